Context: an optimization exercise on an open-source flow, tuned for small area. The choices shown serve that exercise and are no tape-out recipe. The RTL was checked by simulation tests, not by an equivalence proof against the original design. Runs are listed by start time; runs that overlapped did not see each other's results, and the first one shown may already differ from the original design. Not every run is shown, and edits may drop behaviour that the tests do not exercise. The clock cells of runs 10 to 14 come from the design's own scripts or RTL, not from TritonCTS. No driver is modelled on the clock port, so clock power and skew are understated where the tree is cut down; a real chip needs a root buffer or a tree. No activity file was given, so power comes from the tool's default toggle rates.

File: flow/run.sh
#!/bin/bash
# synth_recipe.tcl (not shown) runs the flow's synth.tcl, then flattens the netlist and writes it again
# the make line also repeats each setting of config.mk as NAME=value (left out here)
make -C /OpenROAD-flow-scripts/flow DESIGN_CONFIG=/design/flow/config.mk WORK_HOME=/design/flow/orfs CLKGATE_MAP_FILE= SYNTH_SCRIPT=/design/flow/synth_recipe.tcl finish
File: flow/config.mk
export PLATFORM = sky130hd
export DESIGN_NAME = vga_writer
export DESIGN_NICKNAME = vga_writer
export VERILOG_FILES = /design/flow/design.v
export SDC_FILE = /design/flow/constraint.sdc
export NUM_CORES = 4
export LEC_CHECK = 0
export CAP_MARGIN = 20
export CORE_MARGIN = 2
export CORE_UTILIZATION = 40
export SLEW_MARGIN = 20
File: flow/constraint.sdc
create_clock -name core_clock -period 12.0 [get_ports {vclock}]
set_input_delay 2.4000 -clock core_clock [delete_from_list [all_inputs] [get_ports {vclock}]]
set_output_delay 2.4000 -clock core_clock [all_outputs]
set_load 0.01 [all_outputs]
File: flow/design.v
`timescale 1ns / 1ps
module delayN
	#(parameter NDELAY = 4)
	(clk,in,out);
   input clk;
   input in;
   output out;
   reg [NDELAY-1:0] shiftreg;
   wire 	    out = shiftreg[NDELAY-1];
   always @(posedge clk)
     shiftreg <= {shiftreg[NDELAY-2:0],in};
endmodule  
`timescale 1ns / 1ps
module polar_to_cartesian
    (input [11:0] r_theta,  
     output reg signed [8:0] x_value,  
     output reg signed [8:0] y_value);
	parameter POS = 9'sb0_0000_0001;
	parameter NEG = 9'sb1_1111_1111;
   parameter ZERO = 9'sb0_0000_0000;
   wire [31:0] rsin_15deg;  
   wire [31:0] rsin_30deg;  
   wire [31:0] rsin_45deg;  
   wire [31:0] rsin_60deg;  
   wire [31:0] rsin_75deg;  
   assign rsin_15deg = (r_theta[7:0]*66) >> 8;  
   assign rsin_30deg = r_theta[7:0] >> 2;  
   assign rsin_45deg = (r_theta[7:0]*181) >> 8;             
   assign rsin_60deg = (r_theta[7:0]*222) >> 8;  
   assign rsin_75deg = (r_theta[7:0]*247) >> 8;
   always @(*) begin
      case (r_theta[11:8])
         4'h1: begin  
            x_value = POS*rsin_75deg[7:0]; 
            y_value = POS*rsin_15deg[7:0];
         end
         4'h2: begin  
            x_value = POS*rsin_60deg[7:0]; 
            y_value = POS*rsin_30deg[7:0];
         end
         4'h3: begin  
            x_value = POS*rsin_45deg[7:0]; 
            y_value = POS*rsin_45deg[7:0];
         end
         4'h4: begin  
            x_value = POS*rsin_30deg[7:0]; 
            y_value = POS*rsin_60deg[7:0];
         end
         4'h5: begin  
            x_value = POS*rsin_15deg[7:0]; 
            y_value = POS*rsin_75deg[7:0];
         end
         4'h6: begin  
            x_value = POS*ZERO; 
            y_value = POS*r_theta[7:0];
         end
         4'h7: begin  
            x_value = NEG*rsin_15deg[7:0]; 
            y_value = POS*rsin_75deg[7:0];
         end
         4'h8: begin  
            x_value = NEG*rsin_30deg[7:0]; 
            y_value = POS*rsin_60deg[7:0];
         end
         4'h9: begin  
            x_value = NEG*rsin_45deg[7:0]; 
            y_value = POS*rsin_45deg[7:0];
         end
         4'hA: begin  
            x_value = NEG*rsin_60deg[7:0]; 
            y_value = POS*rsin_30deg[7:0];
         end
         4'hB: begin  
            x_value = NEG*rsin_75deg[7:0]; 
            y_value = POS*rsin_15deg[7:0];
         end
         4'hC: begin  
            x_value = NEG*r_theta[7:0]; 
            y_value = ZERO;
         end
         default: begin  
            x_value = POS*r_theta[7:0]; 
            y_value = ZERO;
         end
      endcase
   end
endmodule
`timescale 1ns / 1ps
module alpha_blend 
   #(parameter ALPHA_M = 2,ALPHA_N = 4,ALPHA_N_LOG_2 = 2)
   (input [23:0] pixel_1,
    input [23:0] pixel_2,
    output [23:0] overlap_pixel);
   wire [7:0] alpha_blend_R;
   wire [7:0] alpha_blend_G;
   wire [7:0] alpha_blend_B;
   wire [23:0] alpha_blend_pixel;
	assign alpha_blend_R = ((pixel_1[23:16]*ALPHA_M)>>ALPHA_N_LOG_2) + 
	                           ((pixel_2[23:16]*(ALPHA_N-ALPHA_M))>>ALPHA_N_LOG_2);
	assign alpha_blend_G = ((pixel_1[15:8]*ALPHA_M)>>ALPHA_N_LOG_2) + 
	                           ((pixel_2[15:8]*(ALPHA_N-ALPHA_M))>>ALPHA_N_LOG_2);
	assign alpha_blend_B = ((pixel_1[7:0]*ALPHA_M)>>ALPHA_N_LOG_2) +
	                           ((pixel_2[7:0]*(ALPHA_N-ALPHA_M))>>ALPHA_N_LOG_2);
   assign alpha_blend_pixel = {alpha_blend_R, alpha_blend_G, alpha_blend_B};
	assign overlap_pixel = ((pixel_1 & pixel_2) > 0) ? alpha_blend_pixel : (pixel_1 | pixel_2);
endmodule
`timescale 1ns / 1ps
module blob
	#(parameter WIDTH = 64,HEIGHT = 64,COLOR = 24'hFF_FF_FF,BLANK_COLOR=24'h00_00_00)
    (input signed [11:0] center_x,
     input signed [11:0] x_value,
     input signed [11:0] center_y,
     input signed [11:0] y_value,
     output reg [23:0] pixel);
	 parameter WIDTH_D2 = WIDTH/2;
	 parameter HEIGHT_D2 = HEIGHT/2;
	 wire in_square;
	 assign in_square = 	(x_value >= (center_x-WIDTH_D2) && x_value < (center_x+WIDTH_D2)) && 
								(y_value >= (center_y-HEIGHT_D2) && y_value < (center_y+HEIGHT_D2)); 
	 always @(*) begin
		if (in_square) begin
			pixel = COLOR;
		end
		else begin
			pixel = BLANK_COLOR;
		end
	 end
endmodule
`timescale 1ns / 1ps
module oriented_blob
	#(parameter WIDTH = 64,HEIGHT = 64,COLOR = 24'hFF_FF_FF,
	  BLANK_COLOR=24'h00_00_00,INDICATOR_COLOR = 24'h00_FF_00)
    (input signed [11:0] center_x,
     input signed [11:0] x_value,
     input signed [11:0] center_y,
     input signed [11:0] y_value,
	  input [4:0] orientation,
     input clock,
     output reg [23:0] pixel);
	 parameter WIDTH_D2 = WIDTH/2;
	 parameter HEIGHT_D2 = HEIGHT/2;
	 parameter D180 = 12;
    parameter D360 = 24;
    reg in_square;
    reg signed [11:0] delta_x;
	 reg signed [11:0] delta_y;
	 reg signed [11:0] abs_delta_x;
	 reg signed [11:0] abs_delta_y;
    reg [31:0] orientation_quadrant;  
    reg [4:0] orientation2;
    reg test_on_00;
    reg test_on_45;
    reg test_on_90;
    reg signed [31:0] test_on_15;  
	 reg signed [31:0] test_on_30;  
	 reg signed [31:0] test_on_60;  
	 reg signed [31:0] test_on_75;  
    reg [1:0] orientation_quadrant2;
    reg signed [11:0] delta_x2;
    reg signed [11:0] delta_y2;
    reg in_square2;
    reg [4:0] orientation3;
	 parameter ROUNDING_FACTOR = 2;
	 parameter ROUNDING_FACTOR_2 = 2 * ROUNDING_FACTOR;
    reg on_00;
	 reg on_15;
	 reg on_30;
	 reg on_45;
	 reg on_60;
	 reg on_75;
	 reg on_90;
    reg right_quadrant;
    reg [2:0] orientation_angle;
	 reg in_square3;
    always @(posedge clock) begin
      in_square <= (x_value >= (center_x-WIDTH_D2) && x_value < (center_x+WIDTH_D2)) && 
                   (y_value >= (center_y-HEIGHT_D2) && y_value < (center_y+HEIGHT_D2)); 
      delta_x <= x_value - center_x;
      delta_y <= y_value - center_y;
      abs_delta_x <= (center_x > x_value) ? (center_x - x_value) : (x_value - center_x);
      abs_delta_y <= (center_y > y_value) ? (center_y - y_value) : (y_value - center_y);
      orientation_quadrant <= (orientation * 170) >> 10; 
      orientation2 <= orientation;
      test_on_00 <= (!(abs_delta_x == 0)) && (abs_delta_y == 0);  
      test_on_90 <= (abs_delta_x == 0) && (!(abs_delta_y == 0));  
      test_on_45 <= abs_delta_x == abs_delta_y;  
      test_on_15 <= ((abs_delta_x*17) >>> 6) - abs_delta_y;   
      test_on_30 <= ((abs_delta_x*37) >>> 6) - abs_delta_y;  
      test_on_60 <= ((abs_delta_x*111) >>> 6) - abs_delta_y;  
      test_on_75 <= ((abs_delta_x*240) >>> 6) - abs_delta_y;  
      orientation_quadrant2 <= orientation_quadrant[1:0];
      in_square2 <= in_square;
      orientation3 <= orientation2;
      delta_x2 <= delta_x;
      delta_y2 <= delta_y;
      on_00 <= test_on_00;
      on_90 <= test_on_90;
      on_45 <= test_on_45;
      on_15 <= (test_on_15 - ROUNDING_FACTOR <= 0) && 
					(test_on_15 + ROUNDING_FACTOR >= 0);
      on_30 <= (test_on_30 - ROUNDING_FACTOR <= 0) && 
					(test_on_30 + ROUNDING_FACTOR >= 0);
      on_60 <= (test_on_60 - ROUNDING_FACTOR <= 0) && 
					(test_on_60 + ROUNDING_FACTOR >= 0);
      on_75 <= (test_on_75 - ROUNDING_FACTOR_2 <= 0) && 
					(test_on_75 + ROUNDING_FACTOR_2 >= 0);
      case (orientation_quadrant2)         
         1: begin
            right_quadrant <= (delta_x2 <= 0) && (delta_y2 >=0) && in_square2;
            orientation_angle <= D180 - orientation3;  
         end
         2: begin
            right_quadrant <= (delta_x2 <= 0) && (delta_y2 <=0) && in_square2;
            orientation_angle <= orientation3 - D180;  
         end
         3: begin
            right_quadrant <= (delta_x2 >= 0) && (delta_y2 <=0) && in_square2;
            orientation_angle <= D360 - orientation3;  
         end
         default: begin
            right_quadrant <= (delta_x2 >= 0) && (delta_y2 >=0) && in_square2;
            orientation_angle <= orientation3;
         end
      endcase
		in_square3 <= in_square2;
      if (right_quadrant) begin
         case (orientation_angle)
            1: begin
               pixel <= on_15 ? INDICATOR_COLOR : COLOR;
            end
            2: begin
               pixel <= on_30 ? INDICATOR_COLOR : COLOR;
            end
            3: begin
               pixel <= on_45 ? INDICATOR_COLOR : COLOR;
            end
            4: begin
               pixel <= on_60 ? INDICATOR_COLOR : COLOR;
            end
            5: begin
               pixel <= on_75 ? INDICATOR_COLOR : COLOR;
            end
            6: begin
               pixel <= on_90 ? INDICATOR_COLOR : COLOR;
            end
            default: begin
               pixel <= on_00 ? INDICATOR_COLOR : COLOR;
            end
         endcase
      end
      else begin
			if (in_square3) begin
				pixel <= COLOR;
			end
			else begin
				pixel <= BLANK_COLOR;
			end
      end
    end
endmodule
`timescale 1ns / 1ps
module grid
	#(parameter BLANK_COLOR = 24'h00_00_00, GRID_COLOR = 24'hFF_00_00, 
					 LEFT_BORDER = -128, RIGHT_BORDER = 128,
					 TOP_BORDER = 640, BOTTOM_BORDER = 128, LINE_WIDTH = 1)
    (input signed [11:0] x_value,
     input signed [11:0] y_value,
     input clock,
     output reg [23:0] pixel);
   reg on_border;
	reg out_of_border;
	parameter BORDER_WIDTH = 3;  
	reg signed [11:0] y_value_e;
   reg signed [11:0] x_value_e;
	reg signed [31:0] test_15deg;  
	reg signed [31:0] test_45deg;  
	reg signed [31:0] test_75deg;  
	reg [31:0] r_e;  
	reg signed [11:0] y_value_e2;
	reg on_border2;
	reg out_of_border2;
	reg on_arc;
	parameter R_7 = 224*224;
	parameter R_6 = 192*192;
	parameter R_5 = 160*160;
	parameter R_4 = 128*128;
	parameter R_3 = 96*96;
	parameter R_2 = 64*64;
	parameter R_1 = 32*32;
	reg on_15_pos;
	reg on_15_neg;
	reg on_45_pos;
	reg on_45_neg;
	reg on_75_pos;
	reg on_75_neg;
	parameter ROUNDING_FACTOR = 64;
	parameter ROUNDING_FACTOR_2 = 2*ROUNDING_FACTOR;
	parameter ROUNDING_FACTOR_4 = 4*ROUNDING_FACTOR;
	parameter RADIAL_ROUNDING_FACTOR = 3;
	reg on_border3;
	reg out_of_border3;
   always @(posedge clock) begin
      y_value_e <= y_value - BOTTOM_BORDER;
      x_value_e <= x_value;
      on_border <=(x_value - RIGHT_BORDER >= 0) | (x_value - LEFT_BORDER <= 0) |
                  (y_value - TOP_BORDER >= 0) | (y_value - BOTTOM_BORDER <= 0);
      out_of_border <=  (x_value > RIGHT_BORDER + BORDER_WIDTH) 	| (x_value < LEFT_BORDER - BORDER_WIDTH) |
                        (y_value > TOP_BORDER + BORDER_WIDTH) 	| (y_value < BOTTOM_BORDER - BORDER_WIDTH);
      test_15deg <= (x_value_e*17) >>> 6;   
      test_45deg <= x_value_e;              
      test_75deg <= (x_value_e*240) >>> 6;  
      r_e <= x_value_e*x_value_e + y_value_e*y_value_e;
      y_value_e2 <= y_value_e;
      on_border2 <= on_border;
      out_of_border2 <= out_of_border;
      on_15_pos <= 	((test_15deg - y_value_e2) - LINE_WIDTH <= 0) && 
                     ((test_15deg - y_value_e2) + LINE_WIDTH >= 0);
      on_15_neg <= 	((test_15deg + y_value_e2) - LINE_WIDTH <= 0) && 
                     ((test_15deg + y_value_e2) + LINE_WIDTH >= 0);
      on_45_pos <= 	((test_45deg - y_value_e2) - LINE_WIDTH <= 0) && 
                     ((test_45deg - y_value_e2) + LINE_WIDTH >= 0);
      on_45_neg <= 	((test_45deg + y_value_e2) - LINE_WIDTH <= 0) && 
                     ((test_45deg + y_value_e2) + LINE_WIDTH >= 0);
      on_75_pos <= 	((test_75deg - y_value_e2) - (LINE_WIDTH*RADIAL_ROUNDING_FACTOR) <= 0) && 
                     ((test_75deg - y_value_e2) + (LINE_WIDTH*RADIAL_ROUNDING_FACTOR) >= 0);
      on_75_neg <= 	((test_75deg + y_value_e2) - (LINE_WIDTH*RADIAL_ROUNDING_FACTOR) <= 0) && 
                     ((test_75deg + y_value_e2) + (LINE_WIDTH*RADIAL_ROUNDING_FACTOR) >= 0);
      on_arc <= ((r_e - R_1 - (LINE_WIDTH*ROUNDING_FACTOR) <= 0) && (r_e - R_1 + (LINE_WIDTH*ROUNDING_FACTOR) >= 0)) |
                ((r_e - R_2 - (LINE_WIDTH*ROUNDING_FACTOR_2) <= 0) && (r_e - R_2 + (LINE_WIDTH*ROUNDING_FACTOR_2) >= 0)) |
                ((r_e - R_3 - (LINE_WIDTH*ROUNDING_FACTOR_2) <= 0) && (r_e - R_3 + (LINE_WIDTH*ROUNDING_FACTOR_2) >= 0)) |
                ((r_e - R_4 - (LINE_WIDTH*ROUNDING_FACTOR_2) <= 0) && (r_e - R_4 + (LINE_WIDTH*ROUNDING_FACTOR_2) >= 0)) |
                ((r_e - R_5 - (LINE_WIDTH*ROUNDING_FACTOR_4) <= 0) && (r_e - R_5 + (LINE_WIDTH*ROUNDING_FACTOR_4) >= 0)) |
                ((r_e - R_6 - (LINE_WIDTH*ROUNDING_FACTOR_4) <= 0) && (r_e - R_6 + (LINE_WIDTH*ROUNDING_FACTOR_4) >= 0)) |
                ((r_e - R_7 - (LINE_WIDTH*ROUNDING_FACTOR_4) <= 0) && (r_e - R_7 + (LINE_WIDTH*ROUNDING_FACTOR_4) >= 0));
      on_border3 <= on_border2;
      out_of_border3 <= out_of_border2;               
      if ((!out_of_border3) && (on_border3 | on_arc | on_15_pos | on_15_neg | 
                                 on_45_pos | on_45_neg | on_75_pos | on_75_neg)) begin
         pixel <= GRID_COLOR;
      end
      else begin
         pixel <= BLANK_COLOR;
      end
   end
endmodule
`timescale 1ns / 1ps
module vga_writer (
   input vclock,						 
   input reset,						 
   input [11:0] location,		 
   input [4:0] orientation,		 
   input [11:0] target_location, 
   input new_data,					 
   input orientation_ready,   	 
   input [10:0] hcount,			 
   input [9:0]  vcount, 			 
   input hsync,						 
   input vsync,						 
   input blank,						 
   output phsync,					 
   output pvsync,					 
   output pblank,					 
   output reg [23:0] pixel		 
   );
	parameter PIPELINE_LENGTH = 5;
	delayN #(.NDELAY(PIPELINE_LENGTH)) hdelay (.clk(vclock),.in(hsync),.out(phsync));
	delayN #(.NDELAY(PIPELINE_LENGTH)) vdelay (.clk(vclock),.in(vsync),.out(pvsync));
	delayN #(.NDELAY(PIPELINE_LENGTH)) bdelay (.clk(vclock),.in(blank),.out(pblank));
   parameter TOTAL_WIDTH = 1024;
	parameter TOTAL_HEIGHT = 768;
   wire signed [11:0] x_value;
   wire signed [11:0] y_value;
   assign x_value = hcount - TOTAL_WIDTH/2;
   assign y_value = TOTAL_HEIGHT - vcount;
   parameter BLANK_COLOR = 24'h00_00_00;
   parameter GRID_COLOR = 24'hFF_FF_FF;
   parameter TARGET_WIDTH = 16;
	parameter TARGET_HEIGHT = 16;
	parameter TARGET_COLOR = 24'h00_FF_00;
	parameter ROVER_HEIGHT = 16;
	parameter ROVER_WIDTH = 16;
	parameter ROVER_COLOR = 24'hFF_00_00;
	parameter ROVER_ORIENTED_COLOR = 24'h00_00_FF;
	parameter GRID_LINE_WIDTH = 1;
	parameter GRID_HEIGHT = 256;
	parameter GRID_WIDTH = 512;
	parameter GRID_RIGHT_BORDER = (TOTAL_WIDTH-GRID_WIDTH)/2;
	parameter GRID_LEFT_BORDER = -1*GRID_RIGHT_BORDER;
	parameter GRID_BOTTOM_BORDER = (TOTAL_HEIGHT-GRID_HEIGHT)/2;
	parameter GRID_TOP_BORDER = TOTAL_HEIGHT - GRID_BOTTOM_BORDER;
   reg signed [11:0] target_x;
   reg signed [11:0] target_y;
   wire signed [8:0] temp_target_x;
   wire signed [8:0] temp_target_y;
   wire signed [11:0] sized_temp_target_x;
	wire signed [11:0] sized_temp_target_y;
   reg signed [11:0] rover_x;
   reg signed [11:0] rover_y;
   wire signed [8:0] temp_rover_x;
   wire signed [8:0] temp_rover_y;
	wire signed [11:0] sized_temp_rover_x;
	wire signed [11:0] sized_temp_rover_y;
   polar_to_cartesian ptcr (.r_theta(location),.x_value(temp_rover_x),.y_value(temp_rover_y));
   assign sized_temp_rover_x = {temp_rover_x[8],temp_rover_x[8],temp_rover_x[8],temp_rover_x};
	assign sized_temp_rover_y = {temp_rover_y[8],temp_rover_y[8],temp_rover_y[8],temp_rover_y};
   polar_to_cartesian ptct (.r_theta(target_location),.x_value(temp_target_x),.y_value(temp_target_y));
   assign sized_temp_target_x = {temp_target_x[8],temp_target_x[8],temp_target_x[8],temp_target_x};
	assign sized_temp_target_y = {temp_target_y[8],temp_target_y[8],temp_target_y[8],temp_target_y};
	reg signed [11:0] max_x;
	reg signed [11:0] max_y;
	wire [2:0] scale_factor;
	assign scale_factor = 10;
   wire [23:0] grid_pixel;
   grid 	#(.GRID_COLOR(GRID_COLOR),.BLANK_COLOR(BLANK_COLOR), 
			  .BOTTOM_BORDER(GRID_BOTTOM_BORDER),.TOP_BORDER(GRID_TOP_BORDER),
			  .LEFT_BORDER(GRID_LEFT_BORDER),.RIGHT_BORDER(GRID_RIGHT_BORDER),
			  .LINE_WIDTH(GRID_LINE_WIDTH))
		grid(.x_value(x_value),.y_value(y_value),.pixel(grid_pixel),.clock(vclock));
   wire [23:0] target_pixel;
	blob #(.WIDTH(TARGET_WIDTH),.HEIGHT(TARGET_HEIGHT),.COLOR(TARGET_COLOR),.BLANK_COLOR(BLANK_COLOR))
		  target(.center_x(target_x),.center_y(target_y),.x_value(x_value),.y_value(y_value),.pixel(target_pixel));
   wire [23:0] rover_pixel_noO;
   blob #(.WIDTH(ROVER_WIDTH),.HEIGHT(ROVER_HEIGHT),.COLOR(ROVER_COLOR),.BLANK_COLOR(BLANK_COLOR))
		  rover_noO(.center_x(rover_x),.center_y(rover_y),.x_value(x_value),.y_value(y_value),.pixel(rover_pixel_noO));
   wire [23:0] rover_pixel_yesO;
   oriented_blob #(.WIDTH(ROVER_WIDTH),.HEIGHT(ROVER_HEIGHT),.COLOR(ROVER_ORIENTED_COLOR),
						 .BLANK_COLOR(BLANK_COLOR),.INDICATOR_COLOR(ROVER_COLOR))
		  rover_yesO(.center_x(rover_x),.center_y(rover_y),.x_value(x_value),.y_value(y_value),.pixel(rover_pixel_yesO),
						 .orientation(orientation),.clock(vclock));
   reg [23:0] target_pixel2;
   reg [23:0] target_pixel3;
   reg [23:0] target_pixel4;
   reg [23:0] target_pixel5;
   reg [23:0] rover_pixel_noO2;
   reg [23:0] rover_pixel_noO3;
   reg [23:0] rover_pixel_noO4;
   reg [23:0] rover_pixel;
   reg [23:0] grid_pixel2;
   parameter ALPHA_M = 2;
   parameter ALPHA_N = 4;
   parameter ALPHA_N_LOG_2 = 2;
   wire [23:0] overlap_pixel;
   alpha_blend #(.ALPHA_M(ALPHA_M),.ALPHA_N(ALPHA_N),.ALPHA_N_LOG_2(ALPHA_N_LOG_2))
              ab(.pixel_1(rover_pixel),.pixel_2(target_pixel5),.overlap_pixel(overlap_pixel));
   always @(posedge vclock) begin
		if (reset) begin
            rover_x <= 0; 
            rover_y <= GRID_BOTTOM_BORDER/2;
      end
		else begin
			if (!vsync) begin
				if (new_data | orientation_ready) begin
					rover_x <= sized_temp_rover_x * scale_factor;
					rover_y <= (sized_temp_rover_y * scale_factor) + GRID_BOTTOM_BORDER;		
				end
            target_x <= sized_temp_target_x * scale_factor;
				target_y <= (sized_temp_target_y * scale_factor) + GRID_BOTTOM_BORDER;
			end
			else begin
				rover_pixel_noO2 <= rover_pixel_noO;
				target_pixel2 <= target_pixel;
				rover_pixel_noO3 <= rover_pixel_noO2;
				target_pixel3 <= target_pixel2;
            rover_pixel_noO4 <= rover_pixel_noO3;
            target_pixel4 <= target_pixel3;
				rover_pixel <= orientation_ready ? rover_pixel_yesO : rover_pixel_noO4;
				target_pixel5 <= target_pixel4;
            grid_pixel2 <= grid_pixel;
				pixel <= |overlap_pixel ? overlap_pixel : grid_pixel2;
			end
		end
   end
endmodule
==> impl_metrics.ini, run 1 <==
[critical_path]
cpMaxStageDelayCell = fa_1
critical-path-max-stage-delay_ps = 770
end_kind = register
crit_fanout = 8
startpoint_type = input port
arrival_ps = 11060
cp_common_cell = fa_1
crit_required_ps = 12350
path_class = input port to register

[synth]
syn_avg_cell_area_um2 = 8.72
ys_ff_latch = 338
synth_nets = 8352
ys_types = 94
synth_edf_count = 31
seq_area_frac_synth_pct = 12.2
synthCells = 6663
async_flop_share_pct = 0
yosys_warnings = 7
synth_area_mm2 = 0.0581
ys.flop_type = dfxtp_1

[floorplanning]
die_h_um = 385
start_util_pct = 40.4
core_mm2 = 0.144
rows = 139
die_w_um = 385
die-area_mm2 = 0.148
io_pins = 84

[run]
maxCapViolations = 0

[timing]
fin_skew_ps = 28.8
setup_tns_ps = 0
finalSetupViolCount = 0
hold_violations = 0
slew_violations = 0
rsz0062_at_grt = false
tightestPinTransition_ps = 1240
relSlewSlack_pct = 15.2
max_freq_mhz = 93.4
fin_crit_sh_pct = 89.2
layout_min_cycle_time_ps = 10700

[drt]
drt-pass1-iter-count = 8
drc = 0
drtIter0Drc = 3168
vias = 46000
wl_mm = 162
routed_via_density = 5.31
ant_nets = 0
wl_per_cell_um = 18.7

[global_route]
grt_pass1_vias = 46900
antenna_found_initial = 14
gr-total-overflow = 0
grt.total_usage_pct = 22.0
grt_max_degree = 36
grt_pass1_wl_mm = 259

[clock_network]
cts-root-buf = clkbuf_16
clock_path_buffers = 3
clock-sinks = 338
cts_resized = 0
hold_buffers = 0
cts_setup_buffers = 0
tritoncts.num_buffers = 43
clk_pin_slew_ps = 60
htreeDepth = 2
clk_latency_ps = 620
cts_tree = done

[placement]
place_hpwl_mm = 134
dpl-instance-area_mm2 = 0.0612
port_buffers = 83
place.gp.congestion = 0.953
placedCellCount = 8577

[layout]
stdcell_count = 8661
final_cell_mix = inv_1, ha_1, fa_1
final_area_mm2 = 0.0627
nets = 8408
final_common_cell = inv_1
area_growth_pct = 8.01
drive_gt1_share_pct = 3.39

[min_path]
holdCritPathClass = register to register

[run_status]
status = no timing/DRC/antenna violations
critical path: cells and delay by family:
kind / cells / cell delay (ps)
compound gates: 9 / 1930
xor+xnor: 2 / 530
buf+inv: 7 / 1170
fa+ha+maj: 10 / 4750
simple gates: 2 / 270
metrics by stage:
step | util, % | hold slack (ps) | setup slack, ps
after floorplan | - | 310 | 2050
after global placement | 42.5 | 310 | 810
after detailed placement | 42.5 | 312 | 679
after CTS | 43.6 | 325 | 1350
after global routing | 43.6 | 329 | 846
final | 43.6 | 323 | 1300
kinds of logic (layout without fill, tap and decap cells):
kind of cell / Yosys count / in the layout / synth area share (%)
other: 0 / 4 / 0
AOI/OAI and AO/OA: 1118 / 1118 / 12.6
adders and majority gates: 1632 / 1632 / 43.0
buffers and inverters: 1414 / 1505 / 9.32
and+or+nand+nor: 1547 / 1547 / 13.6
DFF: 338 / 338 / 12.2
xor gates and xnor gates: 592 / 592 / 8.95
muxes: 22 / 22 / 0.399
flip-flops by register name, summed over array words and instances, names as in the netlist, 13 cells and up:
name	count
grid.r_e	32
rover_yesO.test_on_75	16
grid.test_75deg	15
rover_yesO.test_on_60	15
rover_yesO.test_on_30	14
rover_yesO.test_on_15	13
final cells by class:
cell class / instances / area [um2]
Clock buffer: 63 / 1330
Antenna cell: 4 / 10.0
Multi-Input combinational cell: 4911 / 45600
Inverter: 1269 / 4760
Tap cell: 1903 / 2380
Fill cell: 14100 / 81100
Sequential cell: 338 / 7080
Timing Repair Buffer: 156 / 1380
Clock inverter: 17 / 193
synthesized netlist by cell type, drive strengths merged, types with 13 or more instances:
cell type  number  area share (%)
nor4b          13            0.22
o31ai          18            0.24
a211oi         18            0.23
clkbuf        101            0.65
o21ai         212             1.8
o211ai         18            0.23
o22ai          17            0.18
nor4           71            0.82
dfxtp         307              11
xor2          163             2.5
o41ai          13            0.20
edfxtp         31             1.6
nand2         303             2.0
a31oi          35            0.38
a21boi         26            0.34
o2111ai        18            0.27
or4            29            0.39
nand3         124             1.1
nor3          141             1.2
mux2i          13            0.22
nor2b          96             1.0
fa            606              21
o221ai         20            0.30
a21oi         335             2.9
or2            40            0.43
and3           35            0.38
nor2          390             2.5
o21a           52            0.67
o21bai         53            0.69
nand2b         76            0.82
inv          1265             8.2
a221oi         27            0.41
nand4          69            0.74
and2           79            0.85
a21o          101             1.3
ha           1026              22
xnor2         428             6.5
or3            28            0.30
a22oi          27            0.35
buf            44            0.47
worst paths after layout:
path	from	to	slack, ps	cells after the start
setup reg to reg	rover_yesO.delta_x[0]$_DFF_P_	grid.r_e[23]$_DFF_P_	4070	30
hold reg to reg	rover_yesO.delta_y[6]$_DFF_P_	rover_yesO.delta_y2[6]$_DFF_P_	320	0
hold / removal	rover_yesO.delta_y[6]$_DFF_P_	rover_yesO.delta_y2[6]$_DFF_P_	320	0
setup / recovery	target_location[4]	target_x[8]$_DFFE_PP_	1300	30
per-layer routing:
| layer | up-vias | track usage, % | share of wire (%) |
|---|---|---|---|
| li1 | 22300 | - | - |
| met1 | 22200 | 30.0 | 46 |
| met5 | - | 0 | 0.071 |
| met3 | 269 | 3.25 | 5.6 |
| met4 | 18 | 6.21 | 2.9 |
| met2 | 1211 | 36.2 | 46 |
Power of run 1 is left out: the tool's default activity adds up to more than one toggle a clock period on the data nets, which glitch-free logic cannot reach.
==> run 2, diff against run 1 <==
==> flow/design.v (replaced) <==
`timescale 1ns / 1ps
module delayN
	#(parameter NDELAY = 4)
	(clk,in,out);
   input clk;
   input in;
   output out;
   reg [NDELAY-1:0] shiftreg;
   wire 	    out = shiftreg[NDELAY-1];
   always @(posedge clk)
     shiftreg <= {shiftreg[NDELAY-2:0],in};
endmodule  
`timescale 1ns / 1ps
module vga_writer (
   input vclock,
   input reset,
   input [11:0] location,
   input [4:0] orientation,
   input [11:0] target_location,
   input new_data,
   input orientation_ready,
   input [10:0] hcount,
   input [9:0]  vcount,
   input hsync,
   input vsync,
   input blank,
   output phsync,
   output pvsync,
   output pblank,
   output [23:0] pixel
   );
   delayN #(.NDELAY(5)) hdelay (.clk(vclock),.in(hsync),.out(phsync));
   delayN #(.NDELAY(5)) vdelay (.clk(vclock),.in(vsync),.out(pvsync));
   delayN #(.NDELAY(5)) bdelay (.clk(vclock),.in(blank),.out(pblank));
   function [15:0] add16;
      input [15:0] a;
      input [15:0] b;
      input cin;
      integer i;
      reg c;
      begin
         c = cin;
         for (i = 0; i < 16; i = i + 1) begin
            add16[i] = a[i] ^ b[i] ^ c;
            c = (a[i] & b[i]) | (a[i] & c) | (b[i] & c);
         end
      end
   endfunction
   function ltu16;
      input [15:0] a;
      input [15:0] b;
      integer i;
      reg c;
      begin
         c = 1'b0;
         for (i = 0; i < 16; i = i + 1)
            c = (~a[i] & b[i]) | (~(a[i] ^ b[i]) & c);
         ltu16 = c;
      end
   endfunction
   reg [11:0] tloc;
   reg [11:0] rloc;
   reg        rrst;    
   always @(posedge vclock) begin
      if (reset) rrst <= 1'b1;
      else if (!vsync && (new_data | orientation_ready)) begin
         rrst <= 1'b0;
         rloc <= location;
      end
      if (!reset && !vsync) tloc <= target_location;
   end
   function [16:0] p2c;      
      input [11:0] loc;
      reg [7:0] r;
      reg [15:0] p66, p181, p222, p247;
      reg [7:0] s15, s30, s45, s60, s75, xm, y;
      reg xn;
      begin
         r = loc[7:0];
         p66  = add16({2'b0, r, 6'b0}, {7'b0, r, 1'b0}, 1'b0);
         p181 = add16(add16({1'b0, r, 7'b0}, {3'b0, r, 5'b0}, 1'b0),
                      add16(add16({4'b0, r, 4'b0}, {6'b0, r, 2'b0}, 1'b0), {8'b0, r}, 1'b0), 1'b0);
         p222 = add16(add16({r, 8'b0}, ~{3'b0, r, 5'b0}, 1'b1), ~{7'b0, r, 1'b0}, 1'b1);
         p247 = add16(add16({r, 8'b0}, ~{5'b0, r, 3'b0}, 1'b1), ~{8'b0, r}, 1'b1);
         s15 = p66[15:8]; s30 = {2'b0, r[7:2]}; s45 = p181[15:8]; s60 = p222[15:8]; s75 = p247[15:8];
         xn = 1'b0;
         case (loc[11:8])
            4'd1:  begin xm = s75; y = s15; end
            4'd2:  begin xm = s60; y = s30; end
            4'd3:  begin xm = s45; y = s45; end
            4'd4:  begin xm = s30; y = s60; end
            4'd5:  begin xm = s15; y = s75; end
            4'd6:  begin xm = 8'd0; y = r; end
            4'd7:  begin xm = s15; y = s75; xn = 1'b1; end
            4'd8:  begin xm = s30; y = s60; xn = 1'b1; end
            4'd9:  begin xm = s45; y = s45; xn = 1'b1; end
            4'd10: begin xm = s60; y = s30; xn = 1'b1; end
            4'd11: begin xm = s75; y = s15; xn = 1'b1; end
            4'd12: begin xm = r; y = 8'd0; xn = 1'b1; end
            default: begin xm = r; y = 8'd0; end
         endcase
         p2c = {xn, xm, y};
      end
   endfunction
   wire [16:0] tc = p2c(tloc);
   wire [16:0] rc = p2c(rloc);
   wire [15:0] tdxh = add16(add16({6'b0, hcount[10:1]}, {8'b0, tc[15:8]} ^ {16{~tc[16]}}, ~tc[16]), 16'hFF04, 1'b0);
   wire [15:0] tdyh = add16(add16({7'b0, vcount[9:1]}, {8'b0, tc[7:0]}, vcount[0]), 16'hFF03, 1'b0);
   wire tsq = (tdxh[15:3] == 13'd0) && (tdyh[15:3] == 13'd0);
   wire [15:0] rxs  = rrst ? 16'hFFFF : ({8'b0, rc[15:8]} ^ {16{~rc[16]}});    
   wire        rxc  = rrst ? 1'b1 : ~rc[16];
   wire [15:0] rdxh = add16(add16({6'b0, hcount[10:1]}, rxs, rxc), 16'hFF04, 1'b0);
   wire [15:0] rys  = rrst ? 16'hFFC0 : {8'b0, rc[7:0]};
   wire [15:0] rdyh = add16(add16({7'b0, vcount[9:1]}, rys, vcount[0]), 16'hFF03, 1'b0);
   wire rsq = (rdxh[15:3] == 13'd0) && (rdyh[15:3] == 13'd0);
   wire [3:0] dx = {~rdxh[2], rdxh[1:0], hcount[0]};
   wire [3:0] dy = {rdyh[2], ~rdyh[1:0], vcount[0]};
   function [3:0] ab;
      input [3:0] v;
      case (v)
         4'd0: ab = 4'd0;
         4'd1: ab = 4'd1;
         4'd2: ab = 4'd2;
         4'd3: ab = 4'd3;
         4'd4: ab = 4'd4;
         4'd5: ab = 4'd5;
         4'd6: ab = 4'd6;
         4'd7: ab = 4'd7;
         4'd8: ab = 4'd8;
         4'd9: ab = 4'd7;
         4'd10: ab = 4'd6;
         4'd11: ab = 4'd5;
         4'd12: ab = 4'd4;
         4'd13: ab = 4'd3;
         4'd14: ab = 4'd2;
         4'd15: ab = 4'd1;
      endcase
   endfunction
   wire [3:0] adx = ab(dx);
   wire [3:0] ady = ab(dy);
   reg  [4:0] qa;
   always @(*) begin
      case (orientation)
         5'd0: qa = 5'd0;
         5'd1: qa = 5'd1;
         5'd2: qa = 5'd2;
         5'd3: qa = 5'd3;
         5'd4: qa = 5'd4;
         5'd5: qa = 5'd5;
         5'd6: qa = 5'd6;
         5'd7: qa = 5'd13;
         5'd8: qa = 5'd12;
         5'd9: qa = 5'd11;
         5'd10: qa = 5'd10;
         5'd11: qa = 5'd9;
         5'd12: qa = 5'd8;
         5'd13: qa = 5'd17;
         5'd14: qa = 5'd18;
         5'd15: qa = 5'd19;
         5'd16: qa = 5'd20;
         5'd17: qa = 5'd21;
         5'd18: qa = 5'd22;
         5'd19: qa = 5'd29;
         5'd20: qa = 5'd28;
         5'd21: qa = 5'd27;
         5'd22: qa = 5'd26;
         5'd23: qa = 5'd25;
         5'd24: qa = 5'd24;
         5'd25: qa = 5'd1;
         5'd26: qa = 5'd2;
         5'd27: qa = 5'd3;
         5'd28: qa = 5'd4;
         5'd29: qa = 5'd5;
         5'd30: qa = 5'd6;
         5'd31: qa = 5'd13;
      endcase
   end
   wire [1:0] quad = qa[4:3];
   wire [2:0] ang  = qa[2:0];
   reg on_line;
   always @(*) begin
      on_line = 1'b0;
      case ({ang, adx, ady})
         {3'd0, 4'd1, 4'd0}: on_line = 1'b1;
         {3'd0, 4'd2, 4'd0}: on_line = 1'b1;
         {3'd0, 4'd3, 4'd0}: on_line = 1'b1;
         {3'd0, 4'd4, 4'd0}: on_line = 1'b1;
         {3'd0, 4'd5, 4'd0}: on_line = 1'b1;
         {3'd0, 4'd6, 4'd0}: on_line = 1'b1;
         {3'd0, 4'd7, 4'd0}: on_line = 1'b1;
         {3'd0, 4'd8, 4'd0}: on_line = 1'b1;
         {3'd1, 4'd0, 4'd0}: on_line = 1'b1;
         {3'd1, 4'd0, 4'd1}: on_line = 1'b1;
         {3'd1, 4'd0, 4'd2}: on_line = 1'b1;
         {3'd1, 4'd1, 4'd0}: on_line = 1'b1;
         {3'd1, 4'd1, 4'd1}: on_line = 1'b1;
         {3'd1, 4'd1, 4'd2}: on_line = 1'b1;
         {3'd1, 4'd2, 4'd0}: on_line = 1'b1;
         {3'd1, 4'd2, 4'd1}: on_line = 1'b1;
         {3'd1, 4'd2, 4'd2}: on_line = 1'b1;
         {3'd1, 4'd3, 4'd0}: on_line = 1'b1;
         {3'd1, 4'd3, 4'd1}: on_line = 1'b1;
         {3'd1, 4'd3, 4'd2}: on_line = 1'b1;
         {3'd1, 4'd4, 4'd0}: on_line = 1'b1;
         {3'd1, 4'd4, 4'd1}: on_line = 1'b1;
         {3'd1, 4'd4, 4'd2}: on_line = 1'b1;
         {3'd1, 4'd4, 4'd3}: on_line = 1'b1;
         {3'd1, 4'd5, 4'd0}: on_line = 1'b1;
         {3'd1, 4'd5, 4'd1}: on_line = 1'b1;
         {3'd1, 4'd5, 4'd2}: on_line = 1'b1;
         {3'd1, 4'd5, 4'd3}: on_line = 1'b1;
         {3'd1, 4'd6, 4'd0}: on_line = 1'b1;
         {3'd1, 4'd6, 4'd1}: on_line = 1'b1;
         {3'd1, 4'd6, 4'd2}: on_line = 1'b1;
         {3'd1, 4'd6, 4'd3}: on_line = 1'b1;
         {3'd1, 4'd7, 4'd0}: on_line = 1'b1;
         {3'd1, 4'd7, 4'd1}: on_line = 1'b1;
         {3'd1, 4'd7, 4'd2}: on_line = 1'b1;
         {3'd1, 4'd7, 4'd3}: on_line = 1'b1;
         {3'd1, 4'd8, 4'd0}: on_line = 1'b1;
         {3'd1, 4'd8, 4'd1}: on_line = 1'b1;
         {3'd1, 4'd8, 4'd2}: on_line = 1'b1;
         {3'd1, 4'd8, 4'd3}: on_line = 1'b1;
         {3'd1, 4'd8, 4'd4}: on_line = 1'b1;
         {3'd2, 4'd0, 4'd0}: on_line = 1'b1;
         {3'd2, 4'd0, 4'd1}: on_line = 1'b1;
         {3'd2, 4'd0, 4'd2}: on_line = 1'b1;
         {3'd2, 4'd1, 4'd0}: on_line = 1'b1;
         {3'd2, 4'd1, 4'd1}: on_line = 1'b1;
         {3'd2, 4'd1, 4'd2}: on_line = 1'b1;
         {3'd2, 4'd2, 4'd0}: on_line = 1'b1;
         {3'd2, 4'd2, 4'd1}: on_line = 1'b1;
         {3'd2, 4'd2, 4'd2}: on_line = 1'b1;
         {3'd2, 4'd2, 4'd3}: on_line = 1'b1;
         {3'd2, 4'd3, 4'd0}: on_line = 1'b1;
         {3'd2, 4'd3, 4'd1}: on_line = 1'b1;
         {3'd2, 4'd3, 4'd2}: on_line = 1'b1;
         {3'd2, 4'd3, 4'd3}: on_line = 1'b1;
         {3'd2, 4'd4, 4'd0}: on_line = 1'b1;
         {3'd2, 4'd4, 4'd1}: on_line = 1'b1;
         {3'd2, 4'd4, 4'd2}: on_line = 1'b1;
         {3'd2, 4'd4, 4'd3}: on_line = 1'b1;
         {3'd2, 4'd4, 4'd4}: on_line = 1'b1;
         {3'd2, 4'd5, 4'd0}: on_line = 1'b1;
         {3'd2, 4'd5, 4'd1}: on_line = 1'b1;
         {3'd2, 4'd5, 4'd2}: on_line = 1'b1;
         {3'd2, 4'd5, 4'd3}: on_line = 1'b1;
         {3'd2, 4'd5, 4'd4}: on_line = 1'b1;
         {3'd2, 4'd6, 4'd1}: on_line = 1'b1;
         {3'd2, 4'd6, 4'd2}: on_line = 1'b1;
         {3'd2, 4'd6, 4'd3}: on_line = 1'b1;
         {3'd2, 4'd6, 4'd4}: on_line = 1'b1;
         {3'd2, 4'd6, 4'd5}: on_line = 1'b1;
         {3'd2, 4'd7, 4'd2}: on_line = 1'b1;
         {3'd2, 4'd7, 4'd3}: on_line = 1'b1;
         {3'd2, 4'd7, 4'd4}: on_line = 1'b1;
         {3'd2, 4'd7, 4'd5}: on_line = 1'b1;
         {3'd2, 4'd7, 4'd6}: on_line = 1'b1;
         {3'd2, 4'd8, 4'd2}: on_line = 1'b1;
         {3'd2, 4'd8, 4'd3}: on_line = 1'b1;
         {3'd2, 4'd8, 4'd4}: on_line = 1'b1;
         {3'd2, 4'd8, 4'd5}: on_line = 1'b1;
         {3'd2, 4'd8, 4'd6}: on_line = 1'b1;
         {3'd3, 4'd0, 4'd0}: on_line = 1'b1;
         {3'd3, 4'd1, 4'd1}: on_line = 1'b1;
         {3'd3, 4'd2, 4'd2}: on_line = 1'b1;
         {3'd3, 4'd3, 4'd3}: on_line = 1'b1;
         {3'd3, 4'd4, 4'd4}: on_line = 1'b1;
         {3'd3, 4'd5, 4'd5}: on_line = 1'b1;
         {3'd3, 4'd6, 4'd6}: on_line = 1'b1;
         {3'd3, 4'd7, 4'd7}: on_line = 1'b1;
         {3'd3, 4'd8, 4'd8}: on_line = 1'b1;
         {3'd4, 4'd0, 4'd0}: on_line = 1'b1;
         {3'd4, 4'd0, 4'd1}: on_line = 1'b1;
         {3'd4, 4'd0, 4'd2}: on_line = 1'b1;
         {3'd4, 4'd1, 4'd0}: on_line = 1'b1;
         {3'd4, 4'd1, 4'd1}: on_line = 1'b1;
         {3'd4, 4'd1, 4'd2}: on_line = 1'b1;
         {3'd4, 4'd1, 4'd3}: on_line = 1'b1;
         {3'd4, 4'd2, 4'd1}: on_line = 1'b1;
         {3'd4, 4'd2, 4'd2}: on_line = 1'b1;
         {3'd4, 4'd2, 4'd3}: on_line = 1'b1;
         {3'd4, 4'd2, 4'd4}: on_line = 1'b1;
         {3'd4, 4'd2, 4'd5}: on_line = 1'b1;
         {3'd4, 4'd3, 4'd3}: on_line = 1'b1;
         {3'd4, 4'd3, 4'd4}: on_line = 1'b1;
         {3'd4, 4'd3, 4'd5}: on_line = 1'b1;
         {3'd4, 4'd3, 4'd6}: on_line = 1'b1;
         {3'd4, 4'd3, 4'd7}: on_line = 1'b1;
         {3'd4, 4'd4, 4'd4}: on_line = 1'b1;
         {3'd4, 4'd4, 4'd5}: on_line = 1'b1;
         {3'd4, 4'd4, 4'd6}: on_line = 1'b1;
         {3'd4, 4'd4, 4'd7}: on_line = 1'b1;
         {3'd4, 4'd4, 4'd8}: on_line = 1'b1;
         {3'd4, 4'd5, 4'd6}: on_line = 1'b1;
         {3'd4, 4'd5, 4'd7}: on_line = 1'b1;
         {3'd4, 4'd5, 4'd8}: on_line = 1'b1;
         {3'd4, 4'd6, 4'd8}: on_line = 1'b1;
         {3'd5, 4'd0, 4'd0}: on_line = 1'b1;
         {3'd5, 4'd0, 4'd1}: on_line = 1'b1;
         {3'd5, 4'd0, 4'd2}: on_line = 1'b1;
         {3'd5, 4'd0, 4'd3}: on_line = 1'b1;
         {3'd5, 4'd0, 4'd4}: on_line = 1'b1;
         {3'd5, 4'd1, 4'd0}: on_line = 1'b1;
         {3'd5, 4'd1, 4'd1}: on_line = 1'b1;
         {3'd5, 4'd1, 4'd2}: on_line = 1'b1;
         {3'd5, 4'd1, 4'd3}: on_line = 1'b1;
         {3'd5, 4'd1, 4'd4}: on_line = 1'b1;
         {3'd5, 4'd1, 4'd5}: on_line = 1'b1;
         {3'd5, 4'd1, 4'd6}: on_line = 1'b1;
         {3'd5, 4'd1, 4'd7}: on_line = 1'b1;
         {3'd5, 4'd2, 4'd3}: on_line = 1'b1;
         {3'd5, 4'd2, 4'd4}: on_line = 1'b1;
         {3'd5, 4'd2, 4'd5}: on_line = 1'b1;
         {3'd5, 4'd2, 4'd6}: on_line = 1'b1;
         {3'd5, 4'd2, 4'd7}: on_line = 1'b1;
         {3'd5, 4'd2, 4'd8}: on_line = 1'b1;
         {3'd5, 4'd3, 4'd7}: on_line = 1'b1;
         {3'd5, 4'd3, 4'd8}: on_line = 1'b1;
         {3'd6, 4'd0, 4'd1}: on_line = 1'b1;
         {3'd6, 4'd0, 4'd2}: on_line = 1'b1;
         {3'd6, 4'd0, 4'd3}: on_line = 1'b1;
         {3'd6, 4'd0, 4'd4}: on_line = 1'b1;
         {3'd6, 4'd0, 4'd5}: on_line = 1'b1;
         {3'd6, 4'd0, 4'd6}: on_line = 1'b1;
         {3'd6, 4'd0, 4'd7}: on_line = 1'b1;
         {3'd6, 4'd0, 4'd8}: on_line = 1'b1;
         {3'd7, 4'd1, 4'd0}: on_line = 1'b1;
         {3'd7, 4'd2, 4'd0}: on_line = 1'b1;
         {3'd7, 4'd3, 4'd0}: on_line = 1'b1;
         {3'd7, 4'd4, 4'd0}: on_line = 1'b1;
         {3'd7, 4'd5, 4'd0}: on_line = 1'b1;
         {3'd7, 4'd6, 4'd0}: on_line = 1'b1;
         {3'd7, 4'd7, 4'd0}: on_line = 1'b1;
         {3'd7, 4'd8, 4'd0}: on_line = 1'b1;
         default: on_line = 1'b0;
      endcase
   end
   wire dx0 = (dx == 4'd0);
   wire dy0 = (dy == 4'd0);
   wire xle = dx[3] | dx0;
   wire xge = ~dx[3];
   wire yle = dy[3] | dy0;
   wire yge = ~dy[3];
   reg right_q;
   always @(*) begin
      case (quad)
         2'd1: right_q = xle & yge;
         2'd2: right_q = xle & yle;
         2'd3: right_q = xge & yle;
         default: right_q = xge & yge;
      endcase
   end
   wire [1:0] ob = !rsq ? 2'b00 : ((right_q & on_line) ? 2'b10 : 2'b01);
   wire oob = ltu16(16'd771, {5'b0, hcount}) | ltu16({5'b0, hcount}, 16'd253) |
              ltu16({6'b0, vcount}, 16'd253) | ltu16(16'd515, {6'b0, vcount});
   wire brd = ~ltu16({5'b0, hcount}, 16'd768) | ltu16({5'b0, hcount}, 16'd257) |
              ltu16({6'b0, vcount}, 16'd257) | ~ltu16({6'b0, vcount}, 16'd512);
   wire       neg = ~hcount[9];
   wire [7:0] u   = hcount[7:0] ^ {8{neg}};       
   wire [7:0] yc  = ~vcount[7:0];                 
   wire [15:0] e15 = add16(add16({4'b0, u, 4'b0}, {8'b0, u}, 1'b0),
                           {2'b11, ~yc, 6'b111111}, 1'b1);
   wire [15:0] e15b = add16(e15, neg ? 16'd80 : 16'd0, 1'b0);
   wire l15 = (e15b[15:8] == 8'd0) && ~(e15b[7] & e15b[6]);
   wire [15:0] e45 = add16({8'b0, u}, {8'hFF, ~yc}, 1'b1);
   wire l45 = (e45 == 16'd0) | (e45 == 16'd1) | (neg ? (e45 == 16'hFFFF) : (e45 == 16'd2));
   wire [15:0] e75 = add16(add16({4'b0, u, 4'b0}, ~{8'b0, u}, 1'b1),
                           {6'b111111, ~yc, 2'b11}, 1'b1);
   wire [15:0] e75b = add16(e75, neg ? 16'd26 : 16'd8, 1'b0);    
   wire l75 = (e75b[15:5] == 11'd0) && ~(e75b[4] & e75b[3] & e75b[2]);
   function arcp;
      input [7:0] uu;
      input n;
      input [7:0] yy;
      input [7:0] m;
      input [7:0] ye;
      arcp = (uu == (n ? m - 8'd1 : m)) && (yy == ye - 8'd1);
   endfunction
   wire arc = arcp(u, neg, yc, 8'd224, 8'd16) | arcp(u, neg, yc, 8'd192, 8'd16) |
              arcp(u, neg, yc, 8'd160, 8'd16) | arcp(u, neg, yc, 8'd144, 8'd128) |
              arcp(u, neg, yc, 8'd128, 8'd144) | arcp(u, neg, yc, 8'd88, 8'd40) |
              arcp(u, neg, yc, 8'd40, 8'd88) | arcp(u, neg, yc, 8'd16, 8'd160) |
              arcp(u, neg, yc, 8'd16, 8'd192) | arcp(u, neg, yc, 8'd16, 8'd224);
   wire gb = ~oob & (brd | l15 | l45 | l75 | arc);
   reg [3:0] gp;
   reg [1:0] op1, op2, op3, op4;
   always @(posedge vclock) begin
      gp  <= {gp[2:0], gb};
      op1 <= ob;
      op2 <= op1;
      op3 <= op2;
      op4 <= op3;
   end
   reg [2:0] tp;       
   reg [2:0] rp;       
   reg [2:0] col;      
   reg [2:0] pix;
   wire rR = orientation_ready ? op4[1] : rp[2];
   wire rB = orientation_ready & op4[0];
   wire g4 = gp[3];
   wire t4 = tp[2];
   always @(posedge vclock) begin
      if (!reset && vsync) begin
         tp  <= {tp[1:0], tsq};
         rp  <= {rp[1:0], rsq};
         col <= {rR | (~rB & ~t4 & g4), t4 | (~rR & ~rB & g4), rB | (~rR & ~t4 & g4)};
         pix <= col;
      end
   end
   assign pixel = {{8{pix[2]}}, {8{pix[1]}}, {8{pix[0]}}};
endmodule
==> impl_metrics.ini, run 2 <==
[placement]
place.gp.congestion = 0.927
placedCellCount = 1505
place_hpwl_mm = 21.5
port_buffers = 83

[critical_path]
end_kind = register
path_class = register to register
startpoint_type = register
crit_required_ps = 12270
cpMaxStageDelayCell = edfxtp_1
arrival_ps = 10370
cp_common_cell = fa_1
critical-path-max-stage-delay_ps = 580
crit_fanout = 8

[global_route]
gr-total-overflow = 0
grt.total_usage_pct = 19.9
grt_max_degree = 21
antenna_found_initial = 0
grt_pass1_wl_mm = 44.5
grt_pass1_vias = 8305

[floorplanning]
rows = 59
io_pins = 84
die_w_um = 166
die_h_um = 166
die-area_mm2 = 0.0277
core_mm2 = 0.0260
start_util_pct = 40.6

[timing]
fin_skew_ps = 7.49
finalSetupViolCount = 0
hold_violations = 0
fin_crit_sh_pct = 84.2
tightestPinTransition_ps = 861
setup_tns_ps = 0
rsz0062_at_grt = false
layout_min_cycle_time_ps = 10100
slew_violations = 0
relSlewSlack_pct = 42.2
max_freq_mhz = 99.0

[synth]
synth_xor_area_share_pct = 3.16
async_flop_share_pct = 0
synth_top_family_by_area = adder cells
synth_area_mm2 = 0.0105
synth_compound_area_share_pct = 15.8
yosysMostFrequentCell = inv_1
syn_avg_cell_area_um2 = 9.27
synthSimpleGateAreaFrac_pct = 12.9
ys_ff_latch = 64
synth_fa_ha_area_share_pct = 41.7
synth_area_leaders = fa_1, ha_1, edfxtp_1
synthMuxAreaShare_pct = 1.02
synth_top_area_share_pct = 23.0
netlist_top_cells_count = inv_1, ha_1, fa_1, nor2_1, nand2_1
ys_types = 91
ys.flop_type = edfxtp_1
synth_nets = 1466
synthCells = 1138
seq_area_frac_synth_pct = 15.6
synth_edf_count = 36
yosys_warnings = 2
yosys.area.top_type = fa_1

[power_and_ir_drop]
leakage_uw = 0.00513
pwr_density_cell_mw_per_mm2 = 127
power_uw = 1500
irDropWorstVdd_mv = 0.0927

[layout]
area_growth_pct = 12.1
nets = 1509
final_common_cell = inv_1
antennaDiodeCount = 0
largest_registers = rloc x12, tloc x12
final_cell_mix = inv_1, ha_1, fa_1
stdcell_count = 1521
drive_gt1_share_pct = 4.38

[drt]
wl_per_cell_um = 17.8
drt-pass1-iter-count = 6
wl_mm = 27.0
ant_nets = 0
routed_via_density = 5.56
drtIter0Drc = 639
drc = 0
vias = 8450

[clock_network]
cts_tree = done
clk_latency_ps = 330
hold_buffers = 0
clk_pin_slew_ps = 60
tritoncts.num_buffers = 9
cts_resized = 0
htreeDepth = 3
clock-sinks = 64
cts_setup_buffers = 0
clock_path_buffers = 2
cts-root-buf = clkbuf_16

[run]
maxCapViolations = 0

[run_status]
status = no timing/DRC/antenna violations

[min_path]
holdCritPathClass = register to register
## run 2: worst paths after layout
check / start / end / slack, ps / cells after the start
setup / recovery: rloc[2]$_DFFE_PP_ / op1[1]$_SDFF_PN0_ / 1900 / 38
hold reg to reg: hdelay.shiftreg[0]$_DFF_P_ / hdelay.shiftreg[1]$_DFF_P_ / 320 / 0
setup reg to reg: rloc[2]$_DFFE_PP_ / op1[1]$_SDFF_PN0_ / 1900 / 38
hold / removal: hdelay.shiftreg[0]$_DFF_P_ / hdelay.shiftreg[1]$_DFF_P_ / 320 / 0
## run 2: layout make-up
type | instances | area, um2
Clock inverter | 7 | 103
Tap cell | 335 | 419
Fill cell | 2504 | 14200
Inverter | 180 | 676
Sequential cell | 64 | 1640
Timing Repair Buffer | 91 | 891
Multi-Input combinational cell | 835 | 7860
Clock buffer | 9 | 225
## run 2: routing by layer
layer	share of wire (%)	track usage, %	up-vias
li1	-	-	4055
met1	46	28.3	4038
met2	46	32.0	329
met3	7.6	3.77	28
met4	1.2	3.75	0
met5	0	0	-
## run 2: stage by stage
step,util [%],area [um2],hold slack (ps),setup slack (ps)
after floorplan,-,10500,310,2540
after global placement,44.2,11500,310,2070
after detailed placement,44.2,11500,312,1910
after CTS,45.5,11800,325,1900
after global routing,45.5,11800,329,1190
final,45.5,11800,324,1900
## run 2: cells by family (layout without fill, tap and decap cells)
family | after synthesis | after routing
AND/OR/NAND/NOR | 270 | 270
buffers and inverters | 239 | 287
multiplexers | 9 | 9
AO/OA/AOI/OAI | 237 | 237
flip-flops | 64 | 64
XOR/XNOR | 38 | 38
adder cells (fa/ha/maj) | 281 | 281
## run 2: power breakdown
part	switching (uW)	internal, uW	leakage (uW)
clock network	108	184	0.000162
registers	19.9	243	0.000573
logic	542	401	0.00440
total	669	829	0.00513
## run 2: worst max-delay path: cells and delay by family, from the launching register on
kind,cells,cell delay [ps]
buffers and inverters,8,490
AND/OR/NAND/NOR,7,1570
flip-flops,1,580
AO/OA/AOI/OAI,3,540
XOR/XNOR,1,150
adder cells (fa/ha/maj),19,6710
==> run 3, diff against run 2 <==
==> flow/design.v (replaced) <==
`timescale 1ns / 1ps
module delayN
	#(parameter NDELAY = 4)
	(clk,in,out);
   input clk;
   input in;
   output out;
   reg [NDELAY-1:0] shiftreg;
   wire 	    out = shiftreg[NDELAY-1];
   always @(posedge clk)
     shiftreg <= {shiftreg[NDELAY-2:0],in};
endmodule  
`timescale 1ns / 1ps
module vga_writer (
   input vclock,
   input reset,
   input [11:0] location,
   input [4:0] orientation,
   input [11:0] target_location,
   input new_data,
   input orientation_ready,
   input [10:0] hcount,
   input [9:0]  vcount,
   input hsync,
   input vsync,
   input blank,
   output phsync,
   output pvsync,
   output pblank,
   output [23:0] pixel
   );
   delayN #(.NDELAY(5)) hdelay (.clk(vclock),.in(hsync),.out(phsync));
   delayN #(.NDELAY(5)) vdelay (.clk(vclock),.in(vsync),.out(pvsync));
   delayN #(.NDELAY(5)) bdelay (.clk(vclock),.in(blank),.out(pblank));
   function [15:0] add16;
      input [15:0] a;
      input [15:0] b;
      input cin;
      integer i;
      reg c;
      begin
         c = cin;
         for (i = 0; i < 16; i = i + 1) begin
            add16[i] = a[i] ^ b[i] ^ c;
            c = (a[i] & b[i]) | (a[i] & c) | (b[i] & c);
         end
      end
   endfunction
   function ltu16;
      input [15:0] a;
      input [15:0] b;
      integer i;
      reg c;
      begin
         c = 1'b0;
         for (i = 0; i < 16; i = i + 1)
            c = (~a[i] & b[i]) | (~(a[i] ^ b[i]) & c);
         ltu16 = c;
      end
   endfunction
   reg [11:0] tloc;
   reg [11:0] rloc;
   reg        rrst;    
   always @(posedge vclock) begin
      if (reset) rrst <= 1'b1;
      else if (!vsync && (new_data | orientation_ready)) begin
         rrst <= 1'b0;
         rloc <= location;
      end
      if (!reset && !vsync) tloc <= target_location;
   end
   function [17:0] p2c;      
      input [11:0] loc;
      reg [7:0] r;
      reg [1:0] c;
      reg sw, xn, c1, c2, c3, nz;
      reg [15:0] p9, p66, o1, o2, t, hi;
      reg [7:0] lo;
      begin
         r = loc[7:0];
         xn   = ((loc[11:8] == 4'd7) | (loc[11:8] == 4'd8) | (loc[11:8] == 4'd9) | (loc[11:8] == 4'd10) | (loc[11:8] == 4'd11) | (loc[11:8] == 4'd12));
         sw   = ((loc[11:8] == 4'd4) | (loc[11:8] == 4'd5) | (loc[11:8] == 4'd6) | (loc[11:8] == 4'd7) | (loc[11:8] == 4'd8));
         c[0] = ((loc[11:8] == 4'd1) | (loc[11:8] == 4'd3) | (loc[11:8] == 4'd5) | (loc[11:8] == 4'd7) | (loc[11:8] == 4'd9) | (loc[11:8] == 4'd11));
         c[1] = (loc[11:8] == 4'd2) | (loc[11:8] == 4'd3) | (loc[11:8] == 4'd4) |
                (loc[11:8] == 4'd8) | (loc[11:8] == 4'd9) | (loc[11:8] == 4'd10);
         c1 = ~c[1] & c[0];
         c2 = c[1] & ~c[0];
         c3 = c[1] & c[0];
         p9  = add16({5'b0, r, 3'b0}, {8'b0, r}, 1'b0);
         p66 = add16({2'b0, r, 6'b0}, {7'b0, r, 1'b0}, 1'b0);
         o1  = c[0] ? p9 : (c2 ? {7'b0, r, 1'b0} : 16'd0);
         o2  = c3 ? p66 : (c2 ? {3'b0, r, 5'b0} : 16'd0);
         t   = add16(o1, o2, 1'b0);
         nz  = |t[7:0];
         hi  = add16({8'b0, r}, ~{8'b0, t[15:8]}, ~nz);
         lo  = c3 ? hi[7:0] : (c2 ? {2'b0, r[7:2]} : (c1 ? p66[15:8] : 8'd0));
         p2c = {1'b0, xn, sw ? lo : hi[7:0], sw ? hi[7:0] : lo};
      end
   endfunction
   wire [17:0] tc = p2c(tloc);
   wire [17:0] rc = p2c(rloc);
   wire [15:0] tz = add16({6'b0, hcount[10:1]}, {8'b0, tc[15:8]} ^ {16{~tc[16]}}, ~tc[16]);
   wire [15:0] tw = add16({7'b0, vcount[9:1]}, {8'b0, tc[7:0]}, vcount[0]);
   wire tsq = ((tz[11:2] == 10'd63) | (tz[11:2] == 10'd64)) &
              ((tw[11:0] == 12'd253) | (tw[11:0] == 12'd254) | (tw[11:0] == 12'd255) |
               ((tw[11:3] == 9'd32) & ~(tw[2] & (tw[1] | tw[0]))));
   wire [7:0]  rxm = rc[15:8] & {8{~rrst}};
   wire [7:0]  ry  = rrst ? 8'd192 : rc[7:0];
   wire [15:0] rz = add16({6'b0, hcount[10:1]}, {8'b0, rxm} ^ {16{~rc[16] | rrst}}, ~rc[16] | rrst);
   wire [15:0] rw = add16({7'b0, vcount[9:1]}, {8'b0, ry}, vcount[0]);
   wire [11:0] rwo = rrst ? 12'd256 : 12'd0;
   wire rsq = ((rz[11:2] == 10'd63) | (rz[11:2] == 10'd64)) &
              (rrst ? ((rw[11:0] == 12'd509) | (rw[11:0] == 12'd510) | (rw[11:0] == 12'd511) |
                       ((rw[11:3] == 9'd64) & ~(rw[2] & (rw[1] | rw[0]))))
                    : ((rw[11:0] == 12'd253) | (rw[11:0] == 12'd254) | (rw[11:0] == 12'd255) |
                       ((rw[11:3] == 9'd32) & ~(rw[2] & (rw[1] | rw[0])))));
   wire [2:0] wl;    
   assign wl[0] = ((rw[2:0] == 3'd6) | (rw[2:0] == 3'd0) | (rw[2:0] == 3'd2) | (rw[2:0] == 3'd4));
   assign wl[1] = ((rw[2:0] == 3'd7) | (rw[2:0] == 3'd0) | (rw[2:0] == 3'd3) | (rw[2:0] == 3'd4));
   assign wl[2] = ((rw[2:0] == 3'd1) | (rw[2:0] == 3'd2) | (rw[2:0] == 3'd3) | (rw[2:0] == 3'd4));
   wire [3:0] dx = {rz[2], rz[1:0], hcount[0]};
   wire [3:0] dy = {wl[2], ~wl[1:0], vcount[0]};
   function [3:0] ab;    
      input [3:0] v;
      begin
         ab[0] = ((v == 4'd1) | (v == 4'd3) | (v == 4'd5) | (v == 4'd7) | (v == 4'd9) | (v == 4'd11) | (v == 4'd13) | (v == 4'd15));
         ab[1] = ((v == 4'd2) | (v == 4'd3) | (v == 4'd6) | (v == 4'd7) | (v == 4'd9) | (v == 4'd10) | (v == 4'd13) | (v == 4'd14));
         ab[2] = ((v == 4'd4) | (v == 4'd5) | (v == 4'd6) | (v == 4'd7) | (v == 4'd9) | (v == 4'd10) | (v == 4'd11) | (v == 4'd12));
         ab[3] = ((v == 4'd8));
      end
   endfunction
   wire [3:0] adx = ab(dx);
   wire [3:0] ady = ab(dy);
   wire [4:0] qa;    
   assign qa[0] = ((orientation == 5'd1) | (orientation == 5'd3) | (orientation == 5'd5) | (orientation == 5'd7) | (orientation == 5'd9) | (orientation == 5'd11) | (orientation == 5'd13) | (orientation == 5'd15) | (orientation == 5'd17) | (orientation == 5'd19) | (orientation == 5'd21) | (orientation == 5'd23) | (orientation == 5'd25) | (orientation == 5'd27) | (orientation == 5'd29) | (orientation == 5'd31));
   assign qa[1] = ((orientation == 5'd2) | (orientation == 5'd3) | (orientation == 5'd6) | (orientation == 5'd9) | (orientation == 5'd10) | (orientation == 5'd14) | (orientation == 5'd15) | (orientation == 5'd18) | (orientation == 5'd21) | (orientation == 5'd22) | (orientation == 5'd26) | (orientation == 5'd27) | (orientation == 5'd30));
   assign qa[2] = ((orientation == 5'd4) | (orientation == 5'd5) | (orientation == 5'd6) | (orientation == 5'd7) | (orientation == 5'd8) | (orientation == 5'd16) | (orientation == 5'd17) | (orientation == 5'd18) | (orientation == 5'd19) | (orientation == 5'd20) | (orientation == 5'd28) | (orientation == 5'd29) | (orientation == 5'd30) | (orientation == 5'd31));
   assign qa[3] = ((orientation == 5'd7) | (orientation == 5'd8) | (orientation == 5'd9) | (orientation == 5'd10) | (orientation == 5'd11) | (orientation == 5'd12) | (orientation == 5'd19) | (orientation == 5'd20) | (orientation == 5'd21) | (orientation == 5'd22) | (orientation == 5'd23) | (orientation == 5'd24) | (orientation == 5'd31));
   assign qa[4] = ((orientation == 5'd13) | (orientation == 5'd14) | (orientation == 5'd15) | (orientation == 5'd16) | (orientation == 5'd17) | (orientation == 5'd18) | (orientation == 5'd19) | (orientation == 5'd20) | (orientation == 5'd21) | (orientation == 5'd22) | (orientation == 5'd23) | (orientation == 5'd24));
   wire [1:0] quad = qa[4:3];
   wire [2:0] ang  = qa[2:0];
   wire on_line = ({ang, adx, ady} == 11'd16) |
                  ({ang, adx, ady} == 11'd32) |
                  ({ang, adx, ady} == 11'd48) |
                  ({ang, adx, ady} == 11'd64) |
                  ({ang, adx, ady} == 11'd80) |
                  ({ang, adx, ady} == 11'd96) |
                  ({ang, adx, ady} == 11'd112) |
                  ({ang, adx, ady} == 11'd128) |
                  ({ang, adx, ady} == 11'd256) |
                  ({ang, adx, ady} == 11'd257) |
                  ({ang, adx, ady} == 11'd258) |
                  ({ang, adx, ady} == 11'd272) |
                  ({ang, adx, ady} == 11'd273) |
                  ({ang, adx, ady} == 11'd274) |
                  ({ang, adx, ady} == 11'd288) |
                  ({ang, adx, ady} == 11'd289) |
                  ({ang, adx, ady} == 11'd290) |
                  ({ang, adx, ady} == 11'd304) |
                  ({ang, adx, ady} == 11'd305) |
                  ({ang, adx, ady} == 11'd306) |
                  ({ang, adx, ady} == 11'd320) |
                  ({ang, adx, ady} == 11'd321) |
                  ({ang, adx, ady} == 11'd322) |
                  ({ang, adx, ady} == 11'd323) |
                  ({ang, adx, ady} == 11'd336) |
                  ({ang, adx, ady} == 11'd337) |
                  ({ang, adx, ady} == 11'd338) |
                  ({ang, adx, ady} == 11'd339) |
                  ({ang, adx, ady} == 11'd352) |
                  ({ang, adx, ady} == 11'd353) |
                  ({ang, adx, ady} == 11'd354) |
                  ({ang, adx, ady} == 11'd355) |
                  ({ang, adx, ady} == 11'd368) |
                  ({ang, adx, ady} == 11'd369) |
                  ({ang, adx, ady} == 11'd370) |
                  ({ang, adx, ady} == 11'd371) |
                  ({ang, adx, ady} == 11'd384) |
                  ({ang, adx, ady} == 11'd385) |
                  ({ang, adx, ady} == 11'd386) |
                  ({ang, adx, ady} == 11'd387) |
                  ({ang, adx, ady} == 11'd388) |
                  ({ang, adx, ady} == 11'd512) |
                  ({ang, adx, ady} == 11'd513) |
                  ({ang, adx, ady} == 11'd514) |
                  ({ang, adx, ady} == 11'd528) |
                  ({ang, adx, ady} == 11'd529) |
                  ({ang, adx, ady} == 11'd530) |
                  ({ang, adx, ady} == 11'd544) |
                  ({ang, adx, ady} == 11'd545) |
                  ({ang, adx, ady} == 11'd546) |
                  ({ang, adx, ady} == 11'd547) |
                  ({ang, adx, ady} == 11'd560) |
                  ({ang, adx, ady} == 11'd561) |
                  ({ang, adx, ady} == 11'd562) |
                  ({ang, adx, ady} == 11'd563) |
                  ({ang, adx, ady} == 11'd576) |
                  ({ang, adx, ady} == 11'd577) |
                  ({ang, adx, ady} == 11'd578) |
                  ({ang, adx, ady} == 11'd579) |
                  ({ang, adx, ady} == 11'd580) |
                  ({ang, adx, ady} == 11'd592) |
                  ({ang, adx, ady} == 11'd593) |
                  ({ang, adx, ady} == 11'd594) |
                  ({ang, adx, ady} == 11'd595) |
                  ({ang, adx, ady} == 11'd596) |
                  ({ang, adx, ady} == 11'd609) |
                  ({ang, adx, ady} == 11'd610) |
                  ({ang, adx, ady} == 11'd611) |
                  ({ang, adx, ady} == 11'd612) |
                  ({ang, adx, ady} == 11'd613) |
                  ({ang, adx, ady} == 11'd626) |
                  ({ang, adx, ady} == 11'd627) |
                  ({ang, adx, ady} == 11'd628) |
                  ({ang, adx, ady} == 11'd629) |
                  ({ang, adx, ady} == 11'd630) |
                  ({ang, adx, ady} == 11'd642) |
                  ({ang, adx, ady} == 11'd643) |
                  ({ang, adx, ady} == 11'd644) |
                  ({ang, adx, ady} == 11'd645) |
                  ({ang, adx, ady} == 11'd646) |
                  ({ang, adx, ady} == 11'd768) |
                  ({ang, adx, ady} == 11'd785) |
                  ({ang, adx, ady} == 11'd802) |
                  ({ang, adx, ady} == 11'd819) |
                  ({ang, adx, ady} == 11'd836) |
                  ({ang, adx, ady} == 11'd853) |
                  ({ang, adx, ady} == 11'd870) |
                  ({ang, adx, ady} == 11'd887) |
                  ({ang, adx, ady} == 11'd904) |
                  ({ang, adx, ady} == 11'd1024) |
                  ({ang, adx, ady} == 11'd1025) |
                  ({ang, adx, ady} == 11'd1026) |
                  ({ang, adx, ady} == 11'd1040) |
                  ({ang, adx, ady} == 11'd1041) |
                  ({ang, adx, ady} == 11'd1042) |
                  ({ang, adx, ady} == 11'd1043) |
                  ({ang, adx, ady} == 11'd1057) |
                  ({ang, adx, ady} == 11'd1058) |
                  ({ang, adx, ady} == 11'd1059) |
                  ({ang, adx, ady} == 11'd1060) |
                  ({ang, adx, ady} == 11'd1061) |
                  ({ang, adx, ady} == 11'd1075) |
                  ({ang, adx, ady} == 11'd1076) |
                  ({ang, adx, ady} == 11'd1077) |
                  ({ang, adx, ady} == 11'd1078) |
                  ({ang, adx, ady} == 11'd1079) |
                  ({ang, adx, ady} == 11'd1092) |
                  ({ang, adx, ady} == 11'd1093) |
                  ({ang, adx, ady} == 11'd1094) |
                  ({ang, adx, ady} == 11'd1095) |
                  ({ang, adx, ady} == 11'd1096) |
                  ({ang, adx, ady} == 11'd1110) |
                  ({ang, adx, ady} == 11'd1111) |
                  ({ang, adx, ady} == 11'd1112) |
                  ({ang, adx, ady} == 11'd1128) |
                  ({ang, adx, ady} == 11'd1280) |
                  ({ang, adx, ady} == 11'd1281) |
                  ({ang, adx, ady} == 11'd1282) |
                  ({ang, adx, ady} == 11'd1283) |
                  ({ang, adx, ady} == 11'd1284) |
                  ({ang, adx, ady} == 11'd1296) |
                  ({ang, adx, ady} == 11'd1297) |
                  ({ang, adx, ady} == 11'd1298) |
                  ({ang, adx, ady} == 11'd1299) |
                  ({ang, adx, ady} == 11'd1300) |
                  ({ang, adx, ady} == 11'd1301) |
                  ({ang, adx, ady} == 11'd1302) |
                  ({ang, adx, ady} == 11'd1303) |
                  ({ang, adx, ady} == 11'd1315) |
                  ({ang, adx, ady} == 11'd1316) |
                  ({ang, adx, ady} == 11'd1317) |
                  ({ang, adx, ady} == 11'd1318) |
                  ({ang, adx, ady} == 11'd1319) |
                  ({ang, adx, ady} == 11'd1320) |
                  ({ang, adx, ady} == 11'd1335) |
                  ({ang, adx, ady} == 11'd1336) |
                  ({ang, adx, ady} == 11'd1537) |
                  ({ang, adx, ady} == 11'd1538) |
                  ({ang, adx, ady} == 11'd1539) |
                  ({ang, adx, ady} == 11'd1540) |
                  ({ang, adx, ady} == 11'd1541) |
                  ({ang, adx, ady} == 11'd1542) |
                  ({ang, adx, ady} == 11'd1543) |
                  ({ang, adx, ady} == 11'd1544) |
                  ({ang, adx, ady} == 11'd1808) |
                  ({ang, adx, ady} == 11'd1824) |
                  ({ang, adx, ady} == 11'd1840) |
                  ({ang, adx, ady} == 11'd1856) |
                  ({ang, adx, ady} == 11'd1872) |
                  ({ang, adx, ady} == 11'd1888) |
                  ({ang, adx, ady} == 11'd1904) |
                  ({ang, adx, ady} == 11'd1920);
   wire dx0 = (dx == 4'd0);
   wire dy0 = (dy == 4'd0);
   wire xle = dx[3] | dx0;
   wire xge = ~dx[3];
   wire yle = dy[3] | dy0;
   wire yge = ~dy[3];
   reg right_q;
   always @(*) begin
      case (quad)
         2'd1: right_q = xle & yge;
         2'd2: right_q = xle & yle;
         2'd3: right_q = xge & yle;
         default: right_q = xge & yge;
      endcase
   end
   wire [1:0] ob = !rsq ? 2'b00 : ((right_q & on_line) ? 2'b10 : 2'b01);
   wire oob = ltu16(16'd771, {5'b0, hcount}) | ltu16({5'b0, hcount}, 16'd253) |
              ltu16({6'b0, vcount}, 16'd253) | ltu16(16'd515, {6'b0, vcount});
   wire brd = ~ltu16({5'b0, hcount}, 16'd768) | ltu16({5'b0, hcount}, 16'd257) |
              ltu16({6'b0, vcount}, 16'd257) | ~ltu16({6'b0, vcount}, 16'd512);
   wire       neg = ~hcount[9];
   wire [7:0] u   = hcount[7:0] ^ {8{neg}};       
   wire [7:0] v   = vcount[7:0];                  
   wire [7:0] yc  = ~v;                           
   wire [15:0] e45 = add16({8'b0, u}, {8'b0, v}, neg);
   wire l45 = (e45 == 16'd255) | (e45 == 16'd256) | (e45 == 16'd257);
   wire [15:0] s17 = add16({4'b0, u, 4'b0}, {8'b0, u}, 1'b0);
   wire [15:0] s17n = add16(s17, {9'b0, neg, 1'b0, neg, 4'b0}, 1'b0);
   wire [15:0] e15 = add16({9'b0, s17n[12:6]}, {8'b0, v}, 1'b0);
   wire l15 = (e15 == 16'd255) | (e15 == 16'd256) | (e15 == 16'd257);
   wire ulo = ~u[7] & ~(u[6] & (u[5] | u[4] | u[3]));
   wire [15:0] t75 = add16({9'h1FF, ~u[6:0]}, {11'b0, neg, 2'b0, neg, 1'b1}, 1'b0);
   wire [15:0] s75 = add16({5'b0, u[6:0], 4'b0}, t75, 1'b0);
   wire [15:0] e75 = add16({6'b0, s75[11:2]}, {8'b0, v}, 1'b0);
   wire l75 = ulo & ~ltu16(e75, 16'd253) & ltu16(e75, 16'd260);
   function arcp;
      input [7:0] uu;
      input n;
      input [7:0] yy;
      input [7:0] m;
      input [7:0] ye;
      arcp = (uu == (n ? m - 8'd1 : m)) && (yy == ye - 8'd1);
   endfunction
   wire arc = arcp(u, neg, yc, 8'd224, 8'd16) | arcp(u, neg, yc, 8'd192, 8'd16) |
              arcp(u, neg, yc, 8'd160, 8'd16) | arcp(u, neg, yc, 8'd144, 8'd128) |
              arcp(u, neg, yc, 8'd128, 8'd144) | arcp(u, neg, yc, 8'd88, 8'd40) |
              arcp(u, neg, yc, 8'd40, 8'd88) | arcp(u, neg, yc, 8'd16, 8'd160) |
              arcp(u, neg, yc, 8'd16, 8'd192) | arcp(u, neg, yc, 8'd16, 8'd224);
   wire gb = ~oob & (brd | l15 | l45 | l75 | arc);
   reg [3:0] gp;
   reg [1:0] op1, op2, op3, op4;
   always @(posedge vclock) begin
      gp  <= {gp[2:0], gb};
      op1 <= ob;
      op2 <= op1;
      op3 <= op2;
      op4 <= op3;
   end
   reg [2:0] tp;       
   reg [2:0] rp;       
   reg [2:0] col;      
   reg [2:0] pix;
   wire rR = orientation_ready ? op4[1] : rp[2];
   wire rB = orientation_ready & op4[0];
   wire g4 = gp[3];
   wire t4 = tp[2];
   always @(posedge vclock) begin
      if (!reset && vsync) begin
         tp  <= {tp[1:0], tsq};
         rp  <= {rp[1:0], rsq};
         col <= {rR | (~rB & ~t4 & g4), t4 | (~rR & ~rB & g4), rB | (~rR & ~t4 & g4)};
         pix <= col;
      end
   end
   assign pixel = {{8{pix[2]}}, {8{pix[1]}}, {8{pix[0]}}};
endmodule
==> impl_metrics.ini, run 3 <==
[synth]
yosys.area.top_type = fa_1
yosys_warnings = 2
synth_area_leaders = fa_1, edfxtp_1, ha_1
ys.flop_type = edfxtp_1
synth_area_mm2 = 0.00905
synth_compound_area_share_pct = 17.2
synthMuxAreaShare_pct = 0.898
synth_top_family_by_area = adder cells
ys_types = 77
yosysMostFrequentCell = fa_1
synth_nets = 1260
synth_xor_area_share_pct = 4.26
synth_fa_ha_area_share_pct = 32.6
synth_top_area_share_pct = 23.7
synthSimpleGateAreaFrac_pct = 19.0
async_flop_share_pct = 0
seq_area_frac_synth_pct = 18.1
ys_ff_latch = 64
synth_edf_count = 36
netlist_top_cells_count = fa_1, inv_1, nand2_1, nor2_1, ha_1
syn_avg_cell_area_um2 = 8.77
synthCells = 1032

[global_route]
grt.total_usage_pct = 19.9
grt_max_degree = 29
grt_pass1_vias = 7407
grt_pass1_wl_mm = 38.3
gr-total-overflow = 0
antenna_found_initial = 0

[floorplanning]
start_util_pct = 40.4
rows = 55
io_pins = 84
die-area_mm2 = 0.0239
core_mm2 = 0.0224
die_h_um = 154
die_w_um = 154

[min_path]
holdCritPathClass = register to register

[clock_network]
cts_tree = done
htreeDepth = 3
cts-root-buf = clkbuf_16
clock_path_buffers = 2
clock-sinks = 64
clk_latency_ps = 340
tritoncts.num_buffers = 9
clk_pin_slew_ps = 60

[placement]
placedCellCount = 1341
port_buffers = 83
place.gp.congestion = 0.881
place_ws_ps = 867
place_hpwl_mm = 18.3

[drt]
wl_per_cell_um = 17.2
drt-pass1-iter-count = 5
wl_mm = 23.4
drc = 0
drtIter0Drc = 692
routed_via_density = 5.68
ant_nets = 0
vias = 7731

[timing]
max_freq_mhz = 90.3
finalSetupViolCount = 0
worst_slack_ps = 928
fin_crit_sh_pct = 92.3
rsz0062_at_grt = false
layout_min_cycle_time_ps = 11070
holdWs_ps = 315
hold_violations = 0
relSlewSlack_pct = 37.8
slew_violations = 0
setup_tns_ps = 0
fin_skew_ps = 8.51
tightestPinTransition_ps = 933

[run]
maxCapViolations = 0

[layout]
final_common_cell = fa_1
stdcell_count = 1361
nets = 1299
area_growth_pct = 13.6
drive_gt1_share_pct = 5.02
antennaDiodeCount = 0
final_cell_mix = fa_1, inv_1, nand2_1
largest_registers = rloc x12, tloc x12

[critical_path]
end_kind = register
crit_required_ps = 12250
cpMaxStageDelayCell = or4b_2
cp_common_cell = fa_1
startpoint_type = register
path_class = register to register
crit_fanout = 15
critical-path-max-stage-delay_ps = 640
arrival_ps = 11330

[power_and_ir_drop]
combPwrFrac_pct = 61.7
power_frac_seq_pct = 19.2
p_int_uw = 738
pwr_density_cell_mw_per_mm2 = 130
irDropWorstVdd_mv = 0.0622
p_sw_uw = 605
leakage_uw = 0.00415
swShare_pct = 45.0
p_clk_share_pct = 19.1

[run_status]
status = no timing/DRC/antenna violations
==> run 3: power by group through the flow <==
stage	registers [uW]	clock network (uW)	logic, uW
5_1_grt	260	272	938
3_3_place_gp	262	0	806
6_report	258	256	828
3_5_place_dp	262	0	816
2_1_floorplan	255	0	617
4_1_cts	258	262	822
==> run 3: logic make-up (layout without fill, tap and decap cells) <==
| kind of cell | count (synthesis) | count (layout) |
|---|---|---|
| muxes | 8 | 8 |
| and+or+nand+nor | 341 | 341 |
| AOI/OAI and AO/OA | 239 | 239 |
| buffers and inverters | 167 | 211 |
| adders and majority gates | 172 | 172 |
| xor gates and xnor gates | 41 | 41 |
| DFF | 64 | 64 |
==> run 3: through the flow <==
stage / area [um2] / utilization (%) / power (uW)
after floorplan: 9050 / - / 872
final: 10300 / 45.9 / 1340
after global placement: 9960 / 44.4 / 1070
after global routing: 10300 / 45.9 / 1470
after CTS: 10300 / 45.7 / 1340
after detailed placement: 9960 / 44.4 / 1080
==> run 3: final cells by class <==
type	instances	area (um2)
Clock buffer	12	268
Fill cell	2179	12100
Tap cell	285	357
Clock inverter	4	26.3
Sequential cell	64	1640
Multi-Input combinational cell	801	6700
Inverter	100	375
Timing Repair Buffer	95	921
==> run 3: timing repair <==
item / CTS / global route
resized for setup: 0 / 1
setup buffers: 0 / 4
endpoints found under the setup margin: 0 / 3
hold buffers: 0 / 0
==> run 3: worst paths after layout <==
path                 startpoint                end  slack, ps  cells after the start
max          rloc[11]$_DFFE_PP_  op1[0]$_SDFF_PN0_        930                     42
min           op1[0]$_SDFF_PN0_     op2[0]$_DFF_P_        320                      0
min reg2reg   op1[0]$_SDFF_PN0_     op2[0]$_DFF_P_        320                      0
max reg2reg  rloc[11]$_DFFE_PP_  op1[0]$_SDFF_PN0_        930                     42
==> run 3: routing by layer <==
| layer | routed length (um) | global-route usage [%] | share of wire [%] |
|---|---|---|---|
| met1 | 10500 | 27.2 | 45 |
| met5 | 0 | 0 | 0 |
| met4 | 408 | 4.54 | 1.7 |
| met3 | 1130 | 2.55 | 4.8 |
| met2 | 11400 | 33.9 | 49 |
==> run 3: critical path: cells and delay by family (launching register included) <==
kind            cells  cell delay [ps]
compound gates     10             2260
fa+ha+maj          15             5210
buf+inv             6              510
flops               1              600
simple gates       11             2410
==> run 4, diff against run 3 <==
--- a/flow/config.mk
+++ b/flow/config.mk
@@ -5,7 +5,9 @@
 export SDC_FILE = /design/flow/constraint.sdc
 export NUM_CORES = 4
 export LEC_CHECK = 0
+export ABC_AREA = 1
 export CAP_MARGIN = 20
 export CORE_MARGIN = 2
-export CORE_UTILIZATION = 40
+export CORE_UTILIZATION = 60
+export CTS_BUF_LIST = sky130_fd_sc_hd__clkbuf_2 sky130_fd_sc_hd__clkbuf_4
 export SLEW_MARGIN = 20
==> impl_metrics.ini, run 4 <==
[floorplanning]
die_w_um = 123
core_mm2 = 0.0139
start_util_pct = 61.3
rows = 43
io_pins = 84
die_h_um = 123
die-area_mm2 = 0.0152

[synth]
synth_top_area_share_pct = 25.2
ys_types = 56
async_flop_share_pct = 0
synth_compound_area_share_pct = 9.32
ys.flop_type = edfxtp_1
synthMuxAreaShare_pct = 0
yosys_warnings = 2
synth_area_leaders = fa_1, edfxtp_1, ha_1
yosysMostFrequentCell = inv_1
yosys.area.top_type = fa_1
synth_top_family_by_area = adder cells
synthCells = 1056
synthSimpleGateAreaFrac_pct = 21.9
seq_area_frac_synth_pct = 19.3
ys_ff_latch = 64
synth_area_mm2 = 0.00851
netlist_top_cells_count = inv_1, nand2_1, nor2_1, fa_1, o21ai_0
synth_edf_count = 36
syn_avg_cell_area_um2 = 8.06
synth_fa_ha_area_share_pct = 34.7
synth_xor_area_share_pct = 2.98
synth_nets = 1284

[drt]
routed_via_density = 5.50
vias = 7196
drt-pass1-iter-count = 6
drc = 0
ant_nets = 0
wl_mm = 19.5
drtIter0Drc = 678
wl_per_cell_um = 14.9

[layout]
final_area_mm2 = 0.00955
post-route-util_pct = 68.8
largest_registers = rloc x12, tloc x12
final_cell_mix = inv_1, nand2_1, nor2_1
final_common_cell = inv_1
fillers = 1217
area_growth_pct = 12.1
nets = 1348
drive_gt1_share_pct = 4.18

[clock_network]
clock-sinks = 64
clock_path_buffers = 2
tritoncts.num_buffers = 9
cts_tree = done
htreeDepth = 3
cts_setup_buffers = 0
cts-root-buf = clkbuf_4
hold_buffers = 0
cts_resized = 0
clk_pin_slew_ps = 100
clk_latency_ps = 450

[critical_path]
endpoint = op1[0]$_SDFF_PN0_
startpoint_type = register
path_class = register to register
r2r_start = rloc[10]$_DFFE_PP_
cp_common_cell = fa_1
critPathLaunch = rloc[10]$_DFFE_PP_
end_kind = register
crit_fanout = 13
crit_required_ps = 12330
cpMaxStageDelayCell = nor2_1
arrival_ps = 10550
rrSetupSlack_ps = 1780
reg2regPathDepth = 36
critical-path-max-stage-delay_ps = 710
rr_endpoint = op1[0]$_SDFF_PN0_

[timing]
worst_slack_ps = 1780
max_freq_mhz = 97.8
hold_violations = 0
slew_violations = 0
fin_crit_sh_pct = 85.2
fin_skew_ps = 17.8
layout_min_cycle_time_ps = 10220
relSlewSlack_pct = 44.7
finalSetupViolCount = 0
rsz0062_at_grt = false
setup_tns_ps = 0
tightestPinTransition_ps = 830

[global_route]
grt_max_degree = 24
gr-total-overflow = 0
grt_pass1_vias = 6860
grt.total_usage_pct = 27.7
grt_pass1_wl_mm = 32.5
antenna_found_initial = 1

[power_and_ir_drop]
pwr_density_cell_mw_per_mm2 = 118
leakage_uw = 0.00451
irDropWorstVdd_mv = 0.0784

[placement]
place_ws_ps = 1840
place_hpwl_mm = 16.3
port_buffers = 83
dpl-instance-area_mm2 = 0.00938
place.gp.congestion = 0.951

[run]
maxCapViolations = 0

[min_path]
holdCritPathClass = register to register

[run_status]
status = no timing/DRC/antenna violations
run 4: changes by cell type after synthesis, moves of 22 or more:
cell / change
o22ai_1: -23
a21oi_1: -35
nor2_1: +25
inv_1: +110
nand2_1: +71
clkbuf_1: -31
xnor2_1: -22
run 4: routing by layer:
metal	GRT usage, %	share of wire, %	vias to the layer above
met4	9.59	2.3	0
met3	4.34	7.0	42
met1	38.2	45	3340
li1	-	-	3513
met5	0	0	-
met2	44.9	46	301
run 4: layout make-up:
| type | count | area [um2] | share of cell area [%] |
|---|---|---|---|
| Multi-Input combinational cell | 746 | 5870 | 61.5 |
| Clock inverter | 6 | 82.6 | 0.865 |
| Antenna cell | 3 | 7.51 | 0.0786 |
| Sequential cell | 64 | 1640 | 17.2 |
| Clock buffer | 10 | 75.1 | 0.786 |
| Tap cell | 180 | 225 | 2.36 |
| Timing Repair Buffer | 84 | 838 | 8.78 |
| Inverter | 215 | 807 | 8.45 |
run 4: how the worst min path moves through the flow:
stage                               start                         end  slack, ps  depth (start not counted)
2_1_floorplan  bdelay.shiftreg[0]$_DFF_P_  bdelay.shiftreg[1]$_DFF_P_        310                          0
3_3_place_gp   hdelay.shiftreg[0]$_DFF_P_  hdelay.shiftreg[1]$_DFF_P_        310                          0
3_5_place_dp   bdelay.shiftreg[2]$_DFF_P_  bdelay.shiftreg[3]$_DFF_P_        310                          0
4_1_cts        hdelay.shiftreg[2]$_DFF_P_  hdelay.shiftreg[3]$_DFF_P_        330                          0
5_1_grt        bdelay.shiftreg[1]$_DFF_P_  bdelay.shiftreg[2]$_DFF_P_        340                          0
6_report       vdelay.shiftreg[3]$_DFF_P_  vdelay.shiftreg[4]$_DFF_P_        330                          0
run 4: per-stage QoR:
step | std cells | power, uW | hold WS [ps]
finish | 1308 | 1130 | 331
global route | 1307 | 1250 | 335
CTS | 1305 | 1130 | 325
detailed placement | 1289 | 956 | 312
global placement | 1289 | 945 | 309
floorplan | 1056 | 784 | 310
run 4: logic make-up (layout without fill, tap and decap cells):
kind of cell	after synthesis	after routing
DFF	64	64
adders and majority gates	172	172
xor gates and xnor gates	29	29
other	0	3
AOI/OAI and AO/OA	132	132
buffers and inverters	246	315
and+or+nand+nor	413	413
run 4: critical path: cells and delay by family, from the launching register on:
family	cells	cell delay, ps
adders and majority gates	17	6140
and+or+nand+nor	7	1910
buffers and inverters	7	760
AOI/OAI and AO/OA	4	670
DFF	1	460
xor gates and xnor gates	1	180
run 4: power breakdown:
part,switching (uW),internal [uW],leakage [uW]
registers,10.6,243,0.000572
clock network,81.6,86.2,0.0000910
logic,433,272,0.00384
==> run 5, diff against run 4 <==
==> flow/flow/run.sh (new file) <==
#!/bin/bash
# Layout flow: the standard flow (standard.sh) with two changes.
# 1. Synthesis is ORFS's own synthesis script with the full-adder extraction
#    step off (ADDER_MAP_FILE empty, no Kogge-Stone adder map) and abc run with
#    an area script (flow/abc_deep.script: &deepsyn, then area mapping), so the
#    arithmetic is optimised together with the logic around it. Registers are
#    inferred, mapped and named exactly as in the standard synthesis.
# 2. Port buffers are the smallest buffer cell (buf_1) instead of the default.
# Each step's full output goes to its own log here (synth.log, layout.log);
# ORFS's per-step logs are under orfs/logs.
set -euo pipefail
W=$(pwd)
mkdir -p "$W/syn_scripts"
for f in "$FLOW_HOME"/scripts/*; do ln -sf "$f" "$W/syn_scripts/"; done
rm -f "$W/syn_scripts/abc_area.script"
cp "$W/flow/abc_deep.script" "$W/syn_scripts/abc_area.script"
SCRIPTS_DIR="$W/syn_scripts" ADDER_MAP_FILE= SYNTH_OPERATIONS_ARGS=-noshare ABC_AREA=1 \
  bash standard.sh synth > "$W/synth.log" 2>&1
BUFFER_PORTS_ARGS="-buffer_cell sky130_fd_sc_hd__buf_1" \
  bash standard.sh > "$W/layout.log" 2>&1
==> flow/flow/abc_deep.script (new file) <==
strash
&get -n
&deepsyn -T 120 -S 1
&put
dch -f
map -a
topo
==> flow/standard.sh (new file) <==
#!/bin/bash
# synth_recipe.tcl (not shown) runs the flow's synth.tcl, then flattens the netlist and writes it again
# the make line also repeats each setting of config.mk as NAME=value (left out here)
make -C /OpenROAD-flow-scripts/flow DESIGN_CONFIG=/design/flow/config.mk WORK_HOME=/design/flow/orfs CLKGATE_MAP_FILE= SYNTH_SCRIPT=/design/flow/synth_recipe.tcl "${@:-finish}"
==> flow/config.mk (replaced) <==
export PLATFORM = sky130hd
export DESIGN_NAME = vga_writer
export DESIGN_NICKNAME = vga_writer
export VERILOG_FILES = /design/flow/design.v
export SDC_FILE = /design/flow/constraint.sdc
export NUM_CORES = 4
export LEC_CHECK = 0
export CAP_MARGIN = 20
export CORE_MARGIN = 2
export CORE_UTILIZATION = 60
export CTS_BUF_LIST = sky130_fd_sc_hd__clkbuf_4 sky130_fd_sc_hd__clkbuf_8
export SLEW_MARGIN = 20
removed: flow/run.sh
==> impl_metrics.ini, run 5 <==
[run_status]
status = no timing/DRC/antenna violations

[global_route]
antenna_found_initial = 0
grt_pass1_wl_mm = 34.6
gr-total-overflow = 0
grt_max_degree = 18
grt.total_usage_pct = 31.3
grt_pass1_vias = 7433

[floorplanning]
die-area_mm2 = 0.0137
die_w_um = 117
core_mm2 = 0.0126
rows = 41
die_h_um = 117
io_pins = 84
start_util_pct = 61.0

[critical_path]
startpoint_type = register
arrival_ps = 7650
cp_common_cell = o21ai_0
critical-path-max-stage-delay_ps = 740
end_kind = register
crit_fanout = 8
path_class = register to register
cpMaxStageDelayCell = a2111oi_0
crit_required_ps = 11980

[power_and_ir_drop]
pwr_density_cell_mw_per_mm2 = 125
irDropWorstVdd_mv = 0.137
leakage_uw = 0.00319

[timing]
fin_crit_sh_pct = 63.9
slew_violations = 0
setup_tns_ps = 0
finalSetupViolCount = 0
tightestPinTransition_ps = 981
fin_skew_ps = 14.0
hold_violations = 0
rsz0062_at_grt = false
layout_min_cycle_time_ps = 7670
relSlewSlack_pct = 34.4
max_freq_mhz = 130

[synth]
seq_area_frac_synth_pct = 21.4
syn_avg_cell_area_um2 = 6.10
yosys.area.top_type = edfxtp_1
ys_ff_latch = 64
synth_area_mm2 = 0.00767
async_flop_share_pct = 0
synth_top_area_share_pct = 14.1
synth_area_leaders = edfxtp_1, nor2_1, nand2_1
yosysMostFrequentCell = nor2_1
ys.flop_type = edfxtp_1
yosys_warnings = 2
synth_nets = 1314
synthCells = 1257
ys_types = 44
synth_edf_count = 36
netlist_top_cells_count = nor2_1, nand2_1, clkinv_1, o21ai_0, xor2_1

[clock_network]
clk_latency_ps = 320
hold_buffers = 0
cts_tree = done
clock_path_buffers = 2
cts-root-buf = clkbuf_8
cts_setup_buffers = 0
cts_resized = 0
clock-sinks = 64
htreeDepth = 3
clk_pin_slew_ps = 70
tritoncts.num_buffers = 9

[drt]
wl_per_cell_um = 14.1
wl_mm = 21.3
ant_nets = 0
routed_via_density = 5.77
drtIter0Drc = 876
drc = 0
vias = 8702
drt-pass1-iter-count = 6

[placement]
port_buffers = 83
place.gp.congestion = 1.01
dpl-instance-area_mm2 = 0.00804
place_hpwl_mm = 17.3

[run]
maxCapViolations = 0

[layout]
nets = 1388
final_cell_mix = nor2_1, nand2_1, clkinv_1
largest_registers = rloc x12, tloc x12
final_common_cell = nor2_1
antennaDiodeCount = 0
final_area_mm2 = 0.00824
area_growth_pct = 7.47
drive_gt1_share_pct = 4.57

[min_path]
holdCritPathClass = register to register
-- run 5: changes by cell type in the layout (fill, tap and decap cells not counted), sizes merged, moves of 83 or more --
cell | previous run | this run
inv | 214 | 0
clkinv | 5 | 175
nor2 | 117 | 254
fa | 107 | 0
buf | 1 | 84
clkdlybuf4s50 | 83 | 0
-- run 5: routing by layer --
metal / wire, um / global-route usage, %
met5: 0 / 0
met4: 411 / 8.71
met1: 9260 / 43.1
met2: 9870 / 51.9
met3: 1790 / 4.17
-- run 5: critical path, delay by kind of cell, from the launching register on --
kind	cells	cell delay [ps]
XOR/XNOR	3	520
buffers and inverters	3	440
AO/OA/AOI/OAI	13	3080
adder cells (fa/ha/maj)	2	780
AND/OR/NAND/NOR	17	2080
flip-flops	1	430
-- run 5: power by group --
part / switching, uW / internal [uW]
clock: 84.3 / 95.8
sequential: 11.4 / 243
combinational: 389 / 205
total: 485 / 544
-- run 5: kinds of logic after synthesis --
logic type,count (synthesis),synth area share [%]
AOI/OAI and AO/OA,263,21.0
adders and majority gates,9,1.17
DFF,64,21.4
buffers and inverters,192,10.4
muxes,1,0.131
xor gates and xnor gates,110,12.6
and+or+nand+nor,618,33.3
-- run 5: worst paths after layout --
kind	endpoint	start	cells past startpoint	slack, ps
max reg2reg	rp[0]$_DFFE_PP_	rloc[4]$_DFFE_PP_	38	4330
min reg2reg	op3[0]$_DFF_P_	op2[0]$_DFF_P_	0	330
min	op3[0]$_DFF_P_	op2[0]$_DFF_P_	0	330
max	rp[0]$_DFFE_PP_	rloc[4]$_DFFE_PP_	38	4330
-- run 5: layout make-up --
cell class	count	area [um2]
Timing Repair Buffer	84	319
Clock buffer	9	124
Fill cell	1252	4330
Multi-Input combinational cell	1001	5230
Sequential cell	64	1640
Tap cell	172	215
Clock inverter	7	72.6
Inverter	171	642
-- run 5: per-stage QoR --
stage	total power (uW)	utilization [%]	hold WS, ps	instances	setup WS (ps)
floorplan	723	-	310	1257	5590
global placement	834	64.0	310	1492	4450
detailed placement	839	64.0	314	1492	4260
CTS	1020	65.6	325	1508	4390
global route	1120	65.6	332	1508	3430
finish	1030	65.6	326	1508	4330
==> run 6, diff against run 5 <==
--- a/flow/flow/run.sh
+++ b/flow/flow/run.sh
@@ -2,7 +2,7 @@
 # Layout flow: the standard flow (standard.sh) with two changes.
 # 1. Synthesis is ORFS's own synthesis script with the full-adder extraction
 #    step off (ADDER_MAP_FILE empty, no Kogge-Stone adder map) and abc run with
-#    an area script (flow/abc_deep.script: &deepsyn, then area mapping), so the
+#    an area script (flow/abc_deep.script: &deepsyn, then amap area mapping), so the
 #    arithmetic is optimised together with the logic around it. Registers are
 #    inferred, mapped and named exactly as in the standard synthesis.
 # 2. Port buffers are the smallest buffer cell (buf_1) instead of the default.
==> flow/flow/abc_deep.script (replaced) <==
strash
&get -n
&deepsyn -T 120 -S 1
&put
dch -f
amap
topo
==> impl_metrics.ini, run 6 <==
[floorplanning]
die-area_mm2 = 0.0126
die_w_um = 112
rows = 39
core_mm2 = 0.0114
start_util_pct = 61.5
io_pins = 84
die_h_um = 112

[layout]
antennaDiodeCount = 0
multi_input_area_mm2 = 0.00481
nets = 1276
drive_gt1_share_pct = 1.55
regArea_mm2 = 0.00164
post-route-util_pct = 66.2
largest_registers = rloc x12, tloc x12
final_common_cell = nor2_1
stdcell_count = 1367
area_growth_pct = 7.50
fillers = 1078
final_cell_mix = nor2_1, o21ai_0, nand2_1

[timing]
fin_crit_sh_pct = 66.3
relSlewSlack_pct = 35.7
layout_min_cycle_time_ps = 7960
rsz0062_at_grt = false
fin_skew_ps = 8.85
max_freq_mhz = 126
finalSetupViolCount = 0
slew_violations = 0
holdWs_ps = 328
tightestPinTransition_ps = 955
setup_tns_ps = 0
hold_violations = 0

[critical_path]
crit_fanout = 7
arrival_ps = 8250
critPathLaunch = rloc[1]$_DFFE_PP_
startpoint_type = register
critical-path-max-stage-delay_ps = 500
crit_required_ps = 12290
cpMaxStageDelayCell = a21oi_1
cp_common_cell = nor2_1
path_class = register to register
r2r_start = rloc[1]$_DFFE_PP_
end_kind = register

[synth]
synth_area_mm2 = 0.00703
seq_area_frac_synth_pct = 23.4
yosys.area.top_type = edfxtp_1
netlist_top_cells_count = nor2_1, o21ai_0, nand2_1, a21oi_1, clkinv_1
synthCells = 1144
yosysMostFrequentCell = nor2_1
syn_avg_cell_area_um2 = 6.14
synth_edf_count = 36
synth_area_leaders = edfxtp_1, nor2_1, o21ai_0
ys_ff_latch = 64
yosys_warnings = 2
ys.flop_type = edfxtp_1
synth_top_area_share_pct = 15.4
synth_nets = 1201
async_flop_share_pct = 0
ys_types = 52

[drt]
vias = 8440
routed_via_density = 6.17
ant_nets = 0
drtIter0Drc = 1148
drt-pass1-iter-count = 7
wl_per_cell_um = 14.9
wl_mm = 20.4
drc = 0

[global_route]
gr-total-overflow = 0
grt.total_usage_pct = 32.4
grt_pass1_vias = 7174
antenna_found_initial = 0
grt_pass1_wl_mm = 33.9
grt_max_degree = 22

[power_and_ir_drop]
pwr_density_cell_mw_per_mm2 = 117
leakage_uw = 0.00253
irDropWorstVdd_mv = 0.0907
power_uw = 887

[clock_network]
cts_resized = 0
clk_pin_slew_ps = 70
cts-root-buf = clkbuf_8
clock_path_buffers = 2
cts_setup_buffers = 0
clk_latency_ps = 350
cts_tree = done
tritoncts.num_buffers = 9
hold_buffers = 0
clock-sinks = 64
htreeDepth = 3

[placement]
place_hpwl_mm = 16.1
port_buffers = 83
placedCellCount = 1350
place.gp.congestion = 1.02

[min_path]
holdCritPathClass = register to register
hp-start = hdelay.shiftreg[2]$_DFF_P_

[run_status]
status = no timing/DRC/antenna violations

[run]
maxCapViolations = 0
[run 6: cell count changes after synthesis, moves of 11 or more]
cell,delta
xor2_1,-86
or2_0,+12
clkinv_1,-58
nor2_1,-23
nand3_1,-27
xnor2_1,-23
a21oi_1,+54
o21a_1,+15
nand4_1,-13
o22ai_1,+49
or2_2,-21
o21ai_0,+68
nor2b_1,+11
nand2_1,-97
[run 6: power by group]
group	total, uW	internal (uW)	switching [uW]	leakage, uW
clock	162	77.8	84.4	0.0000902
combinational	470	155	315	0.00186
sequential	255	243	11.6	0.000572
[run 6: routing by layer]
layer	share of wire [%]	vias up	GRT usage [%]
li1	-	4336	-
met1	44	3627	45.4
met2	45	430	52.2
met3	9.2	47	5.83
met4	1.9	0	8.13
met5	0	-	0
[run 6: critical path: cells and delay by family, from the launching register on]
kind                   cells  cell delay (ps)
AO/OA/AOI/OAI             22             4630
buffers and inverters      4              800
flip-flops                 1              440
AND/OR/NAND/NOR           14             2020
[run 6: cell families (layout without fill, tap and decap cells)]
| family | after synthesis | count (layout) | share of synthesized area, % |
|---|---|---|---|
| AOI/OAI and AO/OA | 465 | 465 | 39.5 |
| xor gates and xnor gates | 1 | 1 | 0.125 |
| buffers and inverters | 134 | 214 | 8.28 |
| DFF | 64 | 64 | 23.4 |
| and+or+nand+nor | 480 | 480 | 28.7 |
[run 6: final cells by class]
cell class	instances	area share (%)
Tap cell	143	2.37
Timing Repair Buffer	85	4.32
Multi-Input combinational cell	946	63.6
Sequential cell	64	21.7
Clock inverter	6	0.596
Inverter	113	5.61
Clock buffer	10	1.74
[run 6: per-stage QoR]
step	setup WS [ps]	cell area (um2)
floorplan	5600	7030
global placement	4010	7370
detailed placement	3990	7370
CTS	4220	7540
global route	3040	7550
finish	4040	7550
[run 6: final timing paths]
path	to	slack, ps	depth (start not counted)
hold / removal	hdelay.shiftreg[3]$_DFF_P_	330	0
setup reg to reg	op1[0]$_SDFF_PN0_	4040	40
setup / recovery	op1[0]$_SDFF_PN0_	4040	40
hold reg to reg	hdelay.shiftreg[3]$_DFF_P_	330	0
==> run 7, diff against run 6 <==
--- a/flow/config.mk
+++ b/flow/config.mk
@@ -8,5 +8,7 @@
 export CAP_MARGIN = 20
 export CORE_MARGIN = 2
 export CORE_UTILIZATION = 60
-export CTS_BUF_LIST = sky130_fd_sc_hd__clkbuf_4 sky130_fd_sc_hd__clkbuf_8
+export CTS_BUF_LIST = sky130_fd_sc_hd__clkbuf_8 sky130_fd_sc_hd__clkbuf_16
+export CTS_CLUSTER_DIAMETER = 100
+export CTS_CLUSTER_SIZE = 32
 export SLEW_MARGIN = 20
==> impl_metrics.ini, run 7 <==
[critical_path]
critical-path-max-stage-delay_ps = 490
cp_common_cell = nor2_1
path_class = register to register
startpoint_type = register
rrSetupSlack_ps = 4120
cpMaxStageDelayCell = a21oi_1
crit_required_ps = 12270
crit_fanout = 7
r2r_start = rloc[1]$_DFFE_PP_
reg2regPathDepth = 40
end_kind = register
arrival_ps = 8160
rr_endpoint = op1[0]$_SDFF_PN0_

[timing]
setup_tns_ps = 0
relSlewSlack_pct = 36.4
slew_violations = 0
tightestPinTransition_ps = 954
layout_min_cycle_time_ps = 7880
fin_skew_ps = 5.69
max_freq_mhz = 127
finalSetupViolCount = 0
rsz0062_at_grt = false
fin_crit_sh_pct = 65.7
hold_violations = 0

[min_path]
holdCritPathClass = register to register
hp-start = hdelay.shiftreg[3]$_DFF_P_
hold_path_end = hdelay.shiftreg[4]$_DFF_P_
hold_depth = 0

[layout]
largest_registers = rloc x12, tloc x12
drive_gt1_share_pct = 1.47
final_common_cell = nor2_1
post-route-util_pct = 67.0
area_growth_pct = 8.88
nets = 1276
final_cell_mix = nor2_1, o21ai_0, nand2_1
antennaDiodeCount = 0

[synth]
synth_area_leaders = edfxtp_1, nor2_1, o21ai_0
netlist_top_cells_count = nor2_1, o21ai_0, nand2_1, a21oi_1, clkinv_1
ys_ff_latch = 64
ys.flop_type = edfxtp_1
synth_area_mm2 = 0.00703
synthCells = 1144
synth_edf_count = 36
yosysMostFrequentCell = nor2_1
syn_avg_cell_area_um2 = 6.14
seq_area_frac_synth_pct = 23.4
yosys.area.top_type = edfxtp_1
synth_nets = 1201
yosys_warnings = 2
synth_top_area_share_pct = 15.4
async_flop_share_pct = 0
ys_types = 52

[power_and_ir_drop]
irDropWorstVdd_mv = 0.125
leakage_uw = 0.00257
power_frac_seq_pct = 26.5
swShare_pct = 44.0
combPwrFrac_pct = 49.0
p_int_uw = 538
p_sw_uw = 423
p_clk_share_pct = 24.5
pwr_density_cell_mw_per_mm2 = 126

[placement]
place.gp.congestion = 1.02
place_hpwl_mm = 16.1
port_buffers = 83

[clock_network]
cts_resized = 0
tritoncts.num_buffers = 9
hold_buffers = 0
cts_tree = done
clock-sinks = 64
clock_path_buffers = 2
cts_setup_buffers = 0
clk_pin_slew_ps = 50
clk_latency_ps = 340
htreeDepth = 3
cts-root-buf = clkbuf_16

[floorplanning]
rows = 39
io_pins = 84
die_w_um = 112
start_util_pct = 61.5
core_mm2 = 0.0114
die_h_um = 112
die-area_mm2 = 0.0126

[global_route]
grt_pass1_wl_mm = 34.0
grt_pass1_vias = 7191
gr-total-overflow = 0
antenna_found_initial = 0
grt_max_degree = 22
grt.total_usage_pct = 32.5

[drt]
wl_per_cell_um = 15.0
routed_via_density = 6.16
drc = 0
ant_nets = 0
vias = 8414
drt-pass1-iter-count = 5
drtIter0Drc = 1144
wl_mm = 20.5

[run_status]
status = no timing/DRC/antenna violations

[run]
maxCapViolations = 0
==> run 7: cell counts after synthesis <==
No cell type changed its count.
==> run 7: worst max-delay path: cells and delay by family, from the launching register on <==
| family | cells | cell delay, ps |
|---|---|---|
| simple gates | 14 | 2000 |
| compound gates | 22 | 4580 |
| buf+inv | 4 | 790 |
| flops | 1 | 430 |
==> run 7: how the worst max path moves through the flow <==
stage,start,end,slack (ps),cells past startpoint
4_1_cts,rloc[4]$_DFFE_PP_,op1[0]$_SDFF_PN0_,4250,40
2_1_floorplan,hcount[9],gp[0]$_DFF_P_,5600,28
3_3_place_gp,hcount[9],gp[0]$_DFF_P_,4010,29
3_5_place_dp,hcount[9],gp[0]$_DFF_P_,3990,29
6_report,rloc[1]$_DFFE_PP_,op1[0]$_SDFF_PN0_,4120,40
5_1_grt,rloc[4]$_DFFE_PP_,op1[0]$_SDFF_PN0_,3100,40
==> run 7: kinds of logic after synthesis <==
kind of cell              after synthesis  synth area share (%)
buffers and inverters                 134                  8.28
AOI/OAI and AO/OA                     465                  39.5
xor gates and xnor gates                1                 0.125
and+or+nand+nor                       480                  28.7
DFF                                    64                  23.4
==> run 7: per-stage QoR <==
step	instance area [um2]	instances	power, uW	setup WS, ps	hold slack [ps]
after floorplan	7030	1144	616	5600	310
after global placement	7370	1350	710	4010	310
final	7650	1367	961	4120	325
after detailed placement	7370	1350	715	3990	312
after CTS	7640	1366	951	4250	325
after global routing	7650	1367	1040	3100	327
==> run 7: power by group through the flow <==
stage          combinational [uW]  sequential, uW  clock [uW]
2_1_floorplan                 360             256           0
3_3_place_gp                  451             259           0
3_5_place_dp                  456             259           0
4_1_cts                       459             255         238
5_1_grt                       536             256         247
6_report                      471             255         235
==> run 7: area by class of cell <==
class	count	area [um2]
sequential	64	1640
timing repair buffer	85	327
clock inverter	7	48.8
clock buffer	9	225
inverter	113	424
fill	1063	3770
multi-input combinational	946	4810
tap	143	179
==> run 7: metal layers <==
layer  share of wire [%]  wire length (um)  vias to the layer above  track usage (%)
met2                  45              9240                      438             52.4
met5                   0                 0                        -                0
met1                  44              8960                     3608             45.4
met4                 1.7               353                        0             8.70
li1                    -                 -                     4329                -
met3                 9.6              1970                       39             5.51
==> run 8, diff against run 7 <==
--- a/flow/design.v
+++ b/flow/design.v
@@ -99,26 +99,18 @@
    endfunction
    wire [17:0] tc = p2c(tloc);
    wire [17:0] rc = p2c(rloc);
-   wire [15:0] tz = add16({6'b0, hcount[10:1]}, {8'b0, tc[15:8]} ^ {16{~tc[16]}}, ~tc[16]);
-   wire [15:0] tw = add16({7'b0, vcount[9:1]}, {8'b0, tc[7:0]}, vcount[0]);
-   wire tsq = ((tz[11:2] == 10'd63) | (tz[11:2] == 10'd64)) &
-              ((tw[11:0] == 12'd253) | (tw[11:0] == 12'd254) | (tw[11:0] == 12'd255) |
-               ((tw[11:3] == 9'd32) & ~(tw[2] & (tw[1] | tw[0]))));
+   wire [15:0] hh = add16({6'b0, hcount[10:1]}, 16'hFF04, 1'b0);
+   wire [15:0] vv = add16({7'b0, vcount[9:1]}, 16'hFF03, vcount[0]);
+   wire [15:0] tz = add16(hh, {8'b0, tc[15:8]} ^ {16{~tc[16]}}, ~tc[16]);
+   wire [15:0] tw = add16(vv, {8'b0, tc[7:0]}, 1'b0);
+   wire tsq = (tz[15:3] == 13'd0) & (tw[15:3] == 13'd0);
    wire [7:0]  rxm = rc[15:8] & {8{~rrst}};
    wire [7:0]  ry  = rrst ? 8'd192 : rc[7:0];
-   wire [15:0] rz = add16({6'b0, hcount[10:1]}, {8'b0, rxm} ^ {16{~rc[16] | rrst}}, ~rc[16] | rrst);
-   wire [15:0] rw = add16({7'b0, vcount[9:1]}, {8'b0, ry}, vcount[0]);
-   wire [11:0] rwo = rrst ? 12'd256 : 12'd0;
-   wire rsq = ((rz[11:2] == 10'd63) | (rz[11:2] == 10'd64)) &
-              (rrst ? ((rw[11:0] == 12'd509) | (rw[11:0] == 12'd510) | (rw[11:0] == 12'd511) |
-                       ((rw[11:3] == 9'd64) & ~(rw[2] & (rw[1] | rw[0]))))
-                    : ((rw[11:0] == 12'd253) | (rw[11:0] == 12'd254) | (rw[11:0] == 12'd255) |
-                       ((rw[11:3] == 9'd32) & ~(rw[2] & (rw[1] | rw[0])))));
-   wire [2:0] wl;    
-   assign wl[0] = ((rw[2:0] == 3'd6) | (rw[2:0] == 3'd0) | (rw[2:0] == 3'd2) | (rw[2:0] == 3'd4));
-   assign wl[1] = ((rw[2:0] == 3'd7) | (rw[2:0] == 3'd0) | (rw[2:0] == 3'd3) | (rw[2:0] == 3'd4));
-   assign wl[2] = ((rw[2:0] == 3'd1) | (rw[2:0] == 3'd2) | (rw[2:0] == 3'd3) | (rw[2:0] == 3'd4));
-   wire [3:0] dx = {rz[2], rz[1:0], hcount[0]};
+   wire [15:0] rz = add16(hh, {8'b0, rxm} ^ {16{~rc[16] | rrst}}, ~rc[16] | rrst);
+   wire [15:0] rw = add16(vv, {8'b0, ry}, 1'b0);
+   wire rsq = (rz[15:3] == 13'd0) & (rw[15:3] == (rrst ? 13'd32 : 13'd0));
+   wire [2:0] wl = rw[2:0];
+   wire [3:0] dx = {~rz[2], rz[1:0], hcount[0]};
    wire [3:0] dy = {wl[2], ~wl[1:0], vcount[0]};
    function [3:0] ab;    
       input [3:0] v;
--- a/flow/flow/run.sh
+++ b/flow/flow/run.sh
@@ -2,7 +2,8 @@
 # Layout flow: the standard flow (standard.sh) with two changes.
 # 1. Synthesis is ORFS's own synthesis script with the full-adder extraction
 #    step off (ADDER_MAP_FILE empty, no Kogge-Stone adder map) and abc run with
-#    an area script (flow/abc_deep.script: &deepsyn, then amap area mapping), so the
+#    an area script (flow/abc_deep.script: four rounds of &deepsyn, then amap
+#    area mapping), so the
 #    arithmetic is optimised together with the logic around it. Registers are
 #    inferred, mapped and named exactly as in the standard synthesis.
 # 2. Port buffers are the smallest buffer cell (buf_1) instead of the default.
==> flow/flow/abc_deep.script (replaced) <==
strash
&get -n
&deepsyn -T 60 -S 1
&deepsyn -T 60 -S 2
&deepsyn -T 60 -S 3
&deepsyn -T 60 -S 4
&put
dch
amap
topo
==> flow/config.mk (replaced) <==
export PLATFORM = sky130hd
export DESIGN_NAME = vga_writer
export DESIGN_NICKNAME = vga_writer
export VERILOG_FILES = /design/flow/design.v
export SDC_FILE = /design/flow/constraint.sdc
export NUM_CORES = 4
export LEC_CHECK = 0
export CAP_MARGIN = 20
export CORE_MARGIN = 2
export CORE_UTILIZATION = 65
export CTS_BUF_LIST = sky130_fd_sc_hd__clkbuf_4 sky130_fd_sc_hd__clkbuf_8
export SLEW_MARGIN = 20
==> impl_metrics.ini, run 8 <==
[clock_network]
clk_latency_ps = 370
cts_resized = 0
clk_pin_slew_ps = 80
clock-sinks = 64
cts_setup_buffers = 0
cts_tree = done
hold_buffers = 0
clock_path_buffers = 2
cts-root-buf = clkbuf_8
htreeDepth = 3
tritoncts.num_buffers = 9

[critical_path]
cpMaxStageDelayCell = o21ai_0
critical-path-max-stage-delay_ps = 670
end_kind = register
cp_common_cell = nor2_1
cp_num_buf_inv = 3
arrival_ps = 8530
startpoint_type = register
path_class = register to register
rrSetupSlack_ps = 3760
crit_family = compound AO/OA/AOI/OAI gates
crit_required_ps = 12300
crit_fanout = 8

[layout]
largest_registers = rloc x12, tloc x12
final_cell_mix = nor2_1, o21ai_0, clkinv_1
area_growth_pct = 9.02
antennaDiodeCount = 0
multi_input_area_mm2 = 0.00460
drive_gt1_share_pct = 1.83
fillers = 886
nets = 1257
regArea_mm2 = 0.00164
final_common_cell = nor2_1

[floorplanning]
io_pins = 84
die_w_um = 107
die-area_mm2 = 0.0114
die_h_um = 107
start_util_pct = 66.7
core_mm2 = 0.0103
rows = 37

[timing]
relSlewSlack_pct = 26.6
max_freq_mhz = 121
fin_crit_sh_pct = 68.6
finalSetupViolCount = 0
hold_violations = 0
layout_min_cycle_time_ps = 8240
worst_slack_ps = 3760
setup_tns_ps = 0
rsz0062_at_grt = false
fin_skew_ps = 7.20
slew_violations = 0
tightestPinTransition_ps = 1100

[synth]
yosysMostFrequentCell = nor2_1
synth_compound_area_share_pct = 37.8
synth_fa_ha_area_share_pct = 0
synth_area_leaders = edfxtp_1, nor2_1, o21ai_0
yosys_warnings = 2
ys.flop_type = edfxtp_1
synth_edf_count = 36
synth_nets = 1178
synthCells = 1121
ys_ff_latch = 64
synth_top_family_by_area = compound AO/OA/AOI/OAI gates
synthSimpleGateAreaFrac_pct = 29.0
synth_area_mm2 = 0.00688
seq_area_frac_synth_pct = 23.9
async_flop_share_pct = 0
syn_avg_cell_area_um2 = 6.14
yosys.area.top_type = edfxtp_1
netlist_top_cells_count = nor2_1, o21ai_0, clkinv_1, nand2_1, a21oi_1
synth_xor_area_share_pct = 0
synthMuxAreaShare_pct = 0
synth_top_area_share_pct = 15.7
ys_types = 48

[global_route]
grt_pass1_vias = 7113
grt_pass1_wl_mm = 32.7
grt_max_degree = 20
grt.total_usage_pct = 35.1
antenna_found_initial = 0
gr-total-overflow = 0

[placement]
place_hpwl_mm = 15.5
port_buffers = 83
place.gp.congestion = 1.08
place_ws_ps = 4030

[min_path]
holdCritPathClass = register to register

[drt]
drtIter0Drc = 1066
vias = 8374
drc = 0
ant_nets = 0
wl_mm = 20.2
drt-pass1-iter-count = 6
wl_per_cell_um = 15.0
routed_via_density = 6.24

[power_and_ir_drop]
irDropWorstVdd_mv = 0.107
pwr_density_cell_mw_per_mm2 = 123
leakage_uw = 0.00259

[run_status]
status = no timing/DRC/antenna violations

[run]
maxCapViolations = 0
[run 8: cell types whose count changed after synthesis, moves of 5 or more]
| cell | delta |
|---|---|
| a21oi_1 | -12 |
| a31oi_1 | +5 |
| clkinv_1 | +16 |
| nand2_1 | -16 |
| nor2_1 | +19 |
| nor3_1 | -9 |
| o21a_1 | +9 |
| o21ai_0 | -17 |
| o32ai_1 | -5 |
[run 8: path summary, 6_finish.rpt]
kind | start | endpoint | cells past startpoint
max reg2reg | rloc[9]$_DFFE_PP_ | op1[1]$_SDFF_PN0_ | 36
min | op2[1]$_DFF_P_ | op3[1]$_DFF_P_ | 0
min reg2reg | op2[1]$_DFF_P_ | op3[1]$_DFF_P_ | 0
max | rloc[9]$_DFFE_PP_ | op1[1]$_SDFF_PN0_ | 36
[run 8: layout make-up]
cell class | count | share of cell area, %
inverter | 129 | 6.45
clock inverter | 7 | 1.70
tap | 136 | 2.27
multi-input combinational | 907 | 61.3
sequential | 64 | 21.9
clock buffer | 9 | 1.65
timing repair buffer | 89 | 4.75
[run 8: cells by family after synthesis]
| group | after synthesis |
|---|---|
| compound gates | 433 |
| buf+inv | 150 |
| flops | 64 |
| simple gates | 474 |
[run 8: where the power goes]
part	switching, uW	leakage [uW]	total [uW]	internal (uW)
combinational	286	0.00190	432	146
clock	98.7	0.000126	240	141
sequential	11.7	0.000572	255	243
[run 8: worst reg2reg max path, delay by kind of cell, from the launching register on]
kind            cells  cell delay [ps]
flops               1              440
compound gates     16             3930
buf+inv             3              850
simple gates       17             2940
[run 8: layer usage]
metal,vias up,routed length [um],track usage (%)
li1,4195,-,-
met1,3629,8420,47.9
met2,501,8990,57.4
met3,49,2340,6.57
met4,0,414,8.44
met5,-,0,0
[run 8: stage by stage]
stage	std cells	utilization (%)	hold WS (ps)	power, uW	area (um2)
after floorplan	1121	-	310	584	6880
after CTS	1341	72.7	324	914	7500
after detailed placement	1325	70.2	312	676	7250
after global placement	1325	70.2	311	669	7250
final	1341	72.7	325	926	7500
after global routing	1341	72.7	334	990	7500
==> run 9, diff against run 8 <==
--- a/flow/design.v
+++ b/flow/design.v
@@ -58,17 +58,6 @@
          ltu16 = c;
       end
    endfunction
-   reg [11:0] tloc;
-   reg [11:0] rloc;
-   reg        rrst;    
-   always @(posedge vclock) begin
-      if (reset) rrst <= 1'b1;
-      else if (!vsync && (new_data | orientation_ready)) begin
-         rrst <= 1'b0;
-         rloc <= location;
-      end
-      if (!reset && !vsync) tloc <= target_location;
-   end
    function [17:0] p2c;      
       input [11:0] loc;
       reg [7:0] r;
@@ -97,18 +86,36 @@
          p2c = {1'b0, xn, sw ? lo : hi[7:0], sw ? hi[7:0] : lo};
       end
    endfunction
-   wire [17:0] tc = p2c(tloc);
-   wire [17:0] rc = p2c(rloc);
+   reg [11:0] tloc;
+   reg        rxs;
+   reg [7:0]  rxv;
+   reg [7:0]  ry;
+   reg        rrst;    
+   wire [17:0] pc  = p2c(vsync ? tloc : location);
+   wire        pxs = ~pc[16];                     
+   wire [7:0]  pxv = pc[15:8] ^ {8{pxs}};
+   always @(posedge vclock) begin
+      if (reset) begin
+         rrst <= 1'b1;
+         rxs  <= 1'b0;
+         rxv  <= 8'd0;
+         ry   <= 8'd0;
+      end else if (!vsync && (new_data | orientation_ready)) begin
+         rrst <= 1'b0;
+         rxs  <= pxs;
+         rxv  <= pxv;
+         ry   <= pc[7:0];
+      end
+      if (!reset && !vsync) tloc <= target_location;
+   end
    wire [15:0] hh = add16({6'b0, hcount[10:1]}, 16'hFF04, 1'b0);
    wire [15:0] vv = add16({7'b0, vcount[9:1]}, 16'hFF03, vcount[0]);
-   wire [15:0] tz = add16(hh, {8'b0, tc[15:8]} ^ {16{~tc[16]}}, ~tc[16]);
-   wire [15:0] tw = add16(vv, {8'b0, tc[7:0]}, 1'b0);
+   wire [15:0] tz = add16(hh, {{8{pxs}}, pxv}, pxs);
+   wire [15:0] tw = add16(vv, {8'b0, pc[7:0]}, 1'b0);
    wire tsq = (tz[15:3] == 13'd0) & (tw[15:3] == 13'd0);
-   wire [7:0]  rxm = rc[15:8] & {8{~rrst}};
-   wire [7:0]  ry  = rrst ? 8'd192 : rc[7:0];
-   wire [15:0] rz = add16(hh, {8'b0, rxm} ^ {16{~rc[16] | rrst}}, ~rc[16] | rrst);
+   wire [15:0] rz = add16(hh, {{8{rxs}}, rxv}, rxs);
    wire [15:0] rw = add16(vv, {8'b0, ry}, 1'b0);
-   wire rsq = (rz[15:3] == 13'd0) & (rw[15:3] == (rrst ? 13'd32 : 13'd0));
+   wire rsq = (rz[15:3] == 13'd0) & (rw[15:3] == (rrst ? 13'd8 : 13'd0));
    wire [2:0] wl = rw[2:0];
    wire [3:0] dx = {~rz[2], rz[1:0], hcount[0]};
    wire [3:0] dy = {wl[2], ~wl[1:0], vcount[0]};
==> impl_metrics.ini, run 9 <==
[synth]
synth_fa_ha_area_share_pct = 0
synth_nets = 987
synth_edf_count = 24
yosys_warnings = 2
synth_top_family_by_area = compound AO/OA/AOI/OAI gates
synthSimpleGateAreaFrac_pct = 25.1
syn_avg_cell_area_um2 = 6.39
seq_area_frac_synth_pct = 27.3
synth_compound_area_share_pct = 37.3
ys_ff_latch = 69
ys.flop_type = dfxtp_1
async_flop_share_pct = 0
ys_types = 46
synth_area_mm2 = 0.00594
synth_top_area_share_pct = 15.2
yosysMostFrequentCell = nor2_1
synthMuxAreaShare_pct = 0
yosys.area.top_type = dfxtp_1
synth_xor_area_share_pct = 0.295
synth_area_leaders = dfxtp_1, nor2_1, edfxtp_1
synthCells = 930
netlist_top_cells_count = nor2_1, clkinv_1, o21ai_0, a21oi_1, nand2_1

[floorplanning]
die_h_um = 99.6
core_mm2 = 0.00881
start_util_pct = 67.4
die_w_um = 99.6
io_pins = 84
die-area_mm2 = 0.00992
rows = 34

[clock_network]
clock-sinks = 69
cts-root-buf = clkbuf_8
cts_resized = 0
tritoncts.num_buffers = 9
htreeDepth = 3
clk_latency_ps = 360
clock_path_buffers = 2
clk_pin_slew_ps = 80
hold_buffers = 0
cts_tree = done
cts_setup_buffers = 0

[critical_path]
path_class = input port to register
end_kind = register
cp_common_cell = nor2_1
r2r_start = tloc[11]$_DFFE_PP_
rrSetupSlack_ps = 4470
endpoint = tp[0]$_DFFE_PP_
arrival_ps = 10500
rr_endpoint = tp[0]$_DFFE_PP_
critPathLaunch = vsync
cpMaxStageDelayCell = o22ai_1
reg2regPathDepth = 33
critical-path-max-stage-delay_ps = 730
startpoint_type = input port
crit_required_ps = 12220
crit_fanout = 16

[power_and_ir_drop]
irDropWorstVdd_mv = 0.0792
pwr_density_cell_mw_per_mm2 = 142
leakage_uw = 0.00225

[placement]
port_buffers = 83
dpl-instance-area_mm2 = 0.00627
place_hpwl_mm = 14.3
place_ws_ps = 1860
place.gp.congestion = 1.00

[timing]
layout_min_cycle_time_ps = 10270
max_freq_mhz = 97.3
worst_slack_ps = 1730
tightestPinTransition_ps = 1230
setup_tns_ps = 0
slew_violations = 0
fin_crit_sh_pct = 85.6
rsz0062_at_grt = false
finalSetupViolCount = 0
fin_skew_ps = 16.6
relSlewSlack_pct = 17.3
hold_violations = 0
holdWs_ps = 322

[global_route]
grt_pass1_vias = 6829
grt_max_degree = 19
antenna_found_initial = 0
grt_pass1_wl_mm = 31.2
gr-total-overflow = 0
grt.total_usage_pct = 38.3

[layout]
final_area_mm2 = 0.00649
nets = 1065
final_cell_mix = nor2_1, clkinv_1, o21ai_0
area_growth_pct = 9.33
antennaDiodeCount = 0
largest_reg_flops = 12
regArea_mm2 = 0.00162
drive_gt1_share_pct = 2.07
largest_registers = tloc x12, rxv x8, ry x8
multi_input_area_mm2 = 0.00372
fillers = 719
largest-register = tloc
final_common_cell = nor2_1

[drt]
drt-pass1-iter-count = 14
ant_nets = 0
wl_mm = 18.8
routed_via_density = 6.60
vias = 7400
drc = 0
wl_per_cell_um = 16.7
drtIter0Drc = 773

[min_path]
holdCritPathClass = register to register
hp-start = bdelay.shiftreg[2]$_DFF_P_

[run]
maxCapViolations = 0

[run_status]
status = no timing/DRC/antenna violations
-- run 9: how the worst min path moves through the flow --
stage	end	slack, ps	cells past startpoint
finish	bdelay.shiftreg[3]$_DFF_P_	320	0
detailed placement	op3[0]$_DFF_P_	310	0
floorplan	bdelay.shiftreg[1]$_DFF_P_	310	0
CTS	bdelay.shiftreg[3]$_DFF_P_	320	0
global route	hdelay.shiftreg[2]$_DFF_P_	340	0
global placement	hdelay.shiftreg[1]$_DFF_P_	310	0
-- run 9: area by class of cell --
class,count,share of cell area (%)
Multi-Input combinational cell,723,57.3
Sequential cell,69,25.0
Inverter,117,6.76
Timing Repair Buffer,88,5.38
Tap cell,108,2.08
Clock buffer,9,1.91
Clock inverter,7,1.60
-- run 9: report_power, final --
group | leakage (uW) | internal (uW) | switching [uW]
combinational | 0.00154 | 141 | 293
clock | 0.000115 | 120 | 102
sequential | 0.000599 | 258 | 9.76
-- run 9: per-layer routing --
metal  up-vias  track usage, %  wire length (um)
met3       135            7.45              2260
met1      3157            47.3              7050
met5         -               0                 0
met4         0            19.4              1080
li1       3509               -                 -
met2       599            63.5              8380
-- run 9: critical path: cells and delay by family --
kind | cells | cell delay, ps
AO/OA/AOI/OAI | 21 | 4470
buffers and inverters | 4 | 1500
AND/OR/NAND/NOR | 14 | 2100
-- run 9: metrics by stage --
step	instances	utilization, %	power [uW]
2_1_floorplan	930	-	588
3_3_place_gp	1105	71.2	673
3_5_place_dp	1105	71.2	684
4_1_cts	1121	73.7	908
5_1_grt	1121	73.7	985
6_report	1121	73.7	923
-- run 9: kinds of logic (layout without fill, tap and decap cells) --
logic type      after synthesis  count (layout)
compound gates              368             368
simple gates                353             353
buf+inv                     138             221
flops                        69              69
xor+xnor                      2               2
==> run 10, diff against run 9 <==
==> flow/flow/run.sh (replaced) <==
#!/bin/bash
# Layout flow: the standard flow (standard.sh) with three changes.
# 1. Synthesis is ORFS's own synthesis script with the full-adder extraction
#    step off (ADDER_MAP_FILE empty, no Kogge-Stone adder map) and abc run with
#    an area script (flow/abc_deep.script: four rounds of &deepsyn, then amap
#    area mapping), so the arithmetic is optimised together with the logic
#    around it. Registers are inferred, mapped and named exactly as in the
#    standard synthesis.
# 2. Port buffers are the smallest buffer cell (buf_1) instead of the default.
# 3. Clock tree: flow/cts.tcl is ORFS's cts.tcl with clock_tree_synthesis
#    replaced by four clkbuf_8, one per quadrant of the registers, each at
#    the centre of its registers and fed from the clock port; the rest of the
#    step (placement legalisation, timing repair) is unchanged.
# Each step's full output goes to its own log here (synth.log, layout.log);
# ORFS's per-step logs are under orfs/logs.
set -euo pipefail
W=$(pwd)
mkdir -p "$W/syn_scripts" "$W/lay_scripts"
for f in "$FLOW_HOME"/scripts/*; do
  ln -sf "$f" "$W/syn_scripts/"
  ln -sf "$f" "$W/lay_scripts/"
done
rm -f "$W/syn_scripts/abc_area.script" "$W/lay_scripts/cts.tcl"
cp "$W/flow/abc_deep.script" "$W/syn_scripts/abc_area.script"
cp "$W/flow/cts.tcl" "$W/lay_scripts/cts.tcl"
SCRIPTS_DIR="$W/syn_scripts" ADDER_MAP_FILE= SYNTH_OPERATIONS_ARGS=-noshare ABC_AREA=1 \
  bash standard.sh synth > "$W/synth.log" 2>&1
SCRIPTS_DIR="$W/lay_scripts" FLOW_CLK_GROUPS=4 FLOW_CLK_BUF=sky130_fd_sc_hd__clkbuf_8 \
BUFFER_PORTS_ARGS="-buffer_cell sky130_fd_sc_hd__buf_1" \
  bash standard.sh > "$W/layout.log" 2>&1
==> flow/flow/cts.tcl (new file) <==
utl::set_metrics_stage "cts__{}"
source $::env(SCRIPTS_DIR)/load.tcl
source $::env(SCRIPTS_DIR)/lec_check.tcl
erase_non_stage_variables cts
load_design 3_place.odb 3_place.sdc
source_step_tcl PRE CTS

# Clone clock tree inverters next to register loads
# so cts does not try to buffer the inverted clocks.
repair_clock_inverters

proc save_progress { stage } {
  puts "Run 'make gui_$stage.odb' to load progress snapshot"
  orfs_write_db $::env(RESULTS_DIR)/$stage.odb
  orfs_write_sdc $::env(RESULTS_DIR)/$stage.sdc
}

# Run CTS
set cts_args [list \
  -sink_clustering_enable \
  -repair_clock_nets]

append_env_var cts_args CTS_BUF_DISTANCE -distance_between_buffers 1
append_env_var cts_args CTS_CLUSTER_SIZE -sink_clustering_size 1
append_env_var cts_args CTS_CLUSTER_DIAMETER -sink_clustering_max_diameter 1
append_env_var cts_args CTS_BUF_LIST -buf_list 1
append_env_var cts_args CTS_LIB_NAME -library 1


if { [env_var_exists_and_non_empty CTS_ARGS] } {
  set cts_args $::env(CTS_ARGS)
}

set_dont_use $::env(DONT_USE_CELLS)

# The clock tree: the registers are split into FLOW_CLK_GROUPS groups (2 or 4:
# halves by x, then by y) and each group gets one buffer at its centre, fed
# from the clock port (instead of clock_tree_synthesis).
proc my_clock_buffers {} {
  set groups $::env(FLOW_CLK_GROUPS)
  set mname $::env(FLOW_CLK_BUF)
  set block [ord::get_db_block]
  set clk_port_net [[$block findBTerm vclock] getNet]
  $clk_port_net setSigType CLOCK
  set master [[ord::get_db] findMaster $mname]
  set sinks {}
  foreach iterm [$clk_port_net getITerms] {
    set loc [[$iterm getInst] getLocation]
    lappend sinks [list $iterm [lindex $loc 0] [lindex $loc 1]]
  }
  # split by x into two halves, then (for 4 groups) each half by y
  set sinks [lsort -integer -index 1 $sinks]
  set h [expr {[llength $sinks] / 2}]
  set parts [list [lrange $sinks 0 [expr {$h - 1}]] [lrange $sinks $h end]]
  if {$groups == 4} {
    set p4 {}
    foreach p $parts {
      set p [lsort -integer -index 2 $p]
      set q [expr {[llength $p] / 2}]
      lappend p4 [lrange $p 0 [expr {$q - 1}]] [lrange $p $q end]
    }
    set parts $p4
  }
  set k 0
  foreach p $parts {
    set buf [odb::dbInst_create $block $master clkbuf_leaf_$k]
    set net [odb::dbNet_create $block clknet_leaf_$k]
    $net setSigType CLOCK
    set sx 0
    set sy 0
    foreach s $p {
      set iterm [lindex $s 0]
      set sx [expr {$sx + [lindex $s 1]}]
      set sy [expr {$sy + [lindex $s 2]}]
      $iterm disconnect
      $iterm connect $net
    }
    [$buf findITerm A] connect $clk_port_net
    [$buf findITerm X] connect $net
    $buf setLocation [expr {$sx / [llength $p]}] [expr {$sy / [llength $p]}]
    $buf setPlacementStatus PLACED
    puts "my_clock_buffers: $mname clkbuf_leaf_$k drives [llength $p] clock pins"
    incr k
  }
}
my_clock_buffers

utl::push_metrics_stage "cts__{}__pre_repair_timing"
log_cmd estimate_parasitics -placement
if { $::env(DETAILED_METRICS) } {
  report_metrics 4 "cts pre-repair-timing"
}
utl::pop_metrics_stage

set_placement_padding -global \
  -left $::env(CELL_PAD_IN_SITES_DETAIL_PLACEMENT) \
  -right $::env(CELL_PAD_IN_SITES_DETAIL_PLACEMENT)

set result [catch { detailed_placement } msg]
if { $result != 0 } {
  save_progress 4_1_error
  error "Detailed placement failed in CTS: $msg"
}

log_cmd estimate_parasitics -placement

if { $::env(CTS_SNAPSHOTS) } {
  save_progress 4_1_pre_repair_hold_setup
}

if { !$::env(SKIP_CTS_REPAIR_TIMING) } {
  if { $::env(EQUIVALENCE_CHECK) } {
    write_eqy_verilog 4_before_rsz.v
  }
  if { $::env(LEC_CHECK) } {
    write_lec_verilog 4_before_rsz_lec.v
  }

  repair_timing_helper

  if { $::env(EQUIVALENCE_CHECK) } {
    run_equivalence_test
  }
  if { $::env(LEC_CHECK) } {
    write_lec_verilog 4_after_rsz_lec.v
    run_lec_test 4_rsz 4_before_rsz_lec.v 4_after_rsz_lec.v
  }

  set result [catch { detailed_placement } msg]
  if { $result != 0 } {
    save_progress 4_1_error
    error "Detailed placement failed in CTS: $msg"
  }

  check_placement -verbose
}

report_metrics 4 "cts final"

source_step_tcl POST CTS

orfs_write_db $::env(RESULTS_DIR)/4_1_cts.odb
orfs_write_sdc $::env(RESULTS_DIR)/4_cts.sdc
--- a/flow/config.mk
+++ b/flow/config.mk
@@ -8,5 +8,4 @@
 export CAP_MARGIN = 20
 export CORE_MARGIN = 2
 export CORE_UTILIZATION = 65
-export CTS_BUF_LIST = sky130_fd_sc_hd__clkbuf_4 sky130_fd_sc_hd__clkbuf_8
 export SLEW_MARGIN = 20
==> impl_metrics.ini, run 10 <==
[drt]
wirelength_met1_mm = 7.08
wl_per_cell_um = 16.0
wl_mm = 17.8
ant_nets = 0
routed_via_density = 6.48
drtIter0Drc = 619
vias = 7181
dr_wl_met3_mm = 1.88
routed.top_layer = met4
drc = 0
drt-pass1-iter-count = 6
met2_length_mm = 8.09

[power_and_ir_drop]
leakage_uw = 0.00217
pwr_density_cell_mw_per_mm2 = 124
irDropWorstVdd_mv = 0.0603

[global_route]
gr-total-overflow = 0
grt_max_degree = 19
grt_pass1_vias = 6620
antenna_found_initial = 0
grt_pass1_wl_mm = 29.6
grt.total_usage_pct = 35.3

[critical_path]
end_kind = register
cpMaxStageDelayCell = o22ai_1
crit_required_ps = 12050
arrival_ps = 10370
crit_fanout = 16
startpoint_type = input port
critical-path-max-stage-delay_ps = 740
path_class = input port to register

[floorplanning]
io_pins = 84
rows = 34
die_h_um = 99.6
start_util_pct = 67.4
die_w_um = 99.6
core_mm2 = 0.00881
die-area_mm2 = 0.00992

[clock_network]
cts_setup_buffers = 0
hold_buffers = 0
cts_resized = 0
clk_latency_ps = 170
clk_pin_slew_ps = 120

[timing]
fin_skew_ps = 15.3
finalSetupViolCount = 0
setup_tns_ps = 0
fin_crit_sh_pct = 86.0
rsz0062_at_grt = false
tightestPinTransition_ps = 1110
holdWs_ps = 336
relSlewSlack_pct = 25.4
hold_violations = 0
slew_violations = 0
layout_min_cycle_time_ps = 10330
worst_slack_ps = 1670
max_freq_mhz = 96.8

[layout]
drive_gt1_share_pct = 0.899
area_growth_pct = 6.43
final_area_mm2 = 0.00632
largest_reg_flops = 12
largest-register = tloc
nets = 1060
fillers = 752
antennaDiodeCount = 0
final_common_cell = nor2_1
final_cell_mix = nor2_1, clkinv_1, o21ai_0
post-route-util_pct = 71.8
largest_registers = tloc x12, rxv x8, ry x8

[synth]
seq_area_frac_synth_pct = 27.3
synth_edf_count = 24
synth_area_leaders = dfxtp_1, nor2_1, edfxtp_1
syn_avg_cell_area_um2 = 6.39
synth_nets = 987
async_flop_share_pct = 0
ys_ff_latch = 69
synth_top_area_share_pct = 15.2
yosysMostFrequentCell = nor2_1
synthCells = 930
ys.flop_type = dfxtp_1
netlist_top_cells_count = nor2_1, clkinv_1, o21ai_0, a21oi_1, nand2_1
synth_area_mm2 = 0.00594
yosys.area.top_type = dfxtp_1
ys_types = 46
yosys_warnings = 2

[placement]
port_buffers = 83
dpl-instance-area_mm2 = 0.00627
place.gp.congestion = 1.00
place_hpwl_mm = 14.3
place_ws_ps = 1860

[min_path]
holdCritPathClass = register to register

[run_status]
status = no timing/DRC/antenna violations

[run]
maxCapViolations = 0
-- run 10: path summary, 6_finish.rpt --
path,slack [ps],endpoint,startpoint,depth (start not counted)
max reg2reg,4710,tp[0]$_DFFE_PP_,tloc[1]$_DFFE_PP_,38
max,1670,tp[0]$_DFFE_PP_,vsync,40
min reg2reg,340,op3[1]$_DFF_P_,op2[1]$_DFF_P_,0
min,340,op3[1]$_DFF_P_,op2[1]$_DFF_P_,0
-- run 10: area by class of cell --
type                            instances  area [um2]  share of cell area (%)
Multi-Input combinational cell        723        3720                    58.9
Sequential cell                        69        1620                    25.7
Inverter                              117         439                    6.95
Timing Repair Buffer                   88         349                    5.52
Tap cell                              108         135                    2.14
Buffer                                  4        55.1                   0.871
-- run 10: cell families after synthesis --
kind of cell	Yosys count	share of synthesized area, %
XOR/XNOR	2	0.295
AND/OR/NAND/NOR	353	25.1
buffers and inverters	138	10.0
AO/OA/AOI/OAI	368	37.3
flip-flops	69	27.3
-- run 10: through the flow --
step           power (uW)  cells
2_1_floorplan         588    930
5_1_grt               843   1109
3_3_place_gp          673   1105
6_report              784   1109
3_5_place_dp          684   1105
4_1_cts               751   1109
-- run 10: worst max-delay path: cells and delay by family --
kind | cells | cell delay, ps
AOI/OAI and AO/OA | 21 | 4360
buffers and inverters | 4 | 1500
and+or+nand+nor | 15 | 2130
-- run 10: power by group --
part	total [uW]	leakage, uW	internal, uW	switching, uW
logic	429	0.00154	141	288
registers	267	0.000599	258	9.55
clock network	88.1	0.0000288	31.0	57.1
-- run 10: metal layers --
| metal | vias up | track usage, % |
|---|---|---|
| li1 | 3493 | - |
| met1 | 3082 | 45.6 |
| met2 | 528 | 60.6 |
| met3 | 78 | 3.30 |
| met4 | 0 | 14.3 |
| met5 | - | 0 |
==> run 11, diff against run 10 <==
--- a/flow/flow/run.sh
+++ b/flow/flow/run.sh
@@ -2,7 +2,7 @@
 # Layout flow: the standard flow (standard.sh) with three changes.
 # 1. Synthesis is ORFS's own synthesis script with the full-adder extraction
 #    step off (ADDER_MAP_FILE empty, no Kogge-Stone adder map) and abc run with
-#    an area script (flow/abc_deep.script: four rounds of &deepsyn, then amap
+#    an area script (flow/abc_deep.script: eight rounds of &deepsyn, then amap
 #    area mapping), so the arithmetic is optimised together with the logic
 #    around it. Registers are inferred, mapped and named exactly as in the
 #    standard synthesis.
==> flow/flow/abc_deep.script (replaced) <==
strash
&get -n
&deepsyn -T 45 -S 1
&deepsyn -T 45 -S 2
&deepsyn -T 45 -S 3
&deepsyn -T 45 -S 4
&deepsyn -T 45 -S 5
&deepsyn -T 45 -S 6
&deepsyn -T 45 -S 7
&deepsyn -T 45 -S 8
&put
dch
amap
topo
--- a/flow/config.mk
+++ b/flow/config.mk
@@ -8,4 +8,5 @@
 export CAP_MARGIN = 20
 export CORE_MARGIN = 2
 export CORE_UTILIZATION = 65
+export GPL_TIMING_DRIVEN = 0
 export SLEW_MARGIN = 20
==> impl_metrics.ini, run 11 <==
[global_route]
grt.total_usage_pct = 31.1
grt_pass1_vias = 6046
grt_max_degree = 19
antenna_found_initial = 0
gr-total-overflow = 0
grt_pass1_wl_mm = 26.3

[clock_network]
clk_latency_ps = 160
cts_resized = 0
cts_setup_buffers = 0
hold_buffers = 0
clk_pin_slew_ps = 110

[layout]
area_growth_pct = 8.60
final_common_cell = nor2_1
drive_gt1_share_pct = 2.67
largest_registers = tloc x12, rxv x8, ry x8
fillers = 776
largest_reg_flops = 12
stdcell_count = 1118
final_cell_mix = nor2_1, clkinv_1, o21ai_0
antennaDiodeCount = 0
largest-register = tloc
nets = 1069

[placement]
place.gp.congestion = 1.01
port_buffers = 83
place_hpwl_mm = 12.6
placedCellCount = 1114

[critical_path]
critical-path-max-stage-delay_ps = 690
r2r_start = tloc[1]$_DFFE_PP_
startpoint_type = input port
crit_family = compound AO/OA/AOI/OAI gates
crit_required_ps = 11940
cp_common_cell = nand2_1
rr_endpoint = tp[0]$_DFFE_PP_
rrSetupSlack_ps = 4940
worst-path-stages = 46
cp_num_buf_inv = 5
arrival_ps = 9990
cpMaxStageDelayCell = o22ai_1
path_class = input port to register
crit_fanout = 16
reg2regPathDepth = 44
end_kind = register

[synth]
syn_avg_cell_area_um2 = 6.42
synthCells = 923
synth_nets = 980
ys.flop_type = dfxtp_1
ys_types = 46
synth_area_mm2 = 0.00592
yosysMostFrequentCell = nor2_1
synth_area_leaders = dfxtp_1, edfxtp_1, nor2_1
synth_edf_count = 24
netlist_top_cells_count = nor2_1, clkinv_1, o21ai_0, nand2_1, a21oi_1
yosys_warnings = 2
yosys.area.top_type = dfxtp_1
seq_area_frac_synth_pct = 27.4
synth_top_area_share_pct = 15.2
ys_ff_latch = 69
async_flop_share_pct = 0

[power_and_ir_drop]
swShare_pct = 44.0
pwr_density_cell_mw_per_mm2 = 119
leakage_uw = 0.00222
irDropWorstVdd_mv = 0.0708
p_sw_uw = 337
combPwrFrac_pct = 54.1
power_frac_seq_pct = 34.7
p_clk_share_pct = 11.1
p_int_uw = 430

[drt]
wl_mm = 15.5
drc = 0
drt-pass1-iter-count = 5
vias = 6860
ant_nets = 0
routed_via_density = 6.14
wl_per_cell_um = 13.8
drtIter0Drc = 449

[timing]
layout_min_cycle_time_ps = 10050
hold_violations = 0
setup_tns_ps = 0
rsz0062_at_grt = false
max_freq_mhz = 99.5
fin_skew_ps = 12.1
finalSetupViolCount = 0
fin_crit_sh_pct = 83.8
tightestPinTransition_ps = 1050
relSlewSlack_pct = 29.4
slew_violations = 0

[floorplanning]
die-area_mm2 = 0.00989
die_w_um = 99.5
io_pins = 84
core_mm2 = 0.00876
die_h_um = 99.5
start_util_pct = 67.6
rows = 34

[min_path]
holdCritPathClass = register to register
hold_path_end = op4[1]$_DFF_P_
hp-start = op3[1]$_DFF_P_
hold_depth = 0

[run]
maxCapViolations = 0

[run_status]
status = no timing/DRC/antenna violations
[run 11: cells by family after synthesis]
logic type,count (synthesis),synth area share (%)
compound gates,368,37.6
buf+inv,139,10.1
simple gates,347,24.9
flops,69,27.4
[run 11: area by class of cell]
class	instances	area [um2]	share of cell area [%]
Multi-Input combinational cell	715	3710	57.7
Timing Repair Buffer	83	312	4.84
Buffer	25	213	3.31
Sequential cell	69	1620	25.2
Inverter	118	443	6.89
Tap cell	108	135	2.10
[run 11: power groups by stage]
stage | Sequential, uW | Combinational [uW] | Clock [uW]
global route | 268 | 474 | 95.5
global placement | 271 | 399 | 0
finish | 266 | 415 | 85.3
CTS | 272 | 407 | 65.1
detailed placement | 272 | 404 | 0
floorplan | 270 | 317 | 0
[run 11: worst max path at each step]
stage | to | start | slack [ps]
after floorplan | tp[0]$_DFFE_PP_ | vsync | 3860
after global routing | tp[0]$_DFFE_PP_ | vsync | 780
after global placement | tp[0]$_DFFE_PP_ | vsync | 2070
after CTS | tp[0]$_DFFE_PP_ | vsync | 1850
after detailed placement | tp[0]$_DFFE_PP_ | vsync | 1850
final | tp[0]$_DFFE_PP_ | vsync | 1950
[run 11: through the flow]
step                util, %  total power, uW  worst slack, ps  hold slack [ps]  cell area (um2)
finish                 73.4              767             1950              335             6430
global route           73.4              838              778              344             6430
CTS                    73.4              744             1850              312             6430
detailed placement     72.8              676             1850              312             6380
global placement       72.7              670             2070              310             6370
floorplan                 -              587             3860              310             5920
[run 11: layer usage]
| metal | part of all wire (%) | GRT usage (%) | vias to the layer above |
|---|---|---|---|
| li1 | - | - | 3518 |
| met1 | 44 | 42.4 | 2963 |
| met2 | 44 | 52.2 | 331 |
| met3 | 8.9 | 3.30 | 48 |
| met4 | 3.2 | 9.48 | 0 |
| met5 | 0 | 0 | - |
==> run 12, diff against run 11 <==
--- a/flow/design.v
+++ b/flow/design.v
@@ -87,9 +87,9 @@
       end
    endfunction
    reg [11:0] tloc;
-   reg        rxs;
-   reg [7:0]  rxv;
-   reg [7:0]  ry;
+   reg        nrxs;
+   reg [7:0]  nrxv;
+   reg [7:0]  nry;
    reg        rrst;    
    wire [17:0] pc  = p2c(vsync ? tloc : location);
    wire        pxs = ~pc[16];                     
@@ -97,17 +97,20 @@
    always @(posedge vclock) begin
       if (reset) begin
          rrst <= 1'b1;
-         rxs  <= 1'b0;
-         rxv  <= 8'd0;
-         ry   <= 8'd0;
+         nrxs <= 1'b1;
+         nrxv <= 8'hFF;
+         nry  <= 8'hFF;
       end else if (!vsync && (new_data | orientation_ready)) begin
          rrst <= 1'b0;
-         rxs  <= pxs;
-         rxv  <= pxv;
-         ry   <= pc[7:0];
+         nrxs <= ~pxs;
+         nrxv <= ~pxv;
+         nry  <= ~pc[7:0];
       end
       if (!reset && !vsync) tloc <= target_location;
    end
+   wire       rxs = ~nrxs;
+   wire [7:0] rxv = ~nrxv;
+   wire [7:0] ry  = ~nry;
    wire [15:0] hh = add16({6'b0, hcount[10:1]}, 16'hFF04, 1'b0);
    wire [15:0] vv = add16({7'b0, vcount[9:1]}, 16'hFF03, vcount[0]);
    wire [15:0] tz = add16(hh, {{8{pxs}}, pxv}, pxs);
==> impl_metrics.ini, run 12 <==
[run_status]
status = no timing/DRC/antenna violations

[floorplanning]
core_mm2 = 0.00881
start_util_pct = 67.4
rows = 34
die_h_um = 99.6
die_w_um = 99.6
die-area_mm2 = 0.00991
io_pins = 84

[synth]
yosys.area.top_type = dfxtp_1
synthCells = 925
ys.flop_type = dfxtp_1
ys_types = 49
synth_nets = 982
seq_area_frac_synth_pct = 27.3
synth_area_leaders = dfxtp_1, edfxtp_1, nor2_1
netlist_top_cells_count = nor2_1, o21ai_0, nand2_1, clkinv_1, a21oi_1
syn_avg_cell_area_um2 = 6.42
synth_edf_count = 24
yosysMostFrequentCell = nor2_1
ys_ff_latch = 69
async_flop_share_pct = 0
synth_area_mm2 = 0.00593
yosys_warnings = 2
synth_top_area_share_pct = 15.2

[power_and_ir_drop]
irDropWorstVdd_mv = 0.0686
leakage_uw = 0.00226
pwr_density_cell_mw_per_mm2 = 118

[timing]
fin_crit_sh_pct = 87.1
finalSetupViolCount = 0
tightestPinTransition_ps = 1080
max_freq_mhz = 95.7
layout_min_cycle_time_ps = 10450
fin_skew_ps = 16.7
slew_violations = 0
hold_violations = 0
setup_tns_ps = 0
rsz0062_at_grt = false
worst_slack_ps = 1550
relSlewSlack_pct = 27.1

[critical_path]
crit_fanout = 15
crit_required_ps = 11940
path_class = input port to register
cpMaxStageDelayCell = or4_1
r2r_start = tloc[10]$_DFFE_PP_
rrSetupSlack_ps = 4420
critical-path-max-stage-delay_ps = 530
arrival_ps = 10400
crit_family = compound AO/OA/AOI/OAI gates
end_kind = register
rr_endpoint = tp[0]$_DFFE_PP_
worst-path-stages = 37
reg2regPathDepth = 35
startpoint_type = input port
cp_num_buf_inv = 5

[global_route]
grt_pass1_vias = 5834
gr-total-overflow = 0
antenna_found_initial = 0
grt.total_usage_pct = 31.6
grt_pass1_wl_mm = 26.6
grt_max_degree = 19

[layout]
largest_reg_flops = 12
fillers = 783
post-route-util_pct = 73.3
nets = 1072
drive_gt1_share_pct = 2.67
final_cell_mix = nor2_1, o21ai_0, nand2_1
final_common_cell = nor2_1
multi_input_area_mm2 = 0.00381
largest_registers = tloc x12, nrxv x8, nry x8
area_growth_pct = 8.71
largest-register = tloc
antennaDiodeCount = 0
regArea_mm2 = 0.00162

[clock_network]
cts_setup_buffers = 0
cts_resized = 0
clk_latency_ps = 160
clk_pin_slew_ps = 110
hold_buffers = 0

[placement]
port_buffers = 83
place.gp.congestion = 1.02
place_ws_ps = 1550
place_hpwl_mm = 13.1

[min_path]
hold_path_end = gp[2]$_DFF_P_
holdCritPathClass = register to register
hold_depth = 0
hp-start = gp[1]$_DFF_P_

[drt]
vias = 6890
wl_mm = 16.2
ant_nets = 0
drtIter0Drc = 511
routed_via_density = 6.15
drt-pass1-iter-count = 5
wl_per_cell_um = 14.5
drc = 0

[run]
maxCapViolations = 0
## run 12: changes by cell type after synthesis, sizes merged, moves of 7 or more
cell,delta
o22a,+10
nor4,-8
nand2,+11
o22ai,-23
o21ai,+16
clkinv,-24
o21a,-8
nor3,+15
nand3,+7
## run 12: worst max-delay path by stage
stage          startpoint              end  slack, ps
6_report            vsync  tp[0]$_DFFE_PP_       1550
5_1_grt             vsync  tp[0]$_DFFE_PP_        550
4_1_cts             vsync  tp[0]$_DFFE_PP_       1500
3_5_place_dp        vsync  tp[0]$_DFFE_PP_       1550
3_3_place_gp        vsync  tp[0]$_DFFE_PP_       1690
2_1_floorplan       vsync  tp[0]$_DFFE_PP_       3590
## run 12: where the power goes
part | internal [uW] | switching, uW
Clock | 31.0 | 54.9
Sequential | 258 | 9.95
Combinational | 136 | 271
Total | 425 | 335
## run 12: layer usage
layer / vias up / part of all wire (%) / track usage [%]
met1: 2966 / 45 / 44.5
met3: 30 / 8.3 / 1.62
met5: - / 0 / 0
met2: 349 / 45 / 54.0
li1: 3545 / - / -
met4: 0 / 2.0 / 7.06
## run 12: cells by family (layout without fill, tap and decap cells)
kind of cell	count (synthesis)	in the layout	synth area share, %
AO/OA/AOI/OAI	369	369	37.7
XOR/XNOR	2	2	0.295
buffers and inverters	115	203	8.60
AND/OR/NAND/NOR	370	370	26.1
flip-flops	69	69	27.3
## run 12: layout make-up
cell class              instances  share of cell area, %
inverters                      94                   5.47
well taps                     108                   2.09
multi-input cells             741                   59.1
repair buffers                 84                   4.95
plain buffers                  25                   3.30
flip-flops and latches         69                   25.1
## run 12: through the flow
step	cells	hold WS, ps	cell area (um2)	power [uW]
4_1_cts	1121	312	6450	735
3_3_place_gp	1116	310	6380	658
3_5_place_dp	1117	312	6400	667
5_1_grt	1121	330	6450	821
6_report	1121	325	6450	760
2_1_floorplan	925	310	5930	574
==> run 13, diff against run 12 <==
--- a/flow/flow/run.sh
+++ b/flow/flow/run.sh
@@ -2,7 +2,7 @@
 # Layout flow: the standard flow (standard.sh) with three changes.
 # 1. Synthesis is ORFS's own synthesis script with the full-adder extraction
 #    step off (ADDER_MAP_FILE empty, no Kogge-Stone adder map) and abc run with
-#    an area script (flow/abc_deep.script: eight rounds of &deepsyn, then amap
+#    an area script (flow/abc_deep.script: four rounds of &deepsyn, then amap
 #    area mapping), so the arithmetic is optimised together with the logic
 #    around it. Registers are inferred, mapped and named exactly as in the
 #    standard synthesis.
==> flow/flow/abc_deep.script (replaced) <==
strash
&get -n
&deepsyn -T 60 -S 1
&deepsyn -T 60 -S 2
&deepsyn -T 60 -S 3
&deepsyn -T 60 -S 4
&put
dch
amap
topo
--- a/flow/config.mk
+++ b/flow/config.mk
@@ -8,5 +8,4 @@
 export CAP_MARGIN = 20
 export CORE_MARGIN = 2
 export CORE_UTILIZATION = 65
-export GPL_TIMING_DRIVEN = 0
 export SLEW_MARGIN = 20
==> impl_metrics.ini, run 13 <==
[timing]
rsz0062_at_grt = false
setup_tns_ps = 0
holdWs_ps = 330
fin_skew_ps = 18.2
finalSetupViolCount = 0
slew_violations = 0
fin_crit_sh_pct = 80.2
hold_violations = 0
tightestPinTransition_ps = 937
max_freq_mhz = 104
worst_slack_ps = 2370
relSlewSlack_pct = 37.3
layout_min_cycle_time_ps = 9630

[layout]
antennaDiodeCount = 0
fillers = 731
multi_input_area_mm2 = 0.00382
nets = 1046
final_common_cell = nor2_1
area_growth_pct = 6.15
final_cell_mix = nor2_1, o21ai_0, nand2_1
largest_registers = tloc x12, nrxv x8, nry x8
post-route-util_pct = 71.8
final_area_mm2 = 0.00632
largest_reg_flops = 12
drive_gt1_share_pct = 0.709
largest-register = tloc
regArea_mm2 = 0.00162

[global_route]
gr-total-overflow = 0
grt_max_degree = 19
grt_pass1_vias = 6308
grt_pass1_wl_mm = 27.9
antenna_found_initial = 0
grt.total_usage_pct = 33.1

[synth]
seq_area_frac_synth_pct = 27.2
synth_area_leaders = dfxtp_1, edfxtp_1, nor2_1
ys_types = 50
ys_ff_latch = 69
synth_nets = 975
ys.flop_type = dfxtp_1
async_flop_share_pct = 0
yosys.area.top_type = dfxtp_1
synth_top_area_share_pct = 15.1
netlist_top_cells_count = nor2_1, o21ai_0, nand2_1, clkinv_1, a21oi_1
synth_area_mm2 = 0.00596
yosysMostFrequentCell = nor2_1
synth_edf_count = 24
synthCells = 918
syn_avg_cell_area_um2 = 6.49
yosys_warnings = 2

[placement]
place_hpwl_mm = 13.6
port_buffers = 83
place.gp.congestion = 1.01
place_ws_ps = 2470
dpl-instance-area_mm2 = 0.00627

[floorplanning]
die_w_um = 99.7
die_h_um = 99.7
start_util_pct = 67.6
rows = 34
die-area_mm2 = 0.00995
core_mm2 = 0.00881
io_pins = 84

[run]
maxCapViolations = 0

[clock_network]
hold_buffers = 0
clk_latency_ps = 170
clk_pin_slew_ps = 100
cts_resized = 0
cts_setup_buffers = 0

[min_path]
hp-start = op2[1]$_DFF_P_
holdCritPathClass = register to register

[critical_path]
crit_required_ps = 12030
cpMaxStageDelayCell = o22ai_1
cp_common_cell = nor2_1
startpoint_type = input port
arrival_ps = 9660
crit_fanout = 17
r2r_start = tloc[4]$_DFFE_PP_
end_kind = register
critPathLaunch = vsync
path_class = input port to register
critical-path-max-stage-delay_ps = 600

[drt]
drtIter0Drc = 637
wl_mm = 17.1
routed_via_density = 6.51
vias = 7129
ant_nets = 0
wl_per_cell_um = 15.6
drt-pass1-iter-count = 7
drc = 0

[power_and_ir_drop]
p_clk_share_pct = 11.2
combPwrFrac_pct = 53.5
power_frac_seq_pct = 35.3
pwr_density_cell_mw_per_mm2 = 119
p_int_uw = 422
irDropWorstVdd_mv = 0.0673
swShare_pct = 44.1
p_sw_uw = 334
leakage_uw = 0.00214

[run_status]
status = no timing/DRC/antenna violations
## run 13: cell types whose count changed in the layout (fill, tap and decap cells not counted), sizes merged, moves of 3 or more
cell | before | now
buf | 105 | 86
o21ai | 128 | 113
o21a | 15 | 27
nand2 | 116 | 108
nor4 | 2 | 9
nor2 | 178 | 172
nor2b | 6 | 11
nand3 | 14 | 10
o211ai | 7 | 3
a21oi | 82 | 79
a22oi | 11 | 14
a32oi | 4 | 1
o22ai | 52 | 55
## run 13: layer usage
layer  track usage [%]  up-vias  wire, um
li1                  -     3484         -
met1              42.4     3121      6820
met3              2.53       72      1790
met4              9.91        0       610
met2              59.5      452      7900
met5                 0        -         0
## run 13: layout make-up
type	instances	share of cell area [%]
Buffer	4	0.871
Inverter	94	5.58
Multi-Input combinational cell	734	60.5
Sequential cell	69	25.6
Tap cell	108	2.14
Timing Repair Buffer	86	5.28
## run 13: metrics by stage
| step | cells | total power (uW) |
|---|---|---|
| after floorplan | 918 | 570 |
| after global placement | 1091 | 641 |
| after detailed placement | 1091 | 659 |
| after CTS | 1095 | 727 |
| after global routing | 1095 | 809 |
| final | 1095 | 756 |
## run 13: path summary, 6_finish.rpt
| path | endpoint | slack [ps] | cells after the start |
|---|---|---|---|
| setup / recovery | tp[0]$_DFFE_PP_ | 2370 | 39 |
| hold / removal | op3[1]$_DFF_P_ | 330 | 0 |
| setup reg to reg | tp[0]$_DFFE_PP_ | 5310 | 37 |
| hold reg to reg | op3[1]$_DFF_P_ | 330 | 0 |
## run 13: critical path: cells and delay by family
| family | cells | cell delay [ps] |
|---|---|---|
| and+or+nand+nor | 18 | 2330 |
| buffers and inverters | 4 | 1440 |
| AOI/OAI and AO/OA | 17 | 3480 |
## run 13: cells by family after synthesis
logic type                Yosys count  synth area share (%)
and+or+nand+nor                   369                  26.5
AOI/OAI and AO/OA                 364                  37.6
buffers and inverters             115                  8.57
DFF                                69                  27.2
xor gates and xnor gates            1                 0.147
## run 13: power groups by stage
stage                     Clock [uW]  Sequential [uW]  Combinational [uW]
after detailed placement           0              272                 388
after CTS                       65.1              272                 390
final                           84.8              267                 404
after floorplan                    0              269                 301
after global placement             0              271                 370
after global routing            93.4              269                 447
==> run 14, diff against run 13 <==
--- a/flow/design.v
+++ b/flow/design.v
@@ -89,36 +89,33 @@
    reg [11:0] tloc;
    reg        nrxs;
    reg [7:0]  nrxv;
-   reg [7:0]  nry;
-   reg        rrst;    
+   reg [8:0]  nry;
    wire [17:0] pc  = p2c(vsync ? tloc : location);
    wire        pxs = ~pc[16];                     
    wire [7:0]  pxv = pc[15:8] ^ {8{pxs}};
    always @(posedge vclock) begin
       if (reset) begin
-         rrst <= 1'b1;
          nrxs <= 1'b1;
          nrxv <= 8'hFF;
-         nry  <= 8'hFF;
+         nry  <= ~9'h1C0;
       end else if (!vsync && (new_data | orientation_ready)) begin
-         rrst <= 1'b0;
          nrxs <= ~pxs;
          nrxv <= ~pxv;
-         nry  <= ~pc[7:0];
+         nry  <= ~{1'b0, pc[7:0]};
       end
       if (!reset && !vsync) tloc <= target_location;
    end
    wire       rxs = ~nrxs;
    wire [7:0] rxv = ~nrxv;
-   wire [7:0] ry  = ~nry;
+   wire [8:0] ry  = ~nry;
    wire [15:0] hh = add16({6'b0, hcount[10:1]}, 16'hFF04, 1'b0);
    wire [15:0] vv = add16({7'b0, vcount[9:1]}, 16'hFF03, vcount[0]);
    wire [15:0] tz = add16(hh, {{8{pxs}}, pxv}, pxs);
    wire [15:0] tw = add16(vv, {8'b0, pc[7:0]}, 1'b0);
    wire tsq = (tz[15:3] == 13'd0) & (tw[15:3] == 13'd0);
    wire [15:0] rz = add16(hh, {{8{rxs}}, rxv}, rxs);
-   wire [15:0] rw = add16(vv, {8'b0, ry}, 1'b0);
-   wire rsq = (rz[15:3] == 13'd0) & (rw[15:3] == (rrst ? 13'd8 : 13'd0));
+   wire [15:0] rw = add16(vv, {{7{ry[8]}}, ry}, 1'b0);
+   wire rsq = (rz[15:3] == 13'd0) & (rw[15:3] == 13'd0);
    wire [2:0] wl = rw[2:0];
    wire [3:0] dx = {~rz[2], rz[1:0], hcount[0]};
    wire [3:0] dy = {wl[2], ~wl[1:0], vcount[0]};
==> impl_metrics.ini, run 14 <==
[layout]
fillers = 719
area_growth_pct = 5.88
largest_registers = tloc x12, nry x9, nrxv x8
drive_gt1_share_pct = 0.507
final_common_cell = nor2_1
post-route-util_pct = 71.8
largest_reg_flops = 12
multi_input_area_mm2 = 0.00384
largest-register = tloc
final_cell_mix = nor2_1, o21ai_0, nand2_1
regArea_mm2 = 0.00162
antennaDiodeCount = 0
nets = 1045

[floorplanning]
die_h_um = 99.9
start_util_pct = 67.8
die-area_mm2 = 0.00997
core_mm2 = 0.00881
rows = 34
die_w_um = 99.9
io_pins = 84

[clock_network]
cts_resized = 0
clk_pin_slew_ps = 100
hold_buffers = 0
clk_latency_ps = 170
cts_setup_buffers = 0

[synth]
yosys.area.top_type = dfxtp_1
netlist_top_cells_count = nor2_1, o21ai_0, nand2_1, clkinv_1, a21oi_1
yosysMostFrequentCell = nor2_1
synth_edf_count = 24
synthCells = 919
async_flop_share_pct = 0
synth_nets = 976
ys.flop_type = dfxtp_1
synth_area_leaders = dfxtp_1, edfxtp_1, nor2_1
ys_types = 49
syn_avg_cell_area_um2 = 6.50
seq_area_frac_synth_pct = 27.1
synth_top_area_share_pct = 15.1
synth_area_mm2 = 0.00597
yosys_warnings = 2
ys_ff_latch = 69

[placement]
place_hpwl_mm = 13.9
port_buffers = 83
place.gp.congestion = 1.03

[timing]
fin_crit_sh_pct = 88.2
rsz0062_at_grt = false
fin_skew_ps = 14.3
relSlewSlack_pct = 32.5
max_freq_mhz = 94.5
slew_violations = 0
finalSetupViolCount = 0
layout_min_cycle_time_ps = 10580
tightestPinTransition_ps = 1010
hold_violations = 0
setup_tns_ps = 0

[power_and_ir_drop]
p_clk_share_pct = 11.5
pwr_density_cell_mw_per_mm2 = 119
leakage_uw = 0.00213
swShare_pct = 44.3
combPwrFrac_pct = 53.2
irDropWorstVdd_mv = 0.0658
p_int_uw = 421
p_sw_uw = 335
power_frac_seq_pct = 35.4

[critical_path]
rr_endpoint = tp[0]$_DFFE_PP_
cpMaxStageDelayCell = clkinv_1
reg2regPathDepth = 37
crit_fanout = 17
arrival_ps = 10620
r2r_start = tloc[11]$_DFFE_PP_
end_kind = register
crit_required_ps = 12040
cp_num_buf_inv = 4
critical-path-max-stage-delay_ps = 540
crit_family = compound AO/OA/AOI/OAI gates
startpoint_type = input port
path_class = input port to register
rrSetupSlack_ps = 4470

[drt]
wl_per_cell_um = 16.0
vias = 7197
wl_mm = 17.5
drtIter0Drc = 608
ant_nets = 0
drt-pass1-iter-count = 6
drc = 0
routed_via_density = 6.58

[run]
maxCapViolations = 0

[min_path]
hp-start = gp[2]$_DFF_P_
holdCritPathClass = register to register
hold_depth = 0
hold_path_end = gp[3]$_DFF_P_

[global_route]
gr-total-overflow = 0
antenna_found_initial = 0
grt.total_usage_pct = 33.8
grt_pass1_vias = 6336
grt_max_degree = 19
grt_pass1_wl_mm = 28.5

[run_status]
status = no timing/DRC/antenna violations
[run 14: changes by cell type after synthesis, moves of 6 or more]
| cell | change |
|---|---|
| nand3_1 | +9 |
| o21a_1 | -6 |
| nor3_1 | -6 |
| nand2_1 | -6 |
[run 14: how the worst max path moves through the flow]
| stage | end | start | depth (start not counted) |
|---|---|---|---|
| after floorplan | tp[0]$_DFFE_PP_ | vsync | 38 |
| after global placement | tp[0]$_DFFE_PP_ | vsync | 39 |
| after detailed placement | tp[0]$_DFFE_PP_ | vsync | 39 |
| after CTS | tp[0]$_DFFE_PP_ | vsync | 39 |
| after global routing | tp[0]$_DFFE_PP_ | vsync | 39 |
| final | tp[0]$_DFFE_PP_ | vsync | 39 |
[run 14: per-stage QoR]
step / worst slack (ps) / hold WS (ps) / cells / area, um2 / total power (uW)
global placement: 2210 / 310 / 1090 / 6270 / 642
floorplan: 3570 / 310 / 919 / 5970 / 568
CTS: 1570 / 313 / 1094 / 6330 / 724
detailed placement: 1560 / 313 / 1090 / 6270 / 657
global route: 731 / 341 / 1094 / 6330 / 807
finish: 1420 / 330 / 1094 / 6330 / 756
[run 14: cells by family (layout without fill, tap and decap cells)]
kind of cell / count (synthesis) / after routing / synth area share (%)
AOI/OAI and AO/OA: 370 / 370 / 38.2
xor gates and xnor gates: 2 / 2 / 0.293
buffers and inverters: 115 / 182 / 8.54
DFF: 69 / 69 / 27.1
and+or+nand+nor: 363 / 363 / 25.9
[run 14: power groups by stage]
stage	combinational (uW)	clock (uW)	sequential [uW]
global route	445	93.6	269
global placement	370	0	271
detailed placement	385	0	272
floorplan	298	0	270
finish	402	86.7	267
CTS	387	65.1	272
[run 14: metal layers]
| metal | track usage, % | share of wire (%) |
|---|---|---|
| met5 | 0 | 0 |
| met4 | 9.91 | 3.6 |
| met3 | 4.25 | 11 |
| met2 | 58.5 | 45 |
| met1 | 44.4 | 40 |
[run 14: final cells by class]
class / instances / share of cell area [%]
Multi-Input combinational cell: 735 / 60.7
Sequential cell: 69 / 25.6
Inverter: 94 / 5.58
Timing Repair Buffer: 84 / 5.04
Tap cell: 108 / 2.14
Buffer: 4 / 0.870

-- static timing again, ports no longer ideal --
In the flow no input, the clock included, has a driving cell. The finished layouts below were timed again as built, in two steps. Step 1: set_driving_cell puts a clkbuf_16 on vclock and a buf_2 on each other input, an assumption about the parent block. Step 2 adds t to the input delays and takes it off the output delays; t is the mean of the earliest and latest rising clock arrival at the registers after step 1. Input paths then give back, and output paths get back, about the clock's delay inside the block. Three values: ideal, step 1, step 2; two values: the first two.
run | shift t [ns] | slack for setup (ns) | worst setup path at the end | slew at the worst register clock pin (ns)
run 1 | 0.682 | 1.296 / 1.351 / 0.669 | input to register | 0.07 / 0.07
run 2 | 0.376 | 1.899 / 1.899 / 1.899 | register to register | 0.06 / 0.06
run 3 | 0.371 | 0.928 / 0.928 / 0.928 | register to register | 0.06 / 0.06
run 4 | 0.480 | 1.780 / 1.780 / 1.780 | register to register | 0.11 / 0.11
run 5 | 0.342 | 4.332 / 4.332 / 4.073 | input to register | 0.08 / 0.08
run 6 | 0.379 | 4.039 / 4.039 / 3.805 | input to register | 0.07 / 0.07
run 7 | 0.374 | 4.118 / 4.118 / 3.762 | input to register | 0.06 / 0.06
run 8 | 0.393 | 3.762 / 3.762 / 3.762 | register to register | 0.08 / 0.08
run 9 | 0.385 | 1.727 / 1.734 / 1.349 | input to register | 0.09 / 0.09
run 10 | 0.223 | 1.674 / 1.707 / 1.484 | input to register | 0.12 / 0.12
run 11 | 0.218 | 1.948 / 1.984 / 1.766 | input to register | 0.11 / 0.11
run 12 | 0.216 | 1.548 / 1.586 / 1.369 | input to register | 0.11 / 0.11
run 13 | 0.210 | 2.373 / 2.396 / 2.186 | input to register | 0.11 / 0.11
run 14 | 0.227 | 1.420 / 1.463 / 1.236 | input to register | 0.11 / 0.11
After both steps setup and hold are still met in every run listed. The setup slack of run 1, which loses most, moves by +0.055 ns with the drivers and by -0.627 ns with both steps.
